This design comes from an exercise in tuning for small area, a short achievable clock period and few clock cycles per item on the open sky130 flow, not from production work. Where RTL was checked, it was by simulation tests only, not by an equivalence proof against the original. Runs are listed by start time; runs that overlapped did not see each other's results, and the first one shown may already differ from the original design. The series may have gaps, and a smaller design here may also do less where the tests do not look. The RTL of run 10 was laid out without a check of its function.

**flow/run.sh**
```bash
#!/bin/bash
# synth_recipe.tcl (not shown) runs the flow's synth.tcl, then flattens the netlist and writes it again
# the make line also repeats each setting of config.mk as NAME=value (left out here)
make -C /OpenROAD-flow-scripts/flow DESIGN_CONFIG=/design/flow/config.mk WORK_HOME=/design/flow/orfs CLKGATE_MAP_FILE= SYNTH_SCRIPT=/design/flow/synth_recipe.tcl finish
```
**flow/constraint.sdc**
```tcl
create_clock -name core_clock -period 200.0 [get_ports {clk}]
set_input_delay 40.0000 -clock core_clock [delete_from_list [all_inputs] [get_ports {clk}]]
set_output_delay 40.0000 -clock core_clock [all_outputs]
set_load 0.01 [all_outputs]
```
**flow/config.mk**
```make
export PLATFORM = sky130hd
export DESIGN_NAME = cordic_top
export DESIGN_NICKNAME = cordic_top
export VERILOG_FILES = /design/flow/design.v
export SDC_FILE = /design/flow/constraint.sdc
export NUM_CORES = 4
export LEC_CHECK = 0
export CAP_MARGIN = 20
export CORE_MARGIN = 2
export CORE_UTILIZATION = 40
export SLEW_MARGIN = 20
```
**flow/design.v**
```verilog
module cordic #(
    parameter WIDTH = 32,
    parameter ITERATIONS = 31
) (
    input wire signed [WIDTH - 1 : 0] x_0,
    input wire signed [WIDTH - 1 : 0] y_0,
    input wire signed [WIDTH - 1 : 0] z_0,
    output wire signed [WIDTH - 1 : 0] x_n,
    output wire signed [WIDTH - 1 : 0] y_n,
    output wire signed [WIDTH - 1 : 0] z_n
);
    reg [WIDTH - 1 : 0] arctan [0 : ITERATIONS - 1];
    initial
        begin
            $readmemb("arctan.mem", arctan);
        end
    reg signed [WIDTH - 1 : 0] x [0 : ITERATIONS - 1];
    reg signed [WIDTH - 1 : 0] y [0 : ITERATIONS - 1];
    reg signed [WIDTH - 1 : 0] z [0 : ITERATIONS - 1];
    wire [1 : 0] quadrant;
    assign quadrant = z_0[WIDTH - 1 : WIDTH - 2];
    always @(x_0, y_0, z_0)
        begin
            case(quadrant)
                2'b00, 2'b11:
                    begin
                        x[0] = x_0;
                        y[0] = y_0;
                        z[0] = z_0;
                    end
                2'b01:
                    begin
                        x[0] = -y_0;
                        y[0] = x_0;
                        z[0] = {2'b00, z_0[WIDTH - 3 : 0]};
                    end
                2'b10:
                    begin
                        x[0] = y_0;
                        y[0] = -x_0;
                        z[0] = {2'b11, z_0[WIDTH - 3 : 0]};
                    end
            endcase
        end
    genvar i;
    generate
    for (i = 0; i < ITERATIONS - 1; i = i + 1)
        begin
            wire z_sign;
            assign z_sign = z[i][WIDTH - 1];
            wire signed [WIDTH - 1 : 0] x_shr, y_shr;
            assign x_shr = x[i] >>> i;
            assign y_shr = y[i] >>> i;
            always @(x[i], y[i], z[i])
                begin
                    x[i + 1] = z_sign ? x[i] + y_shr : x[i] - y_shr;
                    y[i + 1] = z_sign ? y[i] - x_shr : y[i] + x_shr;
                    z[i + 1] = z_sign ? z[i] + arctan[i] : z[i] - arctan[i];
                end
        end
    endgenerate
    assign x_n = x[ITERATIONS - 1];
    assign y_n = y[ITERATIONS - 1];
    assign z_n = z[ITERATIONS - 1];
endmodule
module cordic_top (
    input wire clk,
    input wire rst,
    input wire in_valid,
    output wire in_ready,
    input wire [31 : 0] x_in,
    input wire [31 : 0] y_in,
    input wire [31 : 0] z_in,
    output reg out_valid,
    output reg [31 : 0] x_out,
    output reg [31 : 0] y_out,
    output reg [31 : 0] z_out
);
    reg v_in;
    reg [31 : 0] x_r, y_r, z_r;
    always @(posedge clk) begin
        if (rst) begin
            v_in <= 1'b0;
        end else begin
            v_in <= in_valid;
        end
        x_r <= x_in;
        y_r <= y_in;
        z_r <= z_in;
    end
    wire [31 : 0] x_n, y_n, z_n;
    cordic #(
        .WIDTH (32),
        .ITERATIONS (31)
    ) cordic_inst (
        .x_0 (x_r),
        .y_0 (y_r),
        .z_0 (z_r),
        .x_n (x_n),
        .y_n (y_n),
        .z_n (z_n)
    );
    always @(posedge clk) begin
        if (rst) begin
            out_valid <= 1'b0;
        end else begin
            out_valid <= v_in;
        end
        x_out <= x_n;
        y_out <= y_n;
        z_out <= z_n;
    end
    assign in_ready = 1'b1;
endmodule
```
**flow/arctan.mem**
```
00100000000000000000000000000000
00010010111001000000010100011101
00001001111110110011100001011011
00000101000100010001000111010100
00000010100010110000110101000011
00000001010001011101011111100001
00000000101000101111011000011110
00000000010100010111110001010101
00000000001010001011111001010011
00000000000101000101111100101110
00000000000010100010111110011000
00000000000001010001011111001100
00000000000000101000101111100110
00000000000000010100010111110011
00000000000000001010001011111001
00000000000000000101000101111100
00000000000000000010100010111110
00000000000000000001010001011111
00000000000000000000101000101111
00000000000000000000010100010111
00000000000000000000001010001011
00000000000000000000000101000101
00000000000000000000000010100010
00000000000000000000000001010001
00000000000000000000000000101000
00000000000000000000000000010100
00000000000000000000000000001010
00000000000000000000000000000101
00000000000000000000000000000010
00000000000000000000000000000001
00000000000000000000000000000000
```
==> results of run 1 <==
## flip-flops by register name, summed over array words and instances (netlist names)
signal and count:
z_r 32, y_r 32, out_valid 1, y_out 32
x_out 32, z_out 32, v_in 1, x_r 32
## layout make-up
class,instances,area (um2)
sequential,194,3890
timing repair buffer,316,2880
tap,4972,6220
clock buffer,26,639
multi-input combinational,18581,138000
clock inverter,6,61.3
inverter,1753,6580
fill,38833,215000
antenna,7,17.5
## per-stage QoR
step	cell area, um2	setup WS (ns)	util (%)
after floorplan	150000	51.62	-
after detailed placement	158000	44.56	42.3
after global placement	158000	46.54	42.3
after global routing	159000	25.58	42.5
after CTS	158000	43.82	42.5
final	159000	43.27	42.5
## routing by layer
layer	track usage [%]	vias to the layer above	wire (um)	share of wire, %
met5	0	-	0	0
met4	4.35	0	8870	2.0
met3	1.91	419	19400	4.3
met2	39.8	2839	209000	46
met1	30.9	66255	217000	48
li1	-	74104	-	-
## kinds of logic (layout without fill, tap and decap cells)
group           count (synthesis)  in the layout
mux                           101            101
compound gates               6698           6698
fa+ha+maj                    3141           3141
flops                         194            194
simple gates                 5539           5539
buf+inv                      2108           2101
other cells                     1              8
xor+xnor                     3101           3101
## synth_stat cells (50+ instances only)
| cell | n | share of area (%) |
|---|---|---|
| sky130_fd_sc_hd__nor2b_1 | 227 | 0.95 |
| sky130_fd_sc_hd__a211oi_1 | 101 | 0.50 |
| sky130_fd_sc_hd__nand2_1 | 1321 | 3.3 |
| sky130_fd_sc_hd__nand3_1 | 241 | 0.80 |
| sky130_fd_sc_hd__a31oi_1 | 136 | 0.57 |
| sky130_fd_sc_hd__clkbuf_1 | 255 | 0.64 |
| sky130_fd_sc_hd__nand2b_1 | 268 | 1.1 |
| sky130_fd_sc_hd__inv_1 | 1732 | 4.3 |
| sky130_fd_sc_hd__fa_1 | 75 | 1.0 |
| sky130_fd_sc_hd__buf_1 | 50 | 0.12 |
| sky130_fd_sc_hd__mux2i_1 | 65 | 0.43 |
| sky130_fd_sc_hd__a21oi_1 | 2059 | 6.9 |
| sky130_fd_sc_hd__a22oi_1 | 58 | 0.29 |
| sky130_fd_sc_hd__xnor2_1 | 1985 | 12 |
| sky130_fd_sc_hd__o21a_1 | 478 | 2.4 |
| sky130_fd_sc_hd__o21bai_1 | 857 | 4.3 |
| sky130_fd_sc_hd__or2_2 | 119 | 0.50 |
| sky130_fd_sc_hd__nor2_1 | 1901 | 4.8 |
| sky130_fd_sc_hd__and2_1 | 121 | 0.50 |
| sky130_fd_sc_hd__a21boi_0 | 218 | 1.1 |
| sky130_fd_sc_hd__nand4_1 | 85 | 0.35 |
| sky130_fd_sc_hd__o211ai_1 | 70 | 0.35 |
| sky130_fd_sc_hd__dfxtp_1 | 194 | 2.6 |
| sky130_fd_sc_hd__ha_1 | 3054 | 25 |
| sky130_fd_sc_hd__nor4_1 | 81 | 0.34 |
| sky130_fd_sc_hd__a21o_1 | 810 | 4.0 |
| sky130_fd_sc_hd__nor3_1 | 557 | 1.9 |
| sky130_fd_sc_hd__xor2_1 | 1068 | 6.2 |
| sky130_fd_sc_hd__or3_1 | 199 | 0.83 |
| sky130_fd_sc_hd__o21ai_0 | 1229 | 4.1 |
| sky130_fd_sc_hd__nor3b_1 | 66 | 0.33 |
| sky130_fd_sc_hd__o31ai_1 | 119 | 0.59 |
| sky130_fd_sc_hd__and3_1 | 95 | 0.40 |
## placed cells by master (no fill, tap or decap), types with 199 or more instances in the layout
cell	netlist	final
sky130_fd_sc_hd__nor2_1	1901	1901
sky130_fd_sc_hd__nand2_1	1321	1321
sky130_fd_sc_hd__xor2_1	1068	1068
sky130_fd_sc_hd__a21boi_0	218	218
sky130_fd_sc_hd__o21ai_0	1229	1229
sky130_fd_sc_hd__nand3_1	241	241
sky130_fd_sc_hd__a21o_1	810	805
sky130_fd_sc_hd__a21oi_1	2059	2058
sky130_fd_sc_hd__ha_1	3054	3052
sky130_fd_sc_hd__inv_1	1732	1730
sky130_fd_sc_hd__o21a_1	478	478
sky130_fd_sc_hd__xnor2_1	1985	1982
sky130_fd_sc_hd__nand2b_1	268	265
sky130_fd_sc_hd__nor3_1	557	556
sky130_fd_sc_hd__nor2b_1	227	226
sky130_fd_sc_hd__o21bai_1	857	857
sky130_fd_sc_hd__or3_1	199	199
==> run notes, run 1 <==
Clocking:
- The clock network latency to the later pin of the worst-skew pair is ~0.60 ns.
- TritonCTS built the clock tree.
- The post-CTS setup buffer count is 0.
- The maximum count of clock buffers along a single path is 3.
- The clock slew seen by the registers of the worst setup and hold paths is 0.07 ns.
- The post-cts sizing count is 0.
- The number of levels in the clock H-tree is 4.
- The root buffer selected by CTS is sky130_fd_sc_hd__clkbuf_16.
- The clock sink total is just under 200.
- In this run, CTS created clock tree buffers numbering 25.
- The hold buffer count at CTS is 0.

Synthesis:
- The post-synthesis async set-or-reset flop share is 0%.
- Dividing the synthesized area by the synthesized cell count gives 7.19 um2.
- Summing the areas of all fa, ha and maj instances in the mapped netlist gives 26.5% of the synthesized area.
- The synthesized netlist devotes 18.5% of its cell area to XOR and XNOR gates.
- The net count of the mapped netlist is 24111.
- Summing the areas of all compound-gate instances in the mapped netlist gives around 29% of the synthesized area.
- After synthesis, the largest family of logic cells by area is compound AO/OA/AOI/OAI gates.
- The flip-flop and latch count after synthesis is ~190.
- Counting every instance in the synthesized netlist gives 20883.
- The share of cell area taken by muxes after synthesis is less than 1%.
- The synthesized area is 150000 um2.
- The synthesized design contains 0 enable-type register cells.
- For this run, the leading register cell type out of synthesis is sky130_fd_sc_hd__dfxtp_1.
- The sequential fraction of the synthesis area is 2.59%.
- The count of synthesis-stage warnings from yosys is 5.
- After Yosys synthesis, and, or, nand and nor cells account for 17.5% of the synthesized area.
- The unique cell type count in the Yosys netlist is 169.

Setup path:
- The origin of the critical flop-to-flop path is z_r[30]$_DFF_P_.
- The kind of cell adding the most delay to the critical path is compound AO/OA/AOI/OAI gates.
- The library cell contributing the largest single delay on the critical path is sky130_fd_sc_hd__xor2_1.
- The capture point of the critical path is y_out[31]$_DFF_P_.
- The endpoint type of the worst setup path is a flop.
- The number of buffer and inverter stages on the critical path is 71.
- The setup path with the least slack is of type flop to flop.
- The logic depth of the worst register-to-register path is 822.
- STA classifies the critical path startpoint as a flop.
- The largest fanout of any net on the critical path is 65.
- The cell type with the highest occurrence count on the critical path is sky130_fd_sc_hd__a21oi_1.
- The data arrival time at the worst-slack endpoint is 157.19 ns.
- The largest stage delay on the critical path is 0.73 ns.
- Tracing the worst setup path back leads to its startpoint at z_r[30]$_DFF_P_.
- The endpoint identified for the worst register-to-register timing path is y_out[31]$_DFF_P_.
- The depth of the critical timing path with buffers and inverters included is 918.
- The worst-case register-to-register setup slack is 43.27 ns.
- The data required time of the critical path is 200.46 ns.

Floorplan:
- ~200 I/O pins were placed.
- The area inside the core boundary is 373000 um2.
- The die is 617 um tall.
- The number of standard-cell rows in the floorplan is around 220.
- The floorplan step defined a die boundary enclosing roughly 380000 um2.
- The initial utilization of the core area, before any placement, comes to 40.3%.
- The die boundary width is 617 um.

Detailed routing:
- Wires add up to 454000 um.
- The count of vias placed by the detailed router is about 140k.
- The count of unresolved DRC violations after routing is 0.
- The count of nets left with antenna violations once routing finished came out at 0.
- The first-pass iteration count of the detailed router is 9.
- For this block, the initial DRC count from the detailed router was about 9400.
- In the final routed layout, each cell accounts on average for 17.6 um.
- After detailed routing, the number of vias per cell comes to 5.55.

Place:
- The number of port buffers is 195.
- The post-detailed-placement half-perimeter wirelength is 395000 um.
- The final weighted congestion of routability-driven global placement is 0.940.
- The cell count after placement is 25814.

STA:
- Hold timing on the final database bottoms out at a slack of 0.446 ns.
- Headroom to the max-slew limit came out at approximately an eighth.
- The final number of max-transition violations was 0.
- The slew at the pin with the worst max-slew slack is about 1.3 ns.
- Setup violations remaining at the end of the flow were counted as 0.
- The post-route clock period utilization is 78.4%.
- The final worst clock skew is 0.0382 ns.
- Timing would allow up to 0.00638 GHz.
- The minimum period implied by the final worst setup slack is about 160 ns.
- The final setup TNS is 0 ns.
- The final number of hold-violating endpoints is 0.
- Setup repair after global routing left no endpoint under its margin.

Hold path:
- Counting instances, the worst hold path has a depth of 1.
- The startpoint identified for the worst hold timing path is v_in$_SDFF_PP0_.
- The worst min-delay path endpoint is out_valid$_SDFF_PP0_.
- The min-delay analysis places its worst path in the category flop to flop.

Job:
- Max-cap violations in this run came to 0.

Run status:
- The run finished with no timing, DRC or antenna violations.

Cells and area:
- The non-filler instance count after layout is 25855.
- The fraction of layout cells with a size suffix above 1 is between 3 and 4%.
- The area growth from synthesis to layout is 5.56%.
- The post-layout net count is 24099.

GRT:
- The pin count of the biggest net entering global routing is 123.
- The total congestion overflow after global routing is 0.
- The number of antenna violations at the first check in global routing is 11.
- The global-route total usage across every layer is 22.9%.
- The number of global-route vias before repair is around 130k.
- The first global-routing pass estimated 721000 um of wire.
Testbench counts, summed over its fixed seeds: cycles 2,064, items 2,048.
Power of run 1 is not shown: the default activity estimate is doubtful for this run.
--- run 2: outline of the changes from run 1 ---
flow/design.v: 114 -> 5382 lines; modules unchanged: 0
  cordic: edited, 65 -> 5333 lines, shown in part
  cordic_top: edited, 49 -> 49 lines
==> module cordic, changes in run 2, first 57 of 5397 lines <==
@@ -1,65 +1,5333 @@
-module cordic #(
-    parameter WIDTH = 32,
-    parameter ITERATIONS = 31
-) (
-    input wire signed [WIDTH - 1 : 0] x_0,
-    input wire signed [WIDTH - 1 : 0] y_0,
-    input wire signed [WIDTH - 1 : 0] z_0,
-    output wire signed [WIDTH - 1 : 0] x_n,
-    output wire signed [WIDTH - 1 : 0] y_n,
-    output wire signed [WIDTH - 1 : 0] z_n
+module cordic (
+    input wire clk,
+    input wire [31:0] x_0,
+    input wire [31:0] y_0,
+    input wire [31:0] z_0,
+    output wire [31:0] x_n,
+    output wire [31:0] y_n,
+    output wire [31:0] z_n
 );
-    reg [WIDTH - 1 : 0] arctan [0 : ITERATIONS - 1];
-    initial
-        begin
-            $readmemb("arctan.mem", arctan);
-        end
-    reg signed [WIDTH - 1 : 0] x [0 : ITERATIONS - 1];
-    reg signed [WIDTH - 1 : 0] y [0 : ITERATIONS - 1];
-    reg signed [WIDTH - 1 : 0] z [0 : ITERATIONS - 1];
-    wire [1 : 0] quadrant;
-    assign quadrant = z_0[WIDTH - 1 : WIDTH - 2];
-    always @(x_0, y_0, z_0)
-        begin
-            case(quadrant)
-                2'b00, 2'b11:
-                    begin
-                        x[0] = x_0;
-                        y[0] = y_0;
-                        z[0] = z_0;
-                    end
-                2'b01:
-                    begin
-                        x[0] = -y_0;
-                        y[0] = x_0;
-                        z[0] = {2'b00, z_0[WIDTH - 3 : 0]};
-                    end
-                2'b10:
-                    begin
-                        x[0] = y_0;
-                        y[0] = -x_0;
-                        z[0] = {2'b11, z_0[WIDTH - 3 : 0]};
-                    end
-            endcase
-        end
-    genvar i;
-    generate
-    for (i = 0; i < ITERATIONS - 1; i = i + 1)
-        begin
==> module cordic_top as of run 2 <==
module cordic_top (
    input wire clk,
    input wire rst,
    input wire in_valid,
    output wire in_ready,
    input wire [31 : 0] x_in,
    input wire [31 : 0] y_in,
    input wire [31 : 0] z_in,
    output reg out_valid,
    output reg [31 : 0] x_out,
    output reg [31 : 0] y_out,
    output wire [31 : 0] z_out
);
    reg [8 : 0] v;
    reg [31 : 0] x_r, y_r, z_r;
    always @(posedge clk) begin
        if (rst) begin
            v <= 0;
        end else begin
            v <= {v[7 : 0], in_valid};
        end
        x_r <= x_in;
        y_r <= y_in;
        z_r <= z_in;
    end
    wire [31 : 0] x_n, y_n, z_n;
    cordic cordic_inst (
        .clk (clk),
        .x_0 (x_r),
        .y_0 (y_r),
        .z_0 (z_r),
        .x_n (x_n),
        .y_n (y_n),
        .z_n (z_n)
    );
    reg [4 : 0] z_o;
    always @(posedge clk) begin
        if (rst) begin
            out_valid <= 1'b0;
        end else begin
            out_valid <= v[8];
        end
        x_out <= x_n;
        y_out <= y_n;
        z_o <= z_n[4 : 0];
    end
    assign z_out = {{27{z_o[4]}}, z_o};
    assign in_ready = 1'b1;
endmodule
removed: flow/arctan.mem
==> run 2 against run 1 <==
  * Still clean on timing, DRC and antenna
  * Critical path depth shrank 917
  * Fmax grew to 3.7 times the previous value
  * Die area shrank 46%
  * Wire length shrank 71%
  * Synthesized area shrank 46%
  * First-iteration DRC count shrank 92%
  * Sequential cell count grew 636
  * Final cell count shrank 64%
  * Design area shrank 43%
==> run notes, run 2 <==
STA:
- The slew at the pin with the worst max-slew slack is 1.03 ns (was 1.30 ns).
- The final number of max-transition violations is 0 (unchanged).
- The peak clock frequency supported by timing is 0.0237 GHz (was 0.00638 GHz).
- The total setup violations reported at the end of the flow came to 0 (unchanged).
- RSZ-0062 raised after global routing: no (unchanged).
- The final worst clock skew is 0.0530 ns (was 0.0382 ns).
- The final number of hold-violating endpoints is 0 (unchanged).
- The remaining max-slew budget at the tightest pin came to 31.4% (was 12.6%).
- The minimum period implied by the final worst setup slack is 42.14 ns (was 156.73 ns).
- The final setup TNS is 0 ns (unchanged).
- The post-route clock period utilization is 21.1% (was 78.4%).

Floorplan:
- The starting density of the core is 40.2% (was 40.3%).
- The vertical die dimension is 454 um (was 617 um).
- The total I/O pin count is 197 (unchanged).
- The area inside the core boundary was 202000 um2 (was 373000 um2).
- The number of standard-cell rows in the floorplan is 165 (was 224).
- The floorplan die area is 206000 um2 (was 380000 um2).
- The die boundary width is 454 um (was 617 um).

Synthesis:
- The count of flip-flops with a built-in enable after synthesis is 0 (unchanged).
- The most used standard cell by instance count after synthesis is sky130_fd_sc_hd__fa_1 (was sky130_fd_sc_hd__ha_1).
- The synthesized netlist cell count is 6351 (was 20883).
- The synthesized area was 81100 um2 (was 150000 um2).
- The count of synthesis-stage warnings from yosys is 2 (was 5).
- The main flop type after synthesis is sky130_fd_sc_hd__dfxtp_1 (unchanged).
- The top-area cell type share of the netlist area came to 55.0% (was 25.4%).
- The net count of the mapped netlist was 8756 (was 24111).
- Commonest cells in the synthesized netlist: sky130_fd_sc_hd__fa_1, sky130_fd_sc_hd__inv_1, sky130_fd_sc_hd__xnor2_1 (was sky130_fd_sc_hd__ha_1, sky130_fd_sc_hd__a21oi_1, sky130_fd_sc_hd__xnor2_1).
- The sequential fraction of the synthesis area is 20.5% (was 2.59%).
- The post-synthesis async set-or-reset flop share came to 0% (unchanged).
- The post-synthesis cell type with the largest combined area is sky130_fd_sc_hd__fa_1 (was sky130_fd_sc_hd__ha_1).
- Synth top area cells: sky130_fd_sc_hd__fa_1, sky130_fd_sc_hd__dfxtp_1, sky130_fd_sc_hd__xnor2_1, sky130_fd_sc_hd__inv_1, sky130_fd_sc_hd__xor2_1 (was sky130_fd_sc_hd__ha_1, sky130_fd_sc_hd__xnor2_1, sky130_fd_sc_hd__a21oi_1, sky130_fd_sc_hd__xor2_1, sky130_fd_sc_hd__nor2_1).
- The mean cell area of the mapped netlist is 12.8 um2 (was 7.19 um2).
- The unique cell type count in the Yosys netlist is 25 (was 169).
- The flip-flop and latch count after synthesis is 830 (was 194).

Setup path:
- The depth of the critical timing path with buffers and inverters included is 1 (was 918).
- The data required time of the critical path was 160.00 ns (was 200.46 ns).
- The endpoint type of the worst setup path is an output port (was flop).
- The logic depth of the worst register-to-register path is 99 (was 822).
- The capture point of the critical path was z_out[18] (was y_out[31]$_DFF_P_).
- The origin of the worst setup path is z_o[4]$_DFF_P_ (was z_r[30]$_DFF_P_).
- The worst-case register-to-register setup slack is 162.64 ns (was 43.27 ns).
- The number of buffer and inverter stages on the critical path was 1 (was 71).
- The endpoint of the most critical register-to-register path is x_out[31]$_DFF_P_ (was y_out[31]$_DFF_P_).
- The kind of cell adding the most delay to the critical path is flip-flops (was compound AO/OA/AOI/OAI gates).
- Traced cell by cell, the critical path runs through clkdlybuf4s50_1.
- The largest fanout of any net on the critical path is 28 (was 65).
- The largest stage delay on the critical path came to 0.77 ns (was 0.73 ns).
- The origin of the critical flop-to-flop path was cordic_inst.d_27_p2$_DFF_P_ (was z_r[30]$_DFF_P_).
- The library cell contributing the largest single delay on the critical path is sky130_fd_sc_hd__dfxtp_1 (was sky130_fd_sc_hd__xor2_1).
- The critical path launch point type was a flop (unchanged).
- The data arrival time at the worst-slack endpoint is 2.14 ns (was 157.19 ns).
- The startpoint-to-endpoint class of the critical path is flop to output port (was flop to flop).

Place:
- The number of port buffers was 195 (unchanged).
- The post-detailed-placement half-perimeter wirelength is 119000 um (was 395000 um).
- The final weighted congestion of routability-driven global placement was 0.837 (was 0.940).

Cells and area:
- The area growth from synthesis to layout is 10.9% (was 5.56%).
- The fraction of layout cells with a size suffix above 1 was 4.57% (was 3.05%).
- The most common cell after layout, fill and taps aside is sky130_fd_sc_hd__fa_1 (was sky130_fd_sc_hd__ha_1).
- The post-layout net count is 8976 (was 24099).
- The number of fill cells in the layout is 18541 (was 38833).
- Most frequent cells in the layout: sky130_fd_sc_hd__fa_1, sky130_fd_sc_hd__inv_1, sky130_fd_sc_hd__xnor2_1, sky130_fd_sc_hd__dfxtp_1, sky130_fd_sc_hd__xor2_1 (was sky130_fd_sc_hd__ha_1, sky130_fd_sc_hd__a21oi_1, sky130_fd_sc_hd__xnor2_1, sky130_fd_sc_hd__nor2_1, sky130_fd_sc_hd__inv_1).

Clocking:
- The post-cts sizing count is 0 (unchanged).
- The number of levels in the clock H-tree is 3 (was 4).
- The maximum count of clock buffers along a single path is 3 (unchanged).
- The clock tree from TritonCTS is built (unchanged).
- The clock slew seen by the registers of the worst setup and hold paths is 0.05 ns (was 0.07 ns).
- The clock sink total is 830 (was 194).
- The hold buffer count at CTS is 0 (unchanged).
- The post-CTS setup buffer count was 0 (unchanged).
- The clock network latency to the later pin of the worst-skew pair is 0.74 ns (was 0.60 ns).
- The number of buffers inserted during clock tree synthesis is 99 (was 25).
- The root buffer selected by CTS is sky130_fd_sc_hd__clkbuf_16 (unchanged).

Detailed routing:
- The total detailed-routing wirelength is 133000 um (was 454000 um).
- The final routed wire length divided by cell count came to 14.3 um (was 17.6 um).
- The count of antenna-violating nets left after detailed routing is 0 (unchanged).
- The count of vias placed by the detailed router is 38655 (was 143617).
- The first-pass iteration count of the detailed router is 4 (was 9).
- The routed via count divided by cell count is 4.15 (was 5.55).
- The count of unresolved DRC violations after routing was 0 (unchanged).
- The DRC violation total after the first TritonRoute iteration was 728 (was 9447).

GRT:
- The number of global-route vias before repair is 46818 (was 133888).
- The global-route total usage across every layer is 14.0% (was 22.9%).
- The pin count of the biggest net entering global routing is 67 (was 123).
- The number of antenna violations at the first check in global routing was 3 (was 11).
- The total congestion overflow after global routing was 0 (unchanged).
- The first-pass GRT wire length is 230000 um (was 721000 um).

Run status:
- Outcome: no timing/DRC/antenna violations (unchanged).

Hold path:
- The type of the tightest min-delay check is flop to flop (unchanged).

Job:
- The max-capacitance violation count is 0 (unchanged).
run 2: logic make-up after synthesis:
family                     Yosys count  share of synthesized area, %
xor gates and xnor gates          1263                          13.8
other                                1                       0.00462
buffers and inverters             1832                          8.69
and+or+nand+nor                     65                         0.338
muxes                               17                         0.216
AOI/OAI and AO/OA                   37                         0.228
adders and majority gates         2306                          56.2
DFF                                830                          20.5
run 2: final cells by class:
type | count | area [um2] | area share (%)
diodes | 4 | 10.0 | 0.0111
clock buffers | 136 | 2830 | 3.14
clock inverters | 41 | 512 | 0.569
inverters | 1676 | 6290 | 7.00
multi-input cells | 3689 | 57800 | 64.2
flip-flops and latches | 830 | 16600 | 18.5
well taps | 2672 | 3340 | 3.72
repair buffers | 275 | 2550 | 2.84
run 2: worst min path at each step:
stage	from	endpoint	slack, ns	depth (start not counted)
2_1_floorplan	cordic_inst.d_24_p0$_DFF_P_	cordic_inst.d_24_p1$_DFF_P_	0.31	0
3_3_place_gp	cordic_inst.zf_p0[2]$_DFF_P_	cordic_inst.zf_p1[2]$_DFF_P_	0.31	0
3_5_place_dp	cordic_inst.zf_p1[3]$_DFF_P_	cordic_inst.zf_p2[3]$_DFF_P_	0.31	0
4_1_cts	cordic_inst.zf_p0[2]$_DFF_P_	cordic_inst.zf_p1[2]$_DFF_P_	0.33	0
5_1_grt	cordic_inst.zf_p1[3]$_DFF_P_	cordic_inst.zf_p2[3]$_DFF_P_	0.34	0
6_report	cordic_inst.zf_p0[2]$_DFF_P_	cordic_inst.zf_p1[2]$_DFF_P_	0.33	0
run 2: layer usage:
metal  track usage, %  vias up  wire length (um)
li1                 -    17938                 -
met1             15.0    20113             49000
met2             27.6      404             76200
met3             1.82      200              3270
met4             4.77        0              4680
met5                0        -                 0
run 2: per-stage QoR:
stage / instances / hold slack, ns / area, um2 / setup slack, ns / util, %
detailed placement: 9142 / 0.314 / 86600 / 158.53 / 42.9
floorplan: 6351 / 0.310 / 81100 / 158.99 / -
CTS: 9319 / 0.329 / 89900 / 157.75 / 44.5
global placement: 9142 / 0.313 / 86600 / 158.62 / 42.9
finish: 9323 / 0.325 / 90000 / 157.86 / 44.6
global route: 9323 / 0.336 / 90000 / 157.65 / 44.6
Testbench counts for the RTL of run 2, summed over its fixed seeds: cycles 2,128, items 2,048.
Power of run 2 is not shown: default switching activity piles up to over one toggle a cycle in this logic, so the estimate is an artifact.
==> inputs of run 3 (changes only) <==
==> flow/flow/run.sh (new file) <==
#!/bin/bash
# Standard ORFS layout, with one extra step between synthesis and floorplan:
# flow/polar.py re-polarises the full-adder cells of the synthesized netlist
# (a full adder is self-dual) so that most inverters between them disappear.
set -euo pipefail
R=orfs/results/$FLOW_PLATFORM/cordic_top/base
bash standard.sh synth > make_synth.log 2>&1
cp $R/1_2_yosys.v 1_2_yosys.orig.v
python3 flow/polar.py $R/1_2_yosys.v > polar.log 2>&1
rm -f $R/1_synth.odb $R/1_synth.sdc
bash standard.sh finish > make_finish.log 2>&1
==> flow/flow/cells.txt (new file) <==
a2111o_1
a2111o_2
a2111o_4
a2111oi_0
a2111oi_1
a2111oi_2
a2111oi_4
a211o_1
a211o_2
a211o_4
a211oi_1
a211oi_2
a211oi_4
a21bo_1
a21bo_2
a21bo_4
a21boi_0
a21boi_1
a21boi_2
a21boi_4
a21o_1
a21o_2
a21o_4
a21oi_1
a21oi_2
a21oi_4
a221o_1
a221o_2
a221o_4
a221oi_1
a221oi_2
a221oi_4
a222oi_1
a22o_1
a22o_2
a22o_4
a22oi_1
a22oi_2
a22oi_4
a2bb2o_1
a2bb2o_2
a2bb2o_4
a2bb2oi_1
a2bb2oi_2
a2bb2oi_4
a311o_1
a311o_2
a311o_4
a311oi_1
a311oi_2
a311oi_4
a31o_1
a31o_2
a31o_4
a31oi_1
a31oi_2
a31oi_4
a32o_1
a32o_2
a32o_4
a32oi_1
a32oi_2
a32oi_4
a41o_1
a41o_2
a41o_4
a41oi_1
a41oi_2
a41oi_4
and2_0
and2_1
and2_2
and2_4
and2b_1
and2b_2
and2b_4
and3_1
and3_2
and3_4
and3b_1
and3b_2
and3b_4
and4_1
and4_2
and4_4
and4b_1
and4b_2
and4b_4
and4bb_1
and4bb_2
and4bb_4
buf_1
buf_12
buf_16
buf_2
buf_4
buf_6
buf_8
bufbuf_16
bufbuf_8
bufinv_16
bufinv_8
clkbuf_1
clkbuf_16
clkbuf_2
clkbuf_4
clkbuf_8
clkdlybuf4s15_1
clkdlybuf4s15_2
clkdlybuf4s18_1
clkdlybuf4s18_2
clkdlybuf4s25_1
clkdlybuf4s25_2
clkdlybuf4s50_1
clkdlybuf4s50_2
clkinv_1
clkinv_16
clkinv_2
clkinv_4
clkinv_8
clkinvlp_2
clkinvlp_4
conb_1
decap_12
decap_3
decap_4
decap_6
decap_8
dfbbn_1
dfbbn_2
dfbbp_1
dfrbp_1
dfrbp_2
dfrtn_1
dfrtp_1
dfrtp_2
dfrtp_4
dfsbp_1
dfsbp_2
dfstp_1
dfstp_2
dfstp_4
dfxbp_1
dfxbp_2
dfxtp_1
dfxtp_2
dfxtp_4
diode_2
dlclkp_1
dlclkp_2
dlclkp_4
dlrbn_1
dlrbn_2
dlrbp_1
dlrbp_2
dlrtn_1
dlrtn_2
dlrtn_4
dlrtp_1
dlrtp_2
dlrtp_4
dlxbn_1
dlxbn_2
dlxbp_1
dlxtn_1
dlxtn_2
dlxtn_4
dlxtp_1
dlygate4sd1_1
dlygate4sd2_1
dlygate4sd3_1
dlymetal6s2s_1
dlymetal6s4s_1
dlymetal6s6s_1
ebufn_1
ebufn_2
ebufn_4
ebufn_8
edfxbp_1
edfxtp_1
einvn_0
einvn_1
einvn_2
einvn_4
einvn_8
einvp_1
einvp_2
einvp_4
einvp_8
fa_1
fa_2
fa_4
fah_1
fahcin_1
fahcon_1
ha_1
ha_2
ha_4
inv_1
inv_12
inv_16
inv_2
inv_4
inv_6
inv_8
lpflow_bleeder_1
lpflow_clkbufkapwr_1
lpflow_clkbufkapwr_16
lpflow_clkbufkapwr_2
lpflow_clkbufkapwr_4
lpflow_clkbufkapwr_8
lpflow_clkinvkapwr_1
lpflow_clkinvkapwr_16
lpflow_clkinvkapwr_2
lpflow_clkinvkapwr_4
lpflow_clkinvkapwr_8
lpflow_decapkapwr_12
lpflow_decapkapwr_3
lpflow_decapkapwr_4
lpflow_decapkapwr_6
lpflow_decapkapwr_8
lpflow_inputiso0n_1
lpflow_inputiso0p_1
lpflow_inputiso1n_1
lpflow_inputiso1p_1
lpflow_inputisolatch_1
lpflow_isobufsrc_1
lpflow_isobufsrc_16
lpflow_isobufsrc_2
lpflow_isobufsrc_4
lpflow_isobufsrc_8
lpflow_isobufsrckapwr_16
lpflow_lsbuf_lh_hl_isowell_tap_1
lpflow_lsbuf_lh_hl_isowell_tap_2
lpflow_lsbuf_lh_hl_isowell_tap_4
lpflow_lsbuf_lh_isowell_4
lpflow_lsbuf_lh_isowell_tap_1
lpflow_lsbuf_lh_isowell_tap_2
lpflow_lsbuf_lh_isowell_tap_4
macro_sparecell
maj3_1
maj3_2
maj3_4
mux2_1
mux2_2
mux2_4
mux2_8
mux2i_1
mux2i_2
mux2i_4
mux4_1
mux4_2
mux4_4
nand2_1
nand2_2
nand2_4
nand2_8
nand2b_1
nand2b_2
nand2b_4
nand3_1
nand3_2
nand3_4
nand3b_1
nand3b_2
nand3b_4
nand4_1
nand4_2
nand4_4
nand4b_1
nand4b_2
nand4b_4
nand4bb_1
nand4bb_2
nand4bb_4
nor2_1
nor2_2
nor2_4
nor2_8
nor2b_1
nor2b_2
nor2b_4
nor3_1
nor3_2
nor3_4
nor3b_1
nor3b_2
nor3b_4
nor4_1
nor4_2
nor4_4
nor4b_1
nor4b_2
nor4b_4
nor4bb_1
nor4bb_2
nor4bb_4
o2111a_1
o2111a_2
o2111a_4
o2111ai_1
o2111ai_2
o2111ai_4
o211a_1
o211a_2
o211a_4
o211ai_1
o211ai_2
o211ai_4
o21a_1
o21a_2
o21a_4
o21ai_0
o21ai_1
o21ai_2
o21ai_4
o21ba_1
o21ba_2
o21ba_4
o21bai_1
o21bai_2
o21bai_4
o221a_1
o221a_2
o221a_4
o221ai_1
o221ai_2
o221ai_4
o22a_1
o22a_2
o22a_4
o22ai_1
o22ai_2
o22ai_4
o2bb2a_1
o2bb2a_2
o2bb2a_4
o2bb2ai_1
o2bb2ai_2
o2bb2ai_4
o311a_1
o311a_2
o311a_4
o311ai_0
o311ai_1
o311ai_2
o311ai_4
o31a_1
o31a_2
o31a_4
o31ai_1
o31ai_2
o31ai_4
o32a_1
o32a_2
o32a_4
o32ai_1
o32ai_2
o32ai_4
o41a_1
o41a_2
o41a_4
o41ai_1
o41ai_2
o41ai_4
or2_0
or2_1
or2_2
or2_4
or2b_1
or2b_2
or2b_4
or3_1
or3_2
or3_4
or3b_1
or3b_2
or3b_4
or4_1
or4_2
or4_4
or4b_1
or4b_2
or4b_4
or4bb_1
or4bb_2
or4bb_4
probe_p_8
probec_p_8
sdfbbn_1
sdfbbn_2
sdfbbp_1
sdfrbp_1
sdfrbp_2
sdfrtn_1
sdfrtp_1
sdfrtp_2
sdfrtp_4
sdfsbp_1
sdfsbp_2
sdfstp_1
sdfstp_2
sdfstp_4
sdfxbp_1
sdfxbp_2
sdfxtp_1
sdfxtp_2
sdfxtp_4
sdlclkp_1
sdlclkp_2
sdlclkp_4
sedfxbp_1
sedfxbp_2
sedfxtp_1
sedfxtp_2
sedfxtp_4
xnor2_1
xnor2_2
xnor2_4
xnor3_1
xnor3_2
xnor3_4
xor2_1
xor2_2
xor2_4
xor3_1
xor3_2
xor3_4
==> flow/flow/polar.py (new file) <==
#!/usr/bin/env python3
"""Re-polarise the full-adder cells of a Yosys netlist to remove inverters.

A full adder is self-dual: FA(~a, ~b, ~c) = (~sum, ~cout).  Synthesis leaves
many inverters between full adders (on carries and sums).  This pass chooses,
for every full adder, whether it computes its function on true or on
complemented signals so that as few inverters as possible are needed, then
rebuilds the inverters: one per signal whose complement some pin needs.
Flip-flops and all other cells are left as they are.

usage: polar.py NETLIST.v   (rewritten in place; a summary goes to stdout)
"""
import re, sys, random

path = sys.argv[1]
src = open(path).read()

m = re.search(r'\bmodule\b.*?;', src, re.S)
body_start = m.end()
body_end = src.rindex('endmodule')
head, body, tail = src[:body_start], src[body_start:body_end], src[body_end:]

# split body into statements ending with ';'
stmts = []
i = 0
cell_re = re.compile(r'^\s*(?:\(\*.*?\*\)\s*)*([A-Za-z_][\w$]*)\s+(\\\S+|[A-Za-z_][\w$]*)\s*\((.*)\)\s*;\s*$', re.S)
pin_re = re.compile(r'\.(\w+)\s*\(\s*(.*?)\s*\)\s*(?:,|$)', re.S)
parts = re.split(r'(?<=;)', body)
cells = []   # [type, name, {pin: net}, order]
other = []
items = []
for p in parts:
    if not p.strip():
        items.append(('raw', p)); continue
    mm = cell_re.match(p)
    if mm and mm.group(1) not in ('wire', 'input', 'output', 'inout', 'assign', 'reg'):
        typ, name, conns = mm.group(1), mm.group(2), mm.group(3)
        pins = []
        for pm in re.finditer(r'\.(\w+)\s*\(((?:[^()]|\([^()]*\))*)\)', conns):
            pins.append((pm.group(1), pm.group(2).strip()))
        cells.append([typ, name, pins])
        items.append(('cell', len(cells) - 1))
    else:
        items.append(('raw', p))

def norm(n):
    return n.strip()

OUTS = {'X', 'Y', 'Q', 'Q_N', 'SUM', 'COUT', 'HI', 'LO'}
is_inv = lambda t: re.match(r'sky130_fd_sc_hd__(inv|clkinv)_\d+$', t) is not None
is_fa = lambda t: re.match(r'sky130_fd_sc_hd__fa_\d+$', t) is not None
is_x = lambda t: re.match(r'sky130_fd_sc_hd__x(n)?or[23]_\d+$', t) is not None
def swap_x(t):
    return t.replace('__xnor', '__XOR').replace('__xor', '__xnor').replace('__XOR', '__xor')

# nets used outside cells (assign statements, ports) are fixed loads
raw_text = ''.join(p for k, p in items if k == 'raw')
port_names = set(re.findall(r'\b(?:input|output|inout)\b[^;]*?(\\?\S+)\s*;', src))

driver = {}
for ci, (typ, name, pins) in enumerate(cells):
    for p, n in pins:
        if p in OUTS:
            driver[norm(n)] = (ci, p)

def used_outside(n):
    base = re.sub(r'\s*\[\d+\]$', '', n).lstrip('\\').strip()
    return base in port_names or (n in raw_text and 'assign' in raw_text)

# inverters we may remove: plain inverters whose output is not a port / assign net
removable = set()
for ci, (typ, name, pins) in enumerate(cells):
    if is_inv(typ):
        d = dict(pins)
        if not used_outside(norm(d['Y'])):
            removable.add(ci)

inv_of = {}  # output net -> input net for removable inverters
for ci in removable:
    d = dict(cells[ci][2])
    inv_of[norm(d['Y'])] = norm(d['A'])

def root(n):
    par = 0
    seen = 0
    while n in inv_of and seen < 100:
        n = inv_of[n]; par ^= 1; seen += 1
    return n, par

fa_ids = [ci for ci, c in enumerate(cells) if is_fa(c[0]) or is_x(c[0])]
fa_index = {ci: k for k, ci in enumerate(fa_ids)}
# root nets driven by an FA output
root_fa = {}
for ci in fa_ids:
    for p, n in cells[ci][2]:
        if p in ('SUM', 'COUT', 'X', 'Y'):
            root_fa[norm(n)] = fa_index[ci]

# loads: (cell index, pin position, root, parity, fa owner or None)
loads = []
for ci, (typ, name, pins) in enumerate(cells):
    if ci in removable:
        continue
    for k, (p, n) in enumerate(pins):
        if p in OUTS or p == 'CLK':
            continue
        r, par = root(norm(n))
        if par == 0 and r not in root_fa and not is_fa(typ) and not is_x(typ):
            continue  # untouched
        owner = fa_index.get(ci) if (is_fa(typ) or is_x(typ)) else None
        loads.append((ci, k, r, par, owner))

nfa = len(fa_ids)
xl = {}
for li, (ci, k, r, par, owner) in enumerate(loads):
    if is_x(cells[ci][0]):
        xl.setdefault(ci, []).append(li)
f = [0] * nfa
# per root: list of (load idx)
by_root = {}
for li, (ci, k, r, par, owner) in enumerate(loads):
    by_root.setdefault(r, []).append(li)
# per fa: roots it touches (its outputs and its input roots)
fa_roots = [set() for _ in range(nfa)]
for r, v in root_fa.items():
    fa_roots[v].add(r)
for li, (ci, k, r, par, owner) in enumerate(loads):
    if owner is not None:
        fa_roots[owner].add(r)

def mism(li):
    ci, k, r, par, owner = loads[li]
    return par ^ (f[root_fa[r]] if r in root_fa else 0)

def need(li):
    ci, k, r, par, owner = loads[li]
    if is_x(cells[ci][0]):
        return 0
    rel = par ^ (f[root_fa[r]] if r in root_fa else 0) ^ (f[owner] if owner is not None else 0)
    return rel

def root_cost(r):
    return 1 if any(need(li) for li in by_root.get(r, ())) else 0

def total():
    return sum(root_cost(r) for r in by_root)

before = len(removable)
cur = total()
improved = True
rounds = 0
random.seed(1)
order = list(range(nfa))
best_f = None; best_c = None
while rounds < 60:
    improved = False
    rounds += 1
    random.shuffle(order)
    for v in order:
        rs = fa_roots[v]
        c0 = sum(root_cost(r) for r in rs)
        f[v] ^= 1
        c1 = sum(root_cost(r) for r in rs)
        if c1 < c0:
            improved = True; cur += c1 - c0
        elif c1 == c0 and random.random() < 0.5:
            pass
        else:
            f[v] ^= 1
    if rounds % 10 == 0 or rounds == 60:
        c = total()
        if best_c is None or c < best_c:
            best_c = c; best_f = list(f)
f = best_f
after = total()

# rebuild
for ci in fa_ids:
    if is_x(cells[ci][0]):
        t = f[fa_index[ci]]
        for li in xl.get(ci, ()):
            t ^= mism(li)
        if t:
            old = cells[ci][0]
            cells[ci][0] = swap_x(old)
            if '2_' in old:
                cells[ci][2] = [({'X': 'Y', 'Y': 'X'}.get(p, p), n) for p, n in cells[ci][2]]
newinv = {}
cnt = 0
for li, (ci, k, r, par, owner) in enumerate(loads):
    rel = need(li)
    if rel:
        if r not in newinv:
            cnt += 1
            newinv[r] = '_polinv_%d_' % cnt
        net = newinv[r]
    else:
        net = r
    p, _ = cells[ci][2][k]
    cells[ci][2][k] = (p, net)

def fmt_cell(typ, name, pins):
    return '\n  %s %s (\n%s\n  );' % (typ, name, ',\n'.join('    .%s(%s)' % (p, n if not n.startswith('\\') else n + ' ') for p, n in pins))

# upsize weak drivers of high-fanout nets (the inverters removed above were
# often sized by synthesis for such nets)
import os
libcells = set(open(os.path.join(os.path.dirname(os.path.abspath(__file__)), 'cells.txt')).read().split())
DONT = ('fa_', 'ha_', 'dfxtp', 'conb', 'inv_', 'clkinv')
nfan = {}
for kind, v in items:
    if kind == 'cell' and v not in removable:
        for p, n in cells[v][2]:
            if p not in OUTS:
                nfan[n] = nfan.get(n, 0) + 1
up = 0
for kind, v in items:
    if kind != 'cell' or v in removable:
        continue
    typ = cells[v][0]
    mm = re.match(r'sky130_fd_sc_hd__(\w+)_(\d+)$', typ)
    if not mm or any(mm.group(1).startswith(d.rstrip('_')) and d.endswith('_') and mm.group(1) + '_' == d or mm.group(1) + '_' == d for d in DONT):
        continue
    outs = [n for p, n in cells[v][2] if p in OUTS]
    if len(outs) != 1:
        continue
    k = nfan.get(outs[0], 0)
    want = 1 if k <= 4 else 2 if k <= 8 else 4 if k <= 16 else 8
    base, size = mm.group(1), int(mm.group(2))
    if want > size:
        for sz in (want, 4, 2):
            if sz > size and '%s_%d' % (base, sz) in libcells:
                cells[v][0] = 'sky130_fd_sc_hd__%s_%d' % (base, sz); up += 1
                break
print('upsized', up)
out = [head]
for r, nn in newinv.items():
    out.append('\n  wire %s;' % nn)
for kind, v in items:
    if kind == 'raw':
        out.append(v)
    else:
        if v in removable:
            continue
        typ, name, pins = cells[v]
        out.append(fmt_cell(typ, name, pins))
fan = {}
for li in range(len(loads)):
    pass
for kind, v in items:
    if kind == 'cell' and v not in removable:
        for p, n in cells[v][2]:
            if n in newinv.values():
                fan[n] = fan.get(n, 0) + 1
def inv_size(n):
    k = fan.get(n, 1)
    return 1 if k <= 3 else 2 if k <= 6 else 4 if k <= 12 else 8
for r, nn in newinv.items():
    rr = r if not r.startswith('\\') else r + ' '
    out.append('\n  sky130_fd_sc_hd__inv_%d %s_cell (\n    .A(%s),\n    .Y(%s)\n  );' % (inv_size(nn), nn.rstrip('_'), rr, nn))
out.append('\n')
out.append(tail)
open(path, 'w').write(''.join(out))
print('full adders %d, flipped %d, inverters removed %d, added %d' % (nfa, sum(f), before, len(newinv)))
==> flow/standard.sh (new file) <==
#!/bin/bash
# synth_recipe.tcl (not shown) runs the flow's synth.tcl, then flattens the netlist and writes it again
# the make line also repeats each setting of config.mk as NAME=value (left out here)
make -C /OpenROAD-flow-scripts/flow DESIGN_CONFIG=/design/flow/config.mk WORK_HOME=/design/flow/orfs CLKGATE_MAP_FILE= SYNTH_SCRIPT=/design/flow/synth_recipe.tcl "${@:-finish}"
removed: flow/run.sh
==> run 3 against run 2 <==
  * Fmax increased by 0.90%
  * Critical path type unchanged
  * Die area decreased by 4.2%
  * Highest routed layer unchanged
  * Synthesized area decreased by 4.2%
  * Design area decreased by 4.7%
  * Final cell count decreased by 15%
==> run notes, run 3 <==
Run status:
- Outcome: no timing/DRC/antenna violations (unchanged).

Cells and area:
- The area growth from synthesis to layout came to 10.4% (was 10.9%).
- The most common cell after layout, fill and taps aside is sky130_fd_sc_hd__fa_1 (unchanged).
- The fraction of layout cells with a size suffix above 1 is 6.35% (was 4.57%).
- The post-layout net count came to 7674 (was 8976).
- Most frequent cells in the layout: sky130_fd_sc_hd__fa_1, sky130_fd_sc_hd__dfxtp_1, sky130_fd_sc_hd__xnor2_1, sky130_fd_sc_hd__xor2_1, sky130_fd_sc_hd__inv_1 (was sky130_fd_sc_hd__fa_1, sky130_fd_sc_hd__inv_1, sky130_fd_sc_hd__xnor2_1, sky130_fd_sc_hd__dfxtp_1, sky130_fd_sc_hd__xor2_1).

STA:
- The post-route clock period utilization was 20.9% (was 21.1%).
- The total setup violations reported at the end of the flow is 0 (unchanged).
- The minimum period implied by the final worst setup slack is 41.76 ns (was 42.14 ns).
- The final worst clock skew was 0.0520 ns (was 0.0530 ns).
- The slew at the pin with the worst max-slew slack was 1.07 ns (was 1.03 ns).
- The final setup TNS came to 0 ns (unchanged).
- The final number of hold-violating endpoints came to 0 (unchanged).
- The final number of max-transition violations is 0 (unchanged).
- The remaining max-slew budget at the tightest pin is 28.6% (was 31.4%).
- RSZ-0062 raised after global routing: no (unchanged).
- The peak clock frequency supported by timing is 0.0239 GHz (was 0.0237 GHz).

Setup path:
- The origin of the critical flop-to-flop path is cordic_inst.zr_6[25]$_DFF_P_ (was cordic_inst.d_27_p2$_DFF_P_).
- The endpoint of the most critical register-to-register path is cordic_inst.zr_10[21]$_DFF_P_ (was x_out[31]$_DFF_P_).
- The origin of the worst setup path is z_o[4]$_DFF_P_ (unchanged).
- The worst-case register-to-register setup slack is 160.49 ns (was 162.64 ns).
- The largest fanout of any net on the critical path is 28 (unchanged).
- The depth of the critical timing path with buffers and inverters included was 1 (unchanged).
- The endpoint type of the worst setup path is an output port (unchanged).
- The data arrival time at the worst-slack endpoint is 1.76 ns (was 2.14 ns).
- The data required time of the critical path is 160.00 ns (about the same).
- The library cell contributing the largest single delay on the critical path is sky130_fd_sc_hd__clkdlybuf4s50_1 (was sky130_fd_sc_hd__dfxtp_1).
- The largest stage delay on the critical path is 0.58 ns (was 0.77 ns).
- The kind of cell adding the most delay to the critical path is buffers and inverters (was flip-flops).
- The logic depth of the worst register-to-register path is 99 (unchanged).
- Ordered list of cells on the worst path: clkdlybuf4s50_1 (unchanged).
- The critical path launch point type was a flop (unchanged).
- The capture point of the critical path is z_out[26] (was z_out[18]).
- The startpoint-to-endpoint class of the critical path is flop to output port (unchanged).
- The number of buffer and inverter stages on the critical path is 1 (unchanged).

GRT:
- The global-route total usage across every layer is 14.6% (was 14.0%).
- The pin count of the biggest net entering global routing is 70 (was 67).
- The total congestion overflow after global routing is 0 (unchanged).
- The first-pass GRT wire length is 225000 um (was 230000 um).
- The number of antenna violations at the first check in global routing is 2 (was 3).
- The number of global-route vias before repair is 42193 (was 46818).

Floorplan:
- The die boundary width was 445 um (was 454 um).
- The number of standard-cell rows in the floorplan is 161 (was 165).
- The vertical die dimension came to 445 um (was 454 um).
- The total I/O pin count is 197 (unchanged).
- The starting density of the core is 40.3% (was 40.2%).
- The area inside the core boundary was 193000 um2 (was 202000 um2).
- The floorplan die area is 198000 um2 (was 206000 um2).

Clocking:
- The root buffer selected by CTS is sky130_fd_sc_hd__clkbuf_16 (unchanged).
- The clock network latency to the later pin of the worst-skew pair came to 0.75 ns (was 0.74 ns).
- The clock sink total came to 830 (unchanged).
- The number of levels in the clock H-tree came to 3 (unchanged).
- The number of buffers inserted during clock tree synthesis is 98 (was 99).
- The hold buffer count at CTS was 0 (unchanged).
- The clock slew seen by the registers of the worst setup and hold paths is 0.05 ns (about the same).
- The maximum count of clock buffers along a single path is 3 (unchanged).
- The post-cts sizing count was 0 (unchanged).
- The post-CTS setup buffer count was 0 (unchanged).
- The clock tree from TritonCTS was built (unchanged).

Detailed routing:
- The first-pass iteration count of the detailed router came to 4 (unchanged).
- The count of antenna-violating nets left after detailed routing was 0 (unchanged).
- The final routed wire length divided by cell count came to 17.1 um (was 14.3 um).
- The count of vias placed by the detailed router is 34252 (was 38655).
- The DRC violation total after the first TritonRoute iteration is 1013 (was 728).
- The count of unresolved DRC violations after routing came to 0 (unchanged).
- The total detailed-routing wirelength is 134000 um (was 133000 um).
- The routed via count divided by cell count was 4.35 (was 4.15).

Job:
- The max-capacitance violation count came to 0 (unchanged).

Synthesis:
- The net count of the mapped netlist is 7472 (was 8756).
- The mean cell area of the mapped netlist is 15.3 um2 (was 12.8 um2).
- The count of synthesis-stage warnings from yosys is 2 (unchanged).
- The synthesized area was 77700 um2 (was 81100 um2).
- The synthesized netlist cell count was 5067 (was 6351).

Place:
- The final weighted congestion of routability-driven global placement is 0.820 (was 0.837).
- The post-detailed-placement half-perimeter wirelength is 121000 um (was 119000 um).
- The number of port buffers came to 195 (unchanged).

Hold path:
- The type of the tightest min-delay check is flop to flop (unchanged).
## run 3: changes by cell type in the layout (fill, tap and decap cells not counted), sizes merged
cell / before / now
buf: 80 / 63
bufinv: 5 / 14
clkinv: 18 / 19
clkinvlp: 11 / 10
diode: 4 / 1
inv: 1683 / 399
xnor2: 914 / 666
xnor3: 9 / 6
xor2: 339 / 587
xor3: 1 / 4
## run 3: layout make-up
type                    count  area (um2)
inverters                 392        1530
clock inverters            50         743
well taps                2526        3160
fillers                 17114      107000
clock buffers             136        2800
diodes                      1        2.50
multi-input cells        3689       58400
flip-flops and latches    830       16600
repair buffers            258        2440
## run 3: per-stage QoR
step	setup WS (ns)	hold slack, ns	std cells	utilization, %	instance area, um2
final	158.24	0.325	7882	44.5	85800
after global routing	158.12	0.330	7882	44.5	85800
after CTS	158.15	0.325	7880	44.5	85700
after detailed placement	158.94	0.313	7694	42.6	82200
after global placement	158.98	0.310	7694	42.6	82200
after floorplan	159.37	0.309	5067	-	77700
## run 3: per-layer routing
layer | share of wire [%] | wire [um] | up-vias | track usage, %
met1 | 39 | 52000 | 18304 | 16.8
met4 | 2.9 | 3930 | 0 | 4.29
met5 | 0 | 0 | - | 0
met2 | 55 | 74500 | 402 | 27.9
met3 | 3.0 | 4000 | 183 | 2.09
li1 | - | - | 15363 | -
## run 3: how the worst min path moves through the flow
stage | depth (start not counted) | endpoint | slack [ns] | from
final | 0 | cordic_inst.zf_p2[4]$_DFF_P_ | 0.32 | cordic_inst.zf_p1[4]$_DFF_P_
after global routing | 0 | cordic_inst.zf_p2[4]$_DFF_P_ | 0.33 | cordic_inst.zf_p1[4]$_DFF_P_
after CTS | 0 | cordic_inst.zf_p2[4]$_DFF_P_ | 0.32 | cordic_inst.zf_p1[4]$_DFF_P_
after detailed placement | 0 | cordic_inst.zf_p1[1]$_DFF_P_ | 0.31 | cordic_inst.zf_p0[1]$_DFF_P_
after global placement | 0 | cordic_inst.d_24_p1$_DFF_P_ | 0.31 | cordic_inst.d_24_p0$_DFF_P_
after floorplan | 0 | z_o[4]$_DFF_P_ | 0.31 | cordic_inst.zf_p2[4]$_DFF_P_
Power of run 3 is left out for the same reason.
==> inputs of run 4 (changes only) <==
--- a/flow/flow/run.sh
+++ b/flow/flow/run.sh
@@ -8,4 +8,4 @@
 cp $R/1_2_yosys.v 1_2_yosys.orig.v
 python3 flow/polar.py $R/1_2_yosys.v > polar.log 2>&1
 rm -f $R/1_synth.odb $R/1_synth.sdc
-bash standard.sh finish > make_finish.log 2>&1
+bash standard.sh finish "BUFFER_PORTS_ARGS=-buffer_cell sky130_fd_sc_hd__buf_2" > make_finish.log 2>&1
--- a/flow/flow/polar.py
+++ b/flow/flow/polar.py
@@ -219,7 +219,7 @@
         continue
     typ = cells[v][0]
     mm = re.match(r'sky130_fd_sc_hd__(\w+)_(\d+)$', typ)
-    if not mm or any(mm.group(1).startswith(d.rstrip('_')) and d.endswith('_') and mm.group(1) + '_' == d or mm.group(1) + '_' == d for d in DONT):
+    if not mm or mm.group(1) in ('fa', 'ha', 'conb', 'inv', 'clkinv'):
         continue
     outs = [n for p, n in cells[v][2] if p in OUTS]
     if len(outs) != 1:
--- a/flow/config.mk
+++ b/flow/config.mk
@@ -8,4 +8,5 @@
 export CAP_MARGIN = 20
 export CORE_MARGIN = 2
 export CORE_UTILIZATION = 40
+export CTS_BUF_LIST = sky130_fd_sc_hd__clkbuf_4
 export SLEW_MARGIN = 20
==> run 4 against run 3 <==
  * Hold slack lost 0.0066 ns
  * Via count up 2.9%
  * Register-to-register slack got worse by 0.08 ns
  * Non-clock buffer count increased by 2
  * Final cell count grew 2.8%
  * First-iteration DRC count down 16%
  * Synthesized area unchanged
  * Sequential share of layout area up 0.33 points
  * Highest routed layer is now met5
==> run notes, run 4 <==
Setup path:
- The number of buffer and inverter stages on the critical path was 1 (unchanged).
- The critical path launch point type is a flop (unchanged).
- The library cell contributing the largest single delay on the critical path is sky130_fd_sc_hd__dfxtp_4 (was sky130_fd_sc_hd__clkdlybuf4s50_1).
- Ordered list of cells on the worst path: buf_2 (was clkdlybuf4s50_1).
- The endpoint type of the worst setup path is an output port (unchanged).
- The largest stage delay on the critical path came to 0.45 ns (was 0.58 ns).
- The data required time of the critical path is 160.00 ns (about the same).
- The data arrival time at the worst-slack endpoint is 1.78 ns (was 1.76 ns).
- The kind of cell adding the most delay to the critical path is flip-flops (was buffers and inverters).
- The largest fanout of any net on the critical path came to 28 (unchanged).
- The startpoint-to-endpoint class of the critical path was flop to output port (unchanged).

STA:
- The final worst-path setup slack is 158.22 ns (was 158.24 ns).
- The minimum period implied by the final worst setup slack is 41.78 ns (was 41.76 ns).
- The final setup TNS is 0 ns (unchanged).
- The final worst clock skew came to 0.0800 ns (was 0.0520 ns).
- The total setup violations reported at the end of the flow is 0 (unchanged).
- The slew at the pin with the worst max-slew slack was 1.07 ns (about the same).
- The remaining max-slew budget at the tightest pin is 28.8% (was 28.6%).
- The post-route clock period utilization is 20.9% (about the same).
- The final number of max-transition violations was 0 (unchanged).
- The final number of hold-violating endpoints came to 0 (unchanged).
- RSZ-0062 raised after global routing: no (unchanged).
- The peak clock frequency supported by timing came to 0.0239 GHz (about the same).

Floorplan:
- The starting density of the core is 40.3% (unchanged).
- The total I/O pin count is 197 (unchanged).
- The area inside the core boundary is 193000 um2 (unchanged).
- The vertical die dimension was 445 um (unchanged).
- The floorplan die area is 198000 um2 (unchanged).
- The number of standard-cell rows in the floorplan is 161 (unchanged).
- The die boundary width is 445 um (unchanged).

Clocking:
- The clock slew seen by the registers of the worst setup and hold paths is 0.06 ns (was 0.05 ns).
- The clock tree from TritonCTS is built (unchanged).
- The clock sink total is 830 (unchanged).
- The maximum count of clock buffers along a single path is 3 (unchanged).
- The clock network latency to the later pin of the worst-skew pair is 1.23 ns (was 0.75 ns).
- The post-CTS setup buffer count came to 0 (unchanged).
- The root buffer selected by CTS is sky130_fd_sc_hd__clkbuf_4 (was sky130_fd_sc_hd__clkbuf_16).
- The number of levels in the clock H-tree was 4 (was 3).
- The hold buffer count at CTS is 0 (unchanged).
- The post-cts sizing count is 0 (unchanged).
- The number of buffers inserted during clock tree synthesis came to 222 (was 98).

Cells and area:
- The area growth from synthesis to layout was 8.50% (was 10.4%).
- The fraction of layout cells with a size suffix above 1 came to 12.8% (was 6.35%).
- Most frequent cells in the layout: sky130_fd_sc_hd__fa_1, sky130_fd_sc_hd__dfxtp_1, sky130_fd_sc_hd__xnor2_1, sky130_fd_sc_hd__xor2_1, sky130_fd_sc_hd__inv_1 (unchanged).
- The post-layout net count is 7800 (was 7674).
- The number of fill cells in the layout came to 17415 (was 17114).
- The most common cell after layout, fill and taps aside is sky130_fd_sc_hd__fa_1 (unchanged).

Detailed routing:
- The final routed wire length divided by cell count is 16.6 um (was 17.1 um).
- The total detailed-routing wirelength came to 134000 um (about the same).
- The count of vias placed by the detailed router is 35251 (was 34252).
- The DRC violation total after the first TritonRoute iteration is 848 (was 1013).
- The count of antenna-violating nets left after detailed routing came to 0 (unchanged).
- The first-pass iteration count of the detailed router is 4 (unchanged).
- The routed via count divided by cell count was 4.35 (about the same).
- The count of unresolved DRC violations after routing is 0 (unchanged).

Job:
- The max-capacitance violation count is 0 (unchanged).

GRT:
- The total congestion overflow after global routing was 0 (unchanged).
- The pin count of the biggest net entering global routing is 71 (was 70).
- The number of global-route vias before repair is 43596 (was 42193).
- The global-route total usage across every layer came to 14.7% (was 14.6%).
- The number of antenna violations at the first check in global routing was 5 (was 2).
- The first-pass GRT wire length was 227000 um (was 225000 um).

Hold path:
- The type of the tightest min-delay check is flop to flop (unchanged).

Place:
- The post-placement worst setup slack was 159.40 ns (was 158.94 ns).
- The post-detailed-placement half-perimeter wirelength is 120000 um (was 121000 um).
- The final weighted congestion of routability-driven global placement is 0.819 (was 0.820).
- The number of port buffers is 195 (unchanged).

Synthesis:
- The count of synthesis-stage warnings from yosys is 2 (unchanged).
- The net count of the mapped netlist is 7472 (unchanged).
- The synthesized netlist cell count was 5067 (unchanged).
- The mean cell area of the mapped netlist is 15.3 um2 (unchanged).
- The synthesized area is 77700 um2 (unchanged).

Run status:
- Outcome: no timing/DRC/antenna violations (unchanged).
## run 4: stage by stage
stage | hold WS [ns] | utilization [%] | area [um2] | instances
2_1_floorplan | 0.309 | - | 77700 | 5067
3_3_place_gp | 0.313 | 42.1 | 81200 | 7695
3_5_place_dp | 0.312 | 42.1 | 81200 | 7695
4_1_cts | 0.316 | 43.7 | 84200 | 8090
5_1_grt | 0.322 | 43.7 | 84300 | 8099
6_report | 0.318 | 43.7 | 84300 | 8100
## run 4: area by class of cell
class / instances / area [um2] / area share, %
clock buffer: 295 / 2210 / 2.63
timing repair buffer: 260 / 1500 / 1.78
inverter: 392 / 1530 / 1.82
multi-input combinational: 3689 / 58400 / 69.3
antenna: 8 / 20.0 / 0.0237
clock inverter: 100 / 801 / 0.950
sequential: 830 / 16600 / 19.7
tap: 2526 / 3160 / 3.75
## run 4: worst reg2reg max path, delay by kind of cell, from the launching register on
kind | cells | cell delay (ns)
simple gates | 1 | 0.09
xor+xnor | 7 | 2.26
flops | 1 | 0.53
fa+ha+maj | 86 | 35.42
buf+inv | 5 | 1.15
## run 4: layer usage
metal / GRT usage [%] / vias to the layer above / wire, um
met1: 16.6 / 18818 / 51200
met3: 2.36 / 211 / 4240
met5: 0 / - / 13
met4: 4.23 / 2 / 3360
li1: - / 15745 / -
met2: 28.1 / 475 / 75400
## run 4: final timing paths
path	from	to	slack, ns	depth (start not counted)
worst max register to register	cordic_inst.zr_6[25]$_DFF_P_	cordic_inst.zr_10[21]$_DFF_P_	160.41	99
worst min-delay path	cordic_inst.zf_p0[3]$_DFF_P_	cordic_inst.zf_p1[3]$_DFF_P_	0.32	0
worst min register to register	cordic_inst.zf_p0[3]$_DFF_P_	cordic_inst.zf_p1[3]$_DFF_P_	0.32	0
worst max-delay path	z_o[4]$_DFF_P_	z_out[11]	158.22	1
Power of run 4 is left out for the same reason.
==> inputs of run 5 (changes only) <==
--- a/flow/config.mk
+++ b/flow/config.mk
@@ -8,5 +8,5 @@
 export CAP_MARGIN = 20
 export CORE_MARGIN = 2
 export CORE_UTILIZATION = 40
-export CTS_BUF_LIST = sky130_fd_sc_hd__clkbuf_4
+export CTS_BUF_LIST = sky130_fd_sc_hd__clkbuf_8
 export SLEW_MARGIN = 20
==> run 5 against run 4 <==
  * First-iteration DRC count fell by 8.0%
  * Wire length about the same
  * Fmax rose by 0.79%
  * Critical path depth unchanged
==> run notes, run 5 <==
Clocking:
- The post-CTS setup buffer count is 0 (unchanged).
- The clock network latency to the later pin of the worst-skew pair is 0.92 ns (was 1.23 ns).
- The post-cts sizing count is 0 (unchanged).
- The number of buffers inserted during clock tree synthesis was 155 (was 222).
- The clock sink total is 830 (unchanged).
- The root buffer selected by CTS is sky130_fd_sc_hd__clkbuf_8 (was sky130_fd_sc_hd__clkbuf_4).
- The clock slew seen by the registers of the worst setup and hold paths was 0.05 ns (was 0.06 ns).
- The hold buffer count at CTS is 0 (unchanged).
- The maximum count of clock buffers along a single path is 3 (unchanged).
- The clock tree from TritonCTS is built (unchanged).
- The number of levels in the clock H-tree is 4 (unchanged).

Synthesis:
- The count of synthesis-stage warnings from yosys is 2 (unchanged).
- The synthesized area is 77700 um2 (unchanged).
- The mean cell area of the mapped netlist is 15.3 um2 (unchanged).
- The synthesized netlist cell count is 5067 (unchanged).
- The net count of the mapped netlist is 7472 (unchanged).

Cells and area:
- The post-layout net count is 7733 (was 7800).
- The fraction of layout cells with a size suffix above 1 was 11.2% (was 12.8%).
- Most frequent cells in the layout: sky130_fd_sc_hd__fa_1, sky130_fd_sc_hd__dfxtp_1, sky130_fd_sc_hd__xnor2_1, sky130_fd_sc_hd__xor2_1, sky130_fd_sc_hd__inv_1 (unchanged).
- The area growth from synthesis to layout is 9.05% (was 8.50%).
- The most common cell after layout, fill and taps aside is sky130_fd_sc_hd__fa_1 (unchanged).

STA:
- The final setup TNS is 0 ns (unchanged).
- The minimum period implied by the final worst setup slack is 41.45 ns (was 41.78 ns).
- RSZ-0062 raised after global routing: no (unchanged).
- The remaining max-slew budget at the tightest pin is 28.4% (was 28.8%).
- The final worst clock skew is 0.0912 ns (was 0.0800 ns).
- The final number of hold-violating endpoints was 0 (unchanged).
- The slew at the pin with the worst max-slew slack is 1.07 ns (about the same).
- The final number of max-transition violations is 0 (unchanged).
- The post-route clock period utilization is 20.7% (was 20.9%).
- The peak clock frequency supported by timing is 0.0241 GHz (was 0.0239 GHz).
- The total setup violations reported at the end of the flow is 0 (unchanged).

GRT:
- The layer with the highest usage after global routing is met2 (unchanged).
- The global-route total usage across every layer is 14.6% (was 14.7%).
- The met1 capacity usage during global routing is 16.8% (was 16.6%).
- The number of antenna violations at the first check in global routing was 1 (was 5).
- The pin count of the biggest net entering global routing came to 71 (unchanged).
- The first-pass GRT wire length came to 227000 um (about the same).
- The number of global-route vias before repair came to 42947 (was 43596).
- The global routing met3 resource utilization is 2.05% (was 2.36%).
- The total congestion overflow after global routing is 0 (unchanged).
- The met2 usage is 28.0% (was 28.1%).

Floorplan:
- The number of standard-cell rows in the floorplan came to 161 (unchanged).
- The starting density of the core came to 40.3% (unchanged).
- The die boundary width is 445 um (unchanged).
- The floorplan die area came to 198000 um2 (unchanged).
- The area inside the core boundary is 193000 um2 (unchanged).
- The total I/O pin count is 197 (unchanged).
- The vertical die dimension is 445 um (unchanged).

Setup path:
- The startpoint-to-endpoint class of the critical path is flop to output port (unchanged).
- The endpoint type of the worst setup path is an output port (unchanged).
- The data required time of the critical path came to 160.00 ns (about the same).
- The data arrival time at the worst-slack endpoint is 1.45 ns (was 1.78 ns).
- The library cell contributing the largest single delay on the critical path was sky130_fd_sc_hd__dfxtp_4 (unchanged).
- The largest stage delay on the critical path is 0.44 ns (was 0.45 ns).
- The kind of cell adding the most delay to the critical path is flip-flops (unchanged).
- The number of buffer and inverter stages on the critical path was 1 (unchanged).
- The largest fanout of any net on the critical path was 28 (unchanged).
- The critical path launch point type is a flop (unchanged).
- Ordered list of cells on the worst path: buf_2 (unchanged).

Detailed routing:
- The first-pass iteration count of the detailed router is 4 (unchanged).
- The routed via count divided by cell count is 4.35 (about the same).
- The count of antenna-violating nets left after detailed routing was 0 (unchanged).
- The DRC violation total after the first TritonRoute iteration was 780 (was 848).
- The count of unresolved DRC violations after routing is 0 (unchanged).
- The total detailed-routing wirelength came to 134000 um (about the same).
- The count of vias placed by the detailed router is 34722 (was 35251).
- The final routed wire length divided by cell count is 16.8 um (was 16.6 um).

Job:
- The max-capacitance violation count was 0 (unchanged).

Place:
- The final weighted congestion of routability-driven global placement is 0.819 (unchanged).
- The number of port buffers was 195 (unchanged).
- The post-detailed-placement half-perimeter wirelength is 120000 um (unchanged).

Hold path:
- The type of the tightest min-delay check is flop to flop (unchanged).

Run status:
- Outcome: no timing/DRC/antenna violations (unchanged).
==> run 5: changes by cell type in the layout (fill, tap and decap cells not counted), moves of 2 or more <==
cell and delta:
sky130_fd_sc_hd__bufinv_16 +4, sky130_fd_sc_hd__inv_6 +2, sky130_fd_sc_hd__inv_12 +2, sky130_fd_sc_hd__diode_2 -7, sky130_fd_sc_hd__clkbuf_8 +182, sky130_fd_sc_hd__clkinv_2 -6, sky130_fd_sc_hd__clkbuf_4 -295, sky130_fd_sc_hd__clkinv_4 -5
sky130_fd_sc_hd__inv_1 +42, sky130_fd_sc_hd__clkinv_1 -50, sky130_fd_sc_hd__clkinvlp_4 +10
==> run 5: through the flow <==
stage	cell area (um2)	util, %	worst slack [ns]	instances	hold slack (ns)
final	84700	44.0	158.55	7979	0.323
after global routing	84700	44.0	158.41	7979	0.330
after CTS	84700	43.9	158.42	7976	0.325
after detailed placement	81200	42.1	159.40	7695	0.312
after global placement	81200	42.1	159.41	7695	0.313
after floorplan	77700	-	159.37	5067	0.309
==> run 5: routing by layer <==
metal / routed length, um / vias to the layer above / share of wire [%]
met1: 51800 / 18606 / 39
li1: - / 15481 / -
met2: 75100 / 442 / 56
met4: 3390 / 0 / 2.5
met5: 0 / - / 0
met3: 3770 / 193 / 2.8
==> run 5: cell type report <==
cell class | count | area [um2]
sequential | 830 | 16600
clock buffer | 182 | 2500
fill | 17348 | 108000
antenna | 1 | 2.50
timing repair buffer | 260 | 1500
multi-input combinational | 3689 | 58400
inverter | 392 | 1530
clock inverter | 99 | 955
tap | 2526 | 3160
==> run 5: path summary, 6_finish.rpt <==
| check | start | end | slack, ns | depth (start not counted) |
|---|---|---|---|---|
| worst min-delay path | cordic_inst.zf_p2[4]$_DFF_P_ | z_o[4]$_DFF_P_ | 0.32 | 0 |
| worst min register to register | cordic_inst.zf_p2[4]$_DFF_P_ | z_o[4]$_DFF_P_ | 0.32 | 0 |
| worst max-delay path | z_o[4]$_DFF_P_ | z_out[11] | 158.55 | 1 |
| worst max register to register | cordic_inst.zr_6[25]$_DFF_P_ | cordic_inst.zr_10[21]$_DFF_P_ | 160.39 | 99 |
Power of run 5 is left out for the same reason.
==> inputs of run 6 (changes only) <==
--- a/flow/flow/run.sh
+++ b/flow/flow/run.sh
@@ -8,4 +8,4 @@
 cp $R/1_2_yosys.v 1_2_yosys.orig.v
 python3 flow/polar.py $R/1_2_yosys.v > polar.log 2>&1
 rm -f $R/1_synth.odb $R/1_synth.sdc
-bash standard.sh finish "BUFFER_PORTS_ARGS=-buffer_cell sky130_fd_sc_hd__buf_2" > make_finish.log 2>&1
+bash standard.sh finish "BUFFER_PORTS_ARGS=-buffer_cell sky130_fd_sc_hd__buf_2" "CTS_ARGS=-sink_clustering_enable -repair_clock_nets -root_buf sky130_fd_sc_hd__clkbuf_16 -buf_list sky130_fd_sc_hd__clkbuf_4" > make_finish.log 2>&1
--- a/flow/config.mk
+++ b/flow/config.mk
@@ -8,5 +8,4 @@
 export CAP_MARGIN = 20
 export CORE_MARGIN = 2
 export CORE_UTILIZATION = 40
-export CTS_BUF_LIST = sky130_fd_sc_hd__clkbuf_8
 export SLEW_MARGIN = 20
==> run 6 against run 5 <==
  * Utilization fell by 0.21 points
  * Design area shrank 0.48%
  * Sequential share of layout area rose by 0.095 points
  * Non-clock buffer count is the same
  * Fmax grew 0.11%
  * Register-to-register slack better by 0.03 ns
  * Worst setup slack better by 0.047 ns
  * Highest routed layer is now met5
  * Critical path type unchanged
  * Global-route usage about the same
==> run notes, run 6 <==
Run status:
- Outcome: no timing/DRC/antenna violations (unchanged).

GRT:
- The number of global-route vias before repair was 43597 (was 42947).
- The global-route total usage across every layer came to 14.7% (was 14.6%).
- The total congestion overflow after global routing is 0 (unchanged).
- The number of antenna violations at the first check in global routing is 5 (was 1).
- The pin count of the biggest net entering global routing is 71 (unchanged).
- The first-pass GRT wire length was 227000 um (about the same).

Clocking:
- The clock tree from TritonCTS was built (unchanged).
- The maximum count of clock buffers along a single path came to 3 (unchanged).
- The clock network latency to the later pin of the worst-skew pair is 0.86 ns (was 0.92 ns).
- The clock slew seen by the registers of the worst setup and hold paths was 0.06 ns (was 0.05 ns).
- The post-CTS setup buffer count was 0 (unchanged).
- The hold buffer count at CTS is 0 (unchanged).
- The number of levels in the clock H-tree came to 4 (unchanged).
- The clock sink total is 830 (unchanged).
- The root buffer selected by CTS is sky130_fd_sc_hd__clkbuf_16 (was sky130_fd_sc_hd__clkbuf_8).
- The post-cts sizing count was 0 (unchanged).
- The number of buffers inserted during clock tree synthesis is 222 (was 155).

STA:
- The final setup TNS is 0 ns (unchanged).
- The remaining max-slew budget at the tightest pin is 29.3% (was 28.4%).
- The minimum period implied by the final worst setup slack is 41.40 ns (was 41.45 ns).
- The post-route clock period utilization came to 20.7% (about the same).
- The final number of max-transition violations is 0 (unchanged).
- The slew at the pin with the worst max-slew slack is 1.06 ns (was 1.07 ns).
- The total setup violations reported at the end of the flow is 0 (unchanged).
- The final number of hold-violating endpoints is 0 (unchanged).
- The peak clock frequency supported by timing is 0.0242 GHz (was 0.0241 GHz).
- RSZ-0062 raised after global routing: no (unchanged).
- The final worst clock skew is 0.0782 ns (was 0.0912 ns).

Cells and area:
- The final standard cell area without fillers came to 84300 um2 (was 84700 um2).
- The non-filler instance count after layout is 8100 (was 7979).
- The storage element area is 16600 um2 (unchanged).
- The area growth from synthesis to layout came to 8.52% (was 9.05%).
- Most frequent cells in the layout: sky130_fd_sc_hd__fa_1, sky130_fd_sc_hd__dfxtp_1, sky130_fd_sc_hd__xnor2_1, sky130_fd_sc_hd__xor2_1, sky130_fd_sc_hd__inv_1 (unchanged).
- The number of fill cells in the layout came to 17413 (was 17348).
- The fraction of layout cells with a size suffix above 1 is 12.8% (was 11.2%).
- The post-layout net count is 7800 (was 7733).
- The multi-input combinational cell area is 58400 um2 (unchanged).
- The most common cell after layout, fill and taps aside was sky130_fd_sc_hd__fa_1 (unchanged).

Job:
- The max-capacitance violation count came to 0 (unchanged).

Setup path:
- The endpoint type of the worst setup path is an output port (unchanged).
- Ordered list of cells on the worst path: buf_2 (unchanged).
- The data arrival time at the worst-slack endpoint was 1.40 ns (was 1.45 ns).
- The number of buffer and inverter stages on the critical path was 1 (unchanged).
- The largest fanout of any net on the critical path is 28 (unchanged).
- The library cell contributing the largest single delay on the critical path is sky130_fd_sc_hd__dfxtp_4 (unchanged).
- The critical path launch point type is a flop (unchanged).
- The data required time of the critical path is 160.00 ns (about the same).
- The kind of cell adding the most delay to the critical path is flip-flops (unchanged).
- The largest stage delay on the critical path is 0.45 ns (was 0.44 ns).
- The startpoint-to-endpoint class of the critical path is flop to output port (unchanged).

Place:
- The post-detailed-placement half-perimeter wirelength is 120000 um (unchanged).
- The final weighted congestion of routability-driven global placement is 0.819 (unchanged).
- The cell count after placement is 7695 (unchanged).
- The instance area after placement is 81200 um2 (unchanged).
- The number of port buffers came to 195 (unchanged).

Detailed routing:
- The total detailed-routing wirelength is 134000 um (about the same).
- The first-pass iteration count of the detailed router is 4 (unchanged).
- The DRC violation total after the first TritonRoute iteration is 849 (was 780).
- The count of antenna-violating nets left after detailed routing is 0 (unchanged).
- The final routed wire length divided by cell count is 16.6 um (was 16.8 um).
- The count of vias placed by the detailed router was 35222 (was 34722).
- The routed via count divided by cell count is 4.35 (about the same).
- The count of unresolved DRC violations after routing is 0 (unchanged).

Synthesis:
- The synthesized netlist cell count is 5067 (unchanged).
- The count of synthesis-stage warnings from yosys was 2 (unchanged).
- The synthesized area is 77700 um2 (unchanged).
- The mean cell area of the mapped netlist is 15.3 um2 (unchanged).
- The net count of the mapped netlist is 7472 (unchanged).

Floorplan:
- The area inside the core boundary is 193000 um2 (unchanged).
- The number of standard-cell rows in the floorplan is 161 (unchanged).
- The total I/O pin count was 197 (unchanged).
- The floorplan die area is 198000 um2 (unchanged).
- The die boundary width is 445 um (unchanged).
- The vertical die dimension is 445 um (unchanged).
- The starting density of the core is 40.3% (unchanged).

Hold path:
- The type of the tightest min-delay check is flop to flop (unchanged).
[run 6: routing by layer]
layer  part of all wire [%]  global-route usage (%)  vias up  wire length (um)
met5                 0.0097                       0        -                13
met1                     38                    16.6    18786             51200
li1                       -                       -    15743                 -
met3                    3.2                    2.37      211              4290
met4                    2.5                    4.27        2              3310
met2                     56                    28.1      480             75500
[run 6: path summary, 6_finish.rpt]
check / from / to / slack [ns] / depth (start not counted)
worst max-delay path: z_o[4]$_DFF_P_ / z_out[11] / 158.60 / 1
worst min-delay path: cordic_inst.zf_p0[3]$_DFF_P_ / cordic_inst.zf_p1[3]$_DFF_P_ / 0.32 / 0
worst max register to register: cordic_inst.zr_6[25]$_DFF_P_ / cordic_inst.zr_10[21]$_DFF_P_ / 160.42 / 99
worst min register to register: cordic_inst.zf_p0[3]$_DFF_P_ / cordic_inst.zf_p1[3]$_DFF_P_ / 0.32 / 0
[run 6: final cells by class]
class | instances | share of cell area (%)
inverters | 392 | 1.82
repair buffers | 260 | 1.78
clock inverters | 100 | 0.949
flip-flops and latches | 830 | 19.7
well taps | 2526 | 3.75
diodes | 8 | 0.0237
multi-input cells | 3689 | 69.3
clock buffers | 295 | 2.65
[run 6: per-stage QoR]
step	worst slack [ns]	utilization (%)	hold slack (ns)
floorplan	159.37	-	0.309
global placement	159.41	42.1	0.313
detailed placement	159.40	42.1	0.312
CTS	158.47	43.7	0.316
global route	158.44	43.7	0.322
finish	158.60	43.7	0.318
Power of run 6 is left out for the same reason.
==> inputs of run 7 (changes only) <==
--- a/flow/flow/run.sh
+++ b/flow/flow/run.sh
@@ -8,4 +8,4 @@
 cp $R/1_2_yosys.v 1_2_yosys.orig.v
 python3 flow/polar.py $R/1_2_yosys.v > polar.log 2>&1
 rm -f $R/1_synth.odb $R/1_synth.sdc
-bash standard.sh finish "BUFFER_PORTS_ARGS=-buffer_cell sky130_fd_sc_hd__buf_2" "CTS_ARGS=-sink_clustering_enable -repair_clock_nets -root_buf sky130_fd_sc_hd__clkbuf_16 -buf_list sky130_fd_sc_hd__clkbuf_4" > make_finish.log 2>&1
+bash standard.sh finish "BUFFER_PORTS_ARGS=-buffer_cell sky130_fd_sc_hd__buf_2" "CTS_ARGS=-sink_clustering_enable -repair_clock_nets -root_buf sky130_fd_sc_hd__clkbuf_16 -buf_list sky130_fd_sc_hd__clkbuf_4 -sink_clustering_size 10 -sink_clustering_max_diameter 60" > make_finish.log 2>&1
--- a/flow/flow/polar.py
+++ b/flow/flow/polar.py
@@ -226,6 +226,7 @@
         continue
     k = nfan.get(outs[0], 0)
     want = 1 if k <= 4 else 2 if k <= 8 else 4 if k <= 16 else 8
+    if mm.group(1).startswith("x"): want = min(want, int(os.environ.get("XMAX", "2")))
     base, size = mm.group(1), int(mm.group(2))
     if want > size:
         for sz in (want, 4, 2):
==> run 7 against run 6 <==
  * Wire length is 0.64% lower
  * Global-route usage about the same
  * Die area is 0.63% lower
  * Utilization fell by 0.76 points
  * Synthesized cell count unchanged
  * Worst setup slack better by 0.11 ns
  * Sequential cell count stayed put
  * Fmax up 0.26%
  * Critical path depth stayed put
==> run notes, run 7 <==
Floorplan:
- The total I/O pin count was 197 (unchanged).
- The die boundary width is 443 um (was 445 um).
- The starting density of the core is 40.2% (was 40.3%).
- The number of standard-cell rows in the floorplan came to 161 (unchanged).
- The vertical die dimension is 443 um (was 445 um).
- The floorplan die area came to 197000 um2 (was 198000 um2).
- The area inside the core boundary is 192000 um2 (was 193000 um2).

Clocking:
- The clock slew seen by the registers of the worst setup and hold paths is 0.11 ns (was 0.06 ns).
- The number of buffers inserted during clock tree synthesis was 110 (was 222).
- The maximum count of clock buffers along a single path came to 3 (unchanged).
- The clock sink total came to 830 (unchanged).
- The clock tree from TritonCTS is built (unchanged).
- The hold buffer count at CTS is 0 (unchanged).
- The number of levels in the clock H-tree is 3 (was 4).
- The post-cts sizing count came to 0 (unchanged).
- The root buffer selected by CTS is sky130_fd_sc_hd__clkbuf_16 (unchanged).
- The clock network latency to the later pin of the worst-skew pair is 0.72 ns (was 0.86 ns).
- The post-CTS setup buffer count is 0 (unchanged).

STA:
- The final setup TNS is 0 ns (unchanged).
- The post-route clock period utilization is 20.6% (was 20.7%).
- The peak clock frequency supported by timing is 0.0242 GHz (about the same).
- The slew at the pin with the worst max-slew slack is 1.06 ns (about the same).
- The total setup violations reported at the end of the flow came to 0 (unchanged).
- The minimum period implied by the final worst setup slack came to 41.29 ns (was 41.40 ns).
- The final number of hold-violating endpoints is 0 (unchanged).
- The final number of max-transition violations is 0 (unchanged).
- RSZ-0062 raised after global routing: no (unchanged).
- The remaining max-slew budget at the tightest pin was 29.6% (was 29.3%).
- The final worst clock skew was 0.0597 ns (was 0.0782 ns).

Setup path:
- The data required time of the critical path is 160.00 ns (about the same).
- The library cell contributing the largest single delay on the critical path was sky130_fd_sc_hd__dfxtp_4 (unchanged).
- The worst-case register-to-register setup slack is 160.61 ns (was 160.42 ns).
- The largest fanout of any net on the critical path is 28 (unchanged).
- The endpoint type of the worst setup path is an output port (unchanged).
- The kind of cell adding the most delay to the critical path is flip-flops (unchanged).
- The origin of the worst setup path is z_o[4]$_DFF_P_ (unchanged).
- The data arrival time at the worst-slack endpoint is 1.29 ns (was 1.40 ns).
- The startpoint-to-endpoint class of the critical path is flop to output port (unchanged).
- The number of buffer and inverter stages on the critical path is 1 (unchanged).
- Ordered list of cells on the worst path: buf_2 (unchanged).
- The origin of the critical flop-to-flop path is cordic_inst.zr_6[25]$_DFF_P_ (unchanged).
- The critical path launch point type is a flop (unchanged).
- The largest stage delay on the critical path is 0.46 ns (was 0.45 ns).

Detailed routing:
- The count of unresolved DRC violations after routing is 0 (unchanged).
- The routed via count divided by cell count is 4.37 (was 4.35).
- The DRC violation total after the first TritonRoute iteration came to 787 (was 849).
- The count of antenna-violating nets left after detailed routing is 0 (unchanged).
- The count of vias placed by the detailed router is 34409 (was 35222).
- The total detailed-routing wirelength is 133000 um (was 134000 um).
- The final routed wire length divided by cell count is 17.0 um (was 16.6 um).
- The first-pass iteration count of the detailed router was 4 (unchanged).

GRT:
- The total congestion overflow after global routing is 0 (unchanged).
- The first-pass GRT wire length is 226000 um (was 227000 um).
- The number of antenna violations at the first check in global routing came to 5 (unchanged).
- The number of global-route vias before repair is 42977 (was 43597).
- The global-route total usage across every layer is 14.7% (about the same).
- The pin count of the biggest net entering global routing came to 71 (unchanged).

Cells and area:
- The most common cell after layout, fill and taps aside is sky130_fd_sc_hd__fa_1 (unchanged).
- The fraction of layout cells with a size suffix above 1 was 9.98% (was 12.8%).
- The post-layout net count came to 7692 (was 7800).
- The area growth from synthesis to layout is 6.99% (was 8.52%).
- Most frequent cells in the layout: sky130_fd_sc_hd__fa_1, sky130_fd_sc_hd__dfxtp_1, sky130_fd_sc_hd__xnor2_1, sky130_fd_sc_hd__xor2_1, sky130_fd_sc_hd__inv_1 (unchanged).

Synthesis:
- The net count of the mapped netlist is 7472 (unchanged).
- The mean cell area of the mapped netlist is 15.2 um2 (was 15.3 um2).
- The synthesized netlist cell count was 5067 (unchanged).
- The synthesized area is 77200 um2 (was 77700 um2).
- The count of synthesis-stage warnings from yosys came to 2 (unchanged).

Job:
- The max-capacitance violation count is 0 (unchanged).

Run status:
- Outcome: no timing/DRC/antenna violations (unchanged).

Hold path:
- The type of the tightest min-delay check is flop to flop (unchanged).
- The worst hold path startpoint is cordic_inst.d_24_p0$_DFF_P_ (was cordic_inst.zf_p0[3]$_DFF_P_).

Place:
- The final weighted congestion of routability-driven global placement was 0.819 (about the same).
- The post-detailed-placement half-perimeter wirelength came to 120000 um (about the same).
- The number of port buffers was 195 (unchanged).
==> run 7: path summary, 6_finish.rpt <==
kind,end,cells past startpoint
hold reg to reg,cordic_inst.d_24_p1$_DFF_P_,0
setup / recovery,z_out[17],1
hold / removal,cordic_inst.d_24_p1$_DFF_P_,0
setup reg to reg,cordic_inst.zr_10[21]$_DFF_P_,100
==> run 7: per-stage QoR <==
step                utilization [%]  worst slack [ns]  instance area, um2  hold WS [ns]  cells
global route                   43.0            158.59               82600         0.332   7868
floorplan                         -            159.37               77200         0.309   5067
global placement               42.2            159.42               81000         0.312   7700
detailed placement             42.2            159.39               81000         0.313   7700
finish                         43.0            158.71               82600         0.328   7868
CTS                            43.0            158.61               82600         0.333   7865
==> run 7: area by class of cell <==
type / instances / area, um2
Clock buffer: 122 / 1070
Timing Repair Buffer: 264 / 1520
Inverter: 392 / 1530
Fill cell: 17587 / 110000
Clock inverter: 43 / 470
Sequential cell: 830 / 16600
Tap cell: 2526 / 3160
Multi-Input combinational cell: 3689 / 58200
Antenna cell: 2 / 5.00
==> run 7: metal layers <==
metal	part of all wire (%)	vias to the layer above	GRT usage [%]
li1	-	15374	-
met1	37	18334	16.5
met2	56	455	27.8
met3	3.2	242	2.28
met5	0.025	-	0
met4	3.8	4	5.25
==> run 7: worst reg2reg max path: cells and delay by family, from the launching register on <==
family,cells,cell delay (ns)
XOR/XNOR,7,1.97
adder cells (fa/ha/maj),86,35.34
buffers and inverters,6,1.38
flip-flops,1,0.53
AND/OR/NAND/NOR,1,0.09
Power of run 7 is left out for the same reason.
==> inputs of run 8 (changes only) <==
==> flow/flow/run.sh (replaced) <==
#!/bin/bash
# Standard ORFS layout, with one extra step between synthesis and floorplan:
# flow/polar.py re-polarises the full-adder cells of the synthesized netlist
# (a full adder is self-dual) so that most inverters between them disappear.
set -euo pipefail
R=orfs/results/$FLOW_PLATFORM/cordic_top/base
bash standard.sh synth > make_synth.log 2>&1
cp $R/1_2_yosys.v 1_2_yosys.orig.v
python3 flow/polar.py $R/1_2_yosys.v > polar.log 2>&1
rm -f $R/1_synth.odb $R/1_synth.sdc
bash standard.sh finish "BUFFER_PORTS_ARGS=-buffer_cell sky130_fd_sc_hd__buf_2" "CTS_ARGS=-sink_clustering_enable -repair_clock_nets -root_buf sky130_fd_sc_hd__clkbuf_16 -buf_list sky130_fd_sc_hd__clkbuf_8 -sink_clustering_size 16 -sink_clustering_max_diameter 80" > make_finish.log 2>&1
==> run 8 against run 7 <==
  * Final cell count down 0.38%
  * Via count down 0.52%
  * Critical path depth unchanged
  * Utilization up 0.15 points
  * Global-route usage about the same
  * Clock skew down 0.00053 ns
  * Sequential cell count unchanged
  * First-iteration DRC count up 4.8%
  * Sequential share of layout area down 0.068 points
  * Hold slack worse by 0.0088 ns
  * Wire length up 0.20%
  * Highest routed layer is now met4
==> run notes, run 8 <==
Run status:
- Outcome: no timing/DRC/antenna violations (unchanged).

Floorplan:
- The die boundary width is 443 um (unchanged).
- The vertical die dimension was 443 um (unchanged).
- The starting density of the core came to 40.2% (unchanged).
- The floorplan die area was 197000 um2 (unchanged).
- The total I/O pin count is 197 (unchanged).
- The number of standard-cell rows in the floorplan was 161 (unchanged).
- The area inside the core boundary is 192000 um2 (unchanged).

Detailed routing:
- The final routed wire length divided by cell count is 17.1 um (was 17.0 um).
- The routed via count divided by cell count is 4.37 (about the same).
- The count of vias placed by the detailed router was 34229 (was 34409).
- The first-pass iteration count of the detailed router was 5 (was 4).
- The DRC violation total after the first TritonRoute iteration is 825 (was 787).
- The count of unresolved DRC violations after routing is 0 (unchanged).
- The total detailed-routing wirelength is 134000 um (was 133000 um).
- The count of antenna-violating nets left after detailed routing came to 0 (unchanged).

Clocking:
- The number of levels in the clock H-tree is 3 (unchanged).
- The maximum count of clock buffers along a single path is 3 (unchanged).
- The clock tree from TritonCTS is built (unchanged).
- The number of buffers inserted during clock tree synthesis is 81 (was 110).
- The clock sink total is 830 (unchanged).
- The clock slew seen by the registers of the worst setup and hold paths is 0.09 ns (was 0.11 ns).
- The clock network latency to the later pin of the worst-skew pair is 0.70 ns (was 0.72 ns).
- The post-cts sizing count was 0 (unchanged).
- The post-CTS setup buffer count was 0 (unchanged).
- The root buffer selected by CTS is sky130_fd_sc_hd__clkbuf_16 (unchanged).
- The hold buffer count at CTS is 0 (unchanged).

STA:
- The final number of max-transition violations was 0 (unchanged).
- The final number of hold-violating endpoints is 0 (unchanged).
- The final worst-path setup slack is 158.73 ns (was 158.71 ns).
- The minimum period implied by the final worst setup slack came to 41.27 ns (was 41.29 ns).
- The post-route clock period utilization is 20.6% (about the same).
- The remaining max-slew budget at the tightest pin is 29.5% (was 29.6%).
- The final worst clock skew is 0.0592 ns (was 0.0597 ns).
- The final setup TNS came to 0 ns (unchanged).
- The slew at the pin with the worst max-slew slack is 1.06 ns (about the same).
- The peak clock frequency supported by timing was 0.0242 GHz (about the same).
- The total setup violations reported at the end of the flow is 0 (unchanged).
- RSZ-0062 raised after global routing: no (unchanged).

Synthesis:
- The net count of the mapped netlist is 7472 (unchanged).
- The mean cell area of the mapped netlist came to 15.2 um2 (unchanged).
- The count of synthesis-stage warnings from yosys came to 2 (unchanged).
- The synthesized area was 77200 um2 (unchanged).
- The synthesized netlist cell count came to 5067 (unchanged).

GRT:
- The global-route total usage across every layer is 14.7% (about the same).
- The number of global-route vias before repair is 42684 (was 42977).
- The pin count of the biggest net entering global routing was 71 (unchanged).
- The total congestion overflow after global routing is 0 (unchanged).
- The number of antenna violations at the first check in global routing was 2 (was 5).
- The first-pass GRT wire length came to 227000 um (was 226000 um).

Setup path:
- The startpoint-to-endpoint class of the critical path is flop to output port (unchanged).
- The origin of the critical flop-to-flop path is cordic_inst.zr_6[25]$_DFF_P_ (unchanged).
- The data required time of the critical path is 160.00 ns (about the same).
- Ordered list of cells on the worst path: buf_2 (unchanged).
- The endpoint of the most critical register-to-register path is cordic_inst.zr_10[21]$_DFF_P_ (unchanged).
- The critical path launch point type is a flop (unchanged).
- The logic depth of the worst register-to-register path is 100 (unchanged).
- The largest fanout of any net on the critical path came to 28 (unchanged).
- The origin of the worst setup path is z_o[4]$_DFF_P_ (unchanged).
- The number of buffer and inverter stages on the critical path is 1 (unchanged).
- The kind of cell adding the most delay to the critical path was flip-flops (unchanged).
- The largest stage delay on the critical path is 0.46 ns (about the same).
- The library cell contributing the largest single delay on the critical path is sky130_fd_sc_hd__dfxtp_4 (unchanged).
- The endpoint type of the worst setup path is an output port (unchanged).
- The data arrival time at the worst-slack endpoint is 1.27 ns (was 1.29 ns).
- The worst-case register-to-register setup slack is 160.61 ns (about the same).

Place:
- The post-detailed-placement half-perimeter wirelength is 120000 um (unchanged).
- The post-placement worst setup slack is 159.39 ns (unchanged).
- The number of port buffers is 195 (unchanged).
- The final weighted congestion of routability-driven global placement is 0.819 (unchanged).

Hold path:
- The worst hold path startpoint is cordic_inst.d_25_p0$_DFF_P_ (was cordic_inst.d_24_p0$_DFF_P_).
- The type of the tightest min-delay check was flop to flop (unchanged).
- The number of cells traversed by the worst hold path is 0 (unchanged).
- The worst min-delay path endpoint is cordic_inst.d_25_p1$_DFF_P_ (was cordic_inst.d_24_p1$_DFF_P_).

Cells and area:
- The fraction of layout cells with a size suffix above 1 was 9.45% (was 9.98%).
- The area growth from synthesis to layout is 7.35% (was 6.99%).
- Most frequent cells in the layout: sky130_fd_sc_hd__fa_1, sky130_fd_sc_hd__dfxtp_1, sky130_fd_sc_hd__xnor2_1, sky130_fd_sc_hd__xor2_1, sky130_fd_sc_hd__inv_1 (unchanged).
- The most common cell after layout, fill and taps aside is sky130_fd_sc_hd__fa_1 (unchanged).
- The post-layout net count is 7663 (was 7692).

Job:
- The max-capacitance violation count is 0 (unchanged).
==> run 8: changes by cell type in the layout (fill, tap and decap cells not counted), sizes merged <==
cell,change
inv,+12
bufinv,-5
clkbuf,-34
diode,-1
clkinv,+6
clkinvlp,-8
==> run 8: worst max-delay path by stage <==
stage	to	depth (start not counted)
after global placement	z_out[13]	1
after floorplan	z_out[10]	1
after global routing	z_out[11]	1
after CTS	z_out[17]	1
after detailed placement	z_out[17]	1
final	z_out[17]	1
==> run 8: stage by stage <==
stage	std cells	hold slack, ns	util (%)	area, um2
2_1_floorplan	5067	0.309	-	77200
3_3_place_gp	7700	0.312	42.2	81000
3_5_place_dp	7700	0.313	42.2	81000
4_1_cts	7836	0.323	43.1	82900
5_1_grt	7838	0.334	43.1	82900
6_report	7838	0.319	43.1	82900
==> run 8: cell type report <==
cell class	instances	area (um2)
Antenna cell	1	2.50
Clock buffer	88	1310
Clock inverter	48	514
Fill cell	17523	109000
Inverter	392	1530
Multi-Input combinational cell	3689	58200
Sequential cell	830	16600
Tap cell	2526	3160
Timing Repair Buffer	264	1520
==> run 8: metal layers <==
layer | part of all wire, % | vias up | track usage (%)
met4 | 3.5 | 0 | 4.89
met1 | 38 | 18317 | 16.8
li1 | - | 15284 | -
met5 | 0 | - | 0
met2 | 56 | 428 | 27.9
met3 | 3.0 | 200 | 2.05
Power of run 8 is left out for the same reason.
==> inputs of run 9 (changes only) <==
--- a/flow/config.mk
+++ b/flow/config.mk
@@ -7,5 +7,5 @@
 export LEC_CHECK = 0
 export CAP_MARGIN = 20
 export CORE_MARGIN = 2
-export CORE_UTILIZATION = 40
+export CORE_UTILIZATION = 55
 export SLEW_MARGIN = 20
==> run 9 against run 8 <==
  * Still clean
  * Worst setup slack got worse by 0.017 ns
  * Global-route usage increased by 6.6 points
  * Sequential share of layout area rose by 0.22 points
  * Design area is 1.1% lower
  * Synthesized cell count stayed put
  * Via count increased by 0.47%
  * Non-clock buffer count up 11
  * Critical path type unchanged
  * Critical endpoint is now z_out[6]
  * Highest routed layer unchanged
==> run notes, run 9 <==
STA:
- The slew at the pin with the worst max-slew slack is 1.06 ns (about the same).
- The final number of hold-violating endpoints is 0 (unchanged).
- The final worst clock skew is 0.0342 ns (was 0.0592 ns).
- RSZ-0062 raised after global routing: no (unchanged).
- The final number of max-transition violations is 0 (unchanged).
- The final setup TNS is 0 ns (unchanged).
- The total setup violations reported at the end of the flow is 0 (unchanged).
- The minimum period implied by the final worst setup slack came to 41.29 ns (was 41.27 ns).
- The peak clock frequency supported by timing was 0.0242 GHz (about the same).
- The remaining max-slew budget at the tightest pin came to 29.2% (was 29.5%).
- The post-route clock period utilization was 20.6% (about the same).

Clocking:
- The clock network latency to the later pin of the worst-skew pair is 0.67 ns (was 0.70 ns).
- The number of buffers inserted during clock tree synthesis came to 75 (was 81).
- The post-CTS setup buffer count is 0 (unchanged).
- The maximum count of clock buffers along a single path is 3 (unchanged).
- The root buffer selected by CTS is sky130_fd_sc_hd__clkbuf_16 (unchanged).
- The clock sink total is 830 (unchanged).
- The clock tree from TritonCTS is built (unchanged).
- The clock slew seen by the registers of the worst setup and hold paths is 0.09 ns (about the same).
- The hold buffer count at CTS is 0 (unchanged).
- The post-cts sizing count was 0 (unchanged).
- The number of levels in the clock H-tree is 3 (unchanged).

Setup path:
- The number of buffer and inverter stages on the critical path is 1 (unchanged).
- The largest stage delay on the critical path is 0.46 ns (about the same).
- The origin of the critical flop-to-flop path is cordic_inst.zr_6[25]$_DFF_P_ (unchanged).
- The kind of cell adding the most delay to the critical path is flip-flops (unchanged).
- The data arrival time at the worst-slack endpoint is 1.29 ns (was 1.27 ns).
- The endpoint type of the worst setup path is an output port (unchanged).
- The library cell contributing the largest single delay on the critical path is sky130_fd_sc_hd__dfxtp_4 (unchanged).
- The startpoint-to-endpoint class of the critical path is flop to output port (unchanged).
- The logic depth of the worst register-to-register path is 100 (unchanged).
- The data required time of the critical path is 160.00 ns (about the same).
- The endpoint of the most critical register-to-register path is cordic_inst.zr_10[21]$_DFF_P_ (unchanged).
- The largest fanout of any net on the critical path came to 28 (unchanged).
- The critical path launch point type is a flop (unchanged).
- The worst-case register-to-register setup slack was 160.56 ns (was 160.61 ns).
- Ordered list of cells on the worst path: buf_2 (unchanged).

Cells and area:
- The most common cell after layout, fill and taps aside was sky130_fd_sc_hd__fa_1 (unchanged).
- The post-layout net count was 7668 (was 7663).
- The final standard cell area without fillers came to 82000 um2 (was 82900 um2).
- The fraction of layout cells with a size suffix above 1 is 9.45% (about the same).
- The multi-input combinational cell area was 58200 um2 (about the same).
- Most frequent cells in the layout: sky130_fd_sc_hd__fa_1, sky130_fd_sc_hd__dfxtp_1, sky130_fd_sc_hd__xnor2_1, sky130_fd_sc_hd__xor2_1, sky130_fd_sc_hd__inv_1 (unchanged).
- The storage element area is 16600 um2 (unchanged).
- The area growth from synthesis to layout is 6.19% (was 7.35%).
- The non-filler instance count after layout was 7189 (was 7838).
- The number of fill cells in the layout was 11229 (was 17523).
- The number of antenna cells inserted is 0 (was 1).

Synthesis:
- The count of synthesis-stage warnings from yosys is 2 (unchanged).
- The mean cell area of the mapped netlist is 15.2 um2 (unchanged).
- The net count of the mapped netlist is 7472 (unchanged).
- The synthesized netlist cell count is 5067 (unchanged).
- The synthesized area is 77200 um2 (unchanged).

Run status:
- Outcome: no timing/DRC/antenna violations (unchanged).

Place:
- The instance area after placement was 80300 um2 (was 81000 um2).
- The final weighted congestion of routability-driven global placement is 0.862 (was 0.819).
- The number of port buffers came to 195 (unchanged).
- The cell count after placement is 7062 (was 7700).
- The post-detailed-placement half-perimeter wirelength is 127000 um (was 120000 um).

Floorplan:
- The area inside the core boundary is 139000 um2 (was 192000 um2).
- The number of standard-cell rows in the floorplan came to 137 (was 161).
- The starting density of the core is 55.4% (was 40.2%).
- The die boundary width is 379 um (was 443 um).
- The floorplan die area came to 143000 um2 (was 197000 um2).
- The vertical die dimension is 379 um (was 443 um).
- The total I/O pin count is 197 (unchanged).

GRT:
- The number of antenna violations at the first check in global routing was 0 (was 2).
- The first-pass GRT wire length is 228000 um (was 227000 um).
- The layer with the highest usage after global routing is met2 (unchanged).
- The global-route total usage across every layer is 21.2% (was 14.7%).
- The met1 capacity usage during global routing is 17.8% (was 16.8%).
- The total congestion overflow after global routing is 0 (unchanged).
- The met2 usage came to 46.9% (was 27.9%).
- The global routing met3 resource utilization is 2.38% (was 2.05%).
- The pin count of the biggest net entering global routing was 69 (was 71).
- The number of global-route vias before repair came to 42886 (was 42684).

Detailed routing:
- The count of vias placed by the detailed router is 34389 (was 34229).
- The total detailed-routing wirelength was 140000 um (was 134000 um).
- The final routed wire length divided by cell count is 19.4 um (was 17.1 um).
- The count of unresolved DRC violations after routing is 0 (unchanged).
- The DRC violation total after the first TritonRoute iteration was 641 (was 825).
- The count of antenna-violating nets left after detailed routing is 0 (unchanged).
- The routed via count divided by cell count came to 4.78 (was 4.37).
- The first-pass iteration count of the detailed router is 4 (was 5).

Hold path:
- The type of the tightest min-delay check is flop to flop (unchanged).
- The worst hold path startpoint is cordic_inst.d_28_p0$_DFF_P_ (was cordic_inst.d_25_p0$_DFF_P_).
- The worst min-delay path endpoint is cordic_inst.d_28_p1$_DFF_P_ (was cordic_inst.d_25_p1$_DFF_P_).
- The number of cells traversed by the worst hold path is 0 (unchanged).

Job:
- The max-capacitance violation count came to 0 (unchanged).
[run 9: metrics by stage]
step,setup WS (ns),hold slack [ns],utilization [%]
final,158.71,0.323,58.8
after global routing,158.58,0.313,58.8
after CTS,158.64,0.310,58.8
after detailed placement,159.39,0.312,57.6
after global placement,159.41,0.312,57.6
after floorplan,159.37,0.309,-
[run 9: how the worst max path moves through the flow]
stage | endpoint | depth (start not counted) | startpoint | slack [ns]
2_1_floorplan | z_out[10] | 1 | z_o[4]$_DFF_P_ | 159.37
3_3_place_gp | z_out[10] | 1 | z_o[4]$_DFF_P_ | 159.41
3_5_place_dp | z_out[19] | 1 | z_o[4]$_DFF_P_ | 159.39
4_1_cts | z_out[19] | 1 | z_o[4]$_DFF_P_ | 158.64
5_1_grt | z_out[19] | 1 | z_o[4]$_DFF_P_ | 158.58
6_report | z_out[6] | 1 | z_o[4]$_DFF_P_ | 158.71
[run 9: layout make-up]
cell class / count / share of cell area [%]
sequential: 830 / 20.3
clock buffer: 84 / 1.53
clock inverter: 43 / 0.552
inverter: 392 / 1.87
tap: 1876 / 2.86
multi-input combinational: 3689 / 71.0
timing repair buffer: 275 / 1.92
[run 9: layer usage]
metal	part of all wire, %	wire (um)
met1	27	38300
met2	65	91100
met3	2.1	2890
met4	5.3	7360
met5	0	0
Power of run 9 is left out for the same reason.
--- run 10: outline of the changes from run 9 ---
flow/design.v: 5382 -> 5473 lines; modules unchanged: 0
  cordic: edited, 5333 -> 5424 lines, shown in part
  cordic_top: edited, 49 -> 49 lines
==> module cordic, changes in run 10, first 36 of 2645 lines <==
@@ -1739,6 +1739,7 @@
     reg d_9_p0;
     always @(posedge clk) d_9_p0 <= d_9;
     wire dd_9 = d_9_p0;
+    wire dl_9 = d_9;
     wire mx_8 = ~dd_8, my_8 = dd_8;
     wire [31:0] x_9;
     wire [32:0] x_9_c;
@@ -1872,8 +1873,6 @@
     assign y_9[30] = y_8[30] ^ (x_8[31] ^ my_8) ^ y_9_c[30];
     assign y_9_c[31] = (y_8[30] & (x_8[31] ^ my_8)) | (y_9_c[30] & (y_8[30] ^ (x_8[31] ^ my_8)));
     assign y_9[31] = y_8[31] ^ (x_8[31] ^ my_8) ^ y_9_c[31];
-    reg [31:0] xr_9, yr_9;
-    always @(posedge clk) begin xr_9 <= x_9; yr_9 <= y_9; end
     wire [21:0] z_10;
     wire [22:0] z_10_c;
     assign z_10_c[0] = ~d_9;
@@ -1924,139 +1923,161 @@
     always @(posedge clk) zr_10 <= z_10;
     wire d_10 = zr_10[21];
     wire dd_10 = d_10;
+    wire mxl_9 = ~dl_9, myl_9 = dl_9;
+    wire [23:0] xl_9;
+    wire [24:0] xl_9_c;
+    assign xl_9_c[0] = mxl_9;
+    assign xl_9[0] = x_9[0] ^ (y_9[9] ^ mxl_9) ^ xl_9_c[0];
+    assign xl_9_c[1] = (x_9[0] & (y_9[9] ^ mxl_9)) | (xl_9_c[0] & (x_9[0] ^ (y_9[9] ^ mxl_9)));
+    assign xl_9[1] = x_9[1] ^ (y_9[10] ^ mxl_9) ^ xl_9_c[1];
+    assign xl_9_c[2] = (x_9[1] & (y_9[10] ^ mxl_9)) | (xl_9_c[1] & (x_9[1] ^ (y_9[10] ^ mxl_9)));
+    assign xl_9[2] = x_9[2] ^ (y_9[11] ^ mxl_9) ^ xl_9_c[2];
+    assign xl_9_c[3] = (x_9[2] & (y_9[11] ^ mxl_9)) | (xl_9_c[2] & (x_9[2] ^ (y_9[11] ^ mxl_9)));
+    assign xl_9[3] = x_9[3] ^ (y_9[12] ^ mxl_9) ^ xl_9_c[3];
+    assign xl_9_c[4] = (x_9[3] & (y_9[12] ^ mxl_9)) | (xl_9_c[3] & (x_9[3] ^ (y_9[12] ^ mxl_9)));
+    assign xl_9[4] = x_9[4] ^ (y_9[13] ^ mxl_9) ^ xl_9_c[4];
+    assign xl_9_c[5] = (x_9[4] & (y_9[13] ^ mxl_9)) | (xl_9_c[4] & (x_9[4] ^ (y_9[13] ^ mxl_9)));
+    assign xl_9[5] = x_9[5] ^ (y_9[14] ^ mxl_9) ^ xl_9_c[5];
==> module cordic_top, changes in run 10 <==
@@ -11,13 +11,13 @@
     output reg [31 : 0] y_out,
     output wire [31 : 0] z_out
 );
-    reg [8 : 0] v;
+    reg [7 : 0] v;
     reg [31 : 0] x_r, y_r, z_r;
     always @(posedge clk) begin
         if (rst) begin
             v <= 0;
         end else begin
-            v <= {v[7 : 0], in_valid};
+            v <= {v[6 : 0], in_valid};
         end
         x_r <= x_in;
         y_r <= y_in;
@@ -38,7 +38,7 @@
         if (rst) begin
             out_valid <= 1'b0;
         end else begin
-            out_valid <= v[8];
+            out_valid <= v[7];
         end
         x_out <= x_n;
         y_out <= y_n;
==> flow/flow/run.sh (replaced) <==
#!/bin/bash
# Standard ORFS layout, with one extra step between synthesis and floorplan:
# flow/polar.py re-polarises the full-adder cells of the synthesized netlist
# (a full adder is self-dual) so that most inverters between them disappear.
set -euo pipefail
R=orfs/results/$FLOW_PLATFORM/cordic_top/base
bash standard.sh synth > make_synth.log 2>&1
cp $R/1_2_yosys.v 1_2_yosys.orig.v
python3 flow/polar.py $R/1_2_yosys.v > polar.log 2>&1
rm -f $R/1_synth.odb $R/1_synth.sdc
bash standard.sh finish "BUFFER_PORTS_ARGS=-buffer_cell sky130_fd_sc_hd__buf_2" "CTS_ARGS=-sink_clustering_enable -repair_clock_nets -root_buf sky130_fd_sc_hd__clkbuf_16 -buf_list sky130_fd_sc_hd__clkbuf_8 -sink_clustering_size 16 -sink_clustering_max_diameter 80 -dont_use_dummy_load" > make_finish.log 2>&1
--- a/flow/config.mk
+++ b/flow/config.mk
@@ -7,5 +7,5 @@
 export LEC_CHECK = 0
 export CAP_MARGIN = 20
 export CORE_MARGIN = 2
-export CORE_UTILIZATION = 55
+export CORE_UTILIZATION = 40
 export SLEW_MARGIN = 20
==> run 10 against run 9 <==
  * Utilization is 16 points lower
  * Clock-buffer cell count fell by 13
  * Clock skew up 0.048 ns
  * Critical endpoint is now cordic_inst.xlr_9[23]$_DFF_P_
  * Highest routed layer unchanged
==> run notes, run 10 <==
GRT:
- The number of global-route vias before repair is 41454 (was 42886).
- The global-route total usage across every layer came to 14.3% (was 21.2%).
- The total congestion overflow after global routing is 0 (unchanged).
- The pin count of the biggest net entering global routing is 72 (was 69).
- The number of antenna violations at the first check in global routing is 1 (was 0).
- The first-pass GRT wire length is 218000 um (was 228000 um).

Detailed routing:
- The total detailed-routing wirelength came to 128000 um (was 140000 um).
- The count of unresolved DRC violations after routing came to 0 (unchanged).
- The final routed wire length divided by cell count is 16.6 um (was 19.4 um).
- The count of vias placed by the detailed router is 33330 (was 34389).
- The DRC violation total after the first TritonRoute iteration is 710 (was 641).
- The first-pass iteration count of the detailed router is 6 (was 4).
- The count of antenna-violating nets left after detailed routing is 0 (unchanged).
- The routed via count divided by cell count is 4.31 (was 4.78).

Setup path:
- The endpoint of the most critical register-to-register path was cordic_inst.xlr_9[23]$_DFF_P_ (was cordic_inst.zr_10[21]$_DFF_P_).
- The data arrival time at the worst-slack endpoint is 42.32 ns (was 1.29 ns).
- The logic depth of the worst register-to-register path was 102 (was 100).
- The largest stage delay on the critical path was 0.72 ns (was 0.46 ns).
- The startpoint-to-endpoint class of the critical path was flop to flop (was flop to output port).
- The data required time of the critical path is 200.50 ns (was 160.00 ns).
- The worst-case register-to-register setup slack is 158.18 ns (was 160.56 ns).
- The origin of the worst setup path is cordic_inst.zr_6[25]$_DFF_P_ (was z_o[4]$_DFF_P_).
- The largest fanout of any net on the critical path was 49 (was 28).
- The kind of cell adding the most delay to the critical path is adder cells (was flip-flops).
- The origin of the critical flop-to-flop path is cordic_inst.zr_6[25]$_DFF_P_ (unchanged).
- The library cell contributing the largest single delay on the critical path is sky130_fd_sc_hd__xnor2_1 (was sky130_fd_sc_hd__dfxtp_4).
- The endpoint type of the worst setup path is a flop (was output port).
- The number of buffer and inverter stages on the critical path is 6 (was 1).
- The most numerous cell type found on the critical path is sky130_fd_sc_hd__fa_1.
- The critical path launch point type is a flop (unchanged).

Clocking:
- The clock sink total is 761 (was 830).
- The maximum count of clock buffers along a single path is 3 (unchanged).
- The post-cts sizing count is 0 (unchanged).
- The number of buffers inserted during clock tree synthesis was 71 (was 75).
- The clock slew seen by the registers of the worst setup and hold paths was 0.10 ns (was 0.09 ns).
- The root buffer selected by CTS is sky130_fd_sc_hd__clkbuf_16 (unchanged).
- The number of levels in the clock H-tree was 3 (unchanged).
- The clock network latency to the later pin of the worst-skew pair is 0.69 ns (was 0.67 ns).
- The post-CTS setup buffer count was 0 (unchanged).
- The clock tree from TritonCTS is built (unchanged).
- The hold buffer count at CTS came to 0 (unchanged).

STA:
- The peak clock frequency supported by timing is 0.0239 GHz (was 0.0242 GHz).
- The total setup violations reported at the end of the flow is 0 (unchanged).
- The minimum period implied by the final worst setup slack came to 41.82 ns (was 41.29 ns).
- The final worst-path setup slack is 158.18 ns (was 158.71 ns).
- The final setup TNS was 0 ns (unchanged).
- The final number of hold-violating endpoints came to 0 (unchanged).
- The final number of max-transition violations is 0 (unchanged).
- RSZ-0062 raised after global routing: no (unchanged).
- The remaining max-slew budget at the tightest pin is 28.5% (was 29.2%).
- The post-route clock period utilization is 20.9% (was 20.6%).
- The final worst clock skew is 0.0819 ns (was 0.0342 ns).
- The slew at the pin with the worst max-slew slack is 1.07 ns (was 1.06 ns).

Cells and area:
- The number of fill cells in the layout came to 17292 (was 11229).
- The fraction of layout cells with a size suffix above 1 is 8.63% (was 9.45%).
- The most common cell after layout, fill and taps aside is sky130_fd_sc_hd__fa_1 (unchanged).
- Most frequent cells in the layout: sky130_fd_sc_hd__fa_1, sky130_fd_sc_hd__dfxtp_1, sky130_fd_sc_hd__xnor2_1, sky130_fd_sc_hd__xor2_1, sky130_fd_sc_hd__inv_1 (unchanged).
- The area growth from synthesis to layout is 6.48% (was 6.19%).
- The post-layout net count is 7623 (was 7668).

Run status:
- Outcome: no timing/DRC/antenna violations (unchanged).

Floorplan:
- The number of standard-cell rows in the floorplan was 160 (was 137).
- The starting density of the core was 40.2% (was 55.4%).
- The floorplan die area is 194000 um2 (was 143000 um2).
- The die boundary width was 440 um (was 379 um).
- The vertical die dimension is 440 um (was 379 um).
- The area inside the core boundary is 190000 um2 (was 139000 um2).
- The total I/O pin count is 197 (unchanged).

Synthesis:
- The net count of the mapped netlist is 7435 (was 7472).
- The count of synthesis-stage warnings from yosys is 2 (unchanged).
- The mean cell area of the mapped netlist came to 15.2 um2 (about the same).
- The synthesized area came to 76200 um2 (was 77200 um2).
- The synthesized netlist cell count came to 5027 (was 5067).

Hold path:
- The number of cells traversed by the worst hold path is 0 (unchanged).
- The worst hold path startpoint is cordic_inst.zf_p1[4]$_DFF_P_ (was cordic_inst.d_28_p0$_DFF_P_).
- The worst min-delay path endpoint is z_o[4]$_DFF_P_ (was cordic_inst.d_28_p1$_DFF_P_).
- The type of the tightest min-delay check was flop to flop (unchanged).

Job:
- The max-capacitance violation count is 0 (unchanged).

Place:
- The final weighted congestion of routability-driven global placement is 0.871 (was 0.862).
- The post-placement worst setup slack is 157.90 ns (was 159.39 ns).
- The number of port buffers came to 195 (unchanged).
- The post-detailed-placement half-perimeter wirelength is 117000 um (was 127000 um).
run 10: how the worst max path moves through the flow:
stage | to | slack (ns) | depth (start not counted)
after global placement | cordic_inst.xlr_9[23]$_DFF_P_ | 158.04 | 102
after global routing | cordic_inst.xlr_9[23]$_DFF_P_ | 156.59 | 102
final | cordic_inst.xlr_9[23]$_DFF_P_ | 158.18 | 102
after floorplan | cordic_inst.ylr_9[23]$_DFF_P_ | 159.37 | 107
after detailed placement | cordic_inst.xlr_9[23]$_DFF_P_ | 157.90 | 102
after CTS | cordic_inst.xlr_9[23]$_DFF_P_ | 157.77 | 102
run 10: per-layer routing:
metal	vias up	track usage [%]	part of all wire, %
li1	15053	-	-
met1	17791	15.1	36
met2	349	29.1	59
met3	137	1.72	2.2
met4	0	3.91	2.8
met5	-	0	0
run 10: cell type report:
| class | instances | area, um2 | area share, % |
|---|---|---|---|
| Antenna cell | 1 | 2.50 | 0.00309 |
| Multi-Input combinational cell | 3698 | 58400 | 72.1 |
| Timing Repair Buffer | 265 | 1530 | 1.88 |
| Tap cell | 2511 | 3140 | 3.87 |
| Sequential cell | 761 | 15300 | 18.8 |
| Inverter | 418 | 1640 | 2.03 |
| Clock buffer | 71 | 1080 | 1.33 |
run 10: metrics by stage:
stage	area, um2	std cells	util (%)	hold WS [ns]
2_1_floorplan	76200	5027	-	0.309
3_5_place_dp	80000	7652	42.2	0.313
6_report	81100	7725	42.8	0.331
5_1_grt	81100	7725	42.8	0.339
3_3_place_gp	80000	7652	42.2	0.314
4_1_cts	81000	7723	42.7	0.335
Power of run 10 is left out for the same reason.
==> inputs of run 11 (changes only) <==
==> flow/design.v: back to that of run 2 <==
==> run 11 against run 10 <==
  * Worst setup slack improved by 0.57 ns
  * Design area rose by 1.5%
  * Synthesized area rose by 1.4%
  * Die area rose by 1.4%
  * Synthesized cell count rose by 0.80%
  * Critical path type is now flop to output port
==> run notes, run 11 <==
STA:
- The final number of hold-violating endpoints came to 0 (unchanged).
- The final worst clock skew is 0.0970 ns (was 0.0819 ns).
- The final number of max-transition violations came to 0 (unchanged).
- RSZ-0062 raised after global routing: no (unchanged).
- The minimum period implied by the final worst setup slack is 41.26 ns (was 41.82 ns).
- The worst hold slack after final layout is 0.293 ns (was 0.331 ns).
- The final worst-path setup slack was 158.74 ns (was 158.18 ns).
- The peak clock frequency supported by timing is 0.0242 GHz (was 0.0239 GHz).
- The post-route clock period utilization was 20.6% (was 20.9%).
- The final setup TNS is 0 ns (unchanged).
- The remaining max-slew budget at the tightest pin came to 29.8% (was 28.5%).
- The slew at the pin with the worst max-slew slack was 1.05 ns (was 1.07 ns).
- The total setup violations reported at the end of the flow is 0 (unchanged).

Place:
- The number of port buffers is 195 (unchanged).
- The post-placement worst setup slack is 159.39 ns (was 157.90 ns).
- The post-detailed-placement half-perimeter wirelength came to 120000 um (was 117000 um).
- The final weighted congestion of routability-driven global placement is 0.819 (was 0.871).

Hold path:
- The type of the tightest min-delay check is flop to flop (unchanged).

Setup path:
- The worst-case register-to-register setup slack is 160.61 ns (was 158.18 ns).
- The data arrival time at the worst-slack endpoint is 1.26 ns (was 42.32 ns).
- The kind of cell adding the most delay to the critical path is flip-flops (was adder cells).
- The startpoint-to-endpoint class of the critical path is flop to output port (was flop to flop).
- The capture point of the critical path is z_out[17] (was cordic_inst.xlr_9[23]$_DFF_P_).
- The depth of the critical timing path with buffers and inverters included is 1 (was 102).
- The endpoint of the most critical register-to-register path is cordic_inst.zr_10[21]$_DFF_P_ (was cordic_inst.xlr_9[23]$_DFF_P_).
- The origin of the worst setup path is z_o[4]$_DFF_P_ (was cordic_inst.zr_6[25]$_DFF_P_).
- The logic depth of the worst register-to-register path is 100 (was 102).
- The data required time of the critical path is 160.00 ns (was 200.50 ns).
- The endpoint type of the worst setup path was an output port (was flop).
- The origin of the critical flop-to-flop path is cordic_inst.zr_6[25]$_DFF_P_ (unchanged).
- The critical path launch point type was a flop (unchanged).
- The largest fanout of any net on the critical path is 28 (was 49).
- The largest stage delay on the critical path is 0.46 ns (was 0.72 ns).
- The library cell contributing the largest single delay on the critical path is sky130_fd_sc_hd__dfxtp_4 (was sky130_fd_sc_hd__xnor2_1).
- Walking the worst path, the cells encountered are buf_2.
- The number of buffer and inverter stages on the critical path came to 1 (was 6).

Clocking:
- The number of buffers inserted during clock tree synthesis is 81 (was 71).
- The maximum count of clock buffers along a single path is 3 (unchanged).
- The root buffer selected by CTS is sky130_fd_sc_hd__clkbuf_16 (unchanged).
- The number of levels in the clock H-tree is 3 (unchanged).
- The post-cts sizing count is 0 (unchanged).
- The clock tree from TritonCTS is built (unchanged).
- The clock sink total is 830 (was 761).
- The clock network latency to the later pin of the worst-skew pair came to 0.70 ns (was 0.69 ns).
- The post-CTS setup buffer count is 0 (unchanged).
- The hold buffer count at CTS is 0 (unchanged).
- The clock slew seen by the registers of the worst setup and hold paths came to 0.09 ns (was 0.10 ns).

Floorplan:
- The starting density of the core is 40.2% (about the same).
- The floorplan die area was 197000 um2 (was 194000 um2).
- The die boundary width is 443 um (was 440 um).
- The vertical die dimension is 443 um (was 440 um).
- The number of standard-cell rows in the floorplan came to 161 (was 160).
- The total I/O pin count is 197 (unchanged).
- The area inside the core boundary came to 192000 um2 (was 190000 um2).

Cells and area:
- The number of fill cells in the layout is 17568 (was 17292).
- Most frequent cells in the layout: sky130_fd_sc_hd__fa_1, sky130_fd_sc_hd__dfxtp_1, sky130_fd_sc_hd__xnor2_1, sky130_fd_sc_hd__xor2_1, sky130_fd_sc_hd__inv_1 (unchanged).
- The fraction of layout cells with a size suffix above 1 is 8.62% (was 8.63%).
- The most common cell after layout, fill and taps aside was sky130_fd_sc_hd__fa_1 (unchanged).
- The storage element area is 16600 um2 (was 15300 um2).
- The post-layout net count is 7663 (was 7623).
- The area growth from synthesis to layout is 6.56% (was 6.48%).
- The multi-input combinational cell area is 58200 um2 (was 58400 um2).

GRT:
- The number of global-route vias before repair is 42599 (was 41454).
- The pin count of the biggest net entering global routing is 71 (was 72).
- The first-pass GRT wire length is 226000 um (was 218000 um).
- The total congestion overflow after global routing was 0 (unchanged).
- The number of antenna violations at the first check in global routing came to 2 (was 1).
- The global-route total usage across every layer came to 14.7% (was 14.3%).

Synthesis:
- The net count of the mapped netlist is 7472 (was 7435).
- The mean cell area of the mapped netlist was 15.2 um2 (about the same).
- The count of synthesis-stage warnings from yosys was 2 (unchanged).
- The synthesized area is 77200 um2 (was 76200 um2).
- The synthesized netlist cell count is 5067 (was 5027).

Detailed routing:
- The count of antenna-violating nets left after detailed routing came to 0 (unchanged).
- The first-pass iteration count of the detailed router is 4 (was 6).
- The count of unresolved DRC violations after routing is 0 (unchanged).
- The count of vias placed by the detailed router came to 34056 (was 33330).
- The final routed wire length divided by cell count is 17.1 um (was 16.6 um).
- The routed via count divided by cell count is 4.38 (was 4.31).
- The DRC violation total after the first TritonRoute iteration came to 799 (was 710).
- The total detailed-routing wirelength is 133000 um (was 128000 um).

Job:
- The max-capacitance violation count came to 0 (unchanged).

Run status:
- Outcome: no timing/DRC/antenna violations (unchanged).
==> run 11: cell count changes in the layout (fill, tap and decap cells not counted), sizes merged, moves of 7 or more <==
cell,change
clkbuf,+10
dfxtp,+69
inv,-27
nand2,+14
xnor2,-24
xor2,+7
==> run 11: how the worst min path moves through the flow <==
stage,start,endpoint,depth (start not counted)
3_3_place_gp,cordic_inst.d_29_p0$_DFF_P_,cordic_inst.d_29_p1$_DFF_P_,0
4_1_cts,cordic_inst.d_26_p0$_DFF_P_,cordic_inst.d_26_p1$_DFF_P_,0
3_5_place_dp,cordic_inst.zf_p0[1]$_DFF_P_,cordic_inst.zf_p1[1]$_DFF_P_,0
5_1_grt,cordic_inst.d_26_p0$_DFF_P_,cordic_inst.d_26_p1$_DFF_P_,0
2_1_floorplan,cordic_inst.zf_p2[4]$_DFF_P_,z_o[4]$_DFF_P_,0
6_report,cordic_inst.d_25_p0$_DFF_P_,cordic_inst.d_25_p1$_DFF_P_,0
==> run 11: cell type report <==
| class | instances | share of cell area, % |
|---|---|---|
| inverter | 392 | 1.86 |
| antenna | 1 | 0.00304 |
| tap | 2526 | 3.84 |
| timing repair buffer | 264 | 1.84 |
| multi-input combinational | 3689 | 70.7 |
| clock buffer | 81 | 1.48 |
| sequential | 830 | 20.2 |
==> run 11: metal layers <==
metal | track usage (%) | wire length [um] | part of all wire, % | up-vias
li1 | - | - | - | 15224
met1 | 16.7 | 50600 | 38 | 18219
met2 | 27.9 | 74000 | 56 | 413
met3 | 2.05 | 3900 | 2.9 | 200
met4 | 4.96 | 4790 | 3.6 | 0
met5 | 0 | 0 | 0 | -
==> run 11: worst register-to-register path, delay by kind of cell, from the launching register on <==
family / cells / cell delay, ns
xor gates and xnor gates: 7 / 1.97
adders and majority gates: 86 / 35.33
buffers and inverters: 6 / 1.38
DFF: 1 / 0.52
and+or+nand+nor: 1 / 0.09
==> run 11: stage by stage <==
step           instances  area [um2]  utilization (%)
2_1_floorplan       5067       77200                -
3_3_place_gp        7700       81000             42.2
3_5_place_dp        7700       81000             42.2
4_1_cts             7781       82200             42.8
5_1_grt             7783       82300             42.8
6_report            7783       82300             42.8
Testbench counts for the RTL of run 11, summed over its fixed seeds: cycles 2,128, items 2,048.
Power of run 11 is left out for the same reason.
==> inputs of run 12 (changes only) <==
--- a/flow/flow/polar.py
+++ b/flow/flow/polar.py
@@ -228,6 +228,8 @@
     want = 1 if k <= 4 else 2 if k <= 8 else 4 if k <= 16 else 8
     if mm.group(1).startswith("x"): want = min(want, int(os.environ.get("XMAX", "2")))
     base, size = mm.group(1), int(mm.group(2))
+    if base.startswith('x') and size > int(os.environ.get("XCAP", "2")) and '%s_%s' % (base, os.environ.get("XCAP", "2")) in libcells:
+        cells[v][0] = 'sky130_fd_sc_hd__%s_%s' % (base, os.environ.get("XCAP", "2")); size = int(os.environ.get("XCAP", "2"))
     if want > size:
         for sz in (want, 4, 2):
             if sz > size and '%s_%d' % (base, sz) in libcells:
==> run 12 against run 11 <==
  * Largest cell class unchanged
  * Sequential share of layout area is essentially flat
  * Critical path depth is the same
  * Global-route usage shrank 0.19 points
  * Highest routed layer is now met5
  * Still clean on timing, DRC and antenna
==> run notes, run 12 <==
Place:
- The final weighted congestion of routability-driven global placement is 0.825 (was 0.819).
- The number of port buffers is 195 (unchanged).
- The post-detailed-placement half-perimeter wirelength is 119000 um (was 120000 um).

Setup path:
- Ordered list of cells on the worst path: buf_2 (unchanged).
- The largest fanout of any net on the critical path was 28 (unchanged).
- The largest stage delay on the critical path is 0.44 ns (was 0.46 ns).
- The number of buffer and inverter stages on the critical path is 1 (unchanged).
- The data arrival time at the worst-slack endpoint is 1.25 ns (was 1.26 ns).
- The kind of cell adding the most delay to the critical path is flip-flops (unchanged).
- The endpoint type of the worst setup path is an output port (unchanged).
- The startpoint-to-endpoint class of the critical path is flop to output port (unchanged).
- The critical path launch point type is a flop (unchanged).
- The library cell contributing the largest single delay on the critical path was sky130_fd_sc_hd__dfxtp_4 (unchanged).
- The data required time of the critical path is 160.00 ns (about the same).

Cells and area:
- The most common cell after layout, fill and taps aside is sky130_fd_sc_hd__fa_1 (unchanged).
- The post-layout net count came to 7666 (was 7663).
- The fraction of layout cells with a size suffix above 1 came to 8.67% (was 8.62%).
- Most frequent cells in the layout: sky130_fd_sc_hd__fa_1, sky130_fd_sc_hd__dfxtp_1, sky130_fd_sc_hd__xnor2_1, sky130_fd_sc_hd__xor2_1, sky130_fd_sc_hd__inv_1 (unchanged).
- The area growth from synthesis to layout was 6.58% (was 6.56%).

Detailed routing:
- The first-pass iteration count of the detailed router is 4 (unchanged).
- The count of vias placed by the detailed router is 33972 (was 34056).
- The final routed wire length divided by cell count was 16.9 um (was 17.1 um).
- The count of unresolved DRC violations after routing is 0 (unchanged).
- The DRC violation total after the first TritonRoute iteration is 851 (was 799).
- The count of antenna-violating nets left after detailed routing is 0 (unchanged).
- The routed via count divided by cell count is 4.36 (was 4.38).
- The total detailed-routing wirelength is 132000 um (was 133000 um).

Floorplan:
- The starting density of the core came to 40.2% (about the same).
- The vertical die dimension is 443 um (about the same).
- The area inside the core boundary is 192000 um2 (unchanged).
- The die boundary width came to 443 um (about the same).
- The floorplan die area is 197000 um2 (about the same).
- The number of standard-cell rows in the floorplan is 161 (unchanged).
- The total I/O pin count was 197 (unchanged).

GRT:
- The layer with the highest usage after global routing was met2 (unchanged).
- The global-route total usage across every layer is 14.5% (was 14.7%).
- The global routing met3 resource utilization is 2.07% (was 2.05%).
- The number of global-route vias before repair is 41879 (was 42599).
- The met1 capacity usage during global routing is 16.6% (was 16.7%).
- The total congestion overflow after global routing is 0 (unchanged).
- The met2 usage is 27.8% (was 27.9%).
- The pin count of the biggest net entering global routing is 71 (unchanged).
- The first-pass GRT wire length is 223000 um (was 226000 um).
- The number of antenna violations at the first check in global routing is 2 (unchanged).

STA:
- The slew at the pin with the worst max-slew slack is 1.11 ns (was 1.05 ns).
- The post-route clock period utilization is 20.6% (about the same).
- The minimum period implied by the final worst setup slack is 41.25 ns (was 41.26 ns).
- The final number of hold-violating endpoints is 0 (unchanged).
- The peak clock frequency supported by timing is 0.0242 GHz (about the same).
- The total setup violations reported at the end of the flow is 0 (unchanged).
- RSZ-0062 raised after global routing: no (unchanged).
- The remaining max-slew budget at the tightest pin is 25.7% (was 29.8%).
- The final setup TNS is 0 ns (unchanged).
- The final worst clock skew is 0.0723 ns (was 0.0970 ns).
- The final number of max-transition violations is 0 (unchanged).

Hold path:
- The type of the tightest min-delay check is flop to flop (unchanged).

Job:
- The max-capacitance violation count is 0 (unchanged).

Synthesis:
- The synthesized netlist cell count is 5067 (unchanged).
- The net count of the mapped netlist was 7472 (unchanged).
- The count of synthesis-stage warnings from yosys is 2 (unchanged).
- The synthesized area is 77200 um2 (about the same).
- The mean cell area of the mapped netlist is 15.2 um2 (about the same).

Clocking:
- The post-cts sizing count is 0 (unchanged).
- The hold buffer count at CTS is 0 (unchanged).
- The clock sink total was 830 (unchanged).
- The clock network latency to the later pin of the worst-skew pair was 0.70 ns (about the same).
- The post-CTS setup buffer count is 0 (unchanged).
- The clock tree from TritonCTS is built (unchanged).
- The number of buffers inserted during clock tree synthesis is 81 (unchanged).
- The root buffer selected by CTS is sky130_fd_sc_hd__clkbuf_16 (unchanged).
- The clock slew seen by the registers of the worst setup and hold paths came to 0.09 ns (about the same).
- The maximum count of clock buffers along a single path is 3 (unchanged).
- The number of levels in the clock H-tree is 3 (unchanged).

Run status:
- Outcome: no timing/DRC/antenna violations (unchanged).
run 12: changes by cell type in the layout (fill, tap and decap cells not counted):
cell / previous run / this run
sky130_fd_sc_hd__diode_2: 1 / 5
sky130_fd_sc_hd__xor2_4: 14 / 12
sky130_fd_sc_hd__xor2_2: 13 / 15
sky130_fd_sc_hd__buf_6: 1 / 0
sky130_fd_sc_hd__buf_4: 67 / 71
run 12: stage by stage:
step / std cells / worst slack [ns] / area (um2) / utilization (%) / hold slack (ns)
finish: 7790 / 158.75 / 82300 / 42.8 / 0.285
CTS: 7784 / 158.67 / 82300 / 42.8 / 0.296
detailed placement: 7703 / 159.40 / 81000 / 42.2 / 0.312
global route: 7790 / 158.65 / 82300 / 42.8 / 0.307
floorplan: 5067 / 159.37 / 77200 / - / 0.309
global placement: 7703 / 159.42 / 81000 / 42.2 / 0.311
run 12: worst paths after layout:
check / to / startpoint / cells after the start / slack, ns
setup reg to reg: cordic_inst.zr_10[21]$_DFF_P_ / cordic_inst.zr_6[25]$_DFF_P_ / 100 / 160.59
setup / recovery: z_out[20] / z_o[4]$_DFF_P_ / 1 / 158.75
hold / removal: cordic_inst.zf_p1[0]$_DFF_P_ / cordic_inst.zf_p0[0]$_DFF_P_ / 0 / 0.29
hold reg to reg: cordic_inst.zf_p1[0]$_DFF_P_ / cordic_inst.zf_p0[0]$_DFF_P_ / 0 / 0.29
run 12: routing by layer:
metal	vias to the layer above	part of all wire (%)
li1	15228	-
met1	18192	38
met5	-	0.020
met3	171	2.8
met2	377	56
met4	4	2.9
run 12: cell type report:
cell class,instances,area (um2)
Clock buffer,81,1220
Sequential cell,830,16600
Tap cell,2526,3160
Inverter,392,1530
Antenna cell,5,12.5
Fill cell,17499,110000
Multi-Input combinational cell,3689,58200
Timing Repair Buffer,267,1540
Power of run 12 is left out for the same reason.
--- run 13: outline of the changes from run 12 ---
flow/design.v: 5382 -> 5473 lines; modules unchanged: 0
  cordic: edited, 5333 -> 5424 lines, shown in part
  cordic_top: edited, 49 -> 49 lines
==> module cordic, changes in run 13, first 36 of 2645 lines <==
@@ -1739,6 +1739,7 @@
     reg d_9_p0;
     always @(posedge clk) d_9_p0 <= d_9;
     wire dd_9 = d_9_p0;
+    wire dl_9 = d_9;
     wire mx_8 = ~dd_8, my_8 = dd_8;
     wire [31:0] x_9;
     wire [32:0] x_9_c;
@@ -1872,8 +1873,6 @@
     assign y_9[30] = y_8[30] ^ (x_8[31] ^ my_8) ^ y_9_c[30];
     assign y_9_c[31] = (y_8[30] & (x_8[31] ^ my_8)) | (y_9_c[30] & (y_8[30] ^ (x_8[31] ^ my_8)));
     assign y_9[31] = y_8[31] ^ (x_8[31] ^ my_8) ^ y_9_c[31];
-    reg [31:0] xr_9, yr_9;
-    always @(posedge clk) begin xr_9 <= x_9; yr_9 <= y_9; end
     wire [21:0] z_10;
     wire [22:0] z_10_c;
     assign z_10_c[0] = ~d_9;
@@ -1924,139 +1923,161 @@
     always @(posedge clk) zr_10 <= z_10;
     wire d_10 = zr_10[21];
     wire dd_10 = d_10;
+    wire mxl_9 = ~dl_9, myl_9 = dl_9;
+    wire [22:0] xl_9;
+    wire [23:0] xl_9_c;
+    assign xl_9_c[0] = mxl_9;
+    assign xl_9[0] = x_9[0] ^ (y_9[9] ^ mxl_9) ^ xl_9_c[0];
+    assign xl_9_c[1] = (x_9[0] & (y_9[9] ^ mxl_9)) | (xl_9_c[0] & (x_9[0] ^ (y_9[9] ^ mxl_9)));
+    assign xl_9[1] = x_9[1] ^ (y_9[10] ^ mxl_9) ^ xl_9_c[1];
+    assign xl_9_c[2] = (x_9[1] & (y_9[10] ^ mxl_9)) | (xl_9_c[1] & (x_9[1] ^ (y_9[10] ^ mxl_9)));
+    assign xl_9[2] = x_9[2] ^ (y_9[11] ^ mxl_9) ^ xl_9_c[2];
+    assign xl_9_c[3] = (x_9[2] & (y_9[11] ^ mxl_9)) | (xl_9_c[2] & (x_9[2] ^ (y_9[11] ^ mxl_9)));
+    assign xl_9[3] = x_9[3] ^ (y_9[12] ^ mxl_9) ^ xl_9_c[3];
+    assign xl_9_c[4] = (x_9[3] & (y_9[12] ^ mxl_9)) | (xl_9_c[3] & (x_9[3] ^ (y_9[12] ^ mxl_9)));
+    assign xl_9[4] = x_9[4] ^ (y_9[13] ^ mxl_9) ^ xl_9_c[4];
+    assign xl_9_c[5] = (x_9[4] & (y_9[13] ^ mxl_9)) | (xl_9_c[4] & (x_9[4] ^ (y_9[13] ^ mxl_9)));
+    assign xl_9[5] = x_9[5] ^ (y_9[14] ^ mxl_9) ^ xl_9_c[5];
==> module cordic_top, changes in run 13 <==
@@ -11,13 +11,13 @@
     output reg [31 : 0] y_out,
     output wire [31 : 0] z_out
 );
-    reg [8 : 0] v;
+    reg [7 : 0] v;
     reg [31 : 0] x_r, y_r, z_r;
     always @(posedge clk) begin
         if (rst) begin
             v <= 0;
         end else begin
-            v <= {v[7 : 0], in_valid};
+            v <= {v[6 : 0], in_valid};
         end
         x_r <= x_in;
         y_r <= y_in;
@@ -38,7 +38,7 @@
         if (rst) begin
             out_valid <= 1'b0;
         end else begin
-            out_valid <= v[8];
+            out_valid <= v[7];
         end
         x_out <= x_n;
         y_out <= y_n;
==> run 13 against run 12 <==
  * Non-clock buffer count rose by 1
  * First-iteration DRC count down 16%
  * Die area fell by 1.2%
  * Global-route usage fell by 0.20 points
  * Wire length is 2.7% lower
  * Critical endpoint is now cordic_inst.ylr_23[25]$_DFF_P_
  * Hold slack better by 0.045 ns
  * Worst setup slack got worse by 0.17 ns
==> run notes, run 13 <==
Clocking:
- The clock network latency to the later pin of the worst-skew pair is 0.69 ns (was 0.70 ns).
- The clock sink total is 761 (was 830).
- The number of levels in the clock H-tree was 3 (unchanged).
- The post-cts sizing count was 0 (unchanged).
- The number of buffers inserted during clock tree synthesis is 76 (was 81).
- The clock slew seen by the registers of the worst setup and hold paths is 0.09 ns (about the same).
- The post-CTS setup buffer count is 0 (unchanged).
- The clock tree from TritonCTS is built (unchanged).
- The maximum count of clock buffers along a single path is 3 (unchanged).
- The root buffer selected by CTS is sky130_fd_sc_hd__clkbuf_16 (unchanged).
- The hold buffer count at CTS is 0 (unchanged).

Place:
- The instance area after placement came to 80100 um2 (was 81000 um2).
- The number of port buffers is 195 (unchanged).
- The cell count after placement came to 7657 (was 7703).
- The post-detailed-placement half-perimeter wirelength is 117000 um (was 119000 um).
- The final weighted congestion of routability-driven global placement is 0.850 (was 0.825).

GRT:
- The first-pass GRT wire length is 219000 um (was 223000 um).
- The number of global-route vias before repair is 41995 (was 41879).
- The total congestion overflow after global routing is 0 (unchanged).
- The pin count of the biggest net entering global routing was 72 (was 71).
- The global-route total usage across every layer came to 14.3% (was 14.5%).
- The number of antenna violations at the first check in global routing is 2 (unchanged).

Setup path:
- The worst-case register-to-register setup slack is 158.59 ns (was 160.59 ns).
- The endpoint type of the worst setup path is a flop (was output port).
- The startpoint-to-endpoint class of the critical path is flop to flop (was flop to output port).
- The largest fanout of any net on the critical path was 22 (was 28).
- The critical path launch point type is a flop (unchanged).
- The library cell contributing the largest single delay on the critical path is sky130_fd_sc_hd__fa_1 (was sky130_fd_sc_hd__dfxtp_4).
- The largest stage delay on the critical path is 0.49 ns (was 0.44 ns).
- The data arrival time at the worst-slack endpoint was 41.96 ns (was 1.25 ns).
- The data required time of the critical path is 200.55 ns (was 160.00 ns).
- The cell type with the highest occurrence count on the critical path is sky130_fd_sc_hd__fa_1.

Floorplan:
- The number of standard-cell rows in the floorplan is 160 (was 161).
- The total I/O pin count is 197 (unchanged).
- The vertical die dimension is 441 um (was 443 um).
- The area inside the core boundary is 190000 um2 (was 192000 um2).
- The starting density of the core is 40.2% (about the same).
- The floorplan die area was 194000 um2 (was 197000 um2).
- The die boundary width is 441 um (was 443 um).

Detailed routing:
- The first-pass iteration count of the detailed router is 4 (unchanged).
- The total length of routed met2 wires came to 76100 um (was 73700 um).
- The detailed route wirelength on metal3 is 2870 um (was 3710 um).
- The total detailed-routing wirelength came to 128000 um (was 132000 um).
- The count of vias placed by the detailed router is 33607 (was 33972).
- The count of antenna-violating nets left after detailed routing came to 0 (unchanged).
- The routed via count divided by cell count is 4.34 (was 4.36).
- The count of unresolved DRC violations after routing is 0 (unchanged).
- The routed length on met1 is 45700 um (was 50800 um).
- The final routed wire length divided by cell count is 16.6 um (was 16.9 um).
- The DRC violation total after the first TritonRoute iteration was 715 (was 851).
- The highest metal layer with signal wires is met4 (was met5).

STA:
- The worst hold slack after final layout is 0.330 ns (was 0.285 ns).
- The total setup violations reported at the end of the flow is 0 (unchanged).
- The peak clock frequency supported by timing is 0.0241 GHz (was 0.0242 GHz).
- The minimum period implied by the final worst setup slack is 41.41 ns (was 41.25 ns).
- RSZ-0062 raised after global routing: no (unchanged).
- The post-route clock period utilization is 20.7% (was 20.6%).
- The slew at the pin with the worst max-slew slack is 1.10 ns (was 1.11 ns).
- The final number of max-transition violations is 0 (unchanged).
- The final worst clock skew is 0.0606 ns (was 0.0723 ns).
- The remaining max-slew budget at the tightest pin is 26.8% (was 25.7%).
- The final number of hold-violating endpoints is 0 (unchanged).
- The final setup TNS is 0 ns (unchanged).

Cells and area:
- The post-layout net count is 7633 (was 7666).
- The final standard cell area without fillers is 81300 um2 (was 82300 um2).
- The number of fill cells in the layout is 17323 (was 17499).
- The fraction of layout cells with a size suffix above 1 was 8.85% (was 8.67%).
- The non-filler instance count after layout is 7736 (was 7790).
- The most common cell after layout, fill and taps aside was sky130_fd_sc_hd__fa_1 (unchanged).
- Most frequent cells in the layout: sky130_fd_sc_hd__fa_1, sky130_fd_sc_hd__dfxtp_1, sky130_fd_sc_hd__xnor2_1, sky130_fd_sc_hd__xor2_1, sky130_fd_sc_hd__inv_1 (unchanged).
- The area growth from synthesis to layout is 6.61% (was 6.58%).

Synthesis:
- The synthesized area is 76300 um2 (was 77200 um2).
- The synthesized netlist cell count is 5031 (was 5067).
- The net count of the mapped netlist was 7439 (was 7472).
- The mean cell area of the mapped netlist is 15.2 um2 (about the same).
- The count of synthesis-stage warnings from yosys was 2 (unchanged).

Job:
- The max-capacitance violation count came to 0 (unchanged).

Hold path:
- The type of the tightest min-delay check is flop to flop (unchanged).

Run status:
- Outcome: no timing/DRC/antenna violations (unchanged).
run 13: stage by stage:
step                utilization [%]  worst slack, ns
global placement               42.2           158.59
floorplan                         -           159.37
finish                         42.9           158.59
CTS                            42.8           158.39
global route                   42.9           157.00
detailed placement             42.2           158.45
run 13: area by class of cell:
class / instances / area [um2] / share of cell area, %
diodes: 2 / 5.00 / 0.00615
clock buffers: 76 / 1150 / 1.41
inverters: 422 / 1660 / 2.04
multi-input cells: 3696 / 58600 / 72.0
flip-flops and latches: 761 / 15300 / 18.8
well taps: 2511 / 3140 / 3.86
repair buffers: 268 / 1550 / 1.90
run 13: path summary, 6_finish.rpt:
path / startpoint / endpoint / depth (start not counted)
worst max-delay path: cordic_inst.d_19_p0$_DFF_P_ / cordic_inst.ylr_23[25]$_DFF_P_ / 105
worst min-delay path: cordic_inst.zf_p1[4]$_DFF_P_ / z_o[4]$_DFF_P_ / 0
worst max register to register: cordic_inst.d_19_p0$_DFF_P_ / cordic_inst.ylr_23[25]$_DFF_P_ / 105
worst min register to register: cordic_inst.zf_p1[4]$_DFF_P_ / z_o[4]$_DFF_P_ / 0
run 13: layer usage:
metal	global-route usage, %	vias up
met5	0	-
met4	4.06	0
li1	-	15074
met3	1.73	157
met1	14.9	18020
met2	29.2	356
run 13: worst max-delay path: cells and delay by family (launching register included):
kind | cells | cell delay [ns]
adders and majority gates | 91 | 37.34
xor gates and xnor gates | 9 | 2.17
DFF | 1 | 0.37
buffers and inverters | 5 | 1.33
Testbench counts for the RTL of run 13, summed over its fixed seeds: cycles 2,120, items 2,048.
Power of run 13 is left out for the same reason.
==> inputs of run 14 (changes only) <==
==> flow/design.v: back to that of run 2 <==
--- a/flow/flow/run.sh
+++ b/flow/flow/run.sh
@@ -6,6 +6,6 @@
 R=orfs/results/$FLOW_PLATFORM/cordic_top/base
 bash standard.sh synth > make_synth.log 2>&1
 cp $R/1_2_yosys.v 1_2_yosys.orig.v
-python3 flow/polar.py $R/1_2_yosys.v > polar.log 2>&1
+XCAP=1 XMAX=1 python3 flow/polar.py $R/1_2_yosys.v > polar.log 2>&1
 rm -f $R/1_synth.odb $R/1_synth.sdc
 bash standard.sh finish "BUFFER_PORTS_ARGS=-buffer_cell sky130_fd_sc_hd__buf_2" "CTS_ARGS=-sink_clustering_enable -repair_clock_nets -root_buf sky130_fd_sc_hd__clkbuf_16 -buf_list sky130_fd_sc_hd__clkbuf_8 -sink_clustering_size 16 -sink_clustering_max_diameter 80 -dont_use_dummy_load" > make_finish.log 2>&1
--- a/flow/flow/polar.py
+++ b/flow/flow/polar.py
@@ -6,7 +6,11 @@
 for every full adder, whether it computes its function on true or on
 complemented signals so that as few inverters as possible are needed, then
 rebuilds the inverters: one per signal whose complement some pin needs.
-Flip-flops and all other cells are left as they are.
+XOR/XNOR gates are treated as polarity-free (an inverted input is absorbed
+by swapping XOR and XNOR).  Weak drivers of high-fanout nets are then upsized
+(the removed inverters were often sized by synthesis for such nets) and XOR
+gates are capped at drive strength 2.  Flip-flops keep their cell type (only
+their drive strength may grow); no register is added, removed or renamed.
 
 usage: polar.py NETLIST.v   (rewritten in place; a summary goes to stdout)
 """
==> run 14 against run 13 <==
  * Critical endpoint is now z_out[29]
  * Clock-buffer cell count increased by 4
  * Non-clock buffer count increased by 7
  * Wire length increased by 2.8%
  * Hold slack got worse by 0.047 ns
  * Die area increased by 0.64%
  * Synthesized cell count increased by 0.72%
  * Sequential cell count increased by 69
  * Still clean
  * Register-to-register slack improved by 1.9 ns
==> run notes, run 14 <==
Floorplan:
- The area inside the core boundary is 190000 um2 (about the same).
- The floorplan die area was 195000 um2 (was 194000 um2).
- The number of standard-cell rows in the floorplan is 160 (unchanged).
- The starting density of the core is 40.3% (was 40.2%).
- The vertical die dimension is 442 um (was 441 um).
- The die boundary width is 442 um (was 441 um).
- The total I/O pin count is 197 (unchanged).

Cells and area:
- Most frequent cells in the layout: sky130_fd_sc_hd__fa_1, sky130_fd_sc_hd__dfxtp_1, sky130_fd_sc_hd__xnor2_1, sky130_fd_sc_hd__xor2_1, sky130_fd_sc_hd__inv_1 (unchanged).
- The final standard cell area without fillers is 82000 um2 (was 81300 um2).
- The fraction of layout cells with a size suffix above 1 was 8.51% (was 8.85%).
- The most common cell after layout, fill and taps aside is sky130_fd_sc_hd__fa_1 (unchanged).
- The core occupancy in the finished layout came to 43.1% (was 42.9%).
- The post-layout net count was 7673 (was 7633).
- The area growth from synthesis to layout is 6.85% (was 6.61%).

Clocking:
- The post-CTS setup buffer count is 0 (unchanged).
- The clock slew seen by the registers of the worst setup and hold paths is 0.10 ns (was 0.09 ns).
- The post-cts sizing count is 0 (unchanged).
- The number of levels in the clock H-tree is 3 (unchanged).
- The clock sink total is 830 (was 761).
- The number of buffers inserted during clock tree synthesis is 80 (was 76).
- The clock network latency to the later pin of the worst-skew pair is 0.70 ns (was 0.69 ns).
- The hold buffer count at CTS is 0 (unchanged).
- The root buffer selected by CTS is sky130_fd_sc_hd__clkbuf_16 (unchanged).
- The clock tree from TritonCTS was built (unchanged).
- The maximum count of clock buffers along a single path came to 3 (unchanged).

STA:
- The final worst clock skew came to 0.102 ns (was 0.0606 ns).
- The minimum period implied by the final worst setup slack is 41.26 ns (was 41.41 ns).
- The peak clock frequency supported by timing is 0.0242 GHz (was 0.0241 GHz).
- The total setup violations reported at the end of the flow is 0 (unchanged).
- The remaining max-slew budget at the tightest pin was 29.3% (was 26.8%).
- The slew at the pin with the worst max-slew slack is 1.06 ns (was 1.10 ns).
- The final setup TNS came to 0 ns (unchanged).
- The final number of hold-violating endpoints is 0 (unchanged).
- The post-route clock period utilization was 20.6% (was 20.7%).
- The final worst-path setup slack is 158.74 ns (was 158.59 ns).
- RSZ-0062 raised after global routing: no (unchanged).
- The final number of max-transition violations is 0 (unchanged).

Hold path:
- The worst hold path startpoint is cordic_inst.d_26_p0$_DFF_P_ (was cordic_inst.zf_p1[4]$_DFF_P_).
- The type of the tightest min-delay check is flop to flop (unchanged).

Setup path:
- The endpoint of the most critical register-to-register path is cordic_inst.zr_10[21]$_DFF_P_ (was cordic_inst.ylr_23[25]$_DFF_P_).
- The worst-case register-to-register setup slack is 160.47 ns (was 158.59 ns).
- The endpoint type of the worst setup path is an output port (was flop).
- The depth of the critical timing path with buffers and inverters included is 1 (was 105).
- Walking the worst path, the cells encountered are buf_2.
- The number of buffer and inverter stages on the critical path is 1 (was 5).
- The largest stage delay on the critical path is 0.45 ns (was 0.49 ns).
- The logic depth of the worst register-to-register path is 100 (was 105).
- The kind of cell adding the most delay to the critical path is flip-flops (was adder cells).
- The origin of the critical flop-to-flop path is cordic_inst.zr_6[25]$_DFF_P_ (was cordic_inst.d_19_p0$_DFF_P_).
- The critical path launch point type is a flop (unchanged).
- The library cell contributing the largest single delay on the critical path is sky130_fd_sc_hd__dfxtp_4 (was sky130_fd_sc_hd__fa_1).
- The capture point of the critical path is z_out[29] (was cordic_inst.ylr_23[25]$_DFF_P_).
- The startpoint-to-endpoint class of the critical path was flop to output port (was flop to flop).
- The largest fanout of any net on the critical path is 28 (was 22).
- The data arrival time at the worst-slack endpoint came to 1.26 ns (was 41.96 ns).
- The data required time of the critical path is 160.00 ns (was 200.55 ns).
- The origin of the worst setup path is z_o[4]$_DFF_P_ (was cordic_inst.d_19_p0$_DFF_P_).

Synthesis:
- The count of synthesis-stage warnings from yosys is 2 (unchanged).
- The synthesized netlist cell count is 5067 (was 5031).
- The mean cell area of the mapped netlist came to 15.2 um2 (about the same).
- The net count of the mapped netlist came to 7472 (was 7439).
- The synthesized area is 76800 um2 (was 76300 um2).

Detailed routing:
- The first-pass iteration count of the detailed router is 4 (unchanged).
- The count of unresolved DRC violations after routing is 0 (unchanged).
- The DRC violation total after the first TritonRoute iteration was 871 (was 715).
- The total detailed-routing wirelength is 132000 um (was 128000 um).
- The count of antenna-violating nets left after detailed routing is 0 (unchanged).
- The routed via count divided by cell count is 4.37 (was 4.34).
- The final routed wire length divided by cell count was 17.0 um (was 16.6 um).
- The count of vias placed by the detailed router was 33973 (was 33607).

Place:
- The final weighted congestion of routability-driven global placement is 0.827 (was 0.850).
- The post-placement worst setup slack is 159.40 ns (was 158.45 ns).
- The instance area after placement came to 80800 um2 (was 80100 um2).
- The post-detailed-placement half-perimeter wirelength is 119000 um (was 117000 um).
- The number of port buffers is 195 (unchanged).

Job:
- The max-capacitance violation count was 0 (unchanged).

GRT:
- The total congestion overflow after global routing came to 0 (unchanged).
- The first-pass GRT wire length was 225000 um (was 219000 um).
- The number of global-route vias before repair is 42413 (was 41995).
- The pin count of the biggest net entering global routing was 71 (was 72).
- The number of antenna violations at the first check in global routing is 2 (unchanged).
- The global-route total usage across every layer is 14.6% (was 14.3%).

Run status:
- Outcome: no timing/DRC/antenna violations (unchanged).
-- run 14: metal layers --
metal | global-route usage (%) | wire length [um] | vias to the layer above
li1 | - | - | 15236
met1 | 17.1 | 51800 | 18228
met2 | 28.0 | 74000 | 359
met3 | 1.75 | 3050 | 150
met4 | 3.65 | 3330 | 0
met5 | 0 | 0 | -
-- run 14: per-stage QoR --
step                      hold WS, ns  std cells
final                           0.284       7778
after global routing            0.274       7778
after CTS                       0.274       7775
after detailed placement        0.312       7695
after global placement          0.312       7695
after floorplan                 0.309       5067
-- run 14: final cells by class --
| class | count | area [um2] |
|---|---|---|
| Sequential cell | 830 | 16600 |
| Multi-Input combinational cell | 3689 | 57900 |
| Inverter | 392 | 1530 |
| Timing Repair Buffer | 275 | 1600 |
| Tap cell | 2511 | 3140 |
| Antenna cell | 1 | 2.50 |
| Clock buffer | 80 | 1200 |
| Fill cell | 17160 | 108000 |
-- run 14: worst min-delay path by stage --
stage                                             end  slack [ns]  depth (start not counted)
after floorplan                        z_o[4]$_DFF_P_        0.31                          0
after global placement    cordic_inst.d_29_p1$_DFF_P_        0.31                          0
after detailed placement               z_o[0]$_DFF_P_        0.31                          0
after CTS                 cordic_inst.d_26_p1$_DFF_P_        0.27                          0
after global routing      cordic_inst.d_26_p1$_DFF_P_        0.27                          0
final                     cordic_inst.d_26_p1$_DFF_P_        0.28                          0
Testbench counts for the RTL of run 14, summed over its fixed seeds: cycles 2,128, items 2,048.
Power of run 14 is left out for the same reason.
==> inputs of run 15 (changes only) <==
==> flow/design.v: back to that of run 13 <==
==> run 15 against run 14 <==
  * Still clean on timing, DRC and antenna
  * Clock-buffer cell count fell by 3
  * Die area fell by 1.3%
  * Sequential cell count fell by 69
  * Sequential share of layout area fell by 1.5 points
  * Final cell count fell by 0.54%
  * Design area fell by 1.2%
  * Clock skew barely moved
  * Synthesized area fell by 1.3%
  * Register-to-register slack got worse by 1.7 ns
  * Critical path type unchanged
==> run notes, run 15 <==
Clocking:
- The post-cts sizing count is 0 (unchanged).
- The clock slew seen by the registers of the worst setup and hold paths came to 0.06 ns (was 0.10 ns).
- The clock sink total is 761 (was 830).
- The maximum count of clock buffers along a single path came to 3 (unchanged).
- The hold buffer count at CTS is 0 (unchanged).
- The post-CTS setup buffer count is 0 (unchanged).
- The clock network latency to the later pin of the worst-skew pair is 0.70 ns (about the same).
- The root buffer selected by CTS was sky130_fd_sc_hd__clkbuf_16 (unchanged).
- The number of buffers inserted during clock tree synthesis is 77 (was 80).
- The clock tree from TritonCTS is built (unchanged).
- The number of levels in the clock H-tree is 3 (unchanged).

Floorplan:
- The area inside the core boundary came to 188000 um2 (was 190000 um2).
- The floorplan die area is 193000 um2 (was 195000 um2).
- The starting density of the core was 40.3% (about the same).
- The number of standard-cell rows in the floorplan is 159 (was 160).
- The vertical die dimension is 439 um (was 442 um).
- The die boundary width is 439 um (was 442 um).
- The total I/O pin count is 197 (unchanged).

Synthesis:
- The synthesized netlist cell count came to 5031 (was 5067).
- The net count of the mapped netlist is 7439 (was 7472).
- The count of synthesis-stage warnings from yosys came to 2 (unchanged).
- The synthesized area was 75800 um2 (was 76800 um2).
- The mean cell area of the mapped netlist is 15.1 um2 (was 15.2 um2).

GRT:
- The total congestion overflow after global routing is 0 (unchanged).
- The first-pass GRT wire length is 217000 um (was 225000 um).
- The number of antenna violations at the first check in global routing is 2 (unchanged).
- The global-route total usage across every layer is 14.2% (was 14.6%).
- The pin count of the biggest net entering global routing is 72 (was 71).
- The number of global-route vias before repair was 41488 (was 42413).

Hold path:
- The worst hold path startpoint is cordic_inst.zf_p1[4]$_DFF_P_ (was cordic_inst.d_26_p0$_DFF_P_).
- The number of cells traversed by the worst hold path is 0 (unchanged).
- The type of the tightest min-delay check is flop to flop (unchanged).

Run status:
- Outcome: no timing/DRC/antenna violations (unchanged).

Cells and area:
- The area growth from synthesis to layout came to 6.91% (was 6.85%).
- The post-layout net count was 7643 (was 7673).
- The most common cell after layout, fill and taps aside is sky130_fd_sc_hd__fa_1 (unchanged).
- The number of fill cells in the layout is 17121 (was 17160).
- The storage element area is 15300 um2 (was 16600 um2).
- Most frequent cells in the layout: sky130_fd_sc_hd__fa_1, sky130_fd_sc_hd__dfxtp_1, sky130_fd_sc_hd__xnor2_1, sky130_fd_sc_hd__xor2_1, sky130_fd_sc_hd__inv_1 (unchanged).
- The multi-input combinational cell area was 58200 um2 (was 57900 um2).
- The fraction of layout cells with a size suffix above 1 came to 8.62% (was 8.51%).
- The final standard cell area without fillers is 81100 um2 (was 82000 um2).

STA:
- The final worst clock skew is 0.103 ns (was 0.102 ns).
- The peak clock frequency supported by timing came to 0.0242 GHz (about the same).
- The final setup TNS is 0 ns (unchanged).
- The worst hold slack after final layout is 0.326 ns (was 0.284 ns).
- The remaining max-slew budget at the tightest pin is 25.6% (was 29.3%).
- The minimum period implied by the final worst setup slack is 41.28 ns (was 41.26 ns).
- The final number of max-transition violations is 0 (unchanged).
- RSZ-0062 raised after global routing: no (unchanged).
- The final number of hold-violating endpoints is 0 (unchanged).
- The slew at the pin with the worst max-slew slack is 1.11 ns (was 1.06 ns).
- The total setup violations reported at the end of the flow is 0 (unchanged).
- The post-route clock period utilization is 20.6% (about the same).

Detailed routing:
- The first-pass iteration count of the detailed router was 4 (unchanged).
- The count of antenna-violating nets left after detailed routing is 0 (unchanged).
- The count of vias placed by the detailed router is 33597 (was 33973).
- The routed via count divided by cell count was 4.34 (was 4.37).
- The final routed wire length divided by cell count is 16.5 um (was 17.0 um).
- The DRC violation total after the first TritonRoute iteration is 765 (was 871).
- The count of unresolved DRC violations after routing is 0 (unchanged).
- The total detailed-routing wirelength was 128000 um (was 132000 um).

Setup path:
- The origin of the worst setup path is z_o[4]$_DFF_P_ (unchanged).
- The largest fanout of any net on the critical path came to 28 (unchanged).
- The data arrival time at the worst-slack endpoint is 1.28 ns (was 1.26 ns).
- The data required time of the critical path came to 160.00 ns (about the same).
- The endpoint of the most critical register-to-register path is cordic_inst.xlr_19[20]$_DFF_P_ (was cordic_inst.zr_10[21]$_DFF_P_).
- The depth of the critical timing path with buffers and inverters included is 1 (unchanged).
- The library cell contributing the largest single delay on the critical path is sky130_fd_sc_hd__dfxtp_4 (unchanged).
- Ordered list of cells on the worst path: buf_2 (unchanged).
- The capture point of the critical path is z_out[18] (was z_out[29]).
- The origin of the critical flop-to-flop path was cordic_inst.d_14_p0$_DFF_P_ (was cordic_inst.zr_6[25]$_DFF_P_).
- The kind of cell adding the most delay to the critical path was flip-flops (unchanged).
- The number of buffer and inverter stages on the critical path was 1 (unchanged).
- The startpoint-to-endpoint class of the critical path was flop to output port (unchanged).
- The endpoint type of the worst setup path is an output port (unchanged).
- The logic depth of the worst register-to-register path is 103 (was 100).
- The largest stage delay on the critical path is 0.45 ns (about the same).
- The worst-case register-to-register setup slack is 158.80 ns (was 160.47 ns).
- The critical path launch point type is a flop (unchanged).

Place:
- The final weighted congestion of routability-driven global placement is 0.866 (was 0.827).
- The number of port buffers is 195 (unchanged).
- The instance area after placement is 79900 um2 (was 80800 um2).
- The post-detailed-placement half-perimeter wirelength was 117000 um (was 119000 um).

Job:
- The max-capacitance violation count is 0 (unchanged).
run 15: cell count changes in the layout (fill, tap and decap cells not counted), sizes merged, moves of 5 or more:
cell | before | now
xor2 | 587 | 611
diode | 1 | 8
mux2 | 4 | 10
inv | 391 | 422
o21ai | 22 | 17
dfxtp | 830 | 761
xor3 | 4 | 10
nand2 | 31 | 17
xnor2 | 666 | 650
run 15: worst min path at each step:
| stage | endpoint | slack (ns) |
|---|---|---|
| floorplan | z_o[4]$_DFF_P_ | 0.31 |
| global placement | z_o[1]$_DFF_P_ | 0.31 |
| detailed placement | cordic_inst.d_28_p1$_DFF_P_ | 0.31 |
| CTS | z_o[4]$_DFF_P_ | 0.33 |
| global route | z_o[4]$_DFF_P_ | 0.33 |
| finish | z_o[4]$_DFF_P_ | 0.33 |
run 15: through the flow:
step                      instances  setup WS, ns  utilization, %
final                          7736        158.72            43.1
after CTS                      7728        158.61            43.1
after global placement         7650        158.74            42.5
after detailed placement       7651        158.67            42.5
after global routing           7735        157.31            43.1
after floorplan                5031        158.22               -
run 15: cell type report:
class	count	area share, %
antenna	8	0.0247
clock buffer	77	1.43
timing repair buffer	277	1.97
sequential	761	18.8
multi-input combinational	3696	71.9
tap	2495	3.85
inverter	422	2.04
run 15: per-layer routing:
layer	GRT usage [%]	routed length [um]	vias up
li1	-	-	15127
met1	14.6	44900	17884
met2	28.6	74500	389
met3	1.77	2920	195
met4	5.65	5630	2
met5	0	7	-
Testbench counts for the RTL of run 15, summed over its fixed seeds: cycles 2,120, items 2,048.
Power of run 15 is left out for the same reason.
==> inputs of run 16 (changes only) <==
--- a/flow/design.v
+++ b/flow/design.v
@@ -1924,8 +1924,8 @@
     wire d_10 = zr_10[21];
     wire dd_10 = d_10;
     wire mxl_9 = ~dl_9, myl_9 = dl_9;
-    wire [22:0] xl_9;
-    wire [23:0] xl_9_c;
+    wire [21:0] xl_9;
+    wire [22:0] xl_9_c;
     assign xl_9_c[0] = mxl_9;
     assign xl_9[0] = x_9[0] ^ (y_9[9] ^ mxl_9) ^ xl_9_c[0];
     assign xl_9_c[1] = (x_9[0] & (y_9[9] ^ mxl_9)) | (xl_9_c[0] & (x_9[0] ^ (y_9[9] ^ mxl_9)));
@@ -1971,10 +1971,8 @@
     assign xl_9_c[21] = (x_9[20] & (y_9[29] ^ mxl_9)) | (xl_9_c[20] & (x_9[20] ^ (y_9[29] ^ mxl_9)));
     assign xl_9[21] = x_9[21] ^ (y_9[30] ^ mxl_9) ^ xl_9_c[21];
     assign xl_9_c[22] = (x_9[21] & (y_9[30] ^ mxl_9)) | (xl_9_c[21] & (x_9[21] ^ (y_9[30] ^ mxl_9)));
-    assign xl_9[22] = x_9[22] ^ (y_9[31] ^ mxl_9) ^ xl_9_c[22];
-    assign xl_9_c[23] = (x_9[22] & (y_9[31] ^ mxl_9)) | (xl_9_c[22] & (x_9[22] ^ (y_9[31] ^ mxl_9)));
-    wire [22:0] yl_9;
-    wire [23:0] yl_9_c;
+    wire [21:0] yl_9;
+    wire [22:0] yl_9_c;
     assign yl_9_c[0] = myl_9;
     assign yl_9[0] = y_9[0] ^ (x_9[9] ^ myl_9) ^ yl_9_c[0];
     assign yl_9_c[1] = (y_9[0] & (x_9[9] ^ myl_9)) | (yl_9_c[0] & (y_9[0] ^ (x_9[9] ^ myl_9)));
@@ -2020,64 +2018,66 @@
     assign yl_9_c[21] = (y_9[20] & (x_9[29] ^ myl_9)) | (yl_9_c[20] & (y_9[20] ^ (x_9[29] ^ myl_9)));
     assign yl_9[21] = y_9[21] ^ (x_9[30] ^ myl_9) ^ yl_9_c[21];
     assign yl_9_c[22] = (y_9[21] & (x_9[30] ^ myl_9)) | (yl_9_c[21] & (y_9[21] ^ (x_9[30] ^ myl_9)));
-    assign yl_9[22] = y_9[22] ^ (x_9[31] ^ myl_9) ^ yl_9_c[22];
-    assign yl_9_c[23] = (y_9[22] & (x_9[31] ^ myl_9)) | (yl_9_c[22] & (y_9[22] ^ (x_9[31] ^ myl_9)));
-    reg [22:0] xlr_9, ylr_9;
-    reg [8:0] xhr_9, yhr_9;
+    reg [21:0] xlr_9, ylr_9;
+    reg [9:0] xhr_9, yhr_9;
     reg cxr_9, cyr_9;
     always @(posedge clk) begin
-        xlr_9 <= {xl_9[22], xl_9[21], xl_9[20], xl_9[19], xl_9[18], xl_9[17], xl_9[16], xl_9[15], xl_9[14], xl_9[13], xl_9[12], xl_9[11], xl_9[10], xl_9[9], xl_9[8], xl_9[7], xl_9[6], xl_9[5], xl_9[4], xl_9[3], xl_9[2], xl_9[1], xl_9[0]};
-        ylr_9 <= {yl_9[22], yl_9[21], yl_9[20], yl_9[19], yl_9[18], yl_9[17], yl_9[16], yl_9[15], yl_9[14], yl_9[13], yl_9[12], yl_9[11], yl_9[10], yl_9[9], yl_9[8], yl_9[7], yl_9[6], yl_9[5], yl_9[4], yl_9[3], yl_9[2], yl_9[1], yl_9[0]};
-        xhr_9 <= x_9[31:23];
-        yhr_9 <= y_9[31:23];
-        cxr_9 <= xl_9_c[23];
-        cyr_9 <= yl_9_c[23];
+        xlr_9 <= {xl_9[21], xl_9[20], xl_9[19], xl_9[18], xl_9[17], xl_9[16], xl_9[15], xl_9[14], xl_9[13], xl_9[12], xl_9[11], xl_9[10], xl_9[9], xl_9[8], xl_9[7], xl_9[6], xl_9[5], xl_9[4], xl_9[3], xl_9[2], xl_9[1], xl_9[0]};
+        ylr_9 <= {yl_9[21], yl_9[20], yl_9[19], yl_9[18], yl_9[17], yl_9[16], yl_9[15], yl_9[14], yl_9[13], yl_9[12], yl_9[11], yl_9[10], yl_9[9], yl_9[8], yl_9[7], yl_9[6], yl_9[5], yl_9[4], yl_9[3], yl_9[2], yl_9[1], yl_9[0]};
+        xhr_9 <= x_9[31:22];
+        yhr_9 <= y_9[31:22];
+        cxr_9 <= xl_9_c[22];
+        cyr_9 <= yl_9_c[22];
     end
     wire mx_9 = ~dd_9, my_9 = dd_9;
-    wire [8:0] xh_9;
-    wire [9:0] xh_9_c;
+    wire [9:0] xh_9;
+    wire [10:0] xh_9_c;
     assign xh_9_c[0] = cxr_9;
-    assign xh_9[0] = xhr_9[0] ^ (yhr_9[8] ^ mx_9) ^ xh_9_c[0];
-    assign xh_9_c[1] = (xhr_9[0] & (yhr_9[8] ^ mx_9)) | (xh_9_c[0] & (xhr_9[0] ^ (yhr_9[8] ^ mx_9)));
-    assign xh_9[1] = xhr_9[1] ^ (yhr_9[8] ^ mx_9) ^ xh_9_c[1];
-    assign xh_9_c[2] = (xhr_9[1] & (yhr_9[8] ^ mx_9)) | (xh_9_c[1] & (xhr_9[1] ^ (yhr_9[8] ^ mx_9)));
-    assign xh_9[2] = xhr_9[2] ^ (yhr_9[8] ^ mx_9) ^ xh_9_c[2];
-    assign xh_9_c[3] = (xhr_9[2] & (yhr_9[8] ^ mx_9)) | (xh_9_c[2] & (xhr_9[2] ^ (yhr_9[8] ^ mx_9)));
-    assign xh_9[3] = xhr_9[3] ^ (yhr_9[8] ^ mx_9) ^ xh_9_c[3];
-    assign xh_9_c[4] = (xhr_9[3] & (yhr_9[8] ^ mx_9)) | (xh_9_c[3] & (xhr_9[3] ^ (yhr_9[8] ^ mx_9)));
-    assign xh_9[4] = xhr_9[4] ^ (yhr_9[8] ^ mx_9) ^ xh_9_c[4];
-    assign xh_9_c[5] = (xhr_9[4] & (yhr_9[8] ^ mx_9)) | (xh_9_c[4] & (xhr_9[4] ^ (yhr_9[8] ^ mx_9)));
-    assign xh_9[5] = xhr_9[5] ^ (yhr_9[8] ^ mx_9) ^ xh_9_c[5];
-    assign xh_9_c[6] = (xhr_9[5] & (yhr_9[8] ^ mx_9)) | (xh_9_c[5] & (xhr_9[5] ^ (yhr_9[8] ^ mx_9)));
-    assign xh_9[6] = xhr_9[6] ^ (yhr_9[8] ^ mx_9) ^ xh_9_c[6];
-    assign xh_9_c[7] = (xhr_9[6] & (yhr_9[8] ^ mx_9)) | (xh_9_c[6] & (xhr_9[6] ^ (yhr_9[8] ^ mx_9)));
-    assign xh_9[7] = xhr_9[7] ^ (yhr_9[8] ^ mx_9) ^ xh_9_c[7];
-    assign xh_9_c[8] = (xhr_9[7] & (yhr_9[8] ^ mx_9)) | (xh_9_c[7] & (xhr_9[7] ^ (yhr_9[8] ^ mx_9)));
-    assign xh_9[8] = xhr_9[8] ^ (yhr_9[8] ^ mx_9) ^ xh_9_c[8];
-    assign xh_9_c[9] = (xhr_9[8] & (yhr_9[8] ^ mx_9)) | (xh_9_c[8] & (xhr_9[8] ^ (yhr_9[8] ^ mx_9)));
-    wire [8:0] yh_9;
-    wire [9:0] yh_9_c;
+    assign xh_9[0] = xhr_9[0] ^ (yhr_9[9] ^ mx_9) ^ xh_9_c[0];
+    assign xh_9_c[1] = (xhr_9[0] & (yhr_9[9] ^ mx_9)) | (xh_9_c[0] & (xhr_9[0] ^ (yhr_9[9] ^ mx_9)));
+    assign xh_9[1] = xhr_9[1] ^ (yhr_9[9] ^ mx_9) ^ xh_9_c[1];
+    assign xh_9_c[2] = (xhr_9[1] & (yhr_9[9] ^ mx_9)) | (xh_9_c[1] & (xhr_9[1] ^ (yhr_9[9] ^ mx_9)));
+    assign xh_9[2] = xhr_9[2] ^ (yhr_9[9] ^ mx_9) ^ xh_9_c[2];
+    assign xh_9_c[3] = (xhr_9[2] & (yhr_9[9] ^ mx_9)) | (xh_9_c[2] & (xhr_9[2] ^ (yhr_9[9] ^ mx_9)));
+    assign xh_9[3] = xhr_9[3] ^ (yhr_9[9] ^ mx_9) ^ xh_9_c[3];
+    assign xh_9_c[4] = (xhr_9[3] & (yhr_9[9] ^ mx_9)) | (xh_9_c[3] & (xhr_9[3] ^ (yhr_9[9] ^ mx_9)));
+    assign xh_9[4] = xhr_9[4] ^ (yhr_9[9] ^ mx_9) ^ xh_9_c[4];
+    assign xh_9_c[5] = (xhr_9[4] & (yhr_9[9] ^ mx_9)) | (xh_9_c[4] & (xhr_9[4] ^ (yhr_9[9] ^ mx_9)));
+    assign xh_9[5] = xhr_9[5] ^ (yhr_9[9] ^ mx_9) ^ xh_9_c[5];
+    assign xh_9_c[6] = (xhr_9[5] & (yhr_9[9] ^ mx_9)) | (xh_9_c[5] & (xhr_9[5] ^ (yhr_9[9] ^ mx_9)));
+    assign xh_9[6] = xhr_9[6] ^ (yhr_9[9] ^ mx_9) ^ xh_9_c[6];
+    assign xh_9_c[7] = (xhr_9[6] & (yhr_9[9] ^ mx_9)) | (xh_9_c[6] & (xhr_9[6] ^ (yhr_9[9] ^ mx_9)));
+    assign xh_9[7] = xhr_9[7] ^ (yhr_9[9] ^ mx_9) ^ xh_9_c[7];
+    assign xh_9_c[8] = (xhr_9[7] & (yhr_9[9] ^ mx_9)) | (xh_9_c[7] & (xhr_9[7] ^ (yhr_9[9] ^ mx_9)));
+    assign xh_9[8] = xhr_9[8] ^ (yhr_9[9] ^ mx_9) ^ xh_9_c[8];
+    assign xh_9_c[9] = (xhr_9[8] & (yhr_9[9] ^ mx_9)) | (xh_9_c[8] & (xhr_9[8] ^ (yhr_9[9] ^ mx_9)));
+    assign xh_9[9] = xhr_9[9] ^ (yhr_9[9] ^ mx_9) ^ xh_9_c[9];
+    assign xh_9_c[10] = (xhr_9[9] & (yhr_9[9] ^ mx_9)) | (xh_9_c[9] & (xhr_9[9] ^ (yhr_9[9] ^ mx_9)));
+    wire [9:0] yh_9;
+    wire [10:0] yh_9_c;
     assign yh_9_c[0] = cyr_9;
-    assign yh_9[0] = yhr_9[0] ^ (xhr_9[8] ^ my_9) ^ yh_9_c[0];
-    assign yh_9_c[1] = (yhr_9[0] & (xhr_9[8] ^ my_9)) | (yh_9_c[0] & (yhr_9[0] ^ (xhr_9[8] ^ my_9)));
-    assign yh_9[1] = yhr_9[1] ^ (xhr_9[8] ^ my_9) ^ yh_9_c[1];
-    assign yh_9_c[2] = (yhr_9[1] & (xhr_9[8] ^ my_9)) | (yh_9_c[1] & (yhr_9[1] ^ (xhr_9[8] ^ my_9)));
-    assign yh_9[2] = yhr_9[2] ^ (xhr_9[8] ^ my_9) ^ yh_9_c[2];
-    assign yh_9_c[3] = (yhr_9[2] & (xhr_9[8] ^ my_9)) | (yh_9_c[2] & (yhr_9[2] ^ (xhr_9[8] ^ my_9)));
-    assign yh_9[3] = yhr_9[3] ^ (xhr_9[8] ^ my_9) ^ yh_9_c[3];
-    assign yh_9_c[4] = (yhr_9[3] & (xhr_9[8] ^ my_9)) | (yh_9_c[3] & (yhr_9[3] ^ (xhr_9[8] ^ my_9)));
-    assign yh_9[4] = yhr_9[4] ^ (xhr_9[8] ^ my_9) ^ yh_9_c[4];
-    assign yh_9_c[5] = (yhr_9[4] & (xhr_9[8] ^ my_9)) | (yh_9_c[4] & (yhr_9[4] ^ (xhr_9[8] ^ my_9)));
-    assign yh_9[5] = yhr_9[5] ^ (xhr_9[8] ^ my_9) ^ yh_9_c[5];
-    assign yh_9_c[6] = (yhr_9[5] & (xhr_9[8] ^ my_9)) | (yh_9_c[5] & (yhr_9[5] ^ (xhr_9[8] ^ my_9)));
-    assign yh_9[6] = yhr_9[6] ^ (xhr_9[8] ^ my_9) ^ yh_9_c[6];
-    assign yh_9_c[7] = (yhr_9[6] & (xhr_9[8] ^ my_9)) | (yh_9_c[6] & (yhr_9[6] ^ (xhr_9[8] ^ my_9)));
-    assign yh_9[7] = yhr_9[7] ^ (xhr_9[8] ^ my_9) ^ yh_9_c[7];
-    assign yh_9_c[8] = (yhr_9[7] & (xhr_9[8] ^ my_9)) | (yh_9_c[7] & (yhr_9[7] ^ (xhr_9[8] ^ my_9)));
-    assign yh_9[8] = yhr_9[8] ^ (xhr_9[8] ^ my_9) ^ yh_9_c[8];
-    assign yh_9_c[9] = (yhr_9[8] & (xhr_9[8] ^ my_9)) | (yh_9_c[8] & (yhr_9[8] ^ (xhr_9[8] ^ my_9)));
-    wire [31:0] x_10 = {xh_9[8], xh_9[7], xh_9[6], xh_9[5], xh_9[4], xh_9[3], xh_9[2], xh_9[1], xh_9[0], xlr_9};
-    wire [31:0] y_10 = {yh_9[8], yh_9[7], yh_9[6], yh_9[5], yh_9[4], yh_9[3], yh_9[2], yh_9[1], yh_9[0], ylr_9};
+    assign yh_9[0] = yhr_9[0] ^ (xhr_9[9] ^ my_9) ^ yh_9_c[0];
+    assign yh_9_c[1] = (yhr_9[0] & (xhr_9[9] ^ my_9)) | (yh_9_c[0] & (yhr_9[0] ^ (xhr_9[9] ^ my_9)));
+    assign yh_9[1] = yhr_9[1] ^ (xhr_9[9] ^ my_9) ^ yh_9_c[1];
+    assign yh_9_c[2] = (yhr_9[1] & (xhr_9[9] ^ my_9)) | (yh_9_c[1] & (yhr_9[1] ^ (xhr_9[9] ^ my_9)));
+    assign yh_9[2] = yhr_9[2] ^ (xhr_9[9] ^ my_9) ^ yh_9_c[2];
+    assign yh_9_c[3] = (yhr_9[2] & (xhr_9[9] ^ my_9)) | (yh_9_c[2] & (yhr_9[2] ^ (xhr_9[9] ^ my_9)));
+    assign yh_9[3] = yhr_9[3] ^ (xhr_9[9] ^ my_9) ^ yh_9_c[3];
+    assign yh_9_c[4] = (yhr_9[3] & (xhr_9[9] ^ my_9)) | (yh_9_c[3] & (yhr_9[3] ^ (xhr_9[9] ^ my_9)));
+    assign yh_9[4] = yhr_9[4] ^ (xhr_9[9] ^ my_9) ^ yh_9_c[4];
+    assign yh_9_c[5] = (yhr_9[4] & (xhr_9[9] ^ my_9)) | (yh_9_c[4] & (yhr_9[4] ^ (xhr_9[9] ^ my_9)));
+    assign yh_9[5] = yhr_9[5] ^ (xhr_9[9] ^ my_9) ^ yh_9_c[5];
+    assign yh_9_c[6] = (yhr_9[5] & (xhr_9[9] ^ my_9)) | (yh_9_c[5] & (yhr_9[5] ^ (xhr_9[9] ^ my_9)));
+    assign yh_9[6] = yhr_9[6] ^ (xhr_9[9] ^ my_9) ^ yh_9_c[6];
+    assign yh_9_c[7] = (yhr_9[6] & (xhr_9[9] ^ my_9)) | (yh_9_c[6] & (yhr_9[6] ^ (xhr_9[9] ^ my_9)));
+    assign yh_9[7] = yhr_9[7] ^ (xhr_9[9] ^ my_9) ^ yh_9_c[7];
+    assign yh_9_c[8] = (yhr_9[7] & (xhr_9[9] ^ my_9)) | (yh_9_c[7] & (yhr_9[7] ^ (xhr_9[9] ^ my_9)));
+    assign yh_9[8] = yhr_9[8] ^ (xhr_9[9] ^ my_9) ^ yh_9_c[8];
+    assign yh_9_c[9] = (yhr_9[8] & (xhr_9[9] ^ my_9)) | (yh_9_c[8] & (yhr_9[8] ^ (xhr_9[9] ^ my_9)));
+    assign yh_9[9] = yhr_9[9] ^ (xhr_9[9] ^ my_9) ^ yh_9_c[9];
+    assign yh_9_c[10] = (yhr_9[9] & (xhr_9[9] ^ my_9)) | (yh_9_c[9] & (yhr_9[9] ^ (xhr_9[9] ^ my_9)));
+    wire [31:0] x_10 = {xh_9[9], xh_9[8], xh_9[7], xh_9[6], xh_9[5], xh_9[4], xh_9[3], xh_9[2], xh_9[1], xh_9[0], xlr_9};
+    wire [31:0] y_10 = {yh_9[9], yh_9[8], yh_9[7], yh_9[6], yh_9[5], yh_9[4], yh_9[3], yh_9[2], yh_9[1], yh_9[0], ylr_9};
     wire [20:0] z_11;
     wire [21:0] z_11_c;
     assign z_11_c[0] = ~d_10;
@@ -3678,8 +3678,8 @@
     always @(posedge clk) d_20_p0 <= d_20;
     wire dd_20 = d_20_p0;
     wire mxl_19 = ~dl_19, myl_19 = dl_19;
-    wire [20:0] xl_19;
-    wire [21:0] xl_19_c;
+    wire [19:0] xl_19;
+    wire [20:0] xl_19_c;
     assign xl_19_c[0] = mxl_19;
     assign xl_19[0] = x_19[0] ^ (y_19[19] ^ mxl_19) ^ xl_19_c[0];
     assign xl_19_c[1] = (x_19[0] & (y_19[19] ^ mxl_19)) | (xl_19_c[0] & (x_19[0] ^ (y_19[19] ^ mxl_19)));
@@ -3721,10 +3721,8 @@
     assign xl_19_c[19] = (x_19[18] & (y_19[31] ^ mxl_19)) | (xl_19_c[18] & (x_19[18] ^ (y_19[31] ^ mxl_19)));
     assign xl_19[19] = x_19[19] ^ (y_19[31] ^ mxl_19) ^ xl_19_c[19];
     assign xl_19_c[20] = (x_19[19] & (y_19[31] ^ mxl_19)) | (xl_19_c[19] & (x_19[19] ^ (y_19[31] ^ mxl_19)));
-    assign xl_19[20] = x_19[20] ^ (y_19[31] ^ mxl_19) ^ xl_19_c[20];
-    assign xl_19_c[21] = (x_19[20] & (y_19[31] ^ mxl_19)) | (xl_19_c[20] & (x_19[20] ^ (y_19[31] ^ mxl_19)));
-    wire [20:0] yl_19;
-    wire [21:0] yl_19_c;
+    wire [19:0] yl_19;
+    wire [20:0] yl_19_c;
     assign yl_19_c[0] = myl_19;
     assign yl_19[0] = y_19[0] ^ (x_19[19] ^ myl_19) ^ yl_19_c[0];
     assign yl_19_c[1] = (y_19[0] & (x_19[19] ^ myl_19)) | (yl_19_c[0] & (y_19[0] ^ (x_19[19] ^ myl_19)));
@@ -3766,72 +3764,74 @@
     assign yl_19_c[19] = (y_19[18] & (x_19[31] ^ myl_19)) | (yl_19_c[18] & (y_19[18] ^ (x_19[31] ^ myl_19)));
     assign yl_19[19] = y_19[19] ^ (x_19[31] ^ myl_19) ^ yl_19_c[19];
     assign yl_19_c[20] = (y_19[19] & (x_19[31] ^ myl_19)) | (yl_19_c[19] & (y_19[19] ^ (x_19[31] ^ myl_19)));
-    assign yl_19[20] = y_19[20] ^ (x_19[31] ^ myl_19) ^ yl_19_c[20];
-    assign yl_19_c[21] = (y_19[20] & (x_19[31] ^ myl_19)) | (yl_19_c[20] & (y_19[20] ^ (x_19[31] ^ myl_19)));
-    reg [20:0] xlr_19, ylr_19;
-    reg [10:0] xhr_19, yhr_19;
+    reg [19:0] xlr_19, ylr_19;
+    reg [11:0] xhr_19, yhr_19;
     reg cxr_19, cyr_19;
     always @(posedge clk) begin
-        xlr_19 <= {xl_19[20], xl_19[19], xl_19[18], xl_19[17], xl_19[16], xl_19[15], xl_19[14], xl_19[13], xl_19[12], xl_19[11], xl_19[10], xl_19[9], xl_19[8], xl_19[7], xl_19[6], xl_19[5], xl_19[4], xl_19[3], xl_19[2], xl_19[1], xl_19[0]};
-        ylr_19 <= {yl_19[20], yl_19[19], yl_19[18], yl_19[17], yl_19[16], yl_19[15], yl_19[14], yl_19[13], yl_19[12], yl_19[11], yl_19[10], yl_19[9], yl_19[8], yl_19[7], yl_19[6], yl_19[5], yl_19[4], yl_19[3], yl_19[2], yl_19[1], yl_19[0]};
-        xhr_19 <= x_19[31:21];
-        yhr_19 <= y_19[31:21];
-        cxr_19 <= xl_19_c[21];
-        cyr_19 <= yl_19_c[21];
+        xlr_19 <= {xl_19[19], xl_19[18], xl_19[17], xl_19[16], xl_19[15], xl_19[14], xl_19[13], xl_19[12], xl_19[11], xl_19[10], xl_19[9], xl_19[8], xl_19[7], xl_19[6], xl_19[5], xl_19[4], xl_19[3], xl_19[2], xl_19[1], xl_19[0]};
+        ylr_19 <= {yl_19[19], yl_19[18], yl_19[17], yl_19[16], yl_19[15], yl_19[14], yl_19[13], yl_19[12], yl_19[11], yl_19[10], yl_19[9], yl_19[8], yl_19[7], yl_19[6], yl_19[5], yl_19[4], yl_19[3], yl_19[2], yl_19[1], yl_19[0]};
+        xhr_19 <= x_19[31:20];
+        yhr_19 <= y_19[31:20];
+        cxr_19 <= xl_19_c[20];
+        cyr_19 <= yl_19_c[20];
     end
     wire mx_19 = ~dd_19, my_19 = dd_19;
-    wire [10:0] xh_19;
-    wire [11:0] xh_19_c;
+    wire [11:0] xh_19;
+    wire [12:0] xh_19_c;
     assign xh_19_c[0] = cxr_19;
-    assign xh_19[0] = xhr_19[0] ^ (yhr_19[10] ^ mx_19) ^ xh_19_c[0];
-    assign xh_19_c[1] = (xhr_19[0] & (yhr_19[10] ^ mx_19)) | (xh_19_c[0] & (xhr_19[0] ^ (yhr_19[10] ^ mx_19)));
-    assign xh_19[1] = xhr_19[1] ^ (yhr_19[10] ^ mx_19) ^ xh_19_c[1];
-    assign xh_19_c[2] = (xhr_19[1] & (yhr_19[10] ^ mx_19)) | (xh_19_c[1] & (xhr_19[1] ^ (yhr_19[10] ^ mx_19)));
-    assign xh_19[2] = xhr_19[2] ^ (yhr_19[10] ^ mx_19) ^ xh_19_c[2];
-    assign xh_19_c[3] = (xhr_19[2] & (yhr_19[10] ^ mx_19)) | (xh_19_c[2] & (xhr_19[2] ^ (yhr_19[10] ^ mx_19)));
-    assign xh_19[3] = xhr_19[3] ^ (yhr_19[10] ^ mx_19) ^ xh_19_c[3];
-    assign xh_19_c[4] = (xhr_19[3] & (yhr_19[10] ^ mx_19)) | (xh_19_c[3] & (xhr_19[3] ^ (yhr_19[10] ^ mx_19)));
-    assign xh_19[4] = xhr_19[4] ^ (yhr_19[10] ^ mx_19) ^ xh_19_c[4];
-    assign xh_19_c[5] = (xhr_19[4] & (yhr_19[10] ^ mx_19)) | (xh_19_c[4] & (xhr_19[4] ^ (yhr_19[10] ^ mx_19)));
-    assign xh_19[5] = xhr_19[5] ^ (yhr_19[10] ^ mx_19) ^ xh_19_c[5];
-    assign xh_19_c[6] = (xhr_19[5] & (yhr_19[10] ^ mx_19)) | (xh_19_c[5] & (xhr_19[5] ^ (yhr_19[10] ^ mx_19)));
-    assign xh_19[6] = xhr_19[6] ^ (yhr_19[10] ^ mx_19) ^ xh_19_c[6];
-    assign xh_19_c[7] = (xhr_19[6] & (yhr_19[10] ^ mx_19)) | (xh_19_c[6] & (xhr_19[6] ^ (yhr_19[10] ^ mx_19)));
-    assign xh_19[7] = xhr_19[7] ^ (yhr_19[10] ^ mx_19) ^ xh_19_c[7];
-    assign xh_19_c[8] = (xhr_19[7] & (yhr_19[10] ^ mx_19)) | (xh_19_c[7] & (xhr_19[7] ^ (yhr_19[10] ^ mx_19)));
-    assign xh_19[8] = xhr_19[8] ^ (yhr_19[10] ^ mx_19) ^ xh_19_c[8];
-    assign xh_19_c[9] = (xhr_19[8] & (yhr_19[10] ^ mx_19)) | (xh_19_c[8] & (xhr_19[8] ^ (yhr_19[10] ^ mx_19)));
-    assign xh_19[9] = xhr_19[9] ^ (yhr_19[10] ^ mx_19) ^ xh_19_c[9];
-    assign xh_19_c[10] = (xhr_19[9] & (yhr_19[10] ^ mx_19)) | (xh_19_c[9] & (xhr_19[9] ^ (yhr_19[10] ^ mx_19)));
-    assign xh_19[10] = xhr_19[10] ^ (yhr_19[10] ^ mx_19) ^ xh_19_c[10];
-    assign xh_19_c[11] = (xhr_19[10] & (yhr_19[10] ^ mx_19)) | (xh_19_c[10] & (xhr_19[10] ^ (yhr_19[10] ^ mx_19)));
-    wire [10:0] yh_19;
-    wire [11:0] yh_19_c;
+    assign xh_19[0] = xhr_19[0] ^ (yhr_19[11] ^ mx_19) ^ xh_19_c[0];
+    assign xh_19_c[1] = (xhr_19[0] & (yhr_19[11] ^ mx_19)) | (xh_19_c[0] & (xhr_19[0] ^ (yhr_19[11] ^ mx_19)));
+    assign xh_19[1] = xhr_19[1] ^ (yhr_19[11] ^ mx_19) ^ xh_19_c[1];
+    assign xh_19_c[2] = (xhr_19[1] & (yhr_19[11] ^ mx_19)) | (xh_19_c[1] & (xhr_19[1] ^ (yhr_19[11] ^ mx_19)));
+    assign xh_19[2] = xhr_19[2] ^ (yhr_19[11] ^ mx_19) ^ xh_19_c[2];
+    assign xh_19_c[3] = (xhr_19[2] & (yhr_19[11] ^ mx_19)) | (xh_19_c[2] & (xhr_19[2] ^ (yhr_19[11] ^ mx_19)));
+    assign xh_19[3] = xhr_19[3] ^ (yhr_19[11] ^ mx_19) ^ xh_19_c[3];
+    assign xh_19_c[4] = (xhr_19[3] & (yhr_19[11] ^ mx_19)) | (xh_19_c[3] & (xhr_19[3] ^ (yhr_19[11] ^ mx_19)));
+    assign xh_19[4] = xhr_19[4] ^ (yhr_19[11] ^ mx_19) ^ xh_19_c[4];
+    assign xh_19_c[5] = (xhr_19[4] & (yhr_19[11] ^ mx_19)) | (xh_19_c[4] & (xhr_19[4] ^ (yhr_19[11] ^ mx_19)));
+    assign xh_19[5] = xhr_19[5] ^ (yhr_19[11] ^ mx_19) ^ xh_19_c[5];
+    assign xh_19_c[6] = (xhr_19[5] & (yhr_19[11] ^ mx_19)) | (xh_19_c[5] & (xhr_19[5] ^ (yhr_19[11] ^ mx_19)));
+    assign xh_19[6] = xhr_19[6] ^ (yhr_19[11] ^ mx_19) ^ xh_19_c[6];
+    assign xh_19_c[7] = (xhr_19[6] & (yhr_19[11] ^ mx_19)) | (xh_19_c[6] & (xhr_19[6] ^ (yhr_19[11] ^ mx_19)));
+    assign xh_19[7] = xhr_19[7] ^ (yhr_19[11] ^ mx_19) ^ xh_19_c[7];
+    assign xh_19_c[8] = (xhr_19[7] & (yhr_19[11] ^ mx_19)) | (xh_19_c[7] & (xhr_19[7] ^ (yhr_19[11] ^ mx_19)));
+    assign xh_19[8] = xhr_19[8] ^ (yhr_19[11] ^ mx_19) ^ xh_19_c[8];
+    assign xh_19_c[9] = (xhr_19[8] & (yhr_19[11] ^ mx_19)) | (xh_19_c[8] & (xhr_19[8] ^ (yhr_19[11] ^ mx_19)));
+    assign xh_19[9] = xhr_19[9] ^ (yhr_19[11] ^ mx_19) ^ xh_19_c[9];
+    assign xh_19_c[10] = (xhr_19[9] & (yhr_19[11] ^ mx_19)) | (xh_19_c[9] & (xhr_19[9] ^ (yhr_19[11] ^ mx_19)));
+    assign xh_19[10] = xhr_19[10] ^ (yhr_19[11] ^ mx_19) ^ xh_19_c[10];
+    assign xh_19_c[11] = (xhr_19[10] & (yhr_19[11] ^ mx_19)) | (xh_19_c[10] & (xhr_19[10] ^ (yhr_19[11] ^ mx_19)));
+    assign xh_19[11] = xhr_19[11] ^ (yhr_19[11] ^ mx_19) ^ xh_19_c[11];
+    assign xh_19_c[12] = (xhr_19[11] & (yhr_19[11] ^ mx_19)) | (xh_19_c[11] & (xhr_19[11] ^ (yhr_19[11] ^ mx_19)));
+    wire [11:0] yh_19;
+    wire [12:0] yh_19_c;
     assign yh_19_c[0] = cyr_19;
-    assign yh_19[0] = yhr_19[0] ^ (xhr_19[10] ^ my_19) ^ yh_19_c[0];
-    assign yh_19_c[1] = (yhr_19[0] & (xhr_19[10] ^ my_19)) | (yh_19_c[0] & (yhr_19[0] ^ (xhr_19[10] ^ my_19)));
-    assign yh_19[1] = yhr_19[1] ^ (xhr_19[10] ^ my_19) ^ yh_19_c[1];
-    assign yh_19_c[2] = (yhr_19[1] & (xhr_19[10] ^ my_19)) | (yh_19_c[1] & (yhr_19[1] ^ (xhr_19[10] ^ my_19)));
-    assign yh_19[2] = yhr_19[2] ^ (xhr_19[10] ^ my_19) ^ yh_19_c[2];
-    assign yh_19_c[3] = (yhr_19[2] & (xhr_19[10] ^ my_19)) | (yh_19_c[2] & (yhr_19[2] ^ (xhr_19[10] ^ my_19)));
-    assign yh_19[3] = yhr_19[3] ^ (xhr_19[10] ^ my_19) ^ yh_19_c[3];
-    assign yh_19_c[4] = (yhr_19[3] & (xhr_19[10] ^ my_19)) | (yh_19_c[3] & (yhr_19[3] ^ (xhr_19[10] ^ my_19)));
-    assign yh_19[4] = yhr_19[4] ^ (xhr_19[10] ^ my_19) ^ yh_19_c[4];
-    assign yh_19_c[5] = (yhr_19[4] & (xhr_19[10] ^ my_19)) | (yh_19_c[4] & (yhr_19[4] ^ (xhr_19[10] ^ my_19)));
-    assign yh_19[5] = yhr_19[5] ^ (xhr_19[10] ^ my_19) ^ yh_19_c[5];
-    assign yh_19_c[6] = (yhr_19[5] & (xhr_19[10] ^ my_19)) | (yh_19_c[5] & (yhr_19[5] ^ (xhr_19[10] ^ my_19)));
-    assign yh_19[6] = yhr_19[6] ^ (xhr_19[10] ^ my_19) ^ yh_19_c[6];
-    assign yh_19_c[7] = (yhr_19[6] & (xhr_19[10] ^ my_19)) | (yh_19_c[6] & (yhr_19[6] ^ (xhr_19[10] ^ my_19)));
-    assign yh_19[7] = yhr_19[7] ^ (xhr_19[10] ^ my_19) ^ yh_19_c[7];
-    assign yh_19_c[8] = (yhr_19[7] & (xhr_19[10] ^ my_19)) | (yh_19_c[7] & (yhr_19[7] ^ (xhr_19[10] ^ my_19)));
-    assign yh_19[8] = yhr_19[8] ^ (xhr_19[10] ^ my_19) ^ yh_19_c[8];
-    assign yh_19_c[9] = (yhr_19[8] & (xhr_19[10] ^ my_19)) | (yh_19_c[8] & (yhr_19[8] ^ (xhr_19[10] ^ my_19)));
-    assign yh_19[9] = yhr_19[9] ^ (xhr_19[10] ^ my_19) ^ yh_19_c[9];
-    assign yh_19_c[10] = (yhr_19[9] & (xhr_19[10] ^ my_19)) | (yh_19_c[9] & (yhr_19[9] ^ (xhr_19[10] ^ my_19)));
-    assign yh_19[10] = yhr_19[10] ^ (xhr_19[10] ^ my_19) ^ yh_19_c[10];
-    assign yh_19_c[11] = (yhr_19[10] & (xhr_19[10] ^ my_19)) | (yh_19_c[10] & (yhr_19[10] ^ (xhr_19[10] ^ my_19)));
-    wire [31:0] x_20 = {xh_19[10], xh_19[9], xh_19[8], xh_19[7], xh_19[6], xh_19[5], xh_19[4], xh_19[3], xh_19[2], xh_19[1], xh_19[0], xlr_19};
-    wire [31:0] y_20 = {yh_19[10], yh_19[9], yh_19[8], yh_19[7], yh_19[6], yh_19[5], yh_19[4], yh_19[3], yh_19[2], yh_19[1], yh_19[0], ylr_19};
+    assign yh_19[0] = yhr_19[0] ^ (xhr_19[11] ^ my_19) ^ yh_19_c[0];
+    assign yh_19_c[1] = (yhr_19[0] & (xhr_19[11] ^ my_19)) | (yh_19_c[0] & (yhr_19[0] ^ (xhr_19[11] ^ my_19)));
+    assign yh_19[1] = yhr_19[1] ^ (xhr_19[11] ^ my_19) ^ yh_19_c[1];
+    assign yh_19_c[2] = (yhr_19[1] & (xhr_19[11] ^ my_19)) | (yh_19_c[1] & (yhr_19[1] ^ (xhr_19[11] ^ my_19)));
+    assign yh_19[2] = yhr_19[2] ^ (xhr_19[11] ^ my_19) ^ yh_19_c[2];
+    assign yh_19_c[3] = (yhr_19[2] & (xhr_19[11] ^ my_19)) | (yh_19_c[2] & (yhr_19[2] ^ (xhr_19[11] ^ my_19)));
+    assign yh_19[3] = yhr_19[3] ^ (xhr_19[11] ^ my_19) ^ yh_19_c[3];
+    assign yh_19_c[4] = (yhr_19[3] & (xhr_19[11] ^ my_19)) | (yh_19_c[3] & (yhr_19[3] ^ (xhr_19[11] ^ my_19)));
+    assign yh_19[4] = yhr_19[4] ^ (xhr_19[11] ^ my_19) ^ yh_19_c[4];
+    assign yh_19_c[5] = (yhr_19[4] & (xhr_19[11] ^ my_19)) | (yh_19_c[4] & (yhr_19[4] ^ (xhr_19[11] ^ my_19)));
+    assign yh_19[5] = yhr_19[5] ^ (xhr_19[11] ^ my_19) ^ yh_19_c[5];
+    assign yh_19_c[6] = (yhr_19[5] & (xhr_19[11] ^ my_19)) | (yh_19_c[5] & (yhr_19[5] ^ (xhr_19[11] ^ my_19)));
+    assign yh_19[6] = yhr_19[6] ^ (xhr_19[11] ^ my_19) ^ yh_19_c[6];
+    assign yh_19_c[7] = (yhr_19[6] & (xhr_19[11] ^ my_19)) | (yh_19_c[6] & (yhr_19[6] ^ (xhr_19[11] ^ my_19)));
+    assign yh_19[7] = yhr_19[7] ^ (xhr_19[11] ^ my_19) ^ yh_19_c[7];
+    assign yh_19_c[8] = (yhr_19[7] & (xhr_19[11] ^ my_19)) | (yh_19_c[7] & (yhr_19[7] ^ (xhr_19[11] ^ my_19)));
+    assign yh_19[8] = yhr_19[8] ^ (xhr_19[11] ^ my_19) ^ yh_19_c[8];
+    assign yh_19_c[9] = (yhr_19[8] & (xhr_19[11] ^ my_19)) | (yh_19_c[8] & (yhr_19[8] ^ (xhr_19[11] ^ my_19)));
+    assign yh_19[9] = yhr_19[9] ^ (xhr_19[11] ^ my_19) ^ yh_19_c[9];
+    assign yh_19_c[10] = (yhr_19[9] & (xhr_19[11] ^ my_19)) | (yh_19_c[9] & (yhr_19[9] ^ (xhr_19[11] ^ my_19)));
+    assign yh_19[10] = yhr_19[10] ^ (xhr_19[11] ^ my_19) ^ yh_19_c[10];
+    assign yh_19_c[11] = (yhr_19[10] & (xhr_19[11] ^ my_19)) | (yh_19_c[10] & (yhr_19[10] ^ (xhr_19[11] ^ my_19)));
+    assign yh_19[11] = yhr_19[11] ^ (xhr_19[11] ^ my_19) ^ yh_19_c[11];
+    assign yh_19_c[12] = (yhr_19[11] & (xhr_19[11] ^ my_19)) | (yh_19_c[11] & (yhr_19[11] ^ (xhr_19[11] ^ my_19)));
+    wire [31:0] x_20 = {xh_19[11], xh_19[10], xh_19[9], xh_19[8], xh_19[7], xh_19[6], xh_19[5], xh_19[4], xh_19[3], xh_19[2], xh_19[1], xh_19[0], xlr_19};
+    wire [31:0] y_20 = {yh_19[11], yh_19[10], yh_19[9], yh_19[8], yh_19[7], yh_19[6], yh_19[5], yh_19[4], yh_19[3], yh_19[2], yh_19[1], yh_19[0], ylr_19};
     wire [10:0] z_21;
     wire [11:0] z_21_c;
     assign z_21_c[0] = ~d_20;
@@ -4333,8 +4333,8 @@
     always @(posedge clk) d_24_p0 <= d_24;
     wire dd_24 = d_24_p0;
     wire mxl_23 = ~dl_23, myl_23 = dl_23;
-    wire [25:0] xl_23;
-    wire [26:0] xl_23_c;
+    wire [22:0] xl_23;
+    wire [23:0] xl_23_c;
     assign xl_23_c[0] = mxl_23;
     assign xl_23[0] = x_23[0] ^ (y_23[23] ^ mxl_23) ^ xl_23_c[0];
     assign xl_23_c[1] = (x_23[0] & (y_23[23] ^ mxl_23)) | (xl_23_c[0] & (x_23[0] ^ (y_23[23] ^ mxl_23)));
@@ -4382,14 +4382,8 @@
     assign xl_23_c[22] = (x_23[21] & (y_23[31] ^ mxl_23)) | (xl_23_c[21] & (x_23[21] ^ (y_23[31] ^ mxl_23)));
     assign xl_23[22] = x_23[22] ^ (y_23[31] ^ mxl_23) ^ xl_23_c[22];
     assign xl_23_c[23] = (x_23[22] & (y_23[31] ^ mxl_23)) | (xl_23_c[22] & (x_23[22] ^ (y_23[31] ^ mxl_23)));
-    assign xl_23[23] = x_23[23] ^ (y_23[31] ^ mxl_23) ^ xl_23_c[23];
-    assign xl_23_c[24] = (x_23[23] & (y_23[31] ^ mxl_23)) | (xl_23_c[23] & (x_23[23] ^ (y_23[31] ^ mxl_23)));
-    assign xl_23[24] = x_23[24] ^ (y_23[31] ^ mxl_23) ^ xl_23_c[24];
-    assign xl_23_c[25] = (x_23[24] & (y_23[31] ^ mxl_23)) | (xl_23_c[24] & (x_23[24] ^ (y_23[31] ^ mxl_23)));
-    assign xl_23[25] = x_23[25] ^ (y_23[31] ^ mxl_23) ^ xl_23_c[25];
-    assign xl_23_c[26] = (x_23[25] & (y_23[31] ^ mxl_23)) | (xl_23_c[25] & (x_23[25] ^ (y_23[31] ^ mxl_23)));
-    wire [25:0] yl_23;
-    wire [26:0] yl_23_c;
+    wire [22:0] yl_23;
+    wire [23:0] yl_23_c;
     assign yl_23_c[0] = myl_23;
     assign yl_23[0] = y_23[0] ^ (x_23[23] ^ myl_23) ^ yl_23_c[0];
     assign yl_23_c[1] = (y_23[0] & (x_23[23] ^ myl_23)) | (yl_23_c[0] & (y_23[0] ^ (x_23[23] ^ myl_23)));
@@ -4437,56 +4431,62 @@
     assign yl_23_c[22] = (y_23[21] & (x_23[31] ^ myl_23)) | (yl_23_c[21] & (y_23[21] ^ (x_23[31] ^ myl_23)));
     assign yl_23[22] = y_23[22] ^ (x_23[31] ^ myl_23) ^ yl_23_c[22];
     assign yl_23_c[23] = (y_23[22] & (x_23[31] ^ myl_23)) | (yl_23_c[22] & (y_23[22] ^ (x_23[31] ^ myl_23)));
-    assign yl_23[23] = y_23[23] ^ (x_23[31] ^ myl_23) ^ yl_23_c[23];
-    assign yl_23_c[24] = (y_23[23] & (x_23[31] ^ myl_23)) | (yl_23_c[23] & (y_23[23] ^ (x_23[31] ^ myl_23)));
-    assign yl_23[24] = y_23[24] ^ (x_23[31] ^ myl_23) ^ yl_23_c[24];
-    assign yl_23_c[25] = (y_23[24] & (x_23[31] ^ myl_23)) | (yl_23_c[24] & (y_23[24] ^ (x_23[31] ^ myl_23)));
-    assign yl_23[25] = y_23[25] ^ (x_23[31] ^ myl_23) ^ yl_23_c[25];
-    assign yl_23_c[26] = (y_23[25] & (x_23[31] ^ myl_23)) | (yl_23_c[25] & (y_23[25] ^ (x_23[31] ^ myl_23)));
-    reg [25:0] xlr_23, ylr_23;
-    reg [5:0] xhr_23, yhr_23;
+    reg [22:0] xlr_23, ylr_23;
+    reg [8:0] xhr_23, yhr_23;
     reg cxr_23, cyr_23;
     always @(posedge clk) begin
-        xlr_23 <= {xl_23[25], xl_23[24], xl_23[23], xl_23[22], xl_23[21], xl_23[20], xl_23[19], xl_23[18], xl_23[17], xl_23[16], xl_23[15], xl_23[14], xl_23[13], xl_23[12], xl_23[11], xl_23[10], xl_23[9], xl_23[8], xl_23[7], xl_23[6], xl_23[5], xl_23[4], xl_23[3], xl_23[2], xl_23[1], xl_23[0]};
-        ylr_23 <= {yl_23[25], yl_23[24], yl_23[23], yl_23[22], yl_23[21], yl_23[20], yl_23[19], yl_23[18], yl_23[17], yl_23[16], yl_23[15], yl_23[14], yl_23[13], yl_23[12], yl_23[11], yl_23[10], yl_23[9], yl_23[8], yl_23[7], yl_23[6], yl_23[5], yl_23[4], yl_23[3], yl_23[2], yl_23[1], yl_23[0]};
-        xhr_23 <= x_23[31:26];
-        yhr_23 <= y_23[31:26];
-        cxr_23 <= xl_23_c[26];
-        cyr_23 <= yl_23_c[26];
+        xlr_23 <= {xl_23[22], xl_23[21], xl_23[20], xl_23[19], xl_23[18], xl_23[17], xl_23[16], xl_23[15], xl_23[14], xl_23[13], xl_23[12], xl_23[11], xl_23[10], xl_23[9], xl_23[8], xl_23[7], xl_23[6], xl_23[5], xl_23[4], xl_23[3], xl_23[2], xl_23[1], xl_23[0]};
+        ylr_23 <= {yl_23[22], yl_23[21], yl_23[20], yl_23[19], yl_23[18], yl_23[17], yl_23[16], yl_23[15], yl_23[14], yl_23[13], yl_23[12], yl_23[11], yl_23[10], yl_23[9], yl_23[8], yl_23[7], yl_23[6], yl_23[5], yl_23[4], yl_23[3], yl_23[2], yl_23[1], yl_23[0]};
+        xhr_23 <= x_23[31:23];
+        yhr_23 <= y_23[31:23];
+        cxr_23 <= xl_23_c[23];
+        cyr_23 <= yl_23_c[23];
     end
     wire mx_23 = ~dd_23, my_23 = dd_23;
-    wire [5:0] xh_23;
-    wire [6:0] xh_23_c;
+    wire [8:0] xh_23;
+    wire [9:0] xh_23_c;
     assign xh_23_c[0] = cxr_23;
-    assign xh_23[0] = xhr_23[0] ^ (yhr_23[5] ^ mx_23) ^ xh_23_c[0];
-    assign xh_23_c[1] = (xhr_23[0] & (yhr_23[5] ^ mx_23)) | (xh_23_c[0] & (xhr_23[0] ^ (yhr_23[5] ^ mx_23)));
-    assign xh_23[1] = xhr_23[1] ^ (yhr_23[5] ^ mx_23) ^ xh_23_c[1];
-    assign xh_23_c[2] = (xhr_23[1] & (yhr_23[5] ^ mx_23)) | (xh_23_c[1] & (xhr_23[1] ^ (yhr_23[5] ^ mx_23)));
-    assign xh_23[2] = xhr_23[2] ^ (yhr_23[5] ^ mx_23) ^ xh_23_c[2];
-    assign xh_23_c[3] = (xhr_23[2] & (yhr_23[5] ^ mx_23)) | (xh_23_c[2] & (xhr_23[2] ^ (yhr_23[5] ^ mx_23)));
-    assign xh_23[3] = xhr_23[3] ^ (yhr_23[5] ^ mx_23) ^ xh_23_c[3];
-    assign xh_23_c[4] = (xhr_23[3] & (yhr_23[5] ^ mx_23)) | (xh_23_c[3] & (xhr_23[3] ^ (yhr_23[5] ^ mx_23)));
-    assign xh_23[4] = xhr_23[4] ^ (yhr_23[5] ^ mx_23) ^ xh_23_c[4];
-    assign xh_23_c[5] = (xhr_23[4] & (yhr_23[5] ^ mx_23)) | (xh_23_c[4] & (xhr_23[4] ^ (yhr_23[5] ^ mx_23)));
-    assign xh_23[5] = xhr_23[5] ^ (yhr_23[5] ^ mx_23) ^ xh_23_c[5];
-    assign xh_23_c[6] = (xhr_23[5] & (yhr_23[5] ^ mx_23)) | (xh_23_c[5] & (xhr_23[5] ^ (yhr_23[5] ^ mx_23)));
-    wire [5:0] yh_23;
-    wire [6:0] yh_23_c;
+    assign xh_23[0] = xhr_23[0] ^ (yhr_23[8] ^ mx_23) ^ xh_23_c[0];
+    assign xh_23_c[1] = (xhr_23[0] & (yhr_23[8] ^ mx_23)) | (xh_23_c[0] & (xhr_23[0] ^ (yhr_23[8] ^ mx_23)));
+    assign xh_23[1] = xhr_23[1] ^ (yhr_23[8] ^ mx_23) ^ xh_23_c[1];
+    assign xh_23_c[2] = (xhr_23[1] & (yhr_23[8] ^ mx_23)) | (xh_23_c[1] & (xhr_23[1] ^ (yhr_23[8] ^ mx_23)));
+    assign xh_23[2] = xhr_23[2] ^ (yhr_23[8] ^ mx_23) ^ xh_23_c[2];
+    assign xh_23_c[3] = (xhr_23[2] & (yhr_23[8] ^ mx_23)) | (xh_23_c[2] & (xhr_23[2] ^ (yhr_23[8] ^ mx_23)));
+    assign xh_23[3] = xhr_23[3] ^ (yhr_23[8] ^ mx_23) ^ xh_23_c[3];
+    assign xh_23_c[4] = (xhr_23[3] & (yhr_23[8] ^ mx_23)) | (xh_23_c[3] & (xhr_23[3] ^ (yhr_23[8] ^ mx_23)));
+    assign xh_23[4] = xhr_23[4] ^ (yhr_23[8] ^ mx_23) ^ xh_23_c[4];
+    assign xh_23_c[5] = (xhr_23[4] & (yhr_23[8] ^ mx_23)) | (xh_23_c[4] & (xhr_23[4] ^ (yhr_23[8] ^ mx_23)));
+    assign xh_23[5] = xhr_23[5] ^ (yhr_23[8] ^ mx_23) ^ xh_23_c[5];
+    assign xh_23_c[6] = (xhr_23[5] & (yhr_23[8] ^ mx_23)) | (xh_23_c[5] & (xhr_23[5] ^ (yhr_23[8] ^ mx_23)));
+    assign xh_23[6] = xhr_23[6] ^ (yhr_23[8] ^ mx_23) ^ xh_23_c[6];
+    assign xh_23_c[7] = (xhr_23[6] & (yhr_23[8] ^ mx_23)) | (xh_23_c[6] & (xhr_23[6] ^ (yhr_23[8] ^ mx_23)));
+    assign xh_23[7] = xhr_23[7] ^ (yhr_23[8] ^ mx_23) ^ xh_23_c[7];
+    assign xh_23_c[8] = (xhr_23[7] & (yhr_23[8] ^ mx_23)) | (xh_23_c[7] & (xhr_23[7] ^ (yhr_23[8] ^ mx_23)));
+    assign xh_23[8] = xhr_23[8] ^ (yhr_23[8] ^ mx_23) ^ xh_23_c[8];
+    assign xh_23_c[9] = (xhr_23[8] & (yhr_23[8] ^ mx_23)) | (xh_23_c[8] & (xhr_23[8] ^ (yhr_23[8] ^ mx_23)));
+    wire [8:0] yh_23;
+    wire [9:0] yh_23_c;
     assign yh_23_c[0] = cyr_23;
-    assign yh_23[0] = yhr_23[0] ^ (xhr_23[5] ^ my_23) ^ yh_23_c[0];
-    assign yh_23_c[1] = (yhr_23[0] & (xhr_23[5] ^ my_23)) | (yh_23_c[0] & (yhr_23[0] ^ (xhr_23[5] ^ my_23)));
-    assign yh_23[1] = yhr_23[1] ^ (xhr_23[5] ^ my_23) ^ yh_23_c[1];
-    assign yh_23_c[2] = (yhr_23[1] & (xhr_23[5] ^ my_23)) | (yh_23_c[1] & (yhr_23[1] ^ (xhr_23[5] ^ my_23)));
-    assign yh_23[2] = yhr_23[2] ^ (xhr_23[5] ^ my_23) ^ yh_23_c[2];
-    assign yh_23_c[3] = (yhr_23[2] & (xhr_23[5] ^ my_23)) | (yh_23_c[2] & (yhr_23[2] ^ (xhr_23[5] ^ my_23)));
-    assign yh_23[3] = yhr_23[3] ^ (xhr_23[5] ^ my_23) ^ yh_23_c[3];
-    assign yh_23_c[4] = (yhr_23[3] & (xhr_23[5] ^ my_23)) | (yh_23_c[3] & (yhr_23[3] ^ (xhr_23[5] ^ my_23)));
-    assign yh_23[4] = yhr_23[4] ^ (xhr_23[5] ^ my_23) ^ yh_23_c[4];
-    assign yh_23_c[5] = (yhr_23[4] & (xhr_23[5] ^ my_23)) | (yh_23_c[4] & (yhr_23[4] ^ (xhr_23[5] ^ my_23)));
-    assign yh_23[5] = yhr_23[5] ^ (xhr_23[5] ^ my_23) ^ yh_23_c[5];
-    assign yh_23_c[6] = (yhr_23[5] & (xhr_23[5] ^ my_23)) | (yh_23_c[5] & (yhr_23[5] ^ (xhr_23[5] ^ my_23)));
-    wire [31:0] x_24 = {xh_23[5], xh_23[4], xh_23[3], xh_23[2], xh_23[1], xh_23[0], xlr_23};
-    wire [31:0] y_24 = {yh_23[5], yh_23[4], yh_23[3], yh_23[2], yh_23[1], yh_23[0], ylr_23};
+    assign yh_23[0] = yhr_23[0] ^ (xhr_23[8] ^ my_23) ^ yh_23_c[0];
+    assign yh_23_c[1] = (yhr_23[0] & (xhr_23[8] ^ my_23)) | (yh_23_c[0] & (yhr_23[0] ^ (xhr_23[8] ^ my_23)));
+    assign yh_23[1] = yhr_23[1] ^ (xhr_23[8] ^ my_23) ^ yh_23_c[1];
+    assign yh_23_c[2] = (yhr_23[1] & (xhr_23[8] ^ my_23)) | (yh_23_c[1] & (yhr_23[1] ^ (xhr_23[8] ^ my_23)));
+    assign yh_23[2] = yhr_23[2] ^ (xhr_23[8] ^ my_23) ^ yh_23_c[2];
+    assign yh_23_c[3] = (yhr_23[2] & (xhr_23[8] ^ my_23)) | (yh_23_c[2] & (yhr_23[2] ^ (xhr_23[8] ^ my_23)));
+    assign yh_23[3] = yhr_23[3] ^ (xhr_23[8] ^ my_23) ^ yh_23_c[3];
+    assign yh_23_c[4] = (yhr_23[3] & (xhr_23[8] ^ my_23)) | (yh_23_c[3] & (yhr_23[3] ^ (xhr_23[8] ^ my_23)));
+    assign yh_23[4] = yhr_23[4] ^ (xhr_23[8] ^ my_23) ^ yh_23_c[4];
+    assign yh_23_c[5] = (yhr_23[4] & (xhr_23[8] ^ my_23)) | (yh_23_c[4] & (yhr_23[4] ^ (xhr_23[8] ^ my_23)));
+    assign yh_23[5] = yhr_23[5] ^ (xhr_23[8] ^ my_23) ^ yh_23_c[5];
+    assign yh_23_c[6] = (yhr_23[5] & (xhr_23[8] ^ my_23)) | (yh_23_c[5] & (yhr_23[5] ^ (xhr_23[8] ^ my_23)));
+    assign yh_23[6] = yhr_23[6] ^ (xhr_23[8] ^ my_23) ^ yh_23_c[6];
+    assign yh_23_c[7] = (yhr_23[6] & (xhr_23[8] ^ my_23)) | (yh_23_c[6] & (yhr_23[6] ^ (xhr_23[8] ^ my_23)));
+    assign yh_23[7] = yhr_23[7] ^ (xhr_23[8] ^ my_23) ^ yh_23_c[7];
+    assign yh_23_c[8] = (yhr_23[7] & (xhr_23[8] ^ my_23)) | (yh_23_c[7] & (yhr_23[7] ^ (xhr_23[8] ^ my_23)));
+    assign yh_23[8] = yhr_23[8] ^ (xhr_23[8] ^ my_23) ^ yh_23_c[8];
+    assign yh_23_c[9] = (yhr_23[8] & (xhr_23[8] ^ my_23)) | (yh_23_c[8] & (yhr_23[8] ^ (xhr_23[8] ^ my_23)));
+    wire [31:0] x_24 = {xh_23[8], xh_23[7], xh_23[6], xh_23[5], xh_23[4], xh_23[3], xh_23[2], xh_23[1], xh_23[0], xlr_23};
+    wire [31:0] y_24 = {yh_23[8], yh_23[7], yh_23[6], yh_23[5], yh_23[4], yh_23[3], yh_23[2], yh_23[1], yh_23[0], ylr_23};
     wire [6:0] z_25;
     wire [7:0] z_25_c;
     assign z_25_c[0] = ~d_24;
@@ -4964,8 +4964,8 @@
     always @(posedge clk) d_28_p1 <= d_28_p0;
     wire dd_28 = d_28_p1;
     wire mxl_27 = ~dl_27, myl_27 = dl_27;
-    wire [14:0] xl_27;
-    wire [15:0] xl_27_c;
+    wire [10:0] xl_27;
+    wire [11:0] xl_27_c;
     assign xl_27_c[0] = mxl_27;
     assign xl_27[0] = x_27[0] ^ (y_27[27] ^ mxl_27) ^ xl_27_c[0];
     assign xl_27_c[1] = (x_27[0] & (y_27[27] ^ mxl_27)) | (xl_27_c[0] & (x_27[0] ^ (y_27[27] ^ mxl_27)));
@@ -4989,16 +4989,8 @@
     assign xl_27_c[10] = (x_27[9] & (y_27[31] ^ mxl_27)) | (xl_27_c[9] & (x_27[9] ^ (y_27[31] ^ mxl_27)));
     assign xl_27[10] = x_27[10] ^ (y_27[31] ^ mxl_27) ^ xl_27_c[10];
     assign xl_27_c[11] = (x_27[10] & (y_27[31] ^ mxl_27)) | (xl_27_c[10] & (x_27[10] ^ (y_27[31] ^ mxl_27)));
-    assign xl_27[11] = x_27[11] ^ (y_27[31] ^ mxl_27) ^ xl_27_c[11];
-    assign xl_27_c[12] = (x_27[11] & (y_27[31] ^ mxl_27)) | (xl_27_c[11] & (x_27[11] ^ (y_27[31] ^ mxl_27)));
-    assign xl_27[12] = x_27[12] ^ (y_27[31] ^ mxl_27) ^ xl_27_c[12];
-    assign xl_27_c[13] = (x_27[12] & (y_27[31] ^ mxl_27)) | (xl_27_c[12] & (x_27[12] ^ (y_27[31] ^ mxl_27)));
-    assign xl_27[13] = x_27[13] ^ (y_27[31] ^ mxl_27) ^ xl_27_c[13];
-    assign xl_27_c[14] = (x_27[13] & (y_27[31] ^ mxl_27)) | (xl_27_c[13] & (x_27[13] ^ (y_27[31] ^ mxl_27)));
-    assign xl_27[14] = x_27[14] ^ (y_27[31] ^ mxl_27) ^ xl_27_c[14];
-    assign xl_27_c[15] = (x_27[14] & (y_27[31] ^ mxl_27)) | (xl_27_c[14] & (x_27[14] ^ (y_27[31] ^ mxl_27)));
-    wire [14:0] yl_27;
-    wire [15:0] yl_27_c;
+    wire [10:0] yl_27;
+    wire [11:0] yl_27_c;
     assign yl_27_c[0] = myl_27;
     assign yl_27[0] = y_27[0] ^ (x_27[27] ^ myl_27) ^ yl_27_c[0];
     assign yl_27_c[1] = (y_27[0] & (x_27[27] ^ myl_27)) | (yl_27_c[0] & (y_27[0] ^ (x_27[27] ^ myl_27)));
@@ -5022,102 +5014,110 @@
     assign yl_27_c[10] = (y_27[9] & (x_27[31] ^ myl_27)) | (yl_27_c[9] & (y_27[9] ^ (x_27[31] ^ myl_27)));
     assign yl_27[10] = y_27[10] ^ (x_27[31] ^ myl_27) ^ yl_27_c[10];
     assign yl_27_c[11] = (y_27[10] & (x_27[31] ^ myl_27)) | (yl_27_c[10] & (y_27[10] ^ (x_27[31] ^ myl_27)));
-    assign yl_27[11] = y_27[11] ^ (x_27[31] ^ myl_27) ^ yl_27_c[11];
-    assign yl_27_c[12] = (y_27[11] & (x_27[31] ^ myl_27)) | (yl_27_c[11] & (y_27[11] ^ (x_27[31] ^ myl_27)));
-    assign yl_27[12] = y_27[12] ^ (x_27[31] ^ myl_27) ^ yl_27_c[12];
-    assign yl_27_c[13] = (y_27[12] & (x_27[31] ^ myl_27)) | (yl_27_c[12] & (y_27[12] ^ (x_27[31] ^ myl_27)));
-    assign yl_27[13] = y_27[13] ^ (x_27[31] ^ myl_27) ^ yl_27_c[13];
-    assign yl_27_c[14] = (y_27[13] & (x_27[31] ^ myl_27)) | (yl_27_c[13] & (y_27[13] ^ (x_27[31] ^ myl_27)));
-    assign yl_27[14] = y_27[14] ^ (x_27[31] ^ myl_27) ^ yl_27_c[14];
-    assign yl_27_c[15] = (y_27[14] & (x_27[31] ^ myl_27)) | (yl_27_c[14] & (y_27[14] ^ (x_27[31] ^ myl_27)));
-    reg [14:0] xlr_27, ylr_27;
-    reg [16:0] xhr_27, yhr_27;
+    reg [10:0] xlr_27, ylr_27;
+    reg [20:0] xhr_27, yhr_27;
     reg cxr_27, cyr_27;
     always @(posedge clk) begin
-        xlr_27 <= {xl_27[14], xl_27[13], xl_27[12], xl_27[11], xl_27[10], xl_27[9], xl_27[8], xl_27[7], xl_27[6], xl_27[5], xl_27[4], xl_27[3], xl_27[2], xl_27[1], xl_27[0]};
-        ylr_27 <= {yl_27[14], yl_27[13], yl_27[12], yl_27[11], yl_27[10], yl_27[9], yl_27[8], yl_27[7], yl_27[6], yl_27[5], yl_27[4], yl_27[3], yl_27[2], yl_27[1], yl_27[0]};
-        xhr_27 <= x_27[31:15];
-        yhr_27 <= y_27[31:15];
-        cxr_27 <= xl_27_c[15];
-        cyr_27 <= yl_27_c[15];
+        xlr_27 <= {xl_27[10], xl_27[9], xl_27[8], xl_27[7], xl_27[6], xl_27[5], xl_27[4], xl_27[3], xl_27[2], xl_27[1], xl_27[0]};
+        ylr_27 <= {yl_27[10], yl_27[9], yl_27[8], yl_27[7], yl_27[6], yl_27[5], yl_27[4], yl_27[3], yl_27[2], yl_27[1], yl_27[0]};
+        xhr_27 <= x_27[31:11];
+        yhr_27 <= y_27[31:11];
+        cxr_27 <= xl_27_c[11];
+        cyr_27 <= yl_27_c[11];
     end
     wire mx_27 = ~dd_27, my_27 = dd_27;
-    wire [16:0] xh_27;
-    wire [17:0] xh_27_c;
+    wire [20:0] xh_27;
+    wire [21:0] xh_27_c;
     assign xh_27_c[0] = cxr_27;
-    assign xh_27[0] = xhr_27[0] ^ (yhr_27[16] ^ mx_27) ^ xh_27_c[0];
-    assign xh_27_c[1] = (xhr_27[0] & (yhr_27[16] ^ mx_27)) | (xh_27_c[0] & (xhr_27[0] ^ (yhr_27[16] ^ mx_27)));
-    assign xh_27[1] = xhr_27[1] ^ (yhr_27[16] ^ mx_27) ^ xh_27_c[1];
-    assign xh_27_c[2] = (xhr_27[1] & (yhr_27[16] ^ mx_27)) | (xh_27_c[1] & (xhr_27[1] ^ (yhr_27[16] ^ mx_27)));
-    assign xh_27[2] = xhr_27[2] ^ (yhr_27[16] ^ mx_27) ^ xh_27_c[2];
-    assign xh_27_c[3] = (xhr_27[2] & (yhr_27[16] ^ mx_27)) | (xh_27_c[2] & (xhr_27[2] ^ (yhr_27[16] ^ mx_27)));
-    assign xh_27[3] = xhr_27[3] ^ (yhr_27[16] ^ mx_27) ^ xh_27_c[3];
-    assign xh_27_c[4] = (xhr_27[3] & (yhr_27[16] ^ mx_27)) | (xh_27_c[3] & (xhr_27[3] ^ (yhr_27[16] ^ mx_27)));
-    assign xh_27[4] = xhr_27[4] ^ (yhr_27[16] ^ mx_27) ^ xh_27_c[4];
-    assign xh_27_c[5] = (xhr_27[4] & (yhr_27[16] ^ mx_27)) | (xh_27_c[4] & (xhr_27[4] ^ (yhr_27[16] ^ mx_27)));
-    assign xh_27[5] = xhr_27[5] ^ (yhr_27[16] ^ mx_27) ^ xh_27_c[5];
-    assign xh_27_c[6] = (xhr_27[5] & (yhr_27[16] ^ mx_27)) | (xh_27_c[5] & (xhr_27[5] ^ (yhr_27[16] ^ mx_27)));
-    assign xh_27[6] = xhr_27[6] ^ (yhr_27[16] ^ mx_27) ^ xh_27_c[6];
-    assign xh_27_c[7] = (xhr_27[6] & (yhr_27[16] ^ mx_27)) | (xh_27_c[6] & (xhr_27[6] ^ (yhr_27[16] ^ mx_27)));
-    assign xh_27[7] = xhr_27[7] ^ (yhr_27[16] ^ mx_27) ^ xh_27_c[7];
-    assign xh_27_c[8] = (xhr_27[7] & (yhr_27[16] ^ mx_27)) | (xh_27_c[7] & (xhr_27[7] ^ (yhr_27[16] ^ mx_27)));
-    assign xh_27[8] = xhr_27[8] ^ (yhr_27[16] ^ mx_27) ^ xh_27_c[8];
-    assign xh_27_c[9] = (xhr_27[8] & (yhr_27[16] ^ mx_27)) | (xh_27_c[8] & (xhr_27[8] ^ (yhr_27[16] ^ mx_27)));
-    assign xh_27[9] = xhr_27[9] ^ (yhr_27[16] ^ mx_27) ^ xh_27_c[9];
-    assign xh_27_c[10] = (xhr_27[9] & (yhr_27[16] ^ mx_27)) | (xh_27_c[9] & (xhr_27[9] ^ (yhr_27[16] ^ mx_27)));
-    assign xh_27[10] = xhr_27[10] ^ (yhr_27[16] ^ mx_27) ^ xh_27_c[10];
-    assign xh_27_c[11] = (xhr_27[10] & (yhr_27[16] ^ mx_27)) | (xh_27_c[10] & (xhr_27[10] ^ (yhr_27[16] ^ mx_27)));
-    assign xh_27[11] = xhr_27[11] ^ (yhr_27[16] ^ mx_27) ^ xh_27_c[11];
-    assign xh_27_c[12] = (xhr_27[11] & (yhr_27[16] ^ mx_27)) | (xh_27_c[11] & (xhr_27[11] ^ (yhr_27[16] ^ mx_27)));
-    assign xh_27[12] = xhr_27[12] ^ (yhr_27[16] ^ mx_27) ^ xh_27_c[12];
-    assign xh_27_c[13] = (xhr_27[12] & (yhr_27[16] ^ mx_27)) | (xh_27_c[12] & (xhr_27[12] ^ (yhr_27[16] ^ mx_27)));
-    assign xh_27[13] = xhr_27[13] ^ (yhr_27[16] ^ mx_27) ^ xh_27_c[13];
-    assign xh_27_c[14] = (xhr_27[13] & (yhr_27[16] ^ mx_27)) | (xh_27_c[13] & (xhr_27[13] ^ (yhr_27[16] ^ mx_27)));
-    assign xh_27[14] = xhr_27[14] ^ (yhr_27[16] ^ mx_27) ^ xh_27_c[14];
-    assign xh_27_c[15] = (xhr_27[14] & (yhr_27[16] ^ mx_27)) | (xh_27_c[14] & (xhr_27[14] ^ (yhr_27[16] ^ mx_27)));
-    assign xh_27[15] = xhr_27[15] ^ (yhr_27[16] ^ mx_27) ^ xh_27_c[15];
-    assign xh_27_c[16] = (xhr_27[15] & (yhr_27[16] ^ mx_27)) | (xh_27_c[15] & (xhr_27[15] ^ (yhr_27[16] ^ mx_27)));
-    assign xh_27[16] = xhr_27[16] ^ (yhr_27[16] ^ mx_27) ^ xh_27_c[16];
-    assign xh_27_c[17] = (xhr_27[16] & (yhr_27[16] ^ mx_27)) | (xh_27_c[16] & (xhr_27[16] ^ (yhr_27[16] ^ mx_27)));
-    wire [16:0] yh_27;
-    wire [17:0] yh_27_c;
+    assign xh_27[0] = xhr_27[0] ^ (yhr_27[20] ^ mx_27) ^ xh_27_c[0];
+    assign xh_27_c[1] = (xhr_27[0] & (yhr_27[20] ^ mx_27)) | (xh_27_c[0] & (xhr_27[0] ^ (yhr_27[20] ^ mx_27)));
+    assign xh_27[1] = xhr_27[1] ^ (yhr_27[20] ^ mx_27) ^ xh_27_c[1];
+    assign xh_27_c[2] = (xhr_27[1] & (yhr_27[20] ^ mx_27)) | (xh_27_c[1] & (xhr_27[1] ^ (yhr_27[20] ^ mx_27)));
+    assign xh_27[2] = xhr_27[2] ^ (yhr_27[20] ^ mx_27) ^ xh_27_c[2];
+    assign xh_27_c[3] = (xhr_27[2] & (yhr_27[20] ^ mx_27)) | (xh_27_c[2] & (xhr_27[2] ^ (yhr_27[20] ^ mx_27)));
+    assign xh_27[3] = xhr_27[3] ^ (yhr_27[20] ^ mx_27) ^ xh_27_c[3];
+    assign xh_27_c[4] = (xhr_27[3] & (yhr_27[20] ^ mx_27)) | (xh_27_c[3] & (xhr_27[3] ^ (yhr_27[20] ^ mx_27)));
+    assign xh_27[4] = xhr_27[4] ^ (yhr_27[20] ^ mx_27) ^ xh_27_c[4];
+    assign xh_27_c[5] = (xhr_27[4] & (yhr_27[20] ^ mx_27)) | (xh_27_c[4] & (xhr_27[4] ^ (yhr_27[20] ^ mx_27)));
+    assign xh_27[5] = xhr_27[5] ^ (yhr_27[20] ^ mx_27) ^ xh_27_c[5];
+    assign xh_27_c[6] = (xhr_27[5] & (yhr_27[20] ^ mx_27)) | (xh_27_c[5] & (xhr_27[5] ^ (yhr_27[20] ^ mx_27)));
+    assign xh_27[6] = xhr_27[6] ^ (yhr_27[20] ^ mx_27) ^ xh_27_c[6];
+    assign xh_27_c[7] = (xhr_27[6] & (yhr_27[20] ^ mx_27)) | (xh_27_c[6] & (xhr_27[6] ^ (yhr_27[20] ^ mx_27)));
+    assign xh_27[7] = xhr_27[7] ^ (yhr_27[20] ^ mx_27) ^ xh_27_c[7];
+    assign xh_27_c[8] = (xhr_27[7] & (yhr_27[20] ^ mx_27)) | (xh_27_c[7] & (xhr_27[7] ^ (yhr_27[20] ^ mx_27)));
+    assign xh_27[8] = xhr_27[8] ^ (yhr_27[20] ^ mx_27) ^ xh_27_c[8];
+    assign xh_27_c[9] = (xhr_27[8] & (yhr_27[20] ^ mx_27)) | (xh_27_c[8] & (xhr_27[8] ^ (yhr_27[20] ^ mx_27)));
+    assign xh_27[9] = xhr_27[9] ^ (yhr_27[20] ^ mx_27) ^ xh_27_c[9];
+    assign xh_27_c[10] = (xhr_27[9] & (yhr_27[20] ^ mx_27)) | (xh_27_c[9] & (xhr_27[9] ^ (yhr_27[20] ^ mx_27)));
+    assign xh_27[10] = xhr_27[10] ^ (yhr_27[20] ^ mx_27) ^ xh_27_c[10];
+    assign xh_27_c[11] = (xhr_27[10] & (yhr_27[20] ^ mx_27)) | (xh_27_c[10] & (xhr_27[10] ^ (yhr_27[20] ^ mx_27)));
+    assign xh_27[11] = xhr_27[11] ^ (yhr_27[20] ^ mx_27) ^ xh_27_c[11];
+    assign xh_27_c[12] = (xhr_27[11] & (yhr_27[20] ^ mx_27)) | (xh_27_c[11] & (xhr_27[11] ^ (yhr_27[20] ^ mx_27)));
+    assign xh_27[12] = xhr_27[12] ^ (yhr_27[20] ^ mx_27) ^ xh_27_c[12];
+    assign xh_27_c[13] = (xhr_27[12] & (yhr_27[20] ^ mx_27)) | (xh_27_c[12] & (xhr_27[12] ^ (yhr_27[20] ^ mx_27)));
+    assign xh_27[13] = xhr_27[13] ^ (yhr_27[20] ^ mx_27) ^ xh_27_c[13];
+    assign xh_27_c[14] = (xhr_27[13] & (yhr_27[20] ^ mx_27)) | (xh_27_c[13] & (xhr_27[13] ^ (yhr_27[20] ^ mx_27)));
+    assign xh_27[14] = xhr_27[14] ^ (yhr_27[20] ^ mx_27) ^ xh_27_c[14];
+    assign xh_27_c[15] = (xhr_27[14] & (yhr_27[20] ^ mx_27)) | (xh_27_c[14] & (xhr_27[14] ^ (yhr_27[20] ^ mx_27)));
+    assign xh_27[15] = xhr_27[15] ^ (yhr_27[20] ^ mx_27) ^ xh_27_c[15];
+    assign xh_27_c[16] = (xhr_27[15] & (yhr_27[20] ^ mx_27)) | (xh_27_c[15] & (xhr_27[15] ^ (yhr_27[20] ^ mx_27)));
+    assign xh_27[16] = xhr_27[16] ^ (yhr_27[20] ^ mx_27) ^ xh_27_c[16];
+    assign xh_27_c[17] = (xhr_27[16] & (yhr_27[20] ^ mx_27)) | (xh_27_c[16] & (xhr_27[16] ^ (yhr_27[20] ^ mx_27)));
+    assign xh_27[17] = xhr_27[17] ^ (yhr_27[20] ^ mx_27) ^ xh_27_c[17];
+    assign xh_27_c[18] = (xhr_27[17] & (yhr_27[20] ^ mx_27)) | (xh_27_c[17] & (xhr_27[17] ^ (yhr_27[20] ^ mx_27)));
+    assign xh_27[18] = xhr_27[18] ^ (yhr_27[20] ^ mx_27) ^ xh_27_c[18];
+    assign xh_27_c[19] = (xhr_27[18] & (yhr_27[20] ^ mx_27)) | (xh_27_c[18] & (xhr_27[18] ^ (yhr_27[20] ^ mx_27)));
+    assign xh_27[19] = xhr_27[19] ^ (yhr_27[20] ^ mx_27) ^ xh_27_c[19];
+    assign xh_27_c[20] = (xhr_27[19] & (yhr_27[20] ^ mx_27)) | (xh_27_c[19] & (xhr_27[19] ^ (yhr_27[20] ^ mx_27)));
+    assign xh_27[20] = xhr_27[20] ^ (yhr_27[20] ^ mx_27) ^ xh_27_c[20];
+    assign xh_27_c[21] = (xhr_27[20] & (yhr_27[20] ^ mx_27)) | (xh_27_c[20] & (xhr_27[20] ^ (yhr_27[20] ^ mx_27)));
+    wire [20:0] yh_27;
+    wire [21:0] yh_27_c;
     assign yh_27_c[0] = cyr_27;
-    assign yh_27[0] = yhr_27[0] ^ (xhr_27[16] ^ my_27) ^ yh_27_c[0];
-    assign yh_27_c[1] = (yhr_27[0] & (xhr_27[16] ^ my_27)) | (yh_27_c[0] & (yhr_27[0] ^ (xhr_27[16] ^ my_27)));
-    assign yh_27[1] = yhr_27[1] ^ (xhr_27[16] ^ my_27) ^ yh_27_c[1];
-    assign yh_27_c[2] = (yhr_27[1] & (xhr_27[16] ^ my_27)) | (yh_27_c[1] & (yhr_27[1] ^ (xhr_27[16] ^ my_27)));
-    assign yh_27[2] = yhr_27[2] ^ (xhr_27[16] ^ my_27) ^ yh_27_c[2];
-    assign yh_27_c[3] = (yhr_27[2] & (xhr_27[16] ^ my_27)) | (yh_27_c[2] & (yhr_27[2] ^ (xhr_27[16] ^ my_27)));
-    assign yh_27[3] = yhr_27[3] ^ (xhr_27[16] ^ my_27) ^ yh_27_c[3];
-    assign yh_27_c[4] = (yhr_27[3] & (xhr_27[16] ^ my_27)) | (yh_27_c[3] & (yhr_27[3] ^ (xhr_27[16] ^ my_27)));
-    assign yh_27[4] = yhr_27[4] ^ (xhr_27[16] ^ my_27) ^ yh_27_c[4];
-    assign yh_27_c[5] = (yhr_27[4] & (xhr_27[16] ^ my_27)) | (yh_27_c[4] & (yhr_27[4] ^ (xhr_27[16] ^ my_27)));
-    assign yh_27[5] = yhr_27[5] ^ (xhr_27[16] ^ my_27) ^ yh_27_c[5];
-    assign yh_27_c[6] = (yhr_27[5] & (xhr_27[16] ^ my_27)) | (yh_27_c[5] & (yhr_27[5] ^ (xhr_27[16] ^ my_27)));
-    assign yh_27[6] = yhr_27[6] ^ (xhr_27[16] ^ my_27) ^ yh_27_c[6];
-    assign yh_27_c[7] = (yhr_27[6] & (xhr_27[16] ^ my_27)) | (yh_27_c[6] & (yhr_27[6] ^ (xhr_27[16] ^ my_27)));
-    assign yh_27[7] = yhr_27[7] ^ (xhr_27[16] ^ my_27) ^ yh_27_c[7];
-    assign yh_27_c[8] = (yhr_27[7] & (xhr_27[16] ^ my_27)) | (yh_27_c[7] & (yhr_27[7] ^ (xhr_27[16] ^ my_27)));
-    assign yh_27[8] = yhr_27[8] ^ (xhr_27[16] ^ my_27) ^ yh_27_c[8];
-    assign yh_27_c[9] = (yhr_27[8] & (xhr_27[16] ^ my_27)) | (yh_27_c[8] & (yhr_27[8] ^ (xhr_27[16] ^ my_27)));
-    assign yh_27[9] = yhr_27[9] ^ (xhr_27[16] ^ my_27) ^ yh_27_c[9];
-    assign yh_27_c[10] = (yhr_27[9] & (xhr_27[16] ^ my_27)) | (yh_27_c[9] & (yhr_27[9] ^ (xhr_27[16] ^ my_27)));
-    assign yh_27[10] = yhr_27[10] ^ (xhr_27[16] ^ my_27) ^ yh_27_c[10];
-    assign yh_27_c[11] = (yhr_27[10] & (xhr_27[16] ^ my_27)) | (yh_27_c[10] & (yhr_27[10] ^ (xhr_27[16] ^ my_27)));
-    assign yh_27[11] = yhr_27[11] ^ (xhr_27[16] ^ my_27) ^ yh_27_c[11];
-    assign yh_27_c[12] = (yhr_27[11] & (xhr_27[16] ^ my_27)) | (yh_27_c[11] & (yhr_27[11] ^ (xhr_27[16] ^ my_27)));
-    assign yh_27[12] = yhr_27[12] ^ (xhr_27[16] ^ my_27) ^ yh_27_c[12];
-    assign yh_27_c[13] = (yhr_27[12] & (xhr_27[16] ^ my_27)) | (yh_27_c[12] & (yhr_27[12] ^ (xhr_27[16] ^ my_27)));
-    assign yh_27[13] = yhr_27[13] ^ (xhr_27[16] ^ my_27) ^ yh_27_c[13];
-    assign yh_27_c[14] = (yhr_27[13] & (xhr_27[16] ^ my_27)) | (yh_27_c[13] & (yhr_27[13] ^ (xhr_27[16] ^ my_27)));
-    assign yh_27[14] = yhr_27[14] ^ (xhr_27[16] ^ my_27) ^ yh_27_c[14];
-    assign yh_27_c[15] = (yhr_27[14] & (xhr_27[16] ^ my_27)) | (yh_27_c[14] & (yhr_27[14] ^ (xhr_27[16] ^ my_27)));
-    assign yh_27[15] = yhr_27[15] ^ (xhr_27[16] ^ my_27) ^ yh_27_c[15];
-    assign yh_27_c[16] = (yhr_27[15] & (xhr_27[16] ^ my_27)) | (yh_27_c[15] & (yhr_27[15] ^ (xhr_27[16] ^ my_27)));
-    assign yh_27[16] = yhr_27[16] ^ (xhr_27[16] ^ my_27) ^ yh_27_c[16];
-    assign yh_27_c[17] = (yhr_27[16] & (xhr_27[16] ^ my_27)) | (yh_27_c[16] & (yhr_27[16] ^ (xhr_27[16] ^ my_27)));
-    wire [31:0] x_28 = {xh_27[16], xh_27[15], xh_27[14], xh_27[13], xh_27[12], xh_27[11], xh_27[10], xh_27[9], xh_27[8], xh_27[7], xh_27[6], xh_27[5], xh_27[4], xh_27[3], xh_27[2], xh_27[1], xh_27[0], xlr_27};
-    wire [31:0] y_28 = {yh_27[16], yh_27[15], yh_27[14], yh_27[13], yh_27[12], yh_27[11], yh_27[10], yh_27[9], yh_27[8], yh_27[7], yh_27[6], yh_27[5], yh_27[4], yh_27[3], yh_27[2], yh_27[1], yh_27[0], ylr_27};
+    assign yh_27[0] = yhr_27[0] ^ (xhr_27[20] ^ my_27) ^ yh_27_c[0];
+    assign yh_27_c[1] = (yhr_27[0] & (xhr_27[20] ^ my_27)) | (yh_27_c[0] & (yhr_27[0] ^ (xhr_27[20] ^ my_27)));
+    assign yh_27[1] = yhr_27[1] ^ (xhr_27[20] ^ my_27) ^ yh_27_c[1];
+    assign yh_27_c[2] = (yhr_27[1] & (xhr_27[20] ^ my_27)) | (yh_27_c[1] & (yhr_27[1] ^ (xhr_27[20] ^ my_27)));
+    assign yh_27[2] = yhr_27[2] ^ (xhr_27[20] ^ my_27) ^ yh_27_c[2];
+    assign yh_27_c[3] = (yhr_27[2] & (xhr_27[20] ^ my_27)) | (yh_27_c[2] & (yhr_27[2] ^ (xhr_27[20] ^ my_27)));
+    assign yh_27[3] = yhr_27[3] ^ (xhr_27[20] ^ my_27) ^ yh_27_c[3];
+    assign yh_27_c[4] = (yhr_27[3] & (xhr_27[20] ^ my_27)) | (yh_27_c[3] & (yhr_27[3] ^ (xhr_27[20] ^ my_27)));
+    assign yh_27[4] = yhr_27[4] ^ (xhr_27[20] ^ my_27) ^ yh_27_c[4];
+    assign yh_27_c[5] = (yhr_27[4] & (xhr_27[20] ^ my_27)) | (yh_27_c[4] & (yhr_27[4] ^ (xhr_27[20] ^ my_27)));
+    assign yh_27[5] = yhr_27[5] ^ (xhr_27[20] ^ my_27) ^ yh_27_c[5];
+    assign yh_27_c[6] = (yhr_27[5] & (xhr_27[20] ^ my_27)) | (yh_27_c[5] & (yhr_27[5] ^ (xhr_27[20] ^ my_27)));
+    assign yh_27[6] = yhr_27[6] ^ (xhr_27[20] ^ my_27) ^ yh_27_c[6];
+    assign yh_27_c[7] = (yhr_27[6] & (xhr_27[20] ^ my_27)) | (yh_27_c[6] & (yhr_27[6] ^ (xhr_27[20] ^ my_27)));
+    assign yh_27[7] = yhr_27[7] ^ (xhr_27[20] ^ my_27) ^ yh_27_c[7];
+    assign yh_27_c[8] = (yhr_27[7] & (xhr_27[20] ^ my_27)) | (yh_27_c[7] & (yhr_27[7] ^ (xhr_27[20] ^ my_27)));
+    assign yh_27[8] = yhr_27[8] ^ (xhr_27[20] ^ my_27) ^ yh_27_c[8];
+    assign yh_27_c[9] = (yhr_27[8] & (xhr_27[20] ^ my_27)) | (yh_27_c[8] & (yhr_27[8] ^ (xhr_27[20] ^ my_27)));
+    assign yh_27[9] = yhr_27[9] ^ (xhr_27[20] ^ my_27) ^ yh_27_c[9];
+    assign yh_27_c[10] = (yhr_27[9] & (xhr_27[20] ^ my_27)) | (yh_27_c[9] & (yhr_27[9] ^ (xhr_27[20] ^ my_27)));
+    assign yh_27[10] = yhr_27[10] ^ (xhr_27[20] ^ my_27) ^ yh_27_c[10];
+    assign yh_27_c[11] = (yhr_27[10] & (xhr_27[20] ^ my_27)) | (yh_27_c[10] & (yhr_27[10] ^ (xhr_27[20] ^ my_27)));
+    assign yh_27[11] = yhr_27[11] ^ (xhr_27[20] ^ my_27) ^ yh_27_c[11];
+    assign yh_27_c[12] = (yhr_27[11] & (xhr_27[20] ^ my_27)) | (yh_27_c[11] & (yhr_27[11] ^ (xhr_27[20] ^ my_27)));
+    assign yh_27[12] = yhr_27[12] ^ (xhr_27[20] ^ my_27) ^ yh_27_c[12];
+    assign yh_27_c[13] = (yhr_27[12] & (xhr_27[20] ^ my_27)) | (yh_27_c[12] & (yhr_27[12] ^ (xhr_27[20] ^ my_27)));
+    assign yh_27[13] = yhr_27[13] ^ (xhr_27[20] ^ my_27) ^ yh_27_c[13];
+    assign yh_27_c[14] = (yhr_27[13] & (xhr_27[20] ^ my_27)) | (yh_27_c[13] & (yhr_27[13] ^ (xhr_27[20] ^ my_27)));
+    assign yh_27[14] = yhr_27[14] ^ (xhr_27[20] ^ my_27) ^ yh_27_c[14];
+    assign yh_27_c[15] = (yhr_27[14] & (xhr_27[20] ^ my_27)) | (yh_27_c[14] & (yhr_27[14] ^ (xhr_27[20] ^ my_27)));
+    assign yh_27[15] = yhr_27[15] ^ (xhr_27[20] ^ my_27) ^ yh_27_c[15];
+    assign yh_27_c[16] = (yhr_27[15] & (xhr_27[20] ^ my_27)) | (yh_27_c[15] & (yhr_27[15] ^ (xhr_27[20] ^ my_27)));
+    assign yh_27[16] = yhr_27[16] ^ (xhr_27[20] ^ my_27) ^ yh_27_c[16];
+    assign yh_27_c[17] = (yhr_27[16] & (xhr_27[20] ^ my_27)) | (yh_27_c[16] & (yhr_27[16] ^ (xhr_27[20] ^ my_27)));
+    assign yh_27[17] = yhr_27[17] ^ (xhr_27[20] ^ my_27) ^ yh_27_c[17];
+    assign yh_27_c[18] = (yhr_27[17] & (xhr_27[20] ^ my_27)) | (yh_27_c[17] & (yhr_27[17] ^ (xhr_27[20] ^ my_27)));
+    assign yh_27[18] = yhr_27[18] ^ (xhr_27[20] ^ my_27) ^ yh_27_c[18];
+    assign yh_27_c[19] = (yhr_27[18] & (xhr_27[20] ^ my_27)) | (yh_27_c[18] & (yhr_27[18] ^ (xhr_27[20] ^ my_27)));
+    assign yh_27[19] = yhr_27[19] ^ (xhr_27[20] ^ my_27) ^ yh_27_c[19];
+    assign yh_27_c[20] = (yhr_27[19] & (xhr_27[20] ^ my_27)) | (yh_27_c[19] & (yhr_27[19] ^ (xhr_27[20] ^ my_27)));
+    assign yh_27[20] = yhr_27[20] ^ (xhr_27[20] ^ my_27) ^ yh_27_c[20];
+    assign yh_27_c[21] = (yhr_27[20] & (xhr_27[20] ^ my_27)) | (yh_27_c[20] & (yhr_27[20] ^ (xhr_27[20] ^ my_27)));
+    wire [31:0] x_28 = {xh_27[20], xh_27[19], xh_27[18], xh_27[17], xh_27[16], xh_27[15], xh_27[14], xh_27[13], xh_27[12], xh_27[11], xh_27[10], xh_27[9], xh_27[8], xh_27[7], xh_27[6], xh_27[5], xh_27[4], xh_27[3], xh_27[2], xh_27[1], xh_27[0], xlr_27};
+    wire [31:0] y_28 = {yh_27[20], yh_27[19], yh_27[18], yh_27[17], yh_27[16], yh_27[15], yh_27[14], yh_27[13], yh_27[12], yh_27[11], yh_27[10], yh_27[9], yh_27[8], yh_27[7], yh_27[6], yh_27[5], yh_27[4], yh_27[3], yh_27[2], yh_27[1], yh_27[0], ylr_27};
     wire [4:0] z_29;
     wire [5:0] z_29_c;
     assign z_29_c[0] = ~d_28;
==> run 16 against run 15 <==
  * Utilization about the same
  * Highest routed layer is now met4
  * Register-to-register slack better by 0.41 ns
  * Critical path depth unchanged
  * Critical path type unchanged
  * First-iteration DRC count up 2.5%
  * Largest cell class unchanged
  * Fmax about the same
  * Sequential cell count unchanged
  * Hold slack better by 0.0019 ns
  * Final cell count up 0.30%
  * Synthesized area about the same
  * Wire length up 1.3%
  * Via count about the same
  * Worst setup slack better by 0.0060 ns
==> run notes, run 16 <==
Setup path:
- The library cell contributing the largest single delay on the critical path was sky130_fd_sc_hd__dfxtp_4 (unchanged).
- The startpoint-to-endpoint class of the critical path is flop to output port (unchanged).
- Ordered list of cells on the worst path: buf_2 (unchanged).
- The endpoint type of the worst setup path was an output port (unchanged).
- The kind of cell adding the most delay to the critical path is flip-flops (unchanged).
- The critical path launch point type is a flop (unchanged).
- The largest stage delay on the critical path is 0.45 ns (about the same).
- The number of buffer and inverter stages on the critical path is 1 (unchanged).
- The largest fanout of any net on the critical path is 28 (unchanged).
- The data required time of the critical path came to 160.00 ns (about the same).
- The data arrival time at the worst-slack endpoint is 1.27 ns (was 1.28 ns).

GRT:
- The global-route total usage across every layer was 14.5% (was 14.2%).
- The pin count of the biggest net entering global routing was 73 (was 72).
- The number of antenna violations at the first check in global routing is 1 (was 2).
- The total congestion overflow after global routing came to 0 (unchanged).
- The first-pass GRT wire length is 220000 um (was 217000 um).
- The number of global-route vias before repair was 41746 (was 41488).

Place:
- The final weighted congestion of routability-driven global placement is 0.835 (was 0.866).
- The post-detailed-placement half-perimeter wirelength is 118000 um (was 117000 um).
- The number of port buffers was 195 (unchanged).

STA:
- The slew at the pin with the worst max-slew slack came to 1.07 ns (was 1.11 ns).
- The final number of hold-violating endpoints is 0 (unchanged).
- The peak clock frequency supported by timing was 0.0242 GHz (about the same).
- The final worst clock skew is 0.0838 ns (was 0.103 ns).
- The final setup TNS is 0 ns (unchanged).
- The total setup violations reported at the end of the flow is 0 (unchanged).
- The minimum period implied by the final worst setup slack is 41.27 ns (was 41.28 ns).
- The remaining max-slew budget at the tightest pin was 28.0% (was 25.6%).
- The post-route clock period utilization is 20.6% (about the same).
- The final number of max-transition violations is 0 (unchanged).
- RSZ-0062 raised after global routing: no (unchanged).

Detailed routing:
- The count of antenna-violating nets left after detailed routing came to 0 (unchanged).
- The count of unresolved DRC violations after routing came to 0 (unchanged).
- The first-pass iteration count of the detailed router is 4 (unchanged).
- The DRC violation total after the first TritonRoute iteration was 784 (was 765).
- The total detailed-routing wirelength is 130000 um (was 128000 um).
- The routed via count divided by cell count was 4.33 (was 4.34).
- The final routed wire length divided by cell count is 16.7 um (was 16.5 um).
- The count of vias placed by the detailed router is 33569 (was 33597).

Cells and area:
- The fraction of layout cells with a size suffix above 1 is 8.52% (was 8.62%).
- The area growth from synthesis to layout is 7.03% (was 6.91%).
- The post-layout net count was 7667 (was 7643).
- Most frequent cells in the layout: sky130_fd_sc_hd__fa_1, sky130_fd_sc_hd__dfxtp_1, sky130_fd_sc_hd__xnor2_1, sky130_fd_sc_hd__xor2_1, sky130_fd_sc_hd__inv_1 (unchanged).
- The storage element area is 15300 um2 (about the same).
- The number of fill cells in the layout came to 17105 (was 17121).
- The multi-input combinational cell area was 58200 um2 (about the same).
- The most common cell after layout, fill and taps aside was sky130_fd_sc_hd__fa_1 (unchanged).

Clocking:
- The maximum count of clock buffers along a single path was 3 (unchanged).
- The clock tree from TritonCTS was built (unchanged).
- The clock network latency to the later pin of the worst-skew pair is 0.70 ns (about the same).
- The root buffer selected by CTS is sky130_fd_sc_hd__clkbuf_16 (unchanged).
- The clock sink total is 761 (unchanged).
- The post-CTS setup buffer count came to 0 (unchanged).
- The post-cts sizing count was 0 (unchanged).
- The hold buffer count at CTS is 0 (unchanged).
- The clock slew seen by the registers of the worst setup and hold paths is 0.07 ns (was 0.06 ns).
- The number of buffers inserted during clock tree synthesis is 77 (unchanged).
- The number of levels in the clock H-tree is 3 (unchanged).

Floorplan:
- The floorplan die area came to 193000 um2 (about the same).
- The number of standard-cell rows in the floorplan is 159 (unchanged).
- The vertical die dimension is 439 um (about the same).
- The starting density of the core was 40.3% (about the same).
- The area inside the core boundary is 188000 um2 (unchanged).
- The die boundary width was 439 um (about the same).
- The total I/O pin count is 197 (unchanged).

Synthesis:
- The mean cell area of the mapped netlist is 15.0 um2 (was 15.1 um2).
- The net count of the mapped netlist came to 7466 (was 7439).
- The synthesized netlist cell count was 5058 (was 5031).
- The count of synthesis-stage warnings from yosys is 2 (unchanged).
- The synthesized area came to 75800 um2 (about the same).

Hold path:
- The type of the tightest min-delay check is flop to flop (unchanged).

Job:
- The max-capacitance violation count is 0 (unchanged).

Run status:
- Outcome: no timing/DRC/antenna violations (unchanged).
-- run 16: path summary, 6_finish.rpt --
path | start | end | slack (ns) | cells past startpoint
min | cordic_inst.zf_p1[4]$_DFF_P_ | z_o[4]$_DFF_P_ | 0.33 | 0
max | z_o[4]$_DFF_P_ | z_out[29] | 158.73 | 1
min reg2reg | cordic_inst.zf_p1[4]$_DFF_P_ | z_o[4]$_DFF_P_ | 0.33 | 0
max reg2reg | cordic_inst.zr_10[21]$_DFF_P_ | cordic_inst.xlr_14[15]$_DFF_P_ | 159.21 | 101
-- run 16: final cells by class --
class	instances	area share, %
Timing Repair Buffer	272	1.95
Clock buffer	77	1.43
Sequential cell	761	18.8
Inverter	446	2.15
Antenna cell	7	0.0216
Multi-Input combinational cell	3701	71.8
Tap cell	2495	3.85
-- run 16: routing by layer --
| layer | global-route usage (%) | routed length [um] | vias up |
|---|---|---|---|
| li1 | - | - | 15195 |
| met1 | 15.4 | 46700 | 17832 |
| met4 | 4.92 | 4820 | 0 |
| met2 | 28.8 | 74900 | 384 |
| met5 | 0 | 0 | - |
| met3 | 1.93 | 3170 | 158 |
-- run 16: stage by stage --
stage               cell area (um2)  worst slack [ns]  util (%)  hold WS, ns  std cells
CTS                           81000            158.64      43.1        0.330       7751
floorplan                     75800            159.02         -        0.309       5058
global route                  81100            157.52      43.1        0.336       7759
detailed placement            79900            158.96      42.5        0.312       7674
global placement              79800            159.07      42.5        0.314       7674
finish                        81100            158.73      43.1        0.327       7759
Testbench counts for the RTL of run 16, summed over its fixed seeds: cycles 2,120, items 2,048.
Power of run 16 is left out for the same reason.
==> inputs of run 17 (changes only) <==
==> flow/flow/run.sh (replaced) <==
#!/bin/bash
# Standard ORFS layout, with one extra step between synthesis and floorplan:
# flow/polar.py re-polarises the full-adder cells of the synthesized netlist
# (a full adder is self-dual) so that most inverters between them disappear.
set -euo pipefail
R=orfs/results/$FLOW_PLATFORM/cordic_top/base
bash standard.sh synth > make_synth.log 2>&1
cp $R/1_2_yosys.v 1_2_yosys.orig.v
XCAP=1 XMAX=1 python3 flow/polar.py $R/1_2_yosys.v > polar.log 2>&1
rm -f $R/1_synth.odb $R/1_synth.sdc
bash standard.sh finish "BUFFER_PORTS_ARGS=-buffer_cell sky130_fd_sc_hd__buf_2" "CTS_ARGS=-sink_clustering_enable -repair_clock_nets -root_buf sky130_fd_sc_hd__clkbuf_16 -buf_list sky130_fd_sc_hd__clkbuf_8 -sink_clustering_size 18 -sink_clustering_max_diameter 90 -dont_use_dummy_load" > make_finish.log 2>&1
==> run 17 against run 16 <==
  * Clock-buffer cell count shrank 16
  * Global-route usage down 0.11 points
  * Fmax barely moved
  * Still clean on timing, DRC and antenna
  * Sequential share of layout area rose by 0.061 points
  * Die area unchanged
  * Synthesized area did not move
  * Design area shrank 0.32%
==> run notes, run 17 <==
GRT:
- The number of antenna violations at the first check in global routing came to 2 (was 1).
- The number of global-route vias before repair is 41747 (was 41746).
- The global-route total usage across every layer came to 14.4% (was 14.5%).
- The first-pass GRT wire length was 220000 um (about the same).
- The pin count of the biggest net entering global routing is 73 (unchanged).
- The total congestion overflow after global routing is 0 (unchanged).

Setup path:
- The largest stage delay on the critical path is 0.46 ns (was 0.45 ns).
- The critical path launch point type is a flop (unchanged).
- The endpoint type of the worst setup path is an output port (unchanged).
- The kind of cell adding the most delay to the critical path is flip-flops (unchanged).
- The startpoint-to-endpoint class of the critical path was flop to output port (unchanged).
- Ordered list of cells on the worst path: buf_2 (unchanged).
- The library cell contributing the largest single delay on the critical path is sky130_fd_sc_hd__dfxtp_4 (unchanged).
- The largest fanout of any net on the critical path is 28 (unchanged).
- The number of buffer and inverter stages on the critical path is 1 (unchanged).
- The data required time of the critical path is 160.00 ns (about the same).
- The data arrival time at the worst-slack endpoint is 1.28 ns (was 1.27 ns).

Clocking:
- The number of buffers inserted during clock tree synthesis is 61 (was 77).
- The clock sink total is 761 (unchanged).
- The clock network latency to the later pin of the worst-skew pair came to 0.68 ns (was 0.70 ns).
- The post-CTS setup buffer count came to 0 (unchanged).
- The clock slew seen by the registers of the worst setup and hold paths came to 0.10 ns (was 0.07 ns).
- The number of levels in the clock H-tree is 2 (was 3).
- The post-cts sizing count was 0 (unchanged).
- The clock tree from TritonCTS is built (unchanged).
- The maximum count of clock buffers along a single path is 3 (unchanged).
- The hold buffer count at CTS is 0 (unchanged).
- The root buffer selected by CTS is sky130_fd_sc_hd__clkbuf_16 (unchanged).

Detailed routing:
- The total detailed-routing wirelength is 129000 um (was 130000 um).
- The count of unresolved DRC violations after routing is 0 (unchanged).
- The count of antenna-violating nets left after detailed routing is 0 (unchanged).
- The count of vias placed by the detailed router is 33435 (was 33569).
- The routed via count divided by cell count is 4.32 (was 4.33).
- The DRC violation total after the first TritonRoute iteration is 786 (was 784).
- The highest metal layer with signal wires is met5 (was met4).
- The total length of routed met2 wires was 74300 um (was 74900 um).
- The first-pass iteration count of the detailed router is 4 (unchanged).
- The final routed wire length divided by cell count was 16.7 um (about the same).
- The detailed route wirelength on metal3 is 3170 um (about the same).
- The routed length on met1 is 46800 um (was 46700 um).

STA:
- The remaining max-slew budget at the tightest pin came to 26.0% (was 28.0%).
- The peak clock frequency supported by timing was 0.0242 GHz (about the same).
- The slew at the pin with the worst max-slew slack is 1.10 ns (was 1.07 ns).
- The total setup violations reported at the end of the flow is 0 (unchanged).
- The final number of hold-violating endpoints is 0 (unchanged).
- The final setup TNS was 0 ns (unchanged).
- The final number of max-transition violations is 0 (unchanged).
- The minimum period implied by the final worst setup slack is 41.28 ns (was 41.27 ns).
- RSZ-0062 raised after global routing: no (unchanged).
- The final worst clock skew is 0.0870 ns (was 0.0838 ns).
- The post-route clock period utilization came to 20.6% (about the same).

Synthesis:
- The synthesized netlist cell count was 5058 (unchanged).
- The mean cell area of the mapped netlist was 15.0 um2 (unchanged).
- The count of synthesis-stage warnings from yosys came to 2 (unchanged).
- The synthesized area is 75800 um2 (unchanged).
- The net count of the mapped netlist is 7466 (unchanged).

Cells and area:
- Most frequent cells in the layout: sky130_fd_sc_hd__fa_1, sky130_fd_sc_hd__dfxtp_1, sky130_fd_sc_hd__xnor2_1, sky130_fd_sc_hd__xor2_1, sky130_fd_sc_hd__inv_1 (unchanged).
- The fraction of layout cells with a size suffix above 1 is 8.24% (was 8.52%).
- The area growth from synthesis to layout is 6.68% (was 7.03%).
- The most common cell after layout, fill and taps aside is sky130_fd_sc_hd__fa_1 (unchanged).
- The number of fill cells in the layout was 17121 (was 17105).
- The post-layout net count is 7651 (was 7667).

Hold path:
- The type of the tightest min-delay check is flop to flop (unchanged).

Run status:
- Outcome: no timing/DRC/antenna violations (unchanged).

Place:
- The number of port buffers was 195 (unchanged).
- The final weighted congestion of routability-driven global placement came to 0.835 (unchanged).
- The post-detailed-placement half-perimeter wirelength is 118000 um (unchanged).

Floorplan:
- The die boundary width was 439 um (unchanged).
- The vertical die dimension is 439 um (unchanged).
- The starting density of the core is 40.3% (unchanged).
- The number of standard-cell rows in the floorplan is 159 (unchanged).
- The area inside the core boundary is 188000 um2 (unchanged).
- The floorplan die area is 193000 um2 (unchanged).
- The total I/O pin count was 197 (unchanged).

Job:
- The max-capacitance violation count is 0 (unchanged).
[run 17: final timing paths]
| kind | start | end | slack [ns] | cells past startpoint |
|---|---|---|---|---|
| max | z_o[4]$_DFF_P_ | z_out[29] | 158.73 | 1 |
| min reg2reg | cordic_inst.zf_p1[4]$_DFF_P_ | z_o[4]$_DFF_P_ | 0.33 | 0 |
| min | cordic_inst.zf_p1[4]$_DFF_P_ | z_o[4]$_DFF_P_ | 0.33 | 0 |
| max reg2reg | cordic_inst.zr_10[21]$_DFF_P_ | cordic_inst.xlr_14[15]$_DFF_P_ | 159.23 | 101 |
[run 17: cell type report]
type                       count  area (um2)  share of cell area (%)
timing repair buffer         272        1580                    1.96
clock buffer                  61         896                    1.11
multi-input combinational   3701       58200                    72.0
inverter                     446        1740                    2.15
tap                         2495        3120                    3.86
sequential                   761       15300                    18.9
antenna                        8        20.0                  0.0248
[run 17: layer usage]
metal  vias up  track usage (%)
met5         -            0.174
met4         6             4.96
met3       167             1.58
met2       366             28.6
met1     17749             15.5
li1      15147                -
[run 17: per-stage QoR]
step	setup slack [ns]	hold WS, ns	instance area [um2]	util (%)	cells
2_1_floorplan	159.02	0.309	75800	-	5058
3_3_place_gp	159.07	0.314	79800	42.5	7674
3_5_place_dp	158.96	0.312	79900	42.5	7674
4_1_cts	158.65	0.335	80800	43.0	7735
5_1_grt	157.50	0.341	80900	43.0	7743
6_report	158.73	0.332	80900	43.0	7744
Power of run 17 is left out for the same reason.

re-timing with driven ports:
In the flow no input, the clock included, has a driving cell. The finished layouts below were timed again as built, in two steps. Step 1 assumes that a clkbuf_16 drives the clock port and a buf_2 every other input. Step 2, shift: input delay + t, output delay - t, t = (earliest + latest rising clock arrival at the registers) / 2. This alone moves slack from input paths to output paths. Three values: no drivers, after step 1, after step 2; two values: the first two.
run	t, ns	setup slack, ns	hold WS [ns]	clock arrival spread, ns	worst data-port slew with drivers (ns)
run 1	0.651	43.267 / 43.267 / 43.267	0.446 / 0.446 / 0.446	0.042 / 0.042	0.11
run 2	0.803	157.864 / 157.777 / 158.580	0.325 / 0.325 / 0.325	0.056 / 0.056	0.04
run 3	0.808	158.238 / 158.157 / 158.965	0.325 / 0.325 / 0.325	0.055 / 0.056	0.04
run 4	1.272	158.221 / 158.144 / 159.416	0.318 / 0.318 / 0.318	0.084 / 0.084	0.03
run 5	0.951	158.549 / 158.471 / 159.422	0.323 / 0.323 / 0.323	0.092 / 0.092	0.03
run 6	0.905	158.596 / 158.513 / 159.419	0.318 / 0.318 / 0.318	0.088 / 0.087	0.03
run 7	0.776	158.705 / 158.623 / 159.399	0.328 / 0.328 / 0.328	0.060 / 0.060	0.03
run 8	0.748	158.727 / 158.646 / 159.394	0.319 / 0.319 / 0.319	0.076 / 0.077	0.03
run 9	0.723	158.710 / 158.637 / 159.360	0.323 / 0.323 / 0.323	0.036 / 0.036	0.03
run 10	0.718	158.176 / 158.176 / 158.176	0.331 / 0.331 / 0.331	0.103 / 0.103	0.04
run 11	0.720	158.743 / 158.662 / 159.381	0.293 / 0.293 / 0.293	0.115 / 0.115	0.03
run 12	0.752	158.754 / 158.668 / 159.420	0.285 / 0.285 / 0.285	0.073 / 0.073	0.03
run 13	0.736	158.587 / 158.587 / 158.587	0.330 / 0.330 / 0.330	0.065 / 0.065	0.07
run 14	0.728	158.739 / 158.659 / 159.387	0.284 / 0.284 / 0.284	0.115 / 0.115	0.03
run 15	0.725	158.723 / 158.643 / 158.798	0.326 / 0.326 / 0.326	0.104 / 0.103	0.06
run 16	0.734	158.729 / 158.648 / 159.210	0.327 / 0.327 / 0.327	0.083 / 0.084	0.05
run 17	0.713	158.725 / 158.644 / 159.229	0.332 / 0.332 / 0.332	0.104 / 0.104	0.05
After both steps every run listed still meets setup and hold.
